Context: an optimization exercise on an open-source flow, tuned for small area, a short achievable clock period and few clock cycles. The choices shown serve that exercise and are no tape-out recipe.
RTL that was checked went through simulation tests only; none was proved equivalent to the original.
Order is by start time. A run may have started before the one above it ended, and the first run may already hold edits.
The series may have gaps, and a smaller design here may also do less where the tests do not look.
Only the layout flow was run in runs 5, 6, 13, 17, 19, 24, 25, 28 and 29; the RTL was not checked for function there.
Power is estimated from default activity; no workload was simulated.

==> flow/config.mk <==
export PLATFORM = sky130hd
export DESIGN_NAME = divider
export DESIGN_NICKNAME = divider
export VERILOG_FILES = /design/flow/design.v
export SDC_FILE = /design/flow/constraint.sdc
export NUM_CORES = 4
export LEC_CHECK = 0
export CAP_MARGIN = 20
export CORE_MARGIN = 2
export CORE_UTILIZATION = 40
export PLACE_DENSITY = 0.6
export SLEW_MARGIN = 20
==> flow/design.v <==
module divider
	# (parameter SIZE = 32)
   (input clk,
	input start,
	input reset,
	input [SIZE - 1:0] divisor, dividend,
	output reg error, done,
	output [SIZE - 1:0] quotient, remainder
	);
localparam [3-1:0] 
	WAIT_FOR_START = 0,
	CHECK_DIVIDE_BY_ZERO = 1,
	ERROR = 2,
	SHIFT_LEFT = 3,
	SHIFT_RIGHT = 4,
	NO_ERROR = 5;
wire cnt_is_0, divisor_is_0, dvsr_less_than_dvnd, shifted_divisor_MSB;
reg init, left, right, sub;
reg [SIZE-1:0] q, r;
reg [SIZE-1:0] shifted_divisor;
reg [$clog2(SIZE):0] cnt;
assign	shifted_divisor_MSB = shifted_divisor[SIZE-1];
assign	divisor_is_0 = (shifted_divisor == 0) ? 1'b1 : 1'b0;
assign	dvsr_less_than_dvnd = (shifted_divisor <= r) ? 1'b1 : 1'b0;
assign	cnt_is_0 = (cnt == 0) ? 1'b1 : 1'b0;
assign remainder = r;
assign quotient = q;
	always @( posedge clk )
		if ( init )
			shifted_divisor <= divisor;
		else if (left )
			shifted_divisor <= {shifted_divisor[SIZE-2:0], 1'b0};
		else if (right )
			shifted_divisor <= {1'b0, shifted_divisor[SIZE-1:1]};
		else
			shifted_divisor <= shifted_divisor;
	always @( posedge clk )
		if ( init == 1'b1 )
			cnt <= 1;
		else if (left == 1'b1)
			cnt <= (cnt + 1);
		else if (right == 1'b1)
			cnt <= (cnt - 1);
		else
			cnt <= cnt;
	always @( posedge clk )
		if ( init == 1'b1 )
			r <= dividend;
		else if (sub == 1'b1)
			r <= (r - shifted_divisor);
		else
			r <= r;
	always @( posedge clk )
		if ( init == 1'b1 )
			q <= 0;
		else if (right == 1)
			q <= {q[SIZE-2:0], sub};
	reg [3-1:0] state, next_state;
	always @( posedge clk )
		if ( reset == 1'b1 )
			state <= WAIT_FOR_START;
		else
			state <= next_state;
	always @(*)
	begin
		init = 1'b0;
		left = 1'b0;
		right = 1'b0;
		sub = 1'b0;
		error = 1'b0; 
		done = 1'b0;
		casex( state )
			WAIT_FOR_START: 
				if( start == 1'b1 )
				begin
					next_state = CHECK_DIVIDE_BY_ZERO;
					init = 1'b1;
				end
				else
					next_state = WAIT_FOR_START;
			CHECK_DIVIDE_BY_ZERO:
				if( divisor_is_0 == 1'b0 )
					next_state = SHIFT_LEFT;
				else
					next_state = ERROR; 
			ERROR:
			begin
				next_state = WAIT_FOR_START;
				error = 1'b1;
				done = 1'b1;
			end
			SHIFT_LEFT:
				if( shifted_divisor_MSB == 1'b1 )
					next_state = SHIFT_RIGHT;
				else
				begin
					next_state = SHIFT_LEFT;
					left = 1'b1;
				end
			SHIFT_RIGHT:
				if( cnt_is_0 == 1'b1 )
						next_state = NO_ERROR;
				else if( dvsr_less_than_dvnd == 1'b1 )
				begin
					next_state = SHIFT_RIGHT;
					sub = 1'b1;
					right = 1'b1;
				end
				else
				begin
					next_state = SHIFT_RIGHT;
					right = 1'b1;
				end
			NO_ERROR:
			begin
				next_state = WAIT_FOR_START; 
				done = 1'b1;
			end
			default: next_state = {3{1'bx}};
		endcase
	end
endmodule
==> flow/run.sh <==
#!/bin/bash
# synth_recipe.tcl (not shown) runs the flow's synth.tcl, then flattens the netlist and writes it again
# the make line also repeats each setting of config.mk as NAME=value (left out here)
make -C /OpenROAD-flow-scripts/flow DESIGN_CONFIG=/design/flow/config.mk WORK_HOME=/design/flow/orfs CLKGATE_MAP_FILE= SYNTH_SCRIPT=/design/flow/synth_recipe.tcl finish
==> flow/constraint.sdc <==
create_clock -name core_clock -period 4.0 [get_ports {clk}]
set_input_delay 0.8000 -clock core_clock [delete_from_list [all_inputs] [get_ports {clk}]]
set_output_delay 0.8000 -clock core_clock [all_outputs]
set_load 0.01 [all_outputs]
==> results of run 1 <==
sequential cells by signal, summed over array words and instances (netlist names):
| register | flops |
|---|---|
| q | 32 |
| r | 32 |
| shifted_divisor | 32 |
| cnt | 6 |
| state | 3 |
critical path, cell delays in order, from the launching register on:
cell       delay, ps
edfxtp_1         390
inv_1             70
ha_1             160
inv_1             60
fa_1             410
a21oi_1          240
o221ai_2         160
a21oi_1          360
nor2_1           130
a2111oi_0        390
o21ai_0          150
nand2_1          100
nand2_1          190
buf_4            340
synthesized netlist by cell type (12+ instances only):
cell type and count:
nand2_1 143, a21oi_1 111, nor2_1 75, edfxtp_1 64, o21ai_0 63, inv_1 42, dfxtp_1 41, ha_1 36
clkbuf_1 34, xnor2_1 19, a21o_1 18, nand3_1 13, nand4_1 12
power by group:
group / switching (mW) / total [mW] / leakage, nW / internal [mW]
clock network: 0.484 / 0.940 / 0.154 / 0.456
registers: 0.0889 / 1.42 / 0.941 / 1.33
logic: 0.857 / 1.53 / 2.04 / 0.671
metal layers:
| metal | global-route usage | vias to the layer above | share of wire |
|---|---|---|---|
| met5 | 0 | - | 0 |
| met4 | 0.0616 | 0 | 0.014 |
| met3 | 0.0496 | 17 | 0.057 |
| met2 | 0.350 | 144 | 0.47 |
| met1 | 0.274 | 2763 | 0.46 |
| li1 | - | 2973 | - |
final cells by class:
type	count	area, sq um	area share
clock buffers	9	225	0.0269
inverters	43	161	0.0193
well taps	216	270	0.0323
repair buffers	142	1400	0.167
flip-flops and latches	105	2740	0.328
clock inverters	7	98.8	0.0118
multi-input cells	590	3480	0.415
worst paths after layout:
check	start	cells after the start	end	slack, ps
max	r[0]$_DFFE_PP_	13	r[21]$_DFFE_PP_	560
min reg2reg	q[31]$_SDFFE_PP0P_	2	q[31]$_SDFFE_PP0P_	470
min	q[31]$_SDFFE_PP0P_	2	q[31]$_SDFFE_PP0P_	470
max reg2reg	r[0]$_DFFE_PP_	13	r[21]$_DFFE_PP_	560
metrics by stage:
stage	total power, mW	cells
floorplan	2.48	780
global placement	2.94	1096
detailed placement	2.96	1096
CTS	3.92	1112
global route	4.14	1112
finish	3.89	1112
layout by cell type, fill, tap and decap left out, drive strengths merged, types with 8 or more instances in the layout:
cell           instances
a21o                  18
a21oi                113
buf                   10
clkbuf                 9
clkdlybuf4s50        132
dfxtp                 41
edfxtp                64
ha                    36
inv                   45
nand2                143
nand3                 13
nand4                 12
nor2                  75
nor4                   8
o21ai                 66
xnor2                 19
xor2                  10
cell families (layout without fill, tap and decap cells):
logic type      count (synthesis)  after routing
compound gates                240            240
xor+xnor                       29             29
fa+ha+maj                      38             38
buf+inv                        85            201
flops                         105            105
mux                             7              7
simple gates                  276            276
==> qor.txt, run 1 <==
Status - finished clean
Synth area leaders - edfxtp_1 (29%), dfxtp_1 (13%), a21oi_1 (8.5%)
Clk slew on worst S/H paths - 90 ps
XOR/XNOR Fraction of Synth Area - 0.0389
Routed WL per cell - 16.2 um
Tcrit/Tclk final - 0.861
Die area - 17400 sq um
Total grt overflow - 0
Iteration-0 DRC count of the detailed router - 331
Largest family of logic cells by synthesized area - compound AO/OA/AOI/OAI gates
Total negative slack - 0 ps
Die Height - 132 um
Remaining antenna violation count - 0
FFs w/ async S/R, synth - 0
CTS Buf Count - 9
Synth Instances - 780
Slew margin rel. - 0.472
Power density over the cells - 464 nW/um^2
Clock latency (worst-skew pair) - 370 ps
Setup ws final - 556 ps
Final Max Slew Viols - 0
Adder-Cell Fraction of Synth Area - 0.0751
Clock skew - 10.2 ps
Synth Area in Compound Gates - 0.226
Worst Tran Pin Value - 792 ps
Fmax - 290 MHz
Post-Syn Area - 6530 sq um
Hold Path Class - reg2reg
CP Launch Type - register
Hold_buf cts - 0
Hold slack - 466 ps
Root buffer selected by CTS - clkbuf_16
Final setup vio count - 0
CP arrival - 3520 ps
Leakage - 3.14 nW
Vias/cell - 5.30
Crit path capture type - register
DP Worst Slack - 582 ps
Hold Vio Cnt, Final - 0
Synth Area in Simple Gates - 0.180
Layout cell share with drive strength beyond 1 - 0.0502
Number of global-route vias before repair - 5826
# port buffers - 132
Post-synth top area cell - edfxtp_1
Worst vdd ir - 0.240 mV
Yosys cell types - 62
Final core utilization - 0.525
Worst-path maximum fanout - 27
Diodes inserted - 0
Setup Buffers After CTS - 0
WL final - 18.1 mm
Fin crit period - 3440 ps
Setup CP Type - reg2reg
Io pins - 133
Starting Density - 0.410
Worst EP required - 4080 ps
GRT Total Usage - 0.210
First-pass GRT wire length - 29.6 mm
Clock sink total - 105
Fillers - 1498
Post-synthesis sequential area ratio - 0.420
Chip width - 132 um
GP Congestion - 0.871
Ys flop type - edfxtp_1
Clock tree buffer depth - 2
Pin count of the biggest net entering global routing - 84
Clock H-tree levels - 3
YS warnings - 1
Post-CTS Resized - 0
Post-Layout Inst Area - 8370 sq um
Synthesized flop and latch total - 105
Syn Area/Cell - 8.38 sq um
Post-synth EDFFs - 64
1st-pass router iterations - 5
DRC Markers - 0
CTS tree - yes
Yosys top cell area share - 0.294
Vias - 5897
Synthesized Nets - 885
# Max-Cap Violations - 0
Post-synthesis mux area share - 0.0109
Area post-placement - 8050 sq um
# rows - 46
Area Growth Syn to Fin - 28.2%
Nets@finish - 996
Post-DP HPWL - 13.5 mm
Initial antenna violation count - 0
RSZ-0062 raised after global routing - false
CORE AREA - 15900 sq um
Testbench counts, summed over its fixed seeds: cycles 59,532.
==> inputs of run 2 (changes only) <==
==> flow/design.v (replaced) <==
module divider
	# (parameter SIZE = 32)
   (input clk,
	input start,
	input reset,
	input [SIZE - 1:0] divisor, dividend,
	output reg error, done,
	output [SIZE - 1:0] quotient, remainder
	);
localparam [1:0] IDLE = 2'd0, NORM = 2'd1, ITER = 2'd2, FIN = 2'd3;
reg [1:0] state;
reg [SIZE-1:0] r, q, d;
reg [4:0] cnt;
reg err;
function [5:0] lzc;
	input [SIZE-1:0] x;
	integer i;
	begin
		lzc = 6'd32;
		for (i = 0; i < SIZE; i = i + 1)
			if (x[i]) lzc = SIZE - 1 - i;
	end
endfunction
wire [5:0] lz_d = lzc(d);
wire [5:0] lz_r = lzc(r);
wire       d_zero = (d == 0);
wire [6:0] n = {1'b0, lz_d} - {1'b0, lz_r};
wire       q_zero = n[6];             
wire [SIZE:0] diff = {1'b0, r} - {1'b0, d};
wire          ge = ~diff[SIZE];
assign quotient  = q;
assign remainder = r;
always @(*) begin
	done  = 1'b0;
	error = 1'b0;
	case (state)
		NORM: begin
			done  = d_zero | q_zero;
			error = d_zero;
		end
		FIN: done = 1'b1;
		default: ;
	endcase
end
always @(posedge clk) begin
	if (reset) begin
		state <= IDLE;
	end else begin
		case (state)
			IDLE:
				if (start) state <= NORM;
			NORM:
				if (d_zero | q_zero) state <= IDLE;
				else state <= ITER;
			ITER:
				if (cnt == 0) state <= FIN;
			FIN:
				state <= IDLE;
		endcase
	end
end
always @(posedge clk) begin
	case (state)
		IDLE: begin
			r <= dividend;
			d <= divisor;
			q <= 0;
		end
		NORM: begin
			d   <= d << n[4:0];
			cnt <= n[4:0];
		end
		ITER: begin
			if (ge) r <= diff[SIZE-1:0];
			q   <= {q[SIZE-2:0], ge};
			d   <= d >> 1;
			cnt <= cnt - 1'b1;
		end
		default: ;
	endcase
end
endmodule
==> run 2 against run 1 <==
  * The layout now fails its checks (setup timing)
  * Global-route usage up 3.4 points
  * Flip-flop and latch count down 2
  * Design area grew 53%
  * Non-clock buffer count up 203
  * Critical path type is now reg2out
  * Fmax decreased by 25%
==> qor.txt, run 2 <==
Status - complete, but fails checks (was finished clean)
Failed Checks - setup timing
RR Startpoint - d[0]$_DFFE_PP_ (was r[0]$_DFFE_PP_)
Die area - 23500 sq um (was 17400 sq um)
Min-Delay Endpoint - q[6]$_SDFFCE_PN0P_ (was q[31]$_SDFFE_PP0P_)
DRC Markers - 0 (unchanged)
CTS Buf Count - 9 (unchanged)
CTS tree - yes (unchanged)
Slew margin rel. - 0.420 (was 0.472)
YS warnings - 1 (unchanged)
Final core utilization - 0.587 (was 0.525)
Non-Filler Instances - 1549 (was 1112)
R2r endpoint - d[28]$_DFFE_PP_ (was r[21]$_DFFE_PP_)
Synth area leaders - edfxtp_1 (34%), ha_1 (6.3%), mux4_2 (4.8%) (was edfxtp_1 (29%), dfxtp_1 (13%), a21oi_1 (8.5%))
Clock tree buffer depth - 2 (unchanged)
Number of global-route vias before repair - 8345 (was 5826)
Hold_buf cts - 0 (unchanged)
Crit path capture type - primary output (was register)
Syn Area/Cell - 9.30 sq um (was 8.38 sq um)
FFs w/ async S/R, synth - 0 (unchanged)
Pin count of the biggest net entering global routing - 69 (was 84)
Most frequent cell after synthesis - edfxtp_1 (was nand2_1)
Hold Path Stages - 1 (was 2)
Commonest cells post-synth - edfxtp_1 (101), nor2_1 (95), a21oi_1 (85) (was nand2_1 (143), a21oi_1 (111), nor2_1 (75))
Synthesized Nets - 1073 (was 885)
Starting Density - 0.409 (was 0.410)
# port buffers - 132 (unchanged)
Setup ws final - -589 ps (was 556 ps)
First-pass GRT wire length - 45.5 mm (was 29.6 mm)
Reg2reg path depth - 19 (was 13)
Commonest non-fill, non-tap cell in the layout - buf_4 (was nand2_1)
Post-synth top area cell - edfxtp_1 (unchanged)
Fin crit period - 4590 ps (was 3440 ps)
1st-pass router iterations - 5 (unchanged)
Clock sink total - 103 (was 105)
Final setup vio count - 33 (was 0)
CP Launch Type - register (unchanged)
Layout cell share with drive strength beyond 1 - 0.296 (was 0.0502)
Worst EP required - 3200 ps (was 4080 ps)
R2R Setup Slk - -570 ps (was 560 ps)
Top Registers - d: 32 flops, q: 32 flops, r: 32 flops (was q: 32 flops, r: 32 flops, shifted_divisor: 32 flops)
Diodes inserted - 0 (unchanged)
Post-DP HPWL - 22.5 mm (was 13.5 mm)
Io pins - 133 (unchanged)
Synth Instances - 959 (was 780)
Total grt overflow - 0 (unchanged)
Die Height - 153 um (was 132 um)
Synthesized flop and latch total - 103 (was 105)
# Max-Cap Violations - 0 (unchanged)
Iteration-0 DRC count of the detailed router - 768 (was 331)
Chip width - 153 um (was 132 um)
Fmax - 218 MHz (was 290 MHz)
Setup CP Type - reg2out (was reg2reg)
RSZ-0062 raised after global routing - true (was false)
Post-synth EDFFs - 101 (was 64)
Clock skew - 13.0 ps (was 10.2 ps)
Commonest non-fill, non-tap cells in the layout - buf_4 (190), clkdlybuf4s50_1 (131), edfxtp_1 (101) (was nand2_1 (143), clkdlybuf4s50_1 (132), a21oi_1 (110))
Ys flop type - edfxtp_1 (unchanged)
WL final - 29.5 mm (was 18.1 mm)
Placed cells - 1506 (was 1096)
Vias/cell - 5.65 (was 5.30)
Initial antenna violation count - 0 (unchanged)
Yosys top cell area share - 0.340 (was 0.294)
Worst-path maximum fanout - 3 (was 27)
Final Max Slew Viols - 0 (unchanged)
Clock latency (worst-skew pair) - 370 ps (about the same)
Clock H-tree levels - 3 (unchanged)
CP arrival - 3790 ps (was 3520 ps)
Area of the multi-input gates - 5760 sq um (was 3480 sq um)
Routed WL per cell - 19.1 um (was 16.2 um)
GRT Total Usage - 0.244 (was 0.210)
Remaining antenna violation count - 0 (unchanged)
Vias - 8754 (was 5897)
CORE AREA - 21800 sq um (was 15900 sq um)
Worst Tran Pin Value - 870 ps (was 792 ps)
GP Congestion - 0.940 (was 0.871)
Tcrit/Tclk final - 1.15 (was 0.861)
Fillers - 1938 (was 1498)
Post-synthesis sequential area ratio - 0.345 (was 0.420)
Post-Syn Area - 8920 sq um (was 6530 sq um)
Yosys cell types - 79 (was 62)
Register area - 3070 sq um (was 2740 sq um)
Hold Vio Cnt, Final - 0 (unchanged)
# rows - 54 (was 46)
Hold Path Class - reg2reg (unchanged)
Nets@finish - 1378 (was 996)
Root buffer selected by CTS - clkbuf_16 (unchanged)
Area Growth Syn to Fin - 43.7% (was 28.2%)
Clk slew on worst S/H paths - 90 ps (about the same)
Min-delay src - q[5]$_SDFFCE_PN0P_ (was q[31]$_SDFFE_PP0P_)
==> run 2: changes by cell type after synthesis, moves of 12 or more <==
cell      previous run  this run
mux2_2               1        24
nor3_1               7        27
mux2i_1              6        35
nand2_1            143        82
and2_1               1        36
dfxtp_1             41         2
o21ai_0             63        43
a22oi_1              0        18
edfxtp_1            64       101
a211oi_1             3        15
a21oi_1            111        85
nor2_1              75        95
inv_1               42        63
mux4_2               0        19
==> run 2: layout make-up <==
type	count	area share
flip-flops and latches	103	0.240
well taps	280	0.0273
clock buffers	9	0.0176
multi-input cells	741	0.449
clock inverters	7	0.00693
inverters	64	0.0187
repair buffers	345	0.241
==> run 2: stage by stage <==
step / setup slack, ps / instance area (sq um) / hold slack (ps) / TNS, ps
floorplan: -194 / 8930 / 527 / -574
global placement: -643 / 11700 / 546 / -13890
detailed placement: -716 / 11700 / 553 / -15830
CTS: -587 / 12400 / 574 / -11700
global route: -768 / 12800 / 590 / -17960
finish: -589 / 12800 / 565 / -10690
==> run 2: kinds of logic after synthesis <==
group / Yosys count / share of synthesized area
mux: 80 / 0.123
simple gates: 321 / 0.173
fa+ha+maj: 47 / 0.0676
compound gates: 266 / 0.194
flops: 103 / 0.345
xor+xnor: 27 / 0.0303
buf+inv: 115 / 0.0672
==> run 2: how the worst max path moves through the flow <==
stage,start,slack [ps],depth (start not counted),endpoint
final,d[0]$_DFFE_PP_,-590,18,done
after floorplan,d[1]$_DFFE_PP_,-190,16,d[30]$_DFFE_PP_
after global placement,r[1]$_DFFE_PP_,-640,19,d[25]$_DFFE_PP_
after CTS,d[0]$_DFFE_PP_,-590,18,done
after detailed placement,r[18]$_DFFE_PP_,-720,16,d[25]$_DFFE_PP_
after global routing,d[0]$_DFFE_PP_,-770,18,done
==> run 2: timing repair <==
item                       CTS  global route
hold endpoints to repair     0             0
setup endpoints to repair   33            35
gates resized for setup     70            65
buffers inserted            17            11
pin swaps                   27            44
gates cloned                 0             1
==> run 2: critical path, stage by stage (launching register included) <==
cell,delay (ps)
edfxtp_1,430
buf_6,150
nor2_4,100
o311ai_4,100
a311oi_2,270
o31ai_1,120
a211oi_1,260
nor3_2,80
o311ai_2,240
a31oi_2,170
fa_2,410
a21o_1,180
a21oi_2,160
nor2b_1,70
o21a_1,170
o21bai_1,130
buf_4,140
a21o_1,110
buf_2,120
==> run 2: routing by layer <==
metal | global-route usage | part of all wire | vias to the layer above
met1 | 0.328 | 0.44 | 4197
li1 | - | - | 4197
met3 | 0.0235 | 0.041 | 59
met5 | 0 | 0 | -
met2 | 0.408 | 0.48 | 301
met4 | 0.0952 | 0.032 | 0
Testbench counts for the RTL of run 2, summed over its fixed seeds: cycles 13,020.
Power of run 2 is left out: the tool's default activity adds up to more than one toggle a clock period on the data nets, which glitch-free logic cannot reach.
==> inputs of run 3 (changes only) <==
==> flow/design.v (replaced) <==
module divider
	# (parameter SIZE = 32)
   (input clk,
	input start,
	input reset,
	input [SIZE - 1:0] divisor, dividend,
	output reg error, done,
	output [SIZE - 1:0] quotient, remainder
	);
localparam [1:0] IDLE = 2'd0, NORM = 2'd1, ITER = 2'd2;
reg [1:0] state;
reg [SIZE-1:0] r, q, d;
reg [4:0] cnt;
function [5:0] lzc;
	input [SIZE-1:0] x;
	integer i;
	begin
		lzc = 6'd32;
		for (i = 0; i < SIZE; i = i + 1)
			if (x[i]) lzc = SIZE - 1 - i;
	end
endfunction
function [SIZE-1:0] smear;
	input [SIZE-1:0] x;
	integer i;
	begin
		smear = x;
		for (i = 1; i < SIZE; i = i * 2)
			smear = smear | (smear >> i);
	end
endfunction
wire [5:0] n_in = lzc(divisor) - lzc(dividend);
wire       dvsr_zero = (divisor == 0);
wire       q_zero = dvsr_zero | (|(divisor & ~smear(dividend)));
wire [SIZE:0] diff = {1'b0, r} - {1'b0, d};
wire          ge = ~diff[SIZE];
assign quotient  = q;
assign remainder = r;
always @(posedge clk) begin
	if (reset) begin
		state <= IDLE;
		done  <= 1'b0;
		error <= 1'b0;
	end else begin
		done  <= 1'b0;
		error <= 1'b0;
		case (state)
			IDLE:
				if (start) begin
					done  <= q_zero;
					error <= dvsr_zero;
					if (!q_zero) state <= NORM;
				end
			NORM:
				state <= ITER;
			ITER:
				if (cnt == 0) begin
					state <= IDLE;
					done  <= 1'b1;
				end
			default:
				state <= IDLE;
		endcase
	end
end
always @(posedge clk) begin
	case (state)
		IDLE: begin
			r   <= dividend;
			d   <= divisor;
			q   <= 0;
			cnt <= n_in[4:0];
		end
		NORM: begin
			d <= d << cnt;
		end
		default: begin
			if (ge) r <= diff[SIZE-1:0];
			q   <= {q[SIZE-2:0], ge};
			d   <= d >> 1;
			cnt <= cnt - 1'b1;
		end
	endcase
end
endmodule
==> run 3 against run 2 <==
  * The run now finishes clean
  * Worst hold slack got worse by 12 ps
  * Setup slack improved by 900 ps
  * Global-route usage rose by 2.7 points
  * Area after synthesis fell by 8.2%
  * Non-clock buffer count fell by 159
  * Register-to-register slack improved by 1000 ps
  * Critical endpoint is now cnt[4]$_DFFE_PN_
==> qor.txt, run 3 <==
Top Usage Layer GRT - met2 (unchanged)
Met3 Use GR - 0.0450 (was 0.0235)
Met1 Use GR - 0.392 (was 0.328)
Nets@finish - 1222 (was 1378)
Slew margin rel. - 0.336 (was 0.420)
Global-route met2 utilization - 0.408 (about the same)
Crit-path max cell delay - 530 ps (was 430 ps)
RSZ-0062 raised after global routing - false (was true)
Chip width - 147 um (was 153 um)
Top Registers - d: 32 flops, q: 32 flops, r: 32 flops (unchanged)
CTS tree - yes (unchanged)
Clock sink total - 105 (was 103)
FFs w/ async S/R, synth - 0 (unchanged)
Most frequent cell after synthesis - nand2_1 (was edfxtp_1)
Layout cell share with drive strength beyond 1 - 0.0955 (was 0.296)
Worst-path maximum fanout - 4 (was 3)
Worst Tran Pin Value - 996 ps (was 870 ps)
GP Congestion - 1.02 (was 0.940)
Post-synthesis sequential area ratio - 0.341 (was 0.345)
Post-DP HPWL - 23.2 mm (was 22.5 mm)
Largest family of logic cells by synthesized area - compound AO/OA/AOI/OAI gates (unchanged)
Pwr Total - 5.58 mW
R2r endpoint - r[9]$_DFFE_PP_ (was d[28]$_DFFE_PP_)
Post-CTS Resized - 0 (was 70)
Initial antenna violation count - 0 (unchanged)
Io pins - 133 (unchanged)
Status - finished clean (was complete, but fails checks)
Hold Vio Cnt, Final - 0 (unchanged)
# port buffers - 132 (unchanged)
GRT Total Usage - 0.272 (was 0.244)
Synth Instances - 962 (was 959)
Final Max Slew Viols - 0 (unchanged)
Die area - 21600 sq um (was 23500 sq um)
Commonest non-fill, non-tap cells in the layout - clkdlybuf4s50_1 (132), nand2_1 (108), a21oi_1 (87) (was buf_4 (190), clkdlybuf4s50_1 (131), edfxtp_1 (101))
Post-synthesis mux area share - 0.0755 (was 0.123)
Setup CP Type - in2reg (was reg2out)
CP bufs+invs - 2 (was 3)
Slowest cell on crit path - clkdlybuf4s50_1 (was edfxtp_1)
Power density over the cells - 537 nW/um^2
Critical path launch point - divisor[1] (was d[0]$_DFFE_PP_)
# Max-Cap Violations - 0 (unchanged)
Crit path capture type - register (was primary output)
Synth Area in Simple Gates - 0.188 (was 0.173)
# rows - 52 (was 54)
First-pass GRT wire length - 44.9 mm (was 45.5 mm)
Post-synth top area cell - edfxtp_1 (unchanged)
Clock skew - 8.77 ps (was 13.0 ps)
Synth area leaders - edfxtp_1 (25%), dfxtp_1 (8.8%), ha_1 (5.7%) (was edfxtp_1 (34%), ha_1 (6.3%), mux4_2 (4.8%))
CP Launch Type - input pin (was register)
Post-synth EDFFs - 69 (was 101)
Number of global-route vias before repair - 7814 (was 8345)
1st-pass router iterations - 8 (was 5)
Fmax - 271 MHz (was 218 MHz)
Critical path endpoint - cnt[4]$_DFFE_PN_ (was done)
Synth Area in Compound Gates - 0.255 (was 0.194)
Family with the most delay on the worst path - compound AO/OA/AOI/OAI gates (unchanged)
DRC Markers - 0 (unchanged)
Leakage - 4.29 nW
Yosys cell types - 71 (was 79)
Yosys top cell area share - 0.253 (was 0.340)
Total grt overflow - 0 (unchanged)
Commonest cells post-synth - nand2_1 (108), a21oi_1 (87), nor2_1 (84) (was edfxtp_1 (101), nor2_1 (95), a21oi_1 (85))
CP dominant cell by count - o31ai_1 (was a21o_1)
Worst vdd ir - 0.293 mV
XOR/XNOR Fraction of Synth Area - 0.0289 (was 0.0303)
Adder-Cell Fraction of Synth Area - 0.0614 (was 0.0676)
Routed WL per cell - 21.4 um (was 19.1 um)
Clk slew on worst S/H paths - 80 ps (was 90 ps)
Reg2reg path depth - 12 (was 19)
Total negative slack - 0 ps (was -10690 ps)
R2R Setup Slk - 460 ps (was -570 ps)
Synthesized Nets - 1068 (was 1073)
Critical Path Stages - 16 (was 18)
WL final - 29.7 mm (was 29.5 mm)
Vias - 8162 (was 8754)
YS warnings - 1 (unchanged)
Fin crit period - 3690 ps (was 4590 ps)
Vias/cell - 5.87 (was 5.65)
Clock tree buffer depth - 2 (unchanged)
Hold Path Class - reg2reg (unchanged)
Starting Density - 0.406 (was 0.409)
Iteration-0 DRC count of the detailed router - 809 (was 768)
CORE AREA - 20200 sq um (was 21800 sq um)
Hold_buf cts - 0 (unchanged)
Post-Syn Area - 8190 sq um (was 8920 sq um)
Worst EP required - 4100 ps (was 3200 ps)
Ys flop type - edfxtp_1 (unchanged)
Area Growth Syn to Fin - 27.1% (was 43.7%)
Final setup vio count - 0 (was 33)
Pin count of the biggest net entering global routing - 43 (was 69)
RR Startpoint - r[0]$_DFFE_PP_ (was d[0]$_DFFE_PP_)
Critical path, cell by cell - clkdlybuf4s50_1 -> nor2_1 -> o31ai_1 -> a211oi_1 -> o31ai_1 -> a211oi_1 -> nor3_1 -> o31ai_1 -> a21o_1 -> fa_1 -> inv_1 -> a21o_1 -> a21oi_1 -> xor2_1 -> xnor2_1 -> o21ai_0 (was buf_6 -> nor2_4 -> o311ai_4 -> a311oi_2 -> o31ai_1 -> a211oi_1 -> nor3_2 -> o311ai_2 -> a31oi_2 -> fa_2 -> a21o_1 -> a21oi_2 -> nor2b_1 -> o21a_1 -> o21bai_1 -> buf_4 -> a21o_1 -> buf_2)
Clock latency (worst-skew pair) - 370 ps (about the same)
Die Height - 147 um (was 153 um)
Clock H-tree levels - 3 (unchanged)
Root buffer selected by CTS - clkbuf_16 (unchanged)
Commonest non-fill, non-tap cell in the layout - clkdlybuf4s50_1 (was buf_4)
Tcrit/Tclk final - 0.922 (was 1.15)
Diodes inserted - 0 (unchanged)
Final core utilization - 0.516 (was 0.587)
CTS Buf Count - 9 (unchanged)
Setup Buffers After CTS - 0 (was 17)
Synthesized flop and latch total - 105 (was 103)
CP arrival - 3790 ps (about the same)
Syn Area/Cell - 8.51 sq um (was 9.30 sq um)
Remaining antenna violation count - 0 (unchanged)
-- run 3: cell types whose count changed in the layout (fill, tap and decap cells not counted), sizes merged, moves of 13 or more --
cell | before | now
o21ai | 46 | 73
nand2 | 82 | 108
edfxtp | 101 | 69
mux2 | 24 | 2
dfxtp | 2 | 36
nor3 | 27 | 14
buf | 213 | 54
-- run 3: worst reg2reg max path: stages, from the launching register on --
cell and delay (ps):
edfxtp_1 350, inv_1 50, ha_1 210, fa_1 440, nor2b_4 140, o31a_1 280
o31ai_4 120, a211o_2 370, a211oi_2 250, o211a_1 190, o21ai_0 210, a211oi_4 320
buf_12 250
-- run 3: routing by layer --
| layer | vias to the layer above | wire [um] |
|---|---|---|
| li1 | 3885 | - |
| met2 | 328 | 13100 |
| met1 | 3892 | 13600 |
| met3 | 57 | 2220 |
| met5 | - | 0 |
| met4 | 0 | 854 |
-- run 3: area by class of cell --
class / instances / area [sq um]
clock buffer: 10 / 229
clock inverter: 6 / 60.1
fill: 2009 / 9760
inverter: 63 / 236
multi-input combinational: 751 / 5010
sequential: 105 / 2790
tap: 270 / 338
timing repair buffer: 186 / 1740
-- run 3: how the worst min path moves through the flow --
stage,from,slack (ps),to,cells past startpoint
2_1_floorplan,d[17]$_DFF_P_,480,d[16]$_DFF_P_,2
3_3_place_gp,q[18]$_SDFFCE_PP0N_,530,q[19]$_SDFFCE_PP0N_,1
3_5_place_dp,q[8]$_SDFFCE_PP0N_,540,q[9]$_SDFFCE_PP0N_,1
4_1_cts,q[8]$_SDFFCE_PP0N_,560,q[9]$_SDFFCE_PP0N_,1
5_1_grt,q[10]$_SDFFCE_PP0N_,570,q[11]$_SDFFCE_PP0N_,1
6_report,q[8]$_SDFFCE_PP0N_,550,q[9]$_SDFFCE_PP0N_,1
-- run 3: cells by family (layout without fill, tap and decap cells) --
logic type | count (synthesis) | in the layout
buffers and inverters | 106 | 265
multiplexers | 44 | 44
AND/OR/NAND/NOR | 323 | 323
AO/OA/AOI/OAI | 318 | 318
adder cells (fa/ha/maj) | 39 | 39
flip-flops | 105 | 105
XOR/XNOR | 27 | 27
-- run 3: power by group --
group	total, mW	switching (mW)	leakage (nW)	internal (mW)
Clock	0.921	0.482	0.134	0.439
Combinational	2.98	1.68	3.09	1.30
Sequential	1.68	0.274	1.06	1.40
-- run 3: per-stage QoR --
stage                     setup WS [ps]  std cells  cell area, sq um  hold slack [ps]
after floorplan                     285        962              8200              484
after global placement            -76.2       1375             10100              530
after detailed placement          -87.7       1375             10100              538
after CTS                           307       1391             10400              558
after global routing               44.8       1391             10400              567
final                               312       1391             10400              553
Testbench counts for the RTL of run 3, summed over its fixed seeds: cycles 13,020.
==> inputs of run 4 (changes only) <==
==> flow/flow/run.sh (new file) <==
#!/bin/bash
set -euo pipefail
export BUFFER_PORTS_ARGS="-buffer_cell sky130_fd_sc_hd__buf_1"
bash standard.sh > standard.log 2>&1
==> flow/standard.sh (new file) <==
#!/bin/bash
# synth_recipe.tcl (not shown) runs the flow's synth.tcl, then flattens the netlist and writes it again
# the make line also repeats each setting of config.mk as NAME=value (left out here)
make -C /OpenROAD-flow-scripts/flow DESIGN_CONFIG=/design/flow/config.mk WORK_HOME=/design/flow/orfs CLKGATE_MAP_FILE= SYNTH_SCRIPT=/design/flow/synth_recipe.tcl "${@:-finish}"
removed: flow/run.sh
==> run 4 against run 3 <==
  * Sequential share of layout area increased by 3.1 points
  * Fmax grew 4.5%
  * Critical path depth is 4 lower
  * Total power is 4.8% lower
  * Area after synthesis unchanged
  * Die area is the same
  * Largest cell class unchanged
==> qor.txt, run 4 <==
YS warnings - 1 (unchanged)
WL final - 28.0 mm (was 29.7 mm)
Initial antenna violation count - 0 (unchanged)
Clk slew on worst S/H paths - 80 ps (about the same)
Clock sink total - 105 (unchanged)
Clock tree buffer depth - 2 (unchanged)
# rows - 52 (unchanged)
Worst EP required - 4060 ps (was 4100 ps)
Top Registers - d: 32 flops, q: 32 flops, r: 32 flops (unchanged)
Area of the multi-input gates - 5000 sq um (was 5010 sq um)
Placed cells - 1342 (was 1375)
Synthesized flop and latch total - 105 (unchanged)
Post-CTS Resized - 0 (unchanged)
Clock skew - 8.91 ps (was 8.77 ps)
Status - finished clean (unchanged)
Clock H-tree levels - 3 (unchanged)
# port buffers - 132 (unchanged)
CTS Buf Count - 9 (unchanged)
Area Growth Syn to Fin - 13.9% (was 27.1%)
Remaining antenna violation count - 0 (unchanged)
Commonest non-fill, non-tap cells in the layout - buf_1 (132), nand2_1 (108), a21oi_1 (87) (was clkdlybuf4s50_1 (132), nand2_1 (108), a21oi_1 (87))
Total negative slack - 0 ps (unchanged)
Clock latency (worst-skew pair) - 370 ps (about the same)
Commonest cells post-synth - nand2_1 (108), a21oi_1 (87), nor2_1 (84) (unchanged)
GRT Total Usage - 0.257 (was 0.272)
Synth Instances - 962 (unchanged)
Ys flop type - edfxtp_1 (unchanged)
Commonest non-fill, non-tap cell in the layout - buf_1 (was clkdlybuf4s50_1)
Most frequent cell after synthesis - nand2_1 (unchanged)
Total grt overflow - 0 (unchanged)
Root buffer selected by CTS - clkbuf_16 (unchanged)
Leakage - 3.79 nW (was 4.29 nW)
Area post-placement - 9040 sq um (was 10100 sq um)
DRC Markers - 0 (unchanged)
CTS tree - yes (unchanged)
Hold Vio Cnt, Final - 0 (unchanged)
Worst Tran Pin Value - 978 ps (was 996 ps)
Nets@finish - 1189 (was 1222)
Hold slack - 550 ps (was 553 ps)
Power density over the cells - 570 nW/um^2 (was 537 nW/um^2)
Pin count of the biggest net entering global routing - 41 (was 43)
1st-pass router iterations - 6 (was 8)
Synthesized Nets - 1068 (unchanged)
Io pins - 133 (unchanged)
Final core utilization - 0.462 (was 0.516)
Hold_buf cts - 0 (unchanged)
Non-Filler Instances - 1358 (was 1391)
Fillers - 2096 (was 2009)
CORE AREA - 20200 sq um (unchanged)
Final setup vio count - 0 (unchanged)
Reg2reg path depth - 12 (unchanged)
GP Congestion - 1.01 (was 1.02)
Final Max Slew Viols - 0 (unchanged)
Hold Path Class - reg2reg (unchanged)
Post-Layout Inst Area - 9320 sq um (was 10400 sq um)
Number of global-route vias before repair - 7452 (was 7814)
First-pass GRT wire length - 42.8 mm (was 44.9 mm)
Post-DP HPWL - 21.7 mm (was 23.2 mm)
Post-Syn Area - 8190 sq um (unchanged)
Diodes inserted - 0 (unchanged)
Post-synth top area cell - edfxtp_1 (unchanged)
Fmax - 283 MHz (was 271 MHz)
Setup CP Type - reg2reg (was in2reg)
Post-synthesis sequential area ratio - 0.341 (unchanged)
Die area - 21600 sq um (unchanged)
# Max-Cap Violations - 0 (unchanged)
Worst-path maximum fanout - 28 (was 4)
FFs w/ async S/R, synth - 0 (unchanged)
Post-synth EDFFs - 69 (unchanged)
Vias - 7967 (was 8162)
RSZ-0062 raised after global routing - false (unchanged)
Hold Path Stages - 1 (unchanged)
Vias/cell - 5.87 (about the same)
Fin crit period - 3530 ps (was 3690 ps)
Syn Area/Cell - 8.51 sq um (unchanged)
Layout cell share with drive strength beyond 1 - 0.0680 (was 0.0955)
Worst vdd ir - 0.229 mV (was 0.293 mV)
Yosys top cell area share - 0.253 (unchanged)
Slew margin rel. - 0.348 (was 0.336)
Synth area leaders - edfxtp_1 (25%), dfxtp_1 (8.8%), ha_1 (5.7%) (unchanged)
Routed WL per cell - 20.7 um (was 21.4 um)
Yosys cell types - 71 (unchanged)
Chip width - 147 um (unchanged)
Crit path capture type - register (unchanged)
Register area - 2790 sq um (unchanged)
CP Launch Type - register (was input pin)
Starting Density - 0.406 (unchanged)
Tcrit/Tclk final - 0.882 (was 0.922)
Die Height - 147 um (unchanged)
Iteration-0 DRC count of the detailed router - 820 (was 809)
Setup Buffers After CTS - 0 (unchanged)
CP arrival - 3590 ps (was 3790 ps)
## run 4: cell types whose count changed in the layout (fill, tap and decap cells not counted), moves of 2 or more
cell             delta
clkinv_4            +2
buf_1             +132
buf_4              -33
clkdlybuf4s50_1   -132
## run 4: worst max-delay path, stage by stage, from the launching register on
cell and delay, ps:
edfxtp_1 350, inv_1 50, ha_1 220, fa_1 450
nor2b_4 130, o31a_1 260, o31ai_4 110, a211o_2 360
a211oi_2 260, o211a_1 200, o21ai_0 210, a211oi_4 340
buf_12 240
## run 4: power breakdown
group          internal [mW]  switching (mW)
sequential              1.40           0.242
clock                  0.436           0.476
combinational           1.09            1.67
total                   2.93            2.39
## run 4: final timing paths
kind | from | to | slack [ps]
max | r[0]$_DFFE_PP_ | r[4]$_DFFE_PP_ | 470
min | q[9]$_SDFFCE_PP0N_ | q[10]$_SDFFCE_PP0N_ | 550
max reg2reg | r[0]$_DFFE_PP_ | r[4]$_DFFE_PP_ | 470
min reg2reg | q[9]$_SDFFCE_PP0N_ | q[10]$_SDFFCE_PP0N_ | 550
## run 4: layout make-up
class                   count  area share
multi-input cells         751       0.537
flip-flops and latches    105       0.300
repair buffers            153      0.0714
well taps                 270      0.0362
inverters                  63      0.0254
clock buffers               9      0.0242
clock inverters             7     0.00658
## run 4: kinds of logic after synthesis
family,count (synthesis),synth area share
xor+xnor,27,0.0289
fa+ha+maj,39,0.0614
compound gates,318,0.255
flops,105,0.341
buf+inv,106,0.0500
mux,44,0.0755
simple gates,323,0.188
## run 4: through the flow
step	setup WS [ps]	total power, mW
after global routing	196	5.66
after detailed placement	283	4.36
after floorplan	285	3.58
after global placement	334	4.36
final	471	5.31
after CTS	458	5.28
## run 4: per-layer routing
metal,GRT usage,up-vias,routed length [um]
met5,0,-,0
met4,0.0995,0,906
met3,0.0422,52,2330
met2,0.387,389,12300
met1,0.368,3707,12500
li1,-,3819,-
==> inputs of run 5 (changes only) <==
--- a/flow/design.v
+++ b/flow/design.v
@@ -32,8 +32,24 @@
 wire [5:0] n_in = lzc(divisor) - lzc(dividend);
 wire       dvsr_zero = (divisor == 0);
 wire       q_zero = dvsr_zero | (|(divisor & ~smear(dividend)));
-wire [SIZE:0] diff = {1'b0, r} - {1'b0, d};
-wire          ge = ~diff[SIZE];
+function [SIZE:0] sub_ks;      
+	input [SIZE-1:0] a, b;
+	reg [SIZE:0] g, p;
+	integer k, s;
+	begin
+		g = {a & ~b, 1'b1};        
+		p = {~(a ^ b), 1'b0};
+		for (s = 1; s <= SIZE; s = s * 2)
+			for (k = SIZE; k >= s; k = k - 1) begin
+				g[k] = g[k] | (p[k] & g[k-s]);
+				p[k] = p[k] & p[k-s];
+			end
+		sub_ks = {g[SIZE], ~(a ^ b) ^ g[SIZE-1:0]};
+	end
+endfunction
+wire [SIZE:0] sres = sub_ks(r, d);
+wire [SIZE-1:0] diff = sres[SIZE-1:0];
+wire          ge = sres[SIZE];
 assign quotient  = q;
 assign remainder = r;
 always @(posedge clk) begin
@@ -75,7 +91,7 @@
 			d <= d << cnt;
 		end
 		default: begin
-			if (ge) r <= diff[SIZE-1:0];
+			if (ge) r <= diff;
 			q   <= {q[SIZE-2:0], ge};
 			d   <= d >> 1;
 			cnt <= cnt - 1'b1;
--- a/flow/config.mk
+++ b/flow/config.mk
@@ -9,4 +9,5 @@
 export CORE_MARGIN = 2
 export CORE_UTILIZATION = 40
 export PLACE_DENSITY = 0.6
+export SETUP_SLACK_MARGIN = 1.5
 export SLEW_MARGIN = 20
==> run 5 against run 4 <==
  * Still clean on timing, DRC and antenna
  * Non-clock buffer count rose by 55
  * Global-route usage rose by 1.1 points
  * Total power rose by 13%
  * Final cell count rose by 4.3%
  * Count of clock-buffer cells in the layout did not move
  * First-iteration DRC count fell by 16%
  * Critical path depth rose by 4
  * Routed wire length rose by 2.7%
  * Worst hold slack got worse by 0.97 ps
  * Setup slack improved by 280 ps
  * Largest power group unchanged
  * Highest routed layer unchanged
==> qor.txt, run 5 <==
Min-delay src - q[30]$_SDFFCE_PP0N_ (was q[9]$_SDFFCE_PP0N_)
DRC Markers - 0 (unchanged)
RR Startpoint - d[24]$_DFF_P_ (was r[0]$_DFFE_PP_)
Fmax - 308 MHz (was 283 MHz)
Commonest non-fill, non-tap cell in the layout - buf_1 (unchanged)
Layout cell share with drive strength beyond 1 - 0.212 (was 0.0680)
CP Launch Type - input pin (was register)
Post-synth top area cell - edfxtp_1 (unchanged)
Synth area leaders - edfxtp_1 (26%), dfxtp_1 (8.9%), ha_1 (5.9%) (was edfxtp_1 (25%), dfxtp_1 (8.8%), ha_1 (5.7%))
CP arrival - 3360 ps (was 3590 ps)
Slowest cell on crit path - fa_2 (was fa_1)
Post-synthesis sequential area ratio - 0.345 (was 0.341)
Clock latency (worst-skew pair) - 380 ps (was 370 ps)
CTS tree - yes (unchanged)
Top Registers - d: 32 flops, q: 32 flops, r: 32 flops (unchanged)
Fin crit period - 3250 ps (was 3530 ps)
Root buffer selected by CTS - clkbuf_16 (unchanged)
Diodes inserted - 0 (unchanged)
GRT Total Usage - 0.268 (was 0.257)
Worst vdd ir - 0.337 mV (was 0.229 mV)
Crit path capture type - register (unchanged)
Hold Path Class - reg2reg (unchanged)
Final setup vio count - 0 (unchanged)
Hold slack - 549 ps (was 550 ps)
Vias/cell - 5.86 (was 5.87)
Clock sink total - 105 (unchanged)
Synthesized Nets - 1073 (was 1068)
Final Max Slew Viols - 0 (unchanged)
# port buffers - 132 (unchanged)
Clock skew - 14.3 ps (was 8.91 ps)
Slew margin rel. - 0.404 (was 0.348)
Post-DP HPWL - 20.5 mm (was 21.7 mm)
Post-Syn Area - 8100 sq um (was 8190 sq um)
Status - finished clean (unchanged)
Min-Delay Endpoint - q[31]$_SDFFCE_PP0N_ (was q[10]$_SDFFCE_PP0N_)
Post-synth EDFFs - 69 (unchanged)
Area of the multi-input gates - 5530 sq um (was 5000 sq um)
Starting Density - 0.404 (was 0.406)
Synth Instances - 967 (was 962)
CORE AREA - 20000 sq um (was 20200 sq um)
Leakage - 4.19 nW (was 3.79 nW)
Synthesized flop and latch total - 105 (unchanged)
Setup CP Type - in2reg (was reg2reg)
YS warnings - 1 (unchanged)
1st-pass router iterations - 6 (unchanged)
Family with the most delay on the worst path - compound AO/OA/AOI/OAI gates (unchanged)
WL final - 28.8 mm (was 28.0 mm)
Commonest non-fill, non-tap cells in the layout - buf_1 (115), nand2_1 (107), nor2_1 (77) (was buf_1 (132), nand2_1 (108), a21oi_1 (87))
Critical path, cell by cell - buf_8 -> buf_4 -> nor2_4 -> nor3_2 -> o31ai_2 -> a21boi_2 -> o31ai_2 -> a211oi_2 -> o31ai_2 -> a31oi_1 -> fa_2 -> buf_4 -> buf_4 -> xnor2_1 -> nor2_1 -> a31oi_1 (was inv_1 -> ha_1 -> fa_1 -> nor2b_4 -> o31a_1 -> o31ai_4 -> a211o_2 -> a211oi_2 -> o211a_1 -> o21ai_0 -> a211oi_4 -> buf_12)
Die area - 21400 sq um (was 21600 sq um)
Power density over the cells - 570 nW/um^2 (about the same)
Crit-path max cell delay - 380 ps (was 450 ps)
Fillers - 1902 (was 2096)
# rows - 52 (unchanged)
First-pass GRT wire length - 44.7 mm (was 42.8 mm)
Reg2reg path depth - 12 (unchanged)
Total negative slack - 0 ps (unchanged)
# Max-Cap Violations - 0 (unchanged)
Clock tree buffer depth - 2 (unchanged)
Pwr Total - 6.01 mW (was 5.31 mW)
Hold Path Stages - 1 (unchanged)
Clock H-tree levels - 3 (unchanged)
Worst Tran Pin Value - 894 ps (was 978 ps)
Io pins - 133 (unchanged)
Syn Area/Cell - 8.38 sq um (was 8.51 sq um)
Number of global-route vias before repair - 7965 (was 7452)
Ys flop type - edfxtp_1 (unchanged)
Hold Vio Cnt, Final - 0 (unchanged)
Pin count of the biggest net entering global routing - 45 (was 41)
Worst EP required - 4110 ps (was 4060 ps)
Clk slew on worst S/H paths - 90 ps (was 80 ps)
Remaining antenna violation count - 0 (unchanged)
R2R Setup Slk - 1020 ps (was 470 ps)
Total grt overflow - 0 (unchanged)
Commonest cells post-synth - nand2_1 (107), a21oi_1 (84), nor2_1 (83) (was nand2_1 (108), a21oi_1 (87), nor2_1 (84))
Area Growth Syn to Fin - 30.1% (was 13.9%)
Register area - 2830 sq um (was 2790 sq um)
R2r endpoint - r[24]$_DFFE_PP_ (was r[4]$_DFFE_PP_)
Chip width - 146 um (was 147 um)
Vias - 8301 (was 7967)
Yosys cell types - 72 (was 71)
Yosys top cell area share - 0.256 (was 0.253)
GP Congestion - 0.956 (was 1.01)
RSZ-0062 raised after global routing - true (was false)
Routed WL per cell - 20.3 um (was 20.7 um)
CP bufs+invs - 4 (was 2)
Die Height - 146 um (was 147 um)
Initial antenna violation count - 0 (unchanged)
FFs w/ async S/R, synth - 0 (unchanged)
CTS Buf Count - 9 (unchanged)
Most frequent cell after synthesis - nand2_1 (unchanged)
Tcrit/Tclk final - 0.812 (was 0.882)
Iteration-0 DRC count of the detailed router - 691 (was 820)
Nets@finish - 1247 (was 1189)
Worst-path maximum fanout - 2 (was 28)
run 5: changes by cell type after synthesis, sizes merged, moves of 7 or more:
cell / before / now
o21ai: 73 / 84
clkbuf: 28 / 39
xnor2: 13 / 20
mux2i: 28 / 37
buf: 15 / 6
o221ai: 9 / 19
run 5: stage by stage:
| stage | std cells | utilization | setup WS, ps | area [sq um] |
|---|---|---|---|---|
| finish | 1416 | 0.526 | 751 | 10500 |
| global placement | 1340 | 0.452 | 314 | 9060 |
| floorplan | 967 | - | 887 | 8270 |
| CTS | 1397 | 0.510 | 783 | 10200 |
| detailed placement | 1340 | 0.452 | 292 | 9060 |
| global route | 1416 | 0.526 | 680 | 10500 |
run 5: worst max-delay path by stage:
stage	start	endpoint	slack, ps	cells after the start
floorplan	divisor[4]	cnt[4]$_DFFE_PN_	890	15
global placement	dividend[2]	cnt[4]$_DFFE_PN_	310	15
detailed placement	dividend[2]	cnt[4]$_DFFE_PN_	290	15
CTS	dividend[0]	cnt[4]$_DFFE_PN_	780	17
global route	dividend[2]	cnt[4]$_DFFE_PN_	680	16
finish	dividend[0]	cnt[2]$_DFFE_PN_	750	16
run 5: final cells by class:
cell class | count | share of cell area
Multi-Input combinational cell | 748 | 0.524
Tap cell | 270 | 0.0321
Clock inverter | 7 | 0.00795
Clock buffer | 9 | 0.0214
Timing Repair Buffer | 208 | 0.121
Inverter | 69 | 0.0248
Sequential cell | 105 | 0.269
run 5: kinds of logic after synthesis:
logic type | synth area share
multiplexers | 0.0721
flip-flops | 0.345
AO/OA/AOI/OAI | 0.241
buffers and inverters | 0.0535
adder cells (fa/ha/maj) | 0.0612
AND/OR/NAND/NOR | 0.192
XOR/XNOR | 0.0357
run 5: per-layer routing:
layer	global-route usage	wire, um
met5	0	0
met4	0.110	1120
met3	0.0431	2000
met2	0.426	13500
met1	0.365	12200
run 5: repair_timing:
action | 4_1_cts | 5_1_grt
resized for setup | 118 | 53
hold buffers | 0 | 0
endpoints found under the setup margin | 58 | 58
cloned | 3 | 0
pin swaps | 68 | 51
buffers inserted | 38 | 19
run 5: report_power, final:
part	switching, mW	internal (mW)
Combinational	1.91	1.54
Sequential	0.200	1.40
Clock	0.511	0.451
==> inputs of run 6 (changes only) <==
--- a/flow/config.mk
+++ b/flow/config.mk
@@ -9,5 +9,4 @@
 export CORE_MARGIN = 2
 export CORE_UTILIZATION = 40
 export PLACE_DENSITY = 0.6
-export SETUP_SLACK_MARGIN = 1.5
 export SLEW_MARGIN = 20
==> run 6 against run 5 <==
  * Largest power group unchanged
  * Combinational power decreased by 23%
  * Setup slack worse by 330 ps
  * Highest routed layer unchanged
  * Flip-flop and latch count stayed put
  * Clock power decreased by 4.9%
  * Total power is 15% lower
  * Clock skew increased by 3.0 ps
  * Utilization is 6.5 points lower
==> qor.txt, run 6 <==
Status - finished clean (unchanged)
CP arrival - 3670 ps (was 3360 ps)
Tcrit/Tclk final - 0.894 (was 0.812)
CTS Buf Count - 9 (unchanged)
Synthesized Nets - 1073 (unchanged)
First-pass GRT wire length - 40.8 mm (was 44.7 mm)
Worst vdd ir - 0.238 mV (was 0.337 mV)
Hold Path Class - reg2reg (unchanged)
CP Launch Type - register (was input pin)
Adder-Cell Fraction of Synth Area - 0.0612 (unchanged)
Commonest non-fill, non-tap cells in the layout - buf_1 (132), nand2_1 (107), a21oi_1 (83) (was buf_1 (115), nand2_1 (107), nor2_1 (77))
Placed cells - 1344 (was 1340)
Syn Area/Cell - 8.38 sq um (unchanged)
Synthesized flop and latch total - 105 (unchanged)
Nets@finish - 1191 (was 1247)
Slew margin rel. - 0.426 (was 0.404)
Setup ws final - 426 ps (was 751 ps)
Diodes inserted - 0 (unchanged)
Total grt overflow - 0 (unchanged)
Post-synthesis sequential area ratio - 0.345 (unchanged)
Commonest cells post-synth - nand2_1 (107), a21oi_1 (84), nor2_1 (83) (unchanged)
Setup CP Type - reg2reg (was in2reg)
Hold Vio Cnt, Final - 0 (unchanged)
Post-Syn Area - 8100 sq um (unchanged)
Synth Area in Compound Gates - 0.241 (unchanged)
Chip width - 146 um (unchanged)
Iteration-0 DRC count of the detailed router - 761 (was 691)
Clock H-tree levels - 3 (unchanged)
Clk slew on worst S/H paths - 70 ps (was 90 ps)
Non-Filler Instances - 1360 (was 1416)
Total negative slack - 0 ps (unchanged)
Initial antenna violation count - 0 (unchanged)
Clock latency (worst-skew pair) - 360 ps (was 380 ps)
Critical path launch point - d[3]$_DFF_P_ (was dividend[0])
Synth Area in Simple Gates - 0.192 (unchanged)
CTS tree - yes (unchanged)
Clock skew - 17.3 ps (was 14.3 ps)
Commonest non-fill, non-tap cell in the layout - buf_1 (unchanged)
YS warnings - 1 (unchanged)
Die Height - 146 um (unchanged)
DRC Markers - 0 (unchanged)
GRT Total Usage - 0.244 (was 0.268)
Most frequent cell after synthesis - nand2_1 (unchanged)
Post-synth EDFFs - 69 (unchanged)
Top Registers - d: 32 flops, q: 32 flops, r: 32 flops (unchanged)
Final setup vio count - 0 (unchanged)
Number of global-route vias before repair - 7399 (was 7965)
Fmax - 280 MHz (was 308 MHz)
Routed WL per cell - 19.4 um (was 20.3 um)
Crit path capture type - register (unchanged)
1st-pass router iterations - 5 (was 6)
Clock sink total - 105 (unchanged)
Post-DP HPWL - 20.1 mm (was 20.5 mm)
Root buffer selected by CTS - clkbuf_16 (unchanged)
Starting Density - 0.404 (unchanged)
# Max-Cap Violations - 0 (unchanged)
# port buffers - 132 (unchanged)
Remaining antenna violation count - 0 (unchanged)
Clock tree buffer depth - 2 (unchanged)
Synth area leaders - edfxtp_1 (26%), dfxtp_1 (8.9%), ha_1 (5.9%) (unchanged)
Io pins - 133 (unchanged)
Ys flop type - edfxtp_1 (unchanged)
# rows - 52 (unchanged)
DP Worst Slack - 235 ps (was 292 ps)
CORE AREA - 20000 sq um (unchanged)
Die area - 21400 sq um (unchanged)
Hold_buf cts - 0 (unchanged)
Yosys top cell area share - 0.256 (unchanged)
RR Startpoint - d[3]$_DFF_P_ (was d[24]$_DFF_P_)
Power density over the cells - 555 nW/um^2 (was 570 nW/um^2)
Area Growth Syn to Fin - 14.0% (was 30.1%)
Layout cell share with drive strength beyond 1 - 0.0505 (was 0.212)
Pin count of the biggest net entering global routing - 41 (was 45)
RSZ-0062 raised after global routing - false (was true)
GP Congestion - 0.974 (was 0.956)
Fin crit period - 3570 ps (was 3250 ps)
Setup Buffers After CTS - 0 (was 38)
Leakage - 3.73 nW (was 4.19 nW)
Worst Tran Pin Value - 861 ps (was 894 ps)
Post-CTS Resized - 0 (was 118)
Yosys cell types - 72 (unchanged)
Vias - 7833 (was 8301)
Worst EP required - 4100 ps (was 4110 ps)
WL final - 26.3 mm (was 28.8 mm)
Post-synth top area cell - edfxtp_1 (unchanged)
Synth Instances - 967 (unchanged)
Largest family of logic cells by synthesized area - compound AO/OA/AOI/OAI gates (unchanged)
Worst-path maximum fanout - 32 (was 2)
FFs w/ async S/R, synth - 0 (unchanged)
XOR/XNOR Fraction of Synth Area - 0.0357 (unchanged)
Post-synthesis mux area share - 0.0721 (unchanged)
Final Max Slew Viols - 0 (unchanged)
Vias/cell - 5.76 (was 5.86)
Min-delay src - q[29]$_SDFFCE_PP0N_ (was q[30]$_SDFFCE_PP0N_)
## run 6: cell counts after synthesis
No cell type changed its count.
## run 6: worst max-delay path: stages, from the launching register on
cell     delay [ps]
dfxtp_1         410
inv_1            70
ha_1            230
or3_1           380
o22ai_1         300
o21ai_1         270
and4b_1         330
o31ai_1         480
o31ai_1         170
a21oi_1         330
a21oi_4         110
buf_12          200
## run 6: layout make-up
type / instances / area (sq um)
inverters: 69 / 259
clock inverters: 4 / 47.5
fillers: 2044 / 10800
well taps: 270 / 338
flip-flops and latches: 105 / 2790
repair buffers: 152 / 671
clock buffers: 12 / 236
multi-input cells: 748 / 4890
## run 6: logic make-up after synthesis
kind of cell,after synthesis
and+or+nand+nor,320
muxes,48
DFF,105
buffers and inverters,114
AOI/OAI and AO/OA,308
xor gates and xnor gates,33
adders and majority gates,39
## run 6: worst paths after layout
check / endpoint / slack [ps] / cells after the start
min: q[30]$_SDFFCE_PP0N_ / 550 / 1
min reg2reg: q[30]$_SDFFCE_PP0N_ / 550 / 1
max: r[11]$_DFFE_PP_ / 430 / 11
max reg2reg: r[11]$_DFFE_PP_ / 430 / 11
## run 6: routing by layer
| metal | GRT usage | wire length, um | vias up |
|---|---|---|---|
| li1 | - | - | 3793 |
| met1 | 0.333 | 11700 | 3646 |
| met2 | 0.389 | 11900 | 338 |
| met3 | 0.0384 | 1900 | 56 |
| met4 | 0.0942 | 879 | 0 |
| met5 | 0 | 0 | - |
## run 6: metrics by stage
stage / area [sq um] / power, mW / utilization / hold slack (ps)
floorplan: 8100 / 3.44 / - / 478
global placement: 8950 / 4.17 / 0.447 / 535
detailed placement: 8950 / 4.18 / 0.447 / 537
CTS: 9240 / 5.10 / 0.461 / 549
global route: 9240 / 5.47 / 0.461 / 576
finish: 9240 / 5.12 / 0.461 / 550
## run 6: power breakdown
part,switching (mW),internal (mW),total [mW]
Clock,0.429,0.486,0.915
Sequential,0.176,1.39,1.57
Combinational,1.61,1.03,2.64
Total,2.22,2.91,5.12
==> inputs of run 7 (changes only) <==
--- a/flow/design.v
+++ b/flow/design.v
@@ -11,11 +11,12 @@
 reg [1:0] state;
 reg [SIZE-1:0] r, q, d;
 reg [4:0] cnt;
-function [5:0] lzc;
+reg [4:0] lz_d, lz_r;     
+function [4:0] lzc;      
 	input [SIZE-1:0] x;
 	integer i;
 	begin
-		lzc = 6'd32;
+		lzc = 5'd0;
 		for (i = 0; i < SIZE; i = i + 1)
 			if (x[i]) lzc = SIZE - 1 - i;
 	end
@@ -29,7 +30,7 @@
 			smear = smear | (smear >> i);
 	end
 endfunction
-wire [5:0] n_in = lzc(divisor) - lzc(dividend);
+wire [4:0] n = lz_d - lz_r;    
 wire       dvsr_zero = (divisor == 0);
 wire       q_zero = dvsr_zero | (|(divisor & ~smear(dividend)));
 function [SIZE:0] sub_ks;      
@@ -79,23 +80,22 @@
 		endcase
 	end
 end
+wire idle = (state == IDLE);
+wire take = ge & (state == ITER);
+always @(posedge clk)
+	r <= ({SIZE{idle}} & dividend) | ({SIZE{take}} & diff) | ({SIZE{~idle & ~take}} & r);
+always @(posedge clk) begin
+	lz_d <= lzc(divisor);
+	lz_r <= lzc(dividend);
+end
+always @(posedge clk)
+	q <= idle ? {SIZE{1'b0}} : {q[SIZE-2:0], take};
 always @(posedge clk) begin
 	case (state)
-		IDLE: begin
-			r   <= dividend;
-			d   <= divisor;
-			q   <= 0;
-			cnt <= n_in[4:0];
-		end
-		NORM: begin
-			d <= d << cnt;
-		end
-		default: begin
-			if (ge) r <= diff;
-			q   <= {q[SIZE-2:0], ge};
-			d   <= d >> 1;
-			cnt <= cnt - 1'b1;
-		end
+		IDLE: d <= divisor;
+		NORM: d <= d << n;
+		default: d <= d >> 1;
 	endcase
+	cnt <= (state == NORM) ? n : cnt - 1'b1;
 end
 endmodule
--- a/flow/config.mk
+++ b/flow/config.mk
@@ -7,6 +7,6 @@
 export LEC_CHECK = 0
 export CAP_MARGIN = 20
 export CORE_MARGIN = 2
-export CORE_UTILIZATION = 40
-export PLACE_DENSITY = 0.6
+export CORE_UTILIZATION = 65
+export PLACE_DENSITY = 0.8
 export SLEW_MARGIN = 20
==> run 7 against run 6 <==
  * Still clean
  * Clock skew shrank 9.0 ps
  * Global-route usage grew 15 points
  * Sequential power is 8% lower
  * Area after synthesis fell by 2.5%
  * Sequential share of layout area down 5.1 points
  * Critical endpoint is now d[30]$_DFF_P_
==> qor.txt, run 7 <==
Post-CTS Resized - 0 (unchanged)
Post-synth EDFFs - 0 (was 69)
R2r endpoint - d[30]$_DFF_P_ (was r[11]$_DFFE_PP_)
Synth Instances - 967 (unchanged)
Total negative slack - 0 ps (unchanged)
Fmax - 294 MHz (was 280 MHz)
CORE AREA - 11900 sq um (was 20000 sq um)
Status - finished clean (unchanged)
Post-DP HPWL - 18.6 mm (was 20.1 mm)
Sequential power share - 0.277 (was 0.306)
CP Launch Type - register (unchanged)
Nets@finish - 1191 (unchanged)
Slew margin rel. - 0.428 (was 0.426)
Synthesized flop and latch total - 115 (was 105)
Synth area leaders - dfxtp_1 (29%), mux2i_1 (7.0%), ha_1 (6.0%) (was edfxtp_1 (26%), dfxtp_1 (8.9%), ha_1 (5.9%))
Area Growth Syn to Fin - 16.2% (was 14.0%)
1st-pass router iterations - 7 (was 5)
Die Height - 114 um (was 146 um)
Commonest cells post-synth - dfxtp_1 (115), nor2_1 (99), inv_1 (74) (was nand2_1 (107), a21oi_1 (84), nor2_1 (83))
Remaining antenna violation count - 0 (unchanged)
Crit path capture type - register (unchanged)
GP Congestion - 0.974 (about the same)
Fillers - 913 (was 2044)
RSZ-0062 raised after global routing - false (unchanged)
Post-synthesis sequential area ratio - 0.292 (was 0.345)
Io pins - 133 (unchanged)
Hold_buf cts - 0 (unchanged)
Commonest non-fill, non-tap cells in the layout - buf_1 (132), dfxtp_1 (114), nor2_1 (98) (was buf_1 (132), nand2_1 (107), a21oi_1 (83))
Hold Path Class - reg2reg (unchanged)
Die area - 13000 sq um (was 21400 sq um)
Commonest non-fill, non-tap cell in the layout - buf_1 (unchanged)
Worst Tran Pin Value - 858 ps (was 861 ps)
Clock H-tree levels - 4 (was 3)
Iteration-0 DRC count of the detailed router - 876 (was 761)
YS warnings - 1 (unchanged)
# Max-Cap Violations - 0 (unchanged)
Post-synth top area cell - dfxtp_1 (was edfxtp_1)
Total grt overflow - 0 (unchanged)
Starting Density - 0.663 (was 0.404)
Root buffer selected by CTS - clkbuf_16 (unchanged)
Clk slew on worst S/H paths - 50 ps (was 70 ps)
Power density over the cells - 566 nW/um^2 (was 555 nW/um^2)
Min-Delay Endpoint - q[22]$_SDFF_PP0_ (was q[30]$_SDFFCE_PP0N_)
Sw Share - 0.378 (was 0.433)
# rows - 40 (was 52)
Worst EP required - 4360 ps (was 4100 ps)
Yosys top cell area share - 0.292 (was 0.256)
Chip width - 114 um (was 146 um)
CTS Buf Count - 17 (was 9)
Leakage - 3.85 nW (was 3.73 nW)
RR Startpoint - lz_d[0]$_SDFF_PP0_ (was d[3]$_DFF_P_)
# port buffers - 132 (unchanged)
Initial antenna violation count - 0 (unchanged)
Final Max Slew Viols - 0 (unchanged)
Number of global-route vias before repair - 7427 (was 7399)
Final core utilization - 0.770 (was 0.461)
Setup Buffers After CTS - 0 (unchanged)
Syn Area/Cell - 8.17 sq um (was 8.38 sq um)
Setup CP Type - reg2reg (unchanged)
Routed WL per cell - 20.6 um (was 19.4 um)
Tcrit/Tclk final - 0.849 (was 0.894)
Setup ws final - 603 ps (was 426 ps)
Reg2reg path depth - 12 (was 11)
Most frequent cell after synthesis - dfxtp_1 (was nand2_1)
Clock latency (worst-skew pair) - 420 ps (was 360 ps)
Layout cell share with drive strength beyond 1 - 0.0783 (was 0.0505)
Pin count of the biggest net entering global routing - 53 (was 41)
Synthesized Nets - 1073 (unchanged)
CP arrival - 3760 ps (was 3670 ps)
Clock network power share - 0.332 (was 0.179)
Fin crit period - 3400 ps (was 3570 ps)
Comb power frac - 0.392 (was 0.515)
First-pass GRT wire length - 39.6 mm (was 40.8 mm)
Hold Path Stages - 1 (unchanged)
R2R Setup Slk - 600 ps (was 430 ps)
CTS tree - yes (unchanged)
DP Worst Slack - 688 ps (was 235 ps)
Top Registers - d: 32 flops, q: 32 flops, r: 32 flops (unchanged)
Vias/cell - 6.62 (was 5.76)
Vias - 8242 (was 7833)
Hold Vio Cnt, Final - 0 (unchanged)
WL final - 25.7 mm (was 26.3 mm)
Worst vdd ir - 0.442 mV (was 0.238 mV)
GRT Total Usage - 0.395 (was 0.244)
DRC Markers - 0 (unchanged)
Final setup vio count - 0 (unchanged)
Clock sink total - 115 (was 105)
Diodes inserted - 0 (unchanged)
Clock tree buffer depth - 2 (unchanged)
Yosys cell types - 67 (was 72)
Post-Syn Area - 7900 sq um (was 8100 sq um)
FFs w/ async S/R, synth - 0 (unchanged)
Total internal power - 3.23 mW (was 2.91 mW)
Ys flop type - dfxtp_1 (was edfxtp_1)
Clock skew - 8.27 ps (was 17.3 ps)
Total net switching power - 1.96 mW (was 2.22 mW)
Min-delay src - q[21]$_SDFF_PP0_ (was q[29]$_SDFFCE_PP0N_)
Worst-path maximum fanout - 36 (was 32)
==> run 7: changes by cell type after synthesis, sizes merged, moves of 10 or more <==
| cell | previous run | this run |
|---|---|---|
| edfxtp | 69 | 0 |
| a221oi | 0 | 16 |
| nor2 | 83 | 99 |
| dfxtp | 36 | 115 |
| nor3 | 14 | 27 |
| a22oi | 29 | 10 |
| o221ai | 19 | 9 |
| a221o | 1 | 27 |
| o21ai | 84 | 74 |
| nand2 | 107 | 58 |
| mux2i | 37 | 55 |
| a21oi | 84 | 68 |
| a211oi | 8 | 26 |
==> run 7: metrics by stage <==
stage | power (mW) | hold WS, ps | area (sq um) | cells
6_report | 5.20 | 451 | 9180 | 1245
5_1_grt | 5.44 | 465 | 9180 | 1245
4_1_cts | 5.13 | 451 | 9180 | 1245
3_5_place_dp | 3.39 | 438 | 8510 | 1213
3_3_place_gp | 3.38 | 432 | 8510 | 1213
2_1_floorplan | 2.88 | 438 | 7900 | 967
==> run 7: kinds of logic after synthesis <==
kind of cell    after synthesis  synth area share
compound gates              303             0.265
simple gates                283             0.171
buf+inv                     123            0.0624
flops                       115             0.292
mux                          72             0.113
fa+ha+maj                    39            0.0627
xor+xnor                     32            0.0355
==> run 7: worst max-delay path by stage <==
stage | startpoint | endpoint | slack (ps) | cells after the start
after floorplan | lz_d[0]$_SDFF_PP0_ | d[30]$_DFF_P_ | 1310 | 12
after detailed placement | lz_d[0]$_SDFF_PP0_ | d[28]$_DFF_P_ | 690 | 11
final | lz_d[0]$_SDFF_PP0_ | d[30]$_DFF_P_ | 600 | 12
after CTS | lz_d[0]$_SDFF_PP0_ | d[28]$_DFF_P_ | 620 | 11
after global placement | lz_d[0]$_SDFF_PP0_ | d[30]$_DFF_P_ | 740 | 12
after global routing | lz_d[0]$_SDFF_PP0_ | d[30]$_DFF_P_ | 300 | 12
==> run 7: power by group through the flow <==
stage                     sequential [mW]  combinational, mW  clock, mW
after floorplan                      1.43               1.44          0
after global placement               1.45               1.93          0
after detailed placement             1.45               1.94          0
after CTS                            1.43               1.98       1.72
after global routing                 1.45               2.21       1.78
final                                1.44               2.04       1.72
==> run 7: cell type report <==
type / instances / area [sq um] / area share
tap: 147 / 184 / 0.0200
timing repair buffer: 146 / 601 / 0.0654
clock buffer: 18 / 439 / 0.0479
multi-input combinational: 729 / 5140 / 0.560
clock inverter: 14 / 226 / 0.0247
inverter: 76 / 285 / 0.0311
sequential: 115 / 2300 / 0.251
==> run 7: critical path, cell delays in order (launching register included) <==
cell and delay [ps]:
dfxtp_1 300, inv_1 60, ha_2 160, inv_1 60
fa_2 1100, buf_4 310, mux2_2 350, o21ai_0 210
nor2_1 70, a311oi_1 280, a21oi_1 70, a211oi_1 260
a21o_1 100
==> run 7: layer usage <==
| metal | vias up | track usage | wire length, um |
|---|---|---|---|
| met2 | 474 | 0.595 | 11500 |
| met3 | 54 | 0.106 | 2970 |
| met5 | - | 0 | 0 |
| li1 | 3810 | - | - |
| met4 | 0 | 0.141 | 673 |
| met1 | 3904 | 0.546 | 10600 |
Testbench counts for the RTL of run 7, summed over its fixed seeds: cycles 13,020.
==> inputs of run 8 (changes only) <==
--- a/flow/config.mk
+++ b/flow/config.mk
@@ -7,6 +7,7 @@
 export LEC_CHECK = 0
 export CAP_MARGIN = 20
 export CORE_MARGIN = 2
-export CORE_UTILIZATION = 65
-export PLACE_DENSITY = 0.8
+export CORE_UTILIZATION = 40
+export PLACE_DENSITY = 0.6
+export SETUP_SLACK_MARGIN = 0.5
 export SLEW_MARGIN = 20
==> run 8 against run 7 <==
  * Clock power shrank 15%
  * Setup slack improved by 99 ps
  * Critical path depth is 1 lower
  * Critical endpoint is now r[0]$_DFF_P_
  * Utilization down 30 points
  * Still clean on timing, DRC and antenna
  * Worst hold slack lost 1.7 ps
  * Die area up 60%
  * Design area grew 0.33%
  * Combinational power down 2%
  * Non-clock buffer count fell by 2
  * Fmax increased by 3.0%
==> qor.txt, run 8 <==
YS warnings - 1 (unchanged)
CP Launch Type - register (unchanged)
Setup CP Type - reg2reg (unchanged)
Min-Delay Endpoint - q[8]$_SDFF_PP0_ (was q[22]$_SDFF_PP0_)
Clock tree buffer depth - 2 (unchanged)
Post-CTS Resized - 0 (unchanged)
Post-synthesis sequential area ratio - 0.292 (unchanged)
Initial antenna violation count - 2 (was 0)
Syn Area/Cell - 8.17 sq um (unchanged)
Synthesized Nets - 1073 (unchanged)
Leakage - 3.79 nW (was 3.85 nW)
Top Registers - d: 32 flops, q: 32 flops, r: 32 flops (unchanged)
# Max-Cap Violations - 0 (unchanged)
Worst EP required - 4290 ps (was 4360 ps)
Vias/cell - 5.84 (was 6.62)
Synth area leaders - dfxtp_1 (29%), mux2i_1 (7.0%), ha_1 (6.0%) (unchanged)
Hold Path Stages - 1 (unchanged)
First-pass GRT wire length - 41.4 mm (was 39.6 mm)
Slew margin rel. - 0.255 (was 0.428)
Reg2reg path depth - 11 (was 12)
Commonest cells post-synth - dfxtp_1 (115), nor2_1 (99), inv_1 (74) (unchanged)
Number of global-route vias before repair - 7329 (was 7427)
Status - finished clean (unchanged)
CP arrival - 3590 ps (was 3760 ps)
WL final - 27.1 mm (was 25.7 mm)
Final setup vio count - 0 (unchanged)
Post-synth EDFFs - 0 (unchanged)
Yosys top cell area share - 0.292 (unchanged)
Tcrit/Tclk final - 0.824 (was 0.849)
Register area - 2300 sq um (unchanged)
Ys flop type - dfxtp_1 (unchanged)
Pwr Total - 4.90 mW (was 5.20 mW)
Nets@finish - 1189 (was 1191)
Post-DP HPWL - 20.5 mm (was 18.6 mm)
Area Growth Syn to Fin - 16.6% (was 16.2%)
Starting Density - 0.407 (was 0.663)
FFs w/ async S/R, synth - 0 (unchanged)
Hold slack - 449 ps (was 451 ps)
RSZ-0062 raised after global routing - false (unchanged)
DP Worst Slack - 642 ps (was 688 ps)
Worst-path maximum fanout - 27 (was 36)
Synth Instances - 967 (unchanged)
Synthesized flop and latch total - 115 (unchanged)
Fin crit period - 3300 ps (was 3400 ps)
Final Max Slew Viols - 0 (unchanged)
Clock H-tree levels - 4 (unchanged)
Post-Syn Area - 7900 sq um (unchanged)
Total negative slack - 0 ps (unchanged)
Routed WL per cell - 19.9 um (was 20.6 um)
R2R Setup Slk - 700 ps (was 600 ps)
# port buffers - 132 (unchanged)
Post-synth top area cell - dfxtp_1 (unchanged)
Total grt overflow - 0 (unchanged)
CORE AREA - 19400 sq um (was 11900 sq um)
Most frequent cell after synthesis - dfxtp_1 (unchanged)
Setup Buffers After CTS - 0 (unchanged)
# rows - 51 (was 40)
Setup ws final - 703 ps (was 603 ps)
Chip width - 145 um (was 114 um)
Pin count of the biggest net entering global routing - 56 (was 53)
Clock skew - 7.31 ps (was 8.27 ps)
Hold Vio Cnt, Final - 0 (unchanged)
1st-pass router iterations - 7 (unchanged)
Die area - 20900 sq um (was 13000 sq um)
Vias - 7956 (was 8242)
Min-delay src - q[7]$_SDFF_PP0_ (was q[21]$_SDFF_PP0_)
Commonest non-fill, non-tap cell in the layout - buf_1 (unchanged)
DRC Markers - 0 (unchanged)
Worst Tran Pin Value - 1110 ps (was 858 ps)
Worst vdd ir - 0.329 mV (was 0.442 mV)
Hold Path Class - reg2reg (unchanged)
Clock latency (worst-skew pair) - 430 ps (was 420 ps)
Yosys cell types - 67 (unchanged)
Non-Filler Instances - 1362 (was 1245)
Met1 Use GR - 0.367 (was 0.546)
Die Height - 145 um (was 114 um)
Area post-placement - 8640 sq um (was 8510 sq um)
Top Usage Layer GRT - met2 (unchanged)
Fillers - 1999 (was 913)
Area of the multi-input gates - 5140 sq um (unchanged)
Clock sink total - 115 (unchanged)
Placed cells - 1329 (was 1213)
Power density over the cells - 532 nW/um^2 (was 566 nW/um^2)
Layout cell share with drive strength beyond 1 - 0.0766 (was 0.0783)
Crit path capture type - register (unchanged)
Commonest non-fill, non-tap cells in the layout - buf_1 (132), dfxtp_1 (114), nor2_1 (98) (unchanged)
Iteration-0 DRC count of the detailed router - 1031 (was 876)
Met3 Use GR - 0.0533 (was 0.106)
RR Startpoint - d[5]$_DFF_P_ (was lz_d[0]$_SDFF_PP0_)
CTS tree - yes (unchanged)
Clk slew on worst S/H paths - 60 ps (was 50 ps)
Global-route met2 utilization - 0.402 (was 0.595)
GP Congestion - 0.955 (was 0.974)
GRT Total Usage - 0.263 (was 0.395)
Root buffer selected by CTS - clkbuf_16 (unchanged)
CTS Buf Count - 17 (unchanged)
Hold_buf cts - 0 (unchanged)
Fmax - 303 MHz (was 294 MHz)
Final core utilization - 0.475 (was 0.770)
Post-Layout Inst Area - 9210 sq um (was 9180 sq um)
R2r endpoint - r[0]$_DFF_P_ (was d[30]$_DFF_P_)
Remaining antenna violation count - 0 (unchanged)
Io pins - 133 (unchanged)
## run 8: cell counts after synthesis
No cell type changed its count.
## run 8: cell families (layout without fill, tap and decap cells)
logic type | count (synthesis) | after routing | synth area share
mux | 72 | 72 | 0.113
compound gates | 303 | 303 | 0.265
fa+ha+maj | 39 | 39 | 0.0627
buf+inv | 123 | 252 | 0.0624
flops | 115 | 115 | 0.292
other cells | 0 | 1 | 0
simple gates | 283 | 283 | 0.171
xor+xnor | 32 | 32 | 0.0355
## run 8: how the worst max path moves through the flow
stage | slack (ps) | cells past startpoint | to | start
floorplan | 1310 | 12 | d[30]$_DFF_P_ | lz_d[0]$_SDFF_PP0_
global placement | 630 | 10 | done$_SDFF_PP0_ | dividend[1]
detailed placement | 640 | 10 | done$_SDFF_PP0_ | dividend[1]
CTS | 730 | 11 | r[24]$_DFF_P_ | d[5]$_DFF_P_
global route | 520 | 13 | d[27]$_DFF_P_ | lz_d[0]$_SDFF_PP0_
finish | 700 | 11 | r[0]$_DFF_P_ | d[5]$_DFF_P_
## run 8: per-layer routing
metal / up-vias / routed length, um
met3: 46 / 1870
met1: 3797 / 12200
met2: 311 / 12400
met4: 0 / 619
li1: 3802 / -
met5: - / 0
## run 8: power breakdown
part	switching, mW	internal [mW]	total, mW	leakage, nW
registers	0.153	1.29	1.44	0.954
clock network	0.640	0.826	1.47	0.260
logic	1.18	0.807	1.99	2.57
total	1.97	2.92	4.90	3.79
## run 8: worst max-delay path, stage by stage (launching register included)
cell	delay [ps]
dfxtp_1	430
inv_1	110
ha_1	340
a211o_1	320
o21a_1	210
o41ai_2	370
o21ai_2	190
o2111ai_2	290
a21o_1	150
a21o_1	230
buf_4	360
a221oi_1	140
## run 8: cell type report
type,instances,area share
antenna,1,0.000272
tap,265,0.0360
timing repair buffer,144,0.0636
inverter,76,0.0310
multi-input combinational,729,0.558
sequential,115,0.250
clock inverter,14,0.0132
clock buffer,18,0.0477
==> inputs of run 9 (changes only) <==
--- a/flow/config.mk
+++ b/flow/config.mk
@@ -9,5 +9,5 @@
 export CORE_MARGIN = 2
 export CORE_UTILIZATION = 40
 export PLACE_DENSITY = 0.6
-export SETUP_SLACK_MARGIN = 0.5
+export SETUP_SLACK_MARGIN = 1.2
 export SLEW_MARGIN = 20
==> run 9 against run 8 <==
  * Area after synthesis unchanged
  * Clock power about the same
  * Flip-flop and latch count is the same
  * Critical path depth is 1 higher
  * Die area did not move
  * Critical endpoint is now r[28]$_DFF_P_
  * Design area rose by 15%
  * Utilization grew 7.1 points
  * Largest cell class unchanged
  * Worst hold slack better by 1.4 ps
  * Combinational power rose by 34%
  * Final cell count grew 3.3%
  * Clock skew is essentially flat
  * Global-route usage rose by 0.83 points
==> qor.txt, run 9 <==
Status - finished clean (unchanged)
Fin crit period - 2840 ps (was 3300 ps)
Hold Vio Cnt, Final - 0 (unchanged)
Yosys cell types - 67 (unchanged)
Remaining antenna violation count - 0 (unchanged)
Routed WL per cell - 21.4 um (was 19.9 um)
FFs w/ async S/R, synth - 0 (unchanged)
Die Height - 145 um (unchanged)
Synthesized Nets - 1073 (unchanged)
Post-synthesis mux area share - 0.113 (unchanged)
Slowest cell on crit path - or4_1 (was dfxtp_1)
Leakage - 4.11 nW (was 3.79 nW)
Iteration-0 DRC count of the detailed router - 1132 (was 1031)
Clock tree buffer depth - 2 (unchanged)
Largest family of logic cells by synthesized area - compound AO/OA/AOI/OAI gates (unchanged)
Clk slew on worst S/H paths - 60 ps (about the same)
Hold Path Class - reg2reg (unchanged)
Vias - 8529 (was 7956)
Crit path capture type - register (unchanged)
DRC Markers - 0 (unchanged)
Total negative slack - 0 ps (unchanged)
Post-Layout Inst Area - 10600 sq um (was 9210 sq um)
Die area - 20900 sq um (unchanged)
CORE AREA - 19400 sq um (unchanged)
Initial antenna violation count - 2 (unchanged)
Layout cell share with drive strength beyond 1 - 0.226 (was 0.0766)
Nets@finish - 1234 (was 1189)
First-pass GRT wire length - 42.6 mm (was 41.4 mm)
Total grt overflow - 0 (unchanged)
Final setup vio count - 0 (unchanged)
Io pins - 133 (unchanged)
Clock H-tree levels - 4 (unchanged)
Commonest cells post-synth - dfxtp_1 (115), nor2_1 (99), inv_1 (74) (unchanged)
Worst Tran Pin Value - 867 ps (was 1110 ps)
GRT Total Usage - 0.271 (was 0.263)
Synthesized flop and latch total - 115 (unchanged)
Commonest non-fill, non-tap cells in the layout - buf_1 (132), dfxtp_1 (90), nor2_1 (80) (was buf_1 (132), dfxtp_1 (114), nor2_1 (98))
Clock latency (worst-skew pair) - 430 ps (about the same)
Fillers - 1833 (was 1999)
Ys flop type - dfxtp_1 (unchanged)
Pin count of the biggest net entering global routing - 56 (unchanged)
# port buffers - 132 (unchanged)
Worst EP required - 4320 ps (was 4290 ps)
Setup ws final - 1160 ps (was 703 ps)
Synth area leaders - dfxtp_1 (29%), mux2i_1 (7.0%), ha_1 (6.0%) (unchanged)
Post-DP HPWL - 20.5 mm (unchanged)
Power density over the cells - 529 nW/um^2 (was 532 nW/um^2)
Most frequent cell after synthesis - dfxtp_1 (unchanged)
Tcrit/Tclk final - 0.711 (was 0.824)
# rows - 51 (unchanged)
Commonest non-fill, non-tap cell in the layout - buf_1 (unchanged)
CTS tree - yes (unchanged)
Adder-Cell Fraction of Synth Area - 0.0627 (unchanged)
CTS Buf Count - 17 (unchanged)
Fmax - 352 MHz (was 303 MHz)
Crit-path max cell delay - 440 ps (was 430 ps)
DP Worst Slack - 642 ps (unchanged)
CP arrival - 3160 ps (was 3590 ps)
RSZ-0062 raised after global routing - true (was false)
Post-synth EDFFs - 0 (unchanged)
Synth Area in Compound Gates - 0.265 (unchanged)
Area post-placement - 8640 sq um (unchanged)
CP Launch Type - register (unchanged)
Post-synth top area cell - dfxtp_1 (unchanged)
Critical path, cell by cell - inv_1 -> ha_4 -> nand2_1 -> o21ai_1 -> or4_1 -> a32oi_2 -> o21ai_4 -> o2111ai_4 -> a211o_4 -> clkbuf_16 -> a21oi_2 -> a221o_1 (was inv_1 -> ha_1 -> a211o_1 -> o21a_1 -> o41ai_2 -> o21ai_2 -> o2111ai_2 -> a21o_1 -> a21o_1 -> buf_4 -> a221oi_1)
Final Max Slew Viols - 0 (unchanged)
Syn Area/Cell - 8.17 sq um (unchanged)
Worst-path maximum fanout - 6 (was 27)
XOR/XNOR Fraction of Synth Area - 0.0355 (unchanged)
Root buffer selected by CTS - clkbuf_16 (unchanged)
Number of global-route vias before repair - 7543 (was 7329)
Area Growth Syn to Fin - 34.0% (was 16.6%)
Worst vdd ir - 0.342 mV (was 0.329 mV)
Setup CP Type - reg2reg (unchanged)
Synth Area in Simple Gates - 0.171 (unchanged)
GP Congestion - 0.955 (unchanged)
Post-synthesis sequential area ratio - 0.292 (unchanged)
Top Registers - d: 32 flops, q: 32 flops, r: 32 flops (unchanged)
Post-Syn Area - 7900 sq um (unchanged)
Clock sink total - 115 (unchanged)
WL final - 30.2 mm (was 27.1 mm)
# Max-Cap Violations - 0 (unchanged)
Synth Instances - 967 (unchanged)
Yosys top cell area share - 0.292 (unchanged)
Vias/cell - 6.06 (was 5.84)
Slew margin rel. - 0.422 (was 0.255)
Chip width - 145 um (unchanged)
Starting Density - 0.407 (unchanged)
YS warnings - 1 (unchanged)
Hold_buf cts - 0 (unchanged)
1st-pass router iterations - 5 (was 7)
Clock skew - 7.31 ps (about the same)
[run 9: logic make-up after synthesis]
logic type                 count (synthesis)
DFF                                      115
adders and majority gates                 39
AOI/OAI and AO/OA                        303
buffers and inverters                    123
muxes                                     72
and+or+nand+nor                          283
xor gates and xnor gates                  32
[run 9: metal layers]
layer | up-vias | global-route usage | part of all wire
met5 | - | 0 | 0
met1 | 4087 | 0.373 | 0.42
met4 | 0 | 0.102 | 0.038
li1 | 3899 | - | -
met2 | 443 | 0.420 | 0.46
met3 | 100 | 0.0520 | 0.081
[run 9: final cells by class]
cell class / instances / area, sq um / share of cell area
multi-input cells: 730 / 5950 / 0.562
clock buffers: 18 / 439 / 0.0415
well taps: 265 / 332 / 0.0313
clock inverters: 14 / 121 / 0.0115
flip-flops and latches: 115 / 2360 / 0.223
repair buffers: 188 / 1090 / 0.103
inverters: 76 / 290 / 0.0274
diodes: 1 / 2.50 / 0.000237
[run 9: metrics by stage]
stage	std cells	hold slack (ps)	total power [mW]	utilization
finish	1407	450	5.60	0.545
global route	1407	468	5.88	0.545
floorplan	967	438	2.88	-
detailed placement	1329	438	3.40	0.446
global placement	1329	431	3.40	0.446
CTS	1372	453	5.05	0.495
[run 9: what timing repair did]
action,in CTS,in global routing
setup buffers,10,28
pin swaps,12,51
gates resized for setup,56,150
endpoints found under the setup margin,59,60
cloned,1,6
[run 9: final timing paths]
kind	start	to	slack, ps	depth (start not counted)
worst max-delay path	d[18]$_DFF_P_	r[28]$_DFF_P_	1160	12
worst max register to register	d[18]$_DFF_P_	r[28]$_DFF_P_	1160	12
worst min register to register	q[7]$_SDFF_PP0_	q[8]$_SDFF_PP0_	450	1
worst min-delay path	q[7]$_SDFF_PP0_	q[8]$_SDFF_PP0_	450	1
[run 9: where the power goes]
part | internal, mW | leakage [nW] | switching (mW)
clock network | 0.826 | 0.260 | 0.641
registers | 1.30 | 0.959 | 0.172
logic | 1.16 | 2.90 | 1.50
total | 3.28 | 4.11 | 2.31
[run 9: critical path: cells and delay by family (launching register included)]
kind                     cells  cell delay, ps
AO/OA/AOI/OAI                7            1260
adder cells (fa/ha/maj)      1             240
buffers and inverters        2             310
flip-flops                   1             370
AND/OR/NAND/NOR              2             530
==> inputs of run 10 (changes only) <==
--- a/flow/config.mk
+++ b/flow/config.mk
@@ -9,5 +9,4 @@
 export CORE_MARGIN = 2
 export CORE_UTILIZATION = 40
 export PLACE_DENSITY = 0.6
-export SETUP_SLACK_MARGIN = 1.2
 export SLEW_MARGIN = 20
==> run 10 against run 9 <==
  * Critical path depth shrank 1
  * Worst hold slack lost 1.4 ps
  * Global-route usage shrank 0.83 points
  * Total power shrank 13%
  * Sequential share of layout area grew 2.7 points
  * First-iteration DRC count shrank 8.9%
  * Count of clock-buffer cells in the layout is the same
  * Design area shrank 13%
  * Clock skew is essentially flat
  * Area after synthesis is the same
  * Combinational power shrank 25%
  * Flip-flop and latch count is the same
  * Critical endpoint is now r[0]$_DFF_P_
==> qor.txt, run 10 <==
Area of the multi-input gates - 5140 sq um (was 5950 sq um)
Hold Vio Cnt, Final - 0 (unchanged)
Sw Share - 0.403 (was 0.413)
Slew margin rel. - 0.255 (was 0.422)
Post-DP HPWL - 20.5 mm (unchanged)
Layout cell share with drive strength beyond 1 - 0.0766 (was 0.226)
Met3 Use GR - 0.0533 (was 0.0520)
Register area - 2300 sq um (was 2360 sq um)
GRT Total Usage - 0.263 (was 0.271)
Io pins - 133 (unchanged)
Synth Area in Simple Gates - 0.171 (unchanged)
Commonest cells post-synth - dfxtp_1 (115), nor2_1 (99), inv_1 (74) (unchanged)
Fin crit period - 3300 ps (was 2840 ps)
CP arrival - 3590 ps (was 3160 ps)
Routed WL per cell - 19.9 um (was 21.4 um)
1st-pass router iterations - 7 (was 5)
Iteration-0 DRC count of the detailed router - 1031 (was 1132)
Post-synthesis sequential area ratio - 0.292 (unchanged)
Total negative slack - 0 ps (unchanged)
Clock latency (worst-skew pair) - 430 ps (about the same)
Yosys cell types - 67 (unchanged)
Pwr Total - 4.90 mW (was 5.60 mW)
CTS tree - yes (unchanged)
Hold_buf cts - 0 (unchanged)
Status - finished clean (unchanged)
Post-Syn Area - 7900 sq um (unchanged)
Setup ws final - 703 ps (was 1160 ps)
Post-CTS Resized - 0 (was 56)
Commonest non-fill, non-tap cells in the layout - buf_1 (132), dfxtp_1 (114), nor2_1 (98) (was buf_1 (132), dfxtp_1 (90), nor2_1 (80))
Area Growth Syn to Fin - 16.6% (was 34.0%)
Clock H-tree levels - 4 (unchanged)
Post-synth EDFFs - 0 (unchanged)
Synth Area in Compound Gates - 0.265 (unchanged)
Top Registers - d: 32 flops, q: 32 flops, r: 32 flops (unchanged)
Number of global-route vias before repair - 7329 (was 7543)
Met1 Use GR - 0.367 (was 0.373)
Clock skew - 7.31 ps (about the same)
Synth area leaders - dfxtp_1 (29%), mux2i_1 (7.0%), ha_1 (6.0%) (unchanged)
Chip width - 145 um (unchanged)
Setup CP Type - reg2reg (unchanged)
XOR/XNOR Fraction of Synth Area - 0.0355 (unchanged)
# rows - 51 (unchanged)
FFs w/ async S/R, synth - 0 (unchanged)
DRC Markers - 0 (unchanged)
Total internal power - 2.92 mW (was 3.28 mW)
Final core utilization - 0.475 (was 0.545)
Power density over the cells - 532 nW/um^2 (was 529 nW/um^2)
Yosys top cell area share - 0.292 (unchanged)
# Max-Cap Violations - 0 (unchanged)
Clock sink total - 115 (unchanged)
Largest family of logic cells by synthesized area - compound AO/OA/AOI/OAI gates (unchanged)
Crit path capture type - register (unchanged)
First-pass GRT wire length - 41.4 mm (was 42.6 mm)
Setup Buffers After CTS - 0 (was 10)
Sequential power share - 0.294 (was 0.263)
Worst-path maximum fanout - 27 (was 6)
Nets@finish - 1189 (was 1234)
Area post-placement - 8640 sq um (unchanged)
Root buffer selected by CTS - clkbuf_16 (unchanged)
Fmax - 303 MHz (was 352 MHz)
Leakage - 3.79 nW (was 4.11 nW)
YS warnings - 1 (unchanged)
Adder-Cell Fraction of Synth Area - 0.0627 (unchanged)
Vias/cell - 5.84 (was 6.06)
Synthesized Nets - 1073 (unchanged)
Commonest non-fill, non-tap cell in the layout - buf_1 (unchanged)
CP Launch Type - register (unchanged)
Synthesized flop and latch total - 115 (unchanged)
DP Worst Slack - 642 ps (unchanged)
Total net switching power - 1.97 mW (was 2.31 mW)
Vias - 7956 (was 8529)
Worst Tran Pin Value - 1110 ps (was 867 ps)
Worst vdd ir - 0.329 mV (was 0.342 mV)
Top Usage Layer GRT - met2 (unchanged)
Fillers - 1999 (was 1833)
Pin count of the biggest net entering global routing - 56 (unchanged)
Hold Path Class - reg2reg (unchanged)
Placed cells - 1329 (unchanged)
Clk slew on worst S/H paths - 60 ps (about the same)
WL final - 27.1 mm (was 30.2 mm)
Total grt overflow - 0 (unchanged)
CTS Buf Count - 17 (unchanged)
Post-synth top area cell - dfxtp_1 (unchanged)
Hold slack - 449 ps (was 450 ps)
Die Height - 145 um (unchanged)
Ys flop type - dfxtp_1 (unchanged)
Final Max Slew Viols - 0 (unchanged)
# port buffers - 132 (unchanged)
Post-synthesis mux area share - 0.113 (unchanged)
Syn Area/Cell - 8.17 sq um (unchanged)
Comb power frac - 0.406 (was 0.475)
Most frequent cell after synthesis - dfxtp_1 (unchanged)
GP Congestion - 0.955 (unchanged)
Remaining antenna violation count - 0 (unchanged)
Tcrit/Tclk final - 0.824 (was 0.711)
Die area - 20900 sq um (unchanged)
Non-Filler Instances - 1362 (was 1407)
Clock tree buffer depth - 2 (unchanged)
Global-route met2 utilization - 0.402 (was 0.420)
Clock network power share - 0.299 (was 0.262)
Starting Density - 0.407 (unchanged)
RSZ-0062 raised after global routing - false (was true)
Synth Instances - 967 (unchanged)
CORE AREA - 19400 sq um (unchanged)
Worst EP required - 4290 ps (was 4320 ps)
Post-Layout Inst Area - 9210 sq um (was 10600 sq um)
Initial antenna violation count - 2 (unchanged)
Final setup vio count - 0 (unchanged)
==> run 10: path summary, 6_finish.rpt <==
| kind | endpoint | slack [ps] | cells past startpoint | startpoint |
|---|---|---|---|---|
| hold / removal | q[8]$_SDFF_PP0_ | 450 | 1 | q[7]$_SDFF_PP0_ |
| setup / recovery | r[0]$_DFF_P_ | 700 | 11 | d[5]$_DFF_P_ |
| hold reg to reg | q[8]$_SDFF_PP0_ | 450 | 1 | q[7]$_SDFF_PP0_ |
| setup reg to reg | r[0]$_DFF_P_ | 700 | 11 | d[5]$_DFF_P_ |
==> run 10: kinds of logic after synthesis <==
| logic type | count (synthesis) |
|---|---|
| fa+ha+maj | 39 |
| flops | 115 |
| xor+xnor | 32 |
| mux | 72 |
| simple gates | 283 |
| compound gates | 303 |
| buf+inv | 123 |
==> run 10: routing by layer <==
layer	vias up	wire [um]
met2	311	12400
met1	3797	12200
met4	0	619
met3	46	1870
li1	3802	-
met5	-	0
==> run 10: layout make-up <==
class / instances / area share
multi-input combinational: 729 / 0.558
sequential: 115 / 0.250
timing repair buffer: 144 / 0.0636
clock buffer: 18 / 0.0477
tap: 265 / 0.0360
inverter: 76 / 0.0310
clock inverter: 14 / 0.0132
antenna: 1 / 0.000272
==> run 10: power by group through the flow <==
stage,clock network [mW],logic [mW],registers [mW]
after global routing,1.54,2.19,1.46
final,1.47,1.99,1.44
after floorplan,0,1.44,1.43
after CTS,1.48,1.96,1.44
after detailed placement,0,1.94,1.46
after global placement,0,1.94,1.46
==> run 10: worst max-delay path, cell delays in order (launching register included) <==
cell and delay, ps:
dfxtp_1 430, inv_1 110, ha_1 340, a211o_1 320, o21a_1 210, o41ai_2 370, o21ai_2 190, o2111ai_2 290
a21o_1 150, a21o_1 230, buf_4 360, a221oi_1 140
==> inputs of run 11 (changes only) <==
--- a/flow/config.mk
+++ b/flow/config.mk
@@ -8,5 +8,8 @@
 export CAP_MARGIN = 20
 export CORE_MARGIN = 2
 export CORE_UTILIZATION = 40
+export CTS_BUF_LIST = sky130_fd_sc_hd__clkbuf_8
+export CTS_CLUSTER_DIAMETER = 100
+export CTS_CLUSTER_SIZE = 40
 export PLACE_DENSITY = 0.6
 export SLEW_MARGIN = 20
==> run 11 against run 10 <==
  * Still clean
  * Setup slack gained 16 ps
  * Global-route usage is 0.10 points lower
  * Flip-flop and latch count is the same
  * Count of clock-buffer cells in the layout unchanged
  * Total power decreased by 8.5%
  * Critical path depth did not move
  * Worst hold slack gained 7.2 ps
  * Utilization decreased by 0.99 points
  * Critical endpoint unchanged
  * Largest cell class unchanged
==> qor.txt, run 11 <==
Total negative slack - 0 ps (unchanged)
CTS tree - yes (unchanged)
CP dominant cell by count - a21o_1 (unchanged)
Vias/cell - 5.82 (was 5.84)
Critical path, cell by cell - inv_1 -> ha_1 -> a211o_1 -> o21a_1 -> o41ai_2 -> o21ai_2 -> o2111ai_2 -> a21o_1 -> a21o_1 -> buf_4 -> a221oi_1 (unchanged)
Critical path launch point - d[5]$_DFF_P_ (unchanged)
Crit path capture type - register (unchanged)
Reg2reg path depth - 11 (unchanged)
Commonest non-fill, non-tap cells in the layout - buf_1 (132), dfxtp_1 (114), nor2_1 (98) (unchanged)
Yosys cell types - 67 (unchanged)
YS warnings - 1 (unchanged)
Synth Instances - 967 (unchanged)
Top Registers - d: 32 flops, q: 32 flops, r: 32 flops (unchanged)
CP Launch Type - register (unchanged)
Fin crit period - 3280 ps (was 3300 ps)
Pin count of the biggest net entering global routing - 56 (unchanged)
Commonest cells post-synth - dfxtp_1 (115), nor2_1 (99), inv_1 (74) (unchanged)
Leakage - 3.70 nW (was 3.79 nW)
GRT Total Usage - 0.262 (was 0.263)
Syn Area/Cell - 8.17 sq um (unchanged)
Status - finished clean (unchanged)
Post-synthesis sequential area ratio - 0.292 (unchanged)
Clock latency (worst-skew pair) - 450 ps (was 430 ps)
Commonest non-fill, non-tap cell in the layout - buf_1 (unchanged)
Ys flop type - dfxtp_1 (unchanged)
Most frequent cell after synthesis - dfxtp_1 (unchanged)
# rows - 51 (unchanged)
1st-pass router iterations - 5 (was 7)
RR Startpoint - d[5]$_DFF_P_ (unchanged)
Final Max Slew Viols - 0 (unchanged)
Synth area leaders - dfxtp_1 (29%), mux2i_1 (7.0%), ha_1 (6.0%) (unchanged)
Chip width - 145 um (unchanged)
Die Height - 145 um (unchanged)
Routed WL per cell - 19.8 um (was 19.9 um)
Hold Vio Cnt, Final - 0 (unchanged)
Initial antenna violation count - 2 (unchanged)
RSZ-0062 raised after global routing - false (unchanged)
Clock skew - 14.2 ps (was 7.31 ps)
Critical path endpoint - r[0]$_DFF_P_ (unchanged)
Worst-path maximum fanout - 27 (unchanged)
Vias - 7931 (was 7956)
Clock H-tree levels - 4 (unchanged)
Setup Buffers After CTS - 0 (unchanged)
Worst vdd ir - 0.231 mV (was 0.329 mV)
Starting Density - 0.407 (unchanged)
First-pass GRT wire length - 41.4 mm (about the same)
# port buffers - 132 (unchanged)
Post-synth EDFFs - 0 (unchanged)
Slew margin rel. - 0.278 (was 0.255)
Root buffer selected by CTS - clkbuf_8 (was clkbuf_16)
Iteration-0 DRC count of the detailed router - 1033 (was 1031)
Area Growth Syn to Fin - 14.2% (was 16.6%)
Slowest cell on crit path - dfxtp_1 (unchanged)
Synthesized flop and latch total - 115 (unchanged)
Remaining antenna violation count - 0 (unchanged)
DRC Markers - 0 (unchanged)
Nets@finish - 1189 (unchanged)
WL final - 27.0 mm (was 27.1 mm)
Io pins - 133 (unchanged)
Power density over the cells - 497 nW/um^2 (was 532 nW/um^2)
Fmax - 305 MHz (was 303 MHz)
Worst EP required - 4320 ps (was 4290 ps)
Post-synth top area cell - dfxtp_1 (unchanged)
Yosys top cell area share - 0.292 (unchanged)
Post-Syn Area - 7900 sq um (unchanged)
Post-DP HPWL - 20.5 mm (unchanged)
Crit-path max cell delay - 420 ps (was 430 ps)
Layout cell share with drive strength beyond 1 - 0.0766 (unchanged)
Worst Tran Pin Value - 1080 ps (was 1110 ps)
Tcrit/Tclk final - 0.820 (was 0.824)
Total grt overflow - 0 (unchanged)
Final setup vio count - 0 (unchanged)
Setup CP Type - reg2reg (unchanged)
Pwr Total - 4.48 mW (was 4.90 mW)
CP arrival - 3600 ps (was 3590 ps)
CTS Buf Count - 17 (unchanged)
Number of global-route vias before repair - 7334 (was 7329)
Die area - 20900 sq um (unchanged)
Post-CTS Resized - 0 (unchanged)
FFs w/ async S/R, synth - 0 (unchanged)
CORE AREA - 19400 sq um (unchanged)
Hold slack - 456 ps (was 449 ps)
Hold Path Class - reg2reg (unchanged)
Hold_buf cts - 0 (unchanged)
GP Congestion - 0.955 (unchanged)
Synthesized Nets - 1073 (unchanged)
Clk slew on worst S/H paths - 90 ps (was 60 ps)
R2R Setup Slk - 720 ps (was 700 ps)
Clock sink total - 115 (unchanged)
Clock tree buffer depth - 2 (unchanged)
# Max-Cap Violations - 0 (unchanged)
R2r endpoint - r[0]$_DFF_P_ (unchanged)
-- run 11: changes by cell type in the layout (fill, tap and decap cells not counted) --
cell	delta
clkbuf_8	+17
clkbuf_16	-17
-- run 11: per-layer routing --
metal  GRT usage  vias to the layer above  share of wire
met3      0.0474                       49          0.081
met4      0.0904                        0          0.027
met1       0.368                     3741           0.44
met2       0.403                      331           0.45
li1            -                     3810              -
met5           0                        -              0
-- run 11: how the worst min path moves through the flow --
stage	slack, ps	endpoint	from	depth (start not counted)
2_1_floorplan	440	cnt[0]$_DFF_P_	cnt[0]$_DFF_P_	1
6_report	460	q[8]$_SDFF_PP0_	q[7]$_SDFF_PP0_	1
3_3_place_gp	430	q[14]$_SDFF_PP0_	q[13]$_SDFF_PP0_	1
3_5_place_dp	440	q[8]$_SDFF_PP0_	q[7]$_SDFF_PP0_	1
4_1_cts	460	q[8]$_SDFF_PP0_	q[7]$_SDFF_PP0_	1
5_1_grt	470	q[27]$_SDFF_PP0_	q[26]$_SDFF_PP0_	1
-- run 11: area by class of cell --
cell class | instances | area [sq um]
Clock inverter | 14 | 121
Sequential cell | 115 | 2300
Multi-Input combinational cell | 729 | 5140
Antenna cell | 1 | 2.50
Fill cell | 2020 | 10400
Inverter | 76 | 285
Timing Repair Buffer | 144 | 586
Tap cell | 265 | 332
Clock buffer | 18 | 248
-- run 11: power breakdown --
part / switching, mW / internal [mW] / leakage [nW]
combinational: 1.18 / 0.807 / 2.57
clock: 0.589 / 0.463 / 0.173
sequential: 0.153 / 1.29 / 0.954
-- run 11: cells by family after synthesis --
logic type | Yosys count | share of synthesized area
flops | 115 | 0.292
fa+ha+maj | 39 | 0.0627
compound gates | 303 | 0.265
xor+xnor | 32 | 0.0355
simple gates | 283 | 0.171
mux | 72 | 0.113
buf+inv | 123 | 0.0624
-- run 11: critical path, delay by kind of cell (launching register included) --
family	cells	cell delay, ps
DFF	1	420
buffers and inverters	2	470
AOI/OAI and AO/OA	8	1890
adders and majority gates	1	340
-- run 11: stage by stage --
stage	util	cell area (sq um)	std cells	setup WS, ps
2_1_floorplan	-	7900	967	1310
3_3_place_gp	0.446	8640	1329	632
3_5_place_dp	0.446	8640	1329	642
4_1_cts	0.465	9010	1361	722
5_1_grt	0.465	9020	1362	509
6_report	0.465	9020	1362	719
==> inputs of run 12 (changes only) <==
--- a/flow/config.mk
+++ b/flow/config.mk
@@ -8,8 +8,7 @@
 export CAP_MARGIN = 20
 export CORE_MARGIN = 2
 export CORE_UTILIZATION = 40
-export CTS_BUF_LIST = sky130_fd_sc_hd__clkbuf_8
-export CTS_CLUSTER_DIAMETER = 100
-export CTS_CLUSTER_SIZE = 40
 export PLACE_DENSITY = 0.6
+export SETUP_SLACK_MARGIN = 1.2
 export SLEW_MARGIN = 20
+export TNS_END_PERCENT = 0
==> run 12 against run 11 <==
  * Via count up 5.5%
  * Fmax up 15%
  * Total power up 19%
  * Synthesized cell count unchanged
  * Area after synthesis unchanged
  * Design area up 12%
  * Final cell count up 2.7%
  * Worst hold slack worse by 7.3 ps
  * Largest power group unchanged
==> qor.txt, run 12 <==
Status - finished clean (unchanged)
Nets@finish - 1226 (was 1189)
# rows - 51 (unchanged)
Vias - 8368 (was 7931)
Synthesized flop and latch total - 115 (unchanged)
Comb power frac - 0.449 (was 0.444)
R2r endpoint - r[23]$_DFF_P_ (was r[0]$_DFF_P_)
Crit path capture type - register (unchanged)
Synthesized Nets - 1073 (unchanged)
Total grt overflow - 0 (unchanged)
Tcrit/Tclk final - 0.713 (was 0.820)
Clock skew - 7.18 ps (was 14.2 ps)
Power density over the cells - 528 nW/um^2 (was 497 nW/um^2)
Hold Vio Cnt, Final - 0 (unchanged)
Sw Share - 0.402 (was 0.430)
Worst Tran Pin Value - 815 ps (was 1080 ps)
Root buffer selected by CTS - clkbuf_16 (was clkbuf_8)
RR Startpoint - d[3]$_DFF_P_ (was d[5]$_DFF_P_)
Starting Density - 0.407 (unchanged)
DRC Markers - 0 (unchanged)
FFs w/ async S/R, synth - 0 (unchanged)
Io pins - 133 (unchanged)
Post-DP HPWL - 20.5 mm (unchanged)
Post-synth top area cell - dfxtp_1 (unchanged)
Die Height - 145 um (unchanged)
Area post-placement - 8640 sq um (unchanged)
Remaining antenna violation count - 0 (unchanged)
Worst EP required - 4310 ps (was 4320 ps)
Synth Instances - 967 (unchanged)
Iteration-0 DRC count of the detailed router - 1201 (was 1033)
Slew margin rel. - 0.456 (was 0.278)
Final setup vio count - 0 (unchanged)
# Max-Cap Violations - 0 (unchanged)
CP Launch Type - register (unchanged)
Post-synthesis sequential area ratio - 0.292 (unchanged)
Clock network power share - 0.276 (was 0.235)
1st-pass router iterations - 5 (unchanged)
Clock tree buffer depth - 2 (unchanged)
Clock sink total - 115 (unchanged)
CORE AREA - 19400 sq um (unchanged)
CP arrival - 3170 ps (was 3600 ps)
Critical path endpoint - r[23]$_DFF_P_ (was r[0]$_DFF_P_)
Hold_buf cts - 0 (unchanged)
Fillers - 1900 (was 2020)
# port buffers - 132 (unchanged)
Layout cell share with drive strength beyond 1 - 0.171 (was 0.0766)
Post-Layout Inst Area - 10100 sq um (was 9020 sq um)
Ys flop type - dfxtp_1 (unchanged)
Fmax - 351 MHz (was 305 MHz)
Sequential power share - 0.275 (was 0.321)
Routed WL per cell - 20.4 um (was 19.8 um)
Commonest non-fill, non-tap cell in the layout - buf_1 (unchanged)
Vias/cell - 5.98 (was 5.82)
Setup CP Type - reg2reg (unchanged)
Clk slew on worst S/H paths - 60 ps (was 90 ps)
Chip width - 145 um (unchanged)
Initial antenna violation count - 2 (unchanged)
Clock H-tree levels - 4 (unchanged)
Syn Area/Cell - 8.17 sq um (unchanged)
Area of the multi-input gates - 5590 sq um (was 5140 sq um)
Post-synth EDFFs - 0 (unchanged)
RSZ-0062 raised after global routing - true (was false)
Critical path launch point - d[3]$_DFF_P_ (was d[5]$_DFF_P_)
Pin count of the biggest net entering global routing - 56 (unchanged)
Synth area leaders - dfxtp_1 (29%), mux2i_1 (7.0%), ha_1 (6.0%) (unchanged)
Worst-path maximum fanout - 27 (unchanged)
Area Growth Syn to Fin - 27.5% (was 14.2%)
CTS tree - yes (unchanged)
Hold Path Class - reg2reg (unchanged)
Leakage - 4.01 nW (was 3.70 nW)
Die area - 20900 sq um (unchanged)
GRT Total Usage - 0.265 (was 0.262)
Reg2reg path depth - 12 (was 11)
Total negative slack - 0 ps (unchanged)
WL final - 28.6 mm (was 27.0 mm)
GP Congestion - 0.955 (unchanged)
Top Registers - d: 32 flops, q: 32 flops, r: 32 flops (unchanged)
Number of global-route vias before repair - 7439 (was 7334)
R2R Setup Slk - 1150 ps (was 720 ps)
Register area - 2350 sq um (was 2300 sq um)
Fin crit period - 2850 ps (was 3280 ps)
CTS Buf Count - 17 (unchanged)
Worst vdd ir - 0.334 mV (was 0.231 mV)
Most frequent cell after synthesis - dfxtp_1 (unchanged)
Yosys cell types - 67 (unchanged)
Post-Syn Area - 7900 sq um (unchanged)
Yosys top cell area share - 0.292 (unchanged)
Total internal power - 3.18 mW (was 2.56 mW)
Clock latency (worst-skew pair) - 420 ps (was 450 ps)
Final Max Slew Viols - 0 (unchanged)
YS warnings - 1 (unchanged)
Total net switching power - 2.14 mW (was 1.93 mW)
Commonest cells post-synth - dfxtp_1 (115), nor2_1 (99), inv_1 (74) (unchanged)
Final core utilization - 0.519 (was 0.465)
Commonest non-fill, non-tap cells in the layout - buf_1 (132), nor2_1 (96), dfxtp_1 (96) (was buf_1 (132), dfxtp_1 (114), nor2_1 (98))
First-pass GRT wire length - 41.8 mm (was 41.4 mm)
[run 12: cell counts after synthesis]
Identical to the previous run, type by type.
[run 12: cell type report]
cell class,instances,share of cell area
Antenna cell,1,0.000249
Clock buffer,18,0.0436
Clock inverter,14,0.0121
Inverter,76,0.0286
Multi-Input combinational cell,730,0.555
Sequential cell,115,0.234
Tap cell,265,0.0329
Timing Repair Buffer,180,0.0937
[run 12: cells by family (layout without fill, tap and decap cells)]
| family | count (synthesis) | in the layout | share of synthesized area |
|---|---|---|---|
| AOI/OAI and AO/OA | 303 | 303 | 0.265 |
| and+or+nand+nor | 283 | 283 | 0.171 |
| buffers and inverters | 123 | 288 | 0.0624 |
| DFF | 115 | 115 | 0.292 |
| muxes | 72 | 72 | 0.113 |
| adders and majority gates | 39 | 39 | 0.0627 |
| xor gates and xnor gates | 32 | 33 | 0.0355 |
| other | 0 | 1 | 0 |
[run 12: critical path, cell delays in order, from the launching register on]
cell and delay (ps):
dfxtp_4 370, inv_1 50, ha_2 330, o21ai_2 70, a21oi_2 190, o21a_1 210, o41ai_4 110, o21ai_2 250
o2111ai_4 180, a21o_1 210, a21o_4 250, buf_12 170, a221o_1 340
[run 12: worst min path at each step]
stage | endpoint | slack [ps] | startpoint | depth (start not counted)
after CTS | q[8]$_SDFF_PP0_ | 450 | q[7]$_SDFF_PP0_ | 1
after detailed placement | q[8]$_SDFF_PP0_ | 440 | q[7]$_SDFF_PP0_ | 1
after global routing | q[27]$_SDFF_PP0_ | 470 | q[26]$_SDFF_PP0_ | 1
final | q[8]$_SDFF_PP0_ | 450 | q[7]$_SDFF_PP0_ | 1
after global placement | q[14]$_SDFF_PP0_ | 430 | q[13]$_SDFF_PP0_ | 1
after floorplan | cnt[0]$_DFF_P_ | 440 | cnt[0]$_DFF_P_ | 1
[run 12: repair_timing]
action | CTS | global route
gates resized for setup | 24 | 91
buffers inserted | 5 | 30
pin swaps | 6 | 27
gates cloned | 0 | 2
setup endpoints to repair | 59 | 67
[run 12: layer usage]
| metal | track usage | up-vias | wire [um] |
|---|---|---|---|
| met5 | 0 | - | 0 |
| met1 | 0.369 | 3989 | 12200 |
| li1 | - | 3871 | - |
| met2 | 0.410 | 437 | 13200 |
| met3 | 0.0540 | 71 | 2270 |
| met4 | 0.0910 | 0 | 893 |
[run 12: through the flow]
step           setup slack, ps  hold slack [ps]  power, mW  instances
6_report                  1150              449       5.31       1399
2_1_floorplan             1310              438       2.88        967
3_5_place_dp               642              438       3.40       1329
3_3_place_gp               632              431       3.40       1329
4_1_cts                   1080              453       4.95       1366
5_1_grt                   1030              468       5.62       1399
[run 12: power by group through the flow]
stage / Clock, mW / Sequential (mW) / Combinational [mW]
after CTS: 1.48 / 1.44 / 2.03
after global placement: 0 / 1.46 / 1.94
after floorplan: 0 / 1.43 / 1.44
after detailed placement: 0 / 1.46 / 1.94
final: 1.47 / 1.46 / 2.39
after global routing: 1.55 / 1.48 / 2.60
==> inputs of run 13 (changes only) <==
--- a/flow/design.v
+++ b/flow/design.v
@@ -32,7 +32,7 @@
 endfunction
 wire [4:0] n = lz_d - lz_r;    
 wire       dvsr_zero = (divisor == 0);
-wire       q_zero = dvsr_zero | (|(divisor & ~smear(dividend)));
+wire       q_zero = dvsr_zero | (lzc(divisor) < lzc(dividend)) | (dividend == 0);
 function [SIZE:0] sub_ks;      
 	input [SIZE-1:0] a, b;
 	reg [SIZE:0] g, p;
--- a/flow/config.mk
+++ b/flow/config.mk
@@ -8,7 +8,6 @@
 export CAP_MARGIN = 20
 export CORE_MARGIN = 2
 export CORE_UTILIZATION = 40
+export CTS_BUF_LIST = sky130_fd_sc_hd__clkbuf_8
 export PLACE_DENSITY = 0.6
-export SETUP_SLACK_MARGIN = 1.2
 export SLEW_MARGIN = 20
-export TNS_END_PERCENT = 0
==> run 13 against run 12 <==
  * Still clean
  * Area after synthesis is 1.9% lower
  * Clock power shrank 26%
  * Worst hold slack improved by 1.4 ps
  * Critical path depth did not move
  * Critical endpoint is now r[31]$_DFF_P_
==> qor.txt, run 13 <==
Power density over the cells - 525 nW/um^2 (was 528 nW/um^2)
RSZ-0062 raised after global routing - false (was true)
Synth Instances - 947 (was 967)
Fmax - 280 MHz (was 351 MHz)
Hold Vio Cnt, Final - 0 (unchanged)
Pwr Total - 4.67 mW (was 5.31 mW)
Non-Filler Instances - 1339 (was 1399)
Worst vdd ir - 0.294 mV (was 0.334 mV)
XOR/XNOR Fraction of Synth Area - 0.0396 (was 0.0355)
Worst Tran Pin Value - 1100 ps (was 815 ps)
Post-Syn Area - 7750 sq um (was 7900 sq um)
Leakage - 3.68 nW (was 4.01 nW)
Number of global-route vias before repair - 7004 (was 7439)
Hold Path Stages - 1 (unchanged)
WL final - 24.3 mm (was 28.6 mm)
Clock skew - 15.5 ps (was 7.18 ps)
Yosys top cell area share - 0.297 (was 0.292)
Total negative slack - 0 ps (unchanged)
Reg2reg path depth - 12 (unchanged)
Clock latency (worst-skew pair) - 450 ps (was 420 ps)
Nets@finish - 1176 (was 1226)
GRT Total Usage - 0.238 (was 0.265)
First-pass GRT wire length - 37.4 mm (was 41.8 mm)
R2R Setup Slk - 430 ps (was 1150 ps)
Slew margin rel. - 0.267 (was 0.456)
Diodes inserted - 0 (was 1)
FFs w/ async S/R, synth - 0 (unchanged)
Synth area leaders - dfxtp_1 (30%), ha_1 (6.8%), mux2i_1 (5.7%) (was dfxtp_1 (29%), mux2i_1 (7.0%), ha_1 (6.0%))
Most frequent cell after synthesis - dfxtp_1 (unchanged)
Pin count of the biggest net entering global routing - 57 (was 56)
Clock sink total - 115 (unchanged)
Io pins - 133 (unchanged)
Syn Area/Cell - 8.18 sq um (was 8.17 sq um)
Hold Path Class - reg2reg (unchanged)
Clk slew on worst S/H paths - 80 ps (was 60 ps)
Placed cells - 1307 (was 1329)
Final setup vio count - 0 (unchanged)
Die Height - 143 um (was 145 um)
CP arrival - 3920 ps (was 3170 ps)
Worst EP required - 4350 ps (was 4310 ps)
Layout cell share with drive strength beyond 1 - 0.0778 (was 0.171)
RR Startpoint - d[2]$_DFF_P_ (was d[3]$_DFF_P_)
Tcrit/Tclk final - 0.893 (was 0.713)
Initial antenna violation count - 0 (was 2)
Crit path capture type - register (unchanged)
Status - finished clean (unchanged)
Post-CTS Resized - 0 (was 24)
Remaining antenna violation count - 0 (unchanged)
Total grt overflow - 0 (unchanged)
Iteration-0 DRC count of the detailed router - 643 (was 1201)
Post-synth top area cell - dfxtp_1 (unchanged)
# Max-Cap Violations - 0 (unchanged)
Area Growth Syn to Fin - 14.9% (was 27.5%)
Worst-path maximum fanout - 15 (was 27)
Synth Area in Simple Gates - 0.151 (was 0.171)
Vias - 7521 (was 8368)
Largest family of logic cells by synthesized area - compound AO/OA/AOI/OAI gates (unchanged)
Vias/cell - 5.62 (was 5.98)
Root buffer selected by CTS - clkbuf_8 (was clkbuf_16)
Hold slack - 450 ps (was 449 ps)
Yosys cell types - 65 (was 67)
Synth Area in Compound Gates - 0.282 (was 0.265)
R2r endpoint - r[31]$_DFF_P_ (was r[23]$_DFF_P_)
Die area - 20500 sq um (was 20900 sq um)
Post-DP HPWL - 18.8 mm (was 20.5 mm)
YS warnings - 1 (unchanged)
Fin crit period - 3570 ps (was 2850 ps)
Top Registers - d: 32 flops, q: 32 flops, r: 32 flops (unchanged)
Final Max Slew Viols - 0 (unchanged)
1st-pass router iterations - 5 (unchanged)
Final core utilization - 0.473 (was 0.519)
# port buffers - 132 (unchanged)
Post-synthesis mux area share - 0.0990 (was 0.113)
Setup CP Type - reg2reg (unchanged)
CTS Buf Count - 17 (unchanged)
CTS tree - yes (unchanged)
Commonest non-fill, non-tap cells in the layout - buf_1 (132), dfxtp_1 (114), a21oi_1 (81) (was buf_1 (132), nor2_1 (96), dfxtp_1 (96))
Setup Buffers After CTS - 0 (was 5)
DRC Markers - 0 (unchanged)
Synthesized Nets - 1057 (was 1073)
Clock tree buffer depth - 2 (unchanged)
# rows - 50 (was 51)
Adder-Cell Fraction of Synth Area - 0.0704 (was 0.0627)
Min-Delay Endpoint - q[3]$_SDFF_PP0_ (was q[8]$_SDFF_PP0_)
GP Congestion - 0.915 (was 0.955)
Starting Density - 0.411 (was 0.407)
Ys flop type - dfxtp_1 (unchanged)
CORE AREA - 18800 sq um (was 19400 sq um)
Min-delay src - q[2]$_SDFF_PP0_ (was q[7]$_SDFF_PP0_)
Routed WL per cell - 18.2 um (was 20.4 um)
Clock H-tree levels - 4 (unchanged)
Post-synthesis sequential area ratio - 0.297 (was 0.292)
Hold_buf cts - 0 (unchanged)
Post-synth EDFFs - 0 (unchanged)
Synthesized flop and latch total - 115 (unchanged)
Commonest cells post-synth - dfxtp_1 (115), a21oi_1 (81), nand2_1 (74) (was dfxtp_1 (115), nor2_1 (99), inv_1 (74))
CP Launch Type - register (unchanged)
Chip width - 143 um (was 145 um)
Commonest non-fill, non-tap cell in the layout - buf_1 (unchanged)
## run 13: critical path: stages (launching register included)
cell       delay, ps
dfxtp_1          420
inv_1             90
ha_1             320
o21a_1           200
a2bb2oi_2        160
o21ai_2          250
a41oi_4          210
a2111oi_4        470
o31ai_2          140
o2111ai_2        260
a21o_2           460
inv_2            190
a222oi_1         290
## run 13: how the worst max path moves through the flow
stage | start | to | slack [ps]
2_1_floorplan | dividend[4] | done$_SDFF_PP0_ | 840
5_1_grt | d[11]$_DFF_P_ | r[31]$_DFF_P_ | 190
3_3_place_gp | divisor[0] | done$_SDFF_PP0_ | 270
6_report | d[2]$_DFF_P_ | r[31]$_DFF_P_ | 430
3_5_place_dp | divisor[0] | done$_SDFF_PP0_ | 210
4_1_cts | d[2]$_DFF_P_ | r[31]$_DFF_P_ | 480
## run 13: cell families after synthesis
logic type | Yosys count
AOI/OAI and AO/OA | 330
and+or+nand+nor | 245
buffers and inverters | 118
DFF | 115
muxes | 61
adders and majority gates | 43
xor gates and xnor gates | 35
## run 13: per-layer routing
layer / vias up / wire [um] / GRT usage
li1: 3713 / - / -
met1: 3462 / 10800 / 0.315
met2: 297 / 11100 / 0.384
met3: 49 / 1640 / 0.0396
met4: 0 / 761 / 0.0964
met5: - / 0 / 0
## run 13: power breakdown
| group | total (mW) | switching, mW | leakage, nW | internal, mW |
|---|---|---|---|---|
| clock network | 1.09 | 0.566 | 0.195 | 0.528 |
| registers | 1.46 | 0.163 | 0.955 | 1.30 |
| logic | 2.11 | 1.25 | 2.53 | 0.867 |
| total | 4.67 | 1.98 | 3.68 | 2.70 |
## run 13: through the flow
stage	setup slack, ps	instance area [sq um]
detailed placement	208	8510
global placement	270	8510
global route	193	8900
finish	428	8900
floorplan	838	7750
CTS	479	8900
## run 13: final cells by class
class / instances / area (sq um)
Sequential cell: 115 / 2300
Multi-Input combinational cell: 714 / 5000
Clock inverter: 14 / 146
Tap cell: 260 / 325
Clock buffer: 18 / 248
Fill cell: 1917 / 9930
Timing Repair Buffer: 148 / 616
Inverter: 70 / 263
==> inputs of run 14 (changes only) <==
--- a/flow/design.v
+++ b/flow/design.v
@@ -32,7 +32,7 @@
 endfunction
 wire [4:0] n = lz_d - lz_r;    
 wire       dvsr_zero = (divisor == 0);
-wire       q_zero = dvsr_zero | (lzc(divisor) < lzc(dividend)) | (dividend == 0);
+wire       q_zero = dvsr_zero | (|(divisor & ~smear(dividend)));
 function [SIZE:0] sub_ks;      
 	input [SIZE-1:0] a, b;
 	reg [SIZE:0] g, p;
--- a/flow/config.mk
+++ b/flow/config.mk
@@ -10,4 +10,6 @@
 export CORE_UTILIZATION = 40
 export CTS_BUF_LIST = sky130_fd_sc_hd__clkbuf_8
 export PLACE_DENSITY = 0.6
+export SETUP_SLACK_MARGIN = 1.5
 export SLEW_MARGIN = 20
+export TNS_END_PERCENT = 0
==> run 14 against run 13 <==
  * Still clean on timing, DRC and antenna
  * Sequential power about the same
  * Critical endpoint is now d[30]$_DFF_P_
  * Utilization increased by 4.4 points
  * First-iteration DRC count increased by 25%
  * Register-to-register slack gained 740 ps
  * Count of clock-buffer cells in the layout is 1 lower
  * Non-clock buffer count increased by 28
  * Die area rose by 1.9%
  * Clock power rose by 5%
  * Sequential share of layout area decreased by 2.5 points
  * Routed wire length rose by 15%
  * Combinational power increased by 16%
  * Worst hold slack got worse by 0.80 ps
==> qor.txt, run 14 <==
Crit path capture type - register (unchanged)
Clock tree buffer depth - 2 (unchanged)
Commonest non-fill, non-tap cells in the layout - buf_1 (132), nor2_1 (94), dfxtp_1 (93) (was buf_1 (132), dfxtp_1 (114), a21oi_1 (81))
Synth area leaders - dfxtp_1 (29%), mux2i_1 (7.0%), ha_1 (6.0%) (was dfxtp_1 (30%), ha_1 (6.8%), mux2i_1 (5.7%))
Post-synth EDFFs - 0 (unchanged)
Total negative slack - 0 ps (unchanged)
Slowest cell on crit path - fa_2 (was a2111oi_4)
Slew margin rel. - 0.567 (was 0.267)
# Max-Cap Violations - 0 (unchanged)
Family with the most delay on the worst path - multiplexers (was compound AO/OA/AOI/OAI gates)
# port buffers - 132 (unchanged)
Post-DP HPWL - 20.5 mm (was 18.8 mm)
Worst vdd ir - 0.248 mV (was 0.294 mV)
Iteration-0 DRC count of the detailed router - 806 (was 643)
GP Congestion - 0.943 (was 0.915)
Top Registers - d: 32 flops, q: 32 flops, r: 32 flops (unchanged)
Syn Area/Cell - 8.17 sq um (was 8.18 sq um)
Hold Path Class - reg2reg (unchanged)
Post-Syn Area - 7900 sq um (was 7750 sq um)
Worst EP required - 4360 ps (was 4350 ps)
YS warnings - 1 (unchanged)
CORE AREA - 19400 sq um (was 18800 sq um)
Starting Density - 0.407 (was 0.411)
Chip width - 145 um (was 143 um)
Commonest cells post-synth - dfxtp_1 (115), nor2_1 (99), inv_1 (74) (was dfxtp_1 (115), a21oi_1 (81), nand2_1 (74))
Root buffer selected by CTS - clkbuf_8 (unchanged)
Clock latency (worst-skew pair) - 460 ps (was 450 ps)
Initial antenna violation count - 1 (was 0)
DRC Markers - 0 (unchanged)
Tcrit/Tclk final - 0.708 (was 0.893)
CTS Buf Count - 17 (unchanged)
Status - finished clean (unchanged)
Commonest non-fill, non-tap cell in the layout - buf_1 (unchanged)
Hold Vio Cnt, Final - 0 (unchanged)
CP Launch Type - register (unchanged)
Remaining antenna violation count - 0 (unchanged)
Most frequent cell after synthesis - dfxtp_1 (unchanged)
# rows - 51 (was 50)
Number of global-route vias before repair - 7813 (was 7004)
Die Height - 145 um (was 143 um)
Io pins - 133 (unchanged)
Post-synthesis sequential area ratio - 0.292 (was 0.297)
Vias - 8200 (was 7521)
Clock H-tree levels - 4 (unchanged)
Vias/cell - 5.88 (was 5.62)
Synthesized Nets - 1073 (was 1057)
Yosys top cell area share - 0.292 (was 0.297)
Clock skew - 11.6 ps (was 15.5 ps)
CP dominant cell by count - inv_2
CTS tree - yes (unchanged)
Clk slew on worst S/H paths - 80 ps (about the same)
Pwr Total - 5.04 mW (was 4.67 mW)
CP bufs+invs - 3 (was 2)
Post-synth top area cell - dfxtp_1 (unchanged)
Hold slack - 449 ps (was 450 ps)
Synth Instances - 967 (was 947)
Worst Tran Pin Value - 650 ps (was 1100 ps)
Total grt overflow - 0 (unchanged)
Final core utilization - 0.516 (was 0.473)
FFs w/ async S/R, synth - 0 (unchanged)
Die area - 20900 sq um (was 20500 sq um)
Final setup vio count - 0 (unchanged)
Fillers - 1936 (was 1917)
Layout cell share with drive strength beyond 1 - 0.184 (was 0.0778)
1st-pass router iterations - 5 (unchanged)
CP arrival - 3190 ps (was 3920 ps)
Crit-path max cell delay - 630 ps (was 470 ps)
Yosys cell types - 67 (was 65)
Nets@finish - 1221 (was 1176)
RSZ-0062 raised after global routing - true (was false)
Hold_buf cts - 0 (unchanged)
First-pass GRT wire length - 42.8 mm (was 37.4 mm)
Fin crit period - 2830 ps (was 3570 ps)
Ys flop type - dfxtp_1 (unchanged)
Final Max Slew Viols - 0 (unchanged)
Worst-path maximum fanout - 7 (was 15)
Synthesized flop and latch total - 115 (unchanged)
Pin count of the biggest net entering global routing - 54 (was 57)
Area Growth Syn to Fin - 26.8% (was 14.9%)
Clock sink total - 115 (unchanged)
Fmax - 353 MHz (was 280 MHz)
WL final - 27.9 mm (was 24.3 mm)
Setup CP Type - reg2reg (unchanged)
Leakage - 3.94 nW (was 3.68 nW)
GRT Total Usage - 0.270 (was 0.238)
Routed WL per cell - 20.0 um (was 18.2 um)
Power density over the cells - 503 nW/um^2 (was 525 nW/um^2)
Critical path, cell by cell - inv_2 -> ha_4 -> inv_2 -> fa_2 -> buf_12 -> mux4_2 -> mux2i_1 -> mux2i_2 -> a21oi_2 -> a211oi_1 -> a21o_1 (was inv_1 -> ha_1 -> o21a_1 -> a2bb2oi_2 -> o21ai_2 -> a41oi_4 -> a2111oi_4 -> o31ai_2 -> o2111ai_2 -> a21o_2 -> inv_2 -> a222oi_1)
run 14: worst register-to-register path, stage by stage (launching register included):
cell and delay, ps:
dfxtp_2 320, inv_2 60, ha_4 120, inv_2 40, fa_2 630, buf_12 160
mux4_2 320, mux2i_1 410, mux2i_2 220, a21oi_2 210, a211oi_1 90, a21o_1 170
run 14: cells by family (layout without fill, tap and decap cells):
group,after synthesis,after routing,share of synthesized area
fa+ha+maj,39,39,0.0627
compound gates,303,303,0.265
xor+xnor,32,32,0.0355
mux,72,72,0.113
flops,115,115,0.292
other cells,0,2,0
buf+inv,123,284,0.0624
simple gates,283,283,0.171
run 14: final timing paths:
kind                                          from               end  slack (ps)  depth (start not counted)
worst min register to register    q[24]$_SDFF_PP0_  q[25]$_SDFF_PP0_         450                          1
worst max-delay path            lz_d[0]$_SDFF_PP0_     d[30]$_DFF_P_        1170                         11
worst max register to register  lz_d[0]$_SDFF_PP0_     d[30]$_DFF_P_        1170                         11
worst min-delay path              q[24]$_SDFF_PP0_  q[25]$_SDFF_PP0_         450                          1
run 14: power by group:
group	leakage, nW	total [mW]	internal (mW)	switching (mW)
Combinational	2.78	2.44	1.08	1.37
Clock	0.204	1.14	0.572	0.571
Sequential	0.957	1.45	1.29	0.154
Total	3.94	5.04	2.94	2.09
run 14: layer usage:
layer  vias to the layer above  share of wire  track usage
met5                         -              0            0
li1                       3860              -            -
met1                      3882           0.43        0.371
met4                         0          0.036        0.113
met2                       387           0.45        0.412
met3                        71          0.083       0.0563
run 14: layout make-up:
| type | count | area [sq um] | area share |
|---|---|---|---|
| clock buffer | 17 | 234 | 0.0234 |
| sequential | 115 | 2340 | 0.234 |
| timing repair buffer | 176 | 968 | 0.0967 |
| antenna | 2 | 5.00 | 0.000500 |
| tap | 265 | 332 | 0.0331 |
| multi-input combinational | 729 | 5680 | 0.567 |
| clock inverter | 15 | 171 | 0.0171 |
| inverter | 76 | 288 | 0.0287 |
run 14: timing repair:
item                                    4_1_cts  5_1_grt
pin swaps                                    25       11
gates resized for setup                      99       13
endpoints found under the setup margin       67       69
setup buffers                                19        5
cloned                                        3        0
hold endpoints to repair                      0        0
run 14: through the flow:
stage          area [sq um]  cells  worst slack (ps)
2_1_floorplan          8010    967              1470
3_3_place_gp           8790   1334               651
3_5_place_dp           8790   1334               642
4_1_cts                9900   1388              1240
5_1_grt               10000   1394              1090
6_report              10000   1395              1170
Testbench counts for the RTL of run 14, summed over its fixed seeds: cycles 13,020.
==> inputs of run 15 (changes only) <==
--- a/flow/config.mk
+++ b/flow/config.mk
@@ -10,6 +10,6 @@
 export CORE_UTILIZATION = 40
 export CTS_BUF_LIST = sky130_fd_sc_hd__clkbuf_8
 export PLACE_DENSITY = 0.6
-export SETUP_SLACK_MARGIN = 1.5
+export SETUP_SLACK_MARGIN = 2.0
 export SLEW_MARGIN = 20
 export TNS_END_PERCENT = 0
==> run 15 against run 14 <==
  * Combinational power is 2% lower
  * Still clean on timing, DRC and antenna
  * Worst hold slack got worse by 2.0 ps
  * Sequential power about the same
  * Via count down 0.61%
  * Area after synthesis unchanged
  * Global-route usage down 0.20 points
  * Final cell count is 0.79% lower
==> qor.txt, run 15 <==
Hold Vio Cnt, Final - 0 (unchanged)
CP arrival - 3180 ps (was 3190 ps)
Number of global-route vias before repair - 7588 (was 7813)
CP Launch Type - register (unchanged)
Status - finished clean (unchanged)
Setup ws final - 1170 ps (about the same)
Commonest non-fill, non-tap cell in the layout - buf_1 (unchanged)
Leakage - 3.89 nW (was 3.94 nW)
Slew margin rel. - 0.522 (was 0.567)
Synthesized flop and latch total - 115 (unchanged)
RR Startpoint - lz_d[0]$_SDFF_PP0_ (unchanged)
Layout cell share with drive strength beyond 1 - 0.169 (was 0.184)
Post-synth EDFFs - 0 (unchanged)
Yosys cell types - 67 (unchanged)
DP Worst Slack - 635 ps (was 642 ps)
# port buffers - 132 (unchanged)
Clock skew - 15.2 ps (was 11.6 ps)
Most frequent cell after synthesis - dfxtp_1 (unchanged)
Vias/cell - 5.89 (was 5.88)
Routed WL per cell - 20.3 um (was 20.0 um)
Area post-placement - 8780 sq um (was 8790 sq um)
Ys flop type - dfxtp_1 (unchanged)
Clock tree buffer depth - 2 (unchanged)
Total grt overflow - 0 (unchanged)
Clock sink total - 115 (unchanged)
Worst EP required - 4340 ps (was 4360 ps)
Synthesized Nets - 1073 (unchanged)
CTS Buf Count - 17 (unchanged)
Initial antenna violation count - 1 (unchanged)
Top Registers - d: 32 flops, q: 32 flops, r: 32 flops (unchanged)
Starting Density - 0.407 (unchanged)
Min-delay src - q[10]$_SDFF_PP0_ (was q[24]$_SDFF_PP0_)
Post-synthesis sequential area ratio - 0.292 (unchanged)
GP Congestion - 0.955 (was 0.943)
Post-synth top area cell - dfxtp_1 (unchanged)
GRT Total Usage - 0.268 (was 0.270)
Clk slew on worst S/H paths - 90 ps (was 80 ps)
Fillers - 1927 (was 1936)
# Max-Cap Violations - 0 (unchanged)
DRC Markers - 0 (unchanged)
Clock latency (worst-skew pair) - 480 ps (was 460 ps)
Root buffer selected by CTS - clkbuf_8 (unchanged)
R2r endpoint - d[25]$_DFF_P_ (was d[30]$_DFF_P_)
Commonest non-fill, non-tap cells in the layout - buf_1 (132), nor2_1 (94), dfxtp_1 (93) (unchanged)
Post-Layout Inst Area - 9860 sq um (was 10000 sq um)
Worst Tran Pin Value - 717 ps (was 650 ps)
Reg2reg path depth - 11 (unchanged)
CORE AREA - 19400 sq um (unchanged)
Final Max Slew Viols - 0 (unchanged)
# rows - 51 (unchanged)
Power density over the cells - 509 nW/um^2 (was 503 nW/um^2)
Setup CP Type - reg2reg (unchanged)
Remaining antenna violation count - 0 (unchanged)
Yosys top cell area share - 0.292 (unchanged)
Hold Path Class - reg2reg (unchanged)
Die area - 20900 sq um (unchanged)
Hold Path Stages - 1 (unchanged)
Vias - 8150 (was 8200)
Iteration-0 DRC count of the detailed router - 793 (was 806)
Hold_buf cts - 0 (unchanged)
CTS tree - yes (unchanged)
Worst-path maximum fanout - 8 (was 7)
Clock H-tree levels - 4 (unchanged)
WL final - 28.0 mm (was 27.9 mm)
1st-pass router iterations - 6 (was 5)
Fin crit period - 2830 ps (about the same)
Final core utilization - 0.508 (was 0.516)
YS warnings - 1 (unchanged)
Post-DP HPWL - 20.4 mm (was 20.5 mm)
Io pins - 133 (unchanged)
Worst vdd ir - 0.236 mV (was 0.248 mV)
Total negative slack - 0 ps (unchanged)
Crit path capture type - register (unchanged)
Final setup vio count - 0 (unchanged)
Synth area leaders - dfxtp_1 (29%), mux2i_1 (7.0%), ha_1 (6.0%) (unchanged)
Post-Syn Area - 7900 sq um (unchanged)
Fmax - 353 MHz (about the same)
Min-Delay Endpoint - q[11]$_SDFF_PP0_ (was q[25]$_SDFF_PP0_)
Syn Area/Cell - 8.17 sq um (unchanged)
R2R Setup Slk - 1170 ps (about the same)
Tcrit/Tclk final - 0.709 (was 0.708)
Synth Instances - 967 (unchanged)
Nets@finish - 1211 (was 1221)
RSZ-0062 raised after global routing - true (unchanged)
Area of the multi-input gates - 5630 sq um (was 5680 sq um)
Die Height - 145 um (unchanged)
Commonest cells post-synth - dfxtp_1 (115), nor2_1 (99), inv_1 (74) (unchanged)
Area Growth Syn to Fin - 24.9% (was 26.8%)
FFs w/ async S/R, synth - 0 (unchanged)
Pin count of the biggest net entering global routing - 50 (was 54)
First-pass GRT wire length - 42.5 mm (was 42.8 mm)
Chip width - 145 um (unchanged)
Register area - 2340 sq um (about the same)
==> run 15: stage by stage <==
stage                     total power [mW]  instances  hold slack (ps)
after detailed placement              3.45       1333              439
after global placement                3.46       1333              431
after CTS                             4.81       1375              455
after floorplan                       2.92        967              438
after global routing                  5.29       1383              476
final                                 5.02       1384              447
==> run 15: kinds of logic (layout without fill, tap and decap cells) <==
family	after synthesis	count (layout)	synth area share
other	0	1	0
adders and majority gates	39	39	0.0627
DFF	115	115	0.292
and+or+nand+nor	283	283	0.171
buffers and inverters	123	274	0.0624
muxes	72	72	0.113
AOI/OAI and AO/OA	303	303	0.265
xor gates and xnor gates	32	32	0.0355
==> run 15: worst max path at each step <==
stage	start	to	slack, ps	cells past startpoint
6_report	lz_d[0]$_SDFF_PP0_	d[25]$_DFF_P_	1170	11
5_1_grt	d[13]$_DFF_P_	r[29]$_DFF_P_	1130	11
4_1_cts	d[4]$_DFF_P_	r[29]$_DFF_P_	1230	11
3_5_place_dp	dividend[1]	state[0]$_SDFFE_PP0P_	630	10
3_3_place_gp	dividend[1]	state[0]$_SDFFE_PP0P_	570	10
2_1_floorplan	d[5]$_DFF_P_	r[3]$_DFF_P_	1470	12
==> run 15: what timing repair did <==
| action | in CTS | in global routing |
|---|---|---|
| pin swaps | 13 | 7 |
| buffers inserted | 9 | 7 |
| gates resized for setup | 64 | 46 |
| endpoints found under the setup margin | 74 | 75 |
| gates cloned | 1 | 1 |
==> run 15: area by class of cell <==
type	instances	area share
antenna	1	0.000254
clock buffer	18	0.0251
clock inverter	14	0.0170
inverter	76	0.0292
multi-input combinational	729	0.571
sequential	115	0.238
tap	265	0.0336
timing repair buffer	166	0.0860
==> run 15: routing by layer <==
metal	track usage	up-vias	part of all wire
met2	0.408	325	0.45
met5	0	-	0.00032
met1	0.371	3923	0.45
li1	-	3834	-
met3	0.0563	66	0.073
met4	0.105	2	0.029
==> run 15: power breakdown <==
group / internal [mW] / switching (mW) / total [mW] / leakage (nW)
Clock: 0.591 / 0.593 / 1.18 / 0.206
Sequential: 1.29 / 0.160 / 1.45 / 0.957
Combinational: 1.04 / 1.35 / 2.38 / 2.72
==> run 15: critical path, stage by stage (launching register included) <==
cell and delay (ps):
dfxtp_1 310, inv_2 60, ha_4 120, inv_1 50
fa_2 580, buf_12 150, buf_8 140, mux4_2 360
mux2i_2 260, mux2i_1 200, a211oi_2 370, o31ai_1 100
==> inputs of run 16 (changes only) <==
==> flow/flow/run.sh (replaced) <==
#!/bin/bash
set -euo pipefail
export BUFFER_PORTS_ARGS="-buffer_cell sky130_fd_sc_hd__buf_1"
export CTS_ARGS="-sink_clustering_enable -repair_clock_nets -sink_clustering_size 30 -sink_clustering_max_diameter 200 -buf_list sky130_fd_sc_hd__clkbuf_8 -root_buf sky130_fd_sc_hd__clkbuf_8"
bash standard.sh > standard.log 2>&1
==> run 16 against run 15 <==
  * Area after synthesis stayed put
  * Via count stayed put
  * Die area stayed put
  * Setup slack stayed put
  * Register-to-register slack hardly changed
  * Sequential power hardly changed
  * Fmax stayed put
  * Global-route usage stayed put
  * Flip-flop and latch count stayed put
  * Combinational power hardly changed
  * Design area stayed put
  * Critical path depth stayed put
  * Critical path type unchanged
==> qor.txt, run 16 <==
Status - finished clean (unchanged)
Starting Density - 0.407 (unchanged)
Post-DP HPWL - 20.4 mm (unchanged)
Placed cells - 1333 (unchanged)
Post-synthesis mux area share - 0.113 (unchanged)
Adder-Cell Fraction of Synth Area - 0.0627 (unchanged)
Worst-path maximum fanout - 8 (unchanged)
Leakage - 3.89 nW (unchanged)
Pwr Total - 5.02 mW (unchanged)
Synth Area in Simple Gates - 0.171 (unchanged)
Synth Area in Compound Gates - 0.265 (unchanged)
Die area - 20900 sq um (unchanged)
Synth area leaders - dfxtp_1 (29%), mux2i_1 (7.0%), ha_1 (6.0%) (unchanged)
Die Height - 145 um (unchanged)
Most frequent cell after synthesis - dfxtp_1 (unchanged)
Post-synth top area cell - dfxtp_1 (unchanged)
Root buffer selected by CTS - clkbuf_8 (unchanged)
Critical path launch point - lz_d[0]$_SDFF_PP0_ (unchanged)
Top Usage Layer GRT - met2 (unchanged)
Synthesized flop and latch total - 115 (unchanged)
Top Registers - d: 32 flops, q: 32 flops, r: 32 flops (unchanged)
Vias/cell - 5.89 (unchanged)
R2r endpoint - d[25]$_DFF_P_ (unchanged)
Clock H-tree levels - 4 (unchanged)
XOR/XNOR Fraction of Synth Area - 0.0355 (unchanged)
Pin count of the biggest net entering global routing - 50 (unchanged)
CTS tree - yes (unchanged)
Total grt overflow - 0 (unchanged)
Critical path endpoint - d[25]$_DFF_P_ (unchanged)
Clock skew - 15.2 ps (unchanged)
# port buffers - 132 (unchanged)
Hold Vio Cnt, Final - 0 (unchanged)
Global-route met2 utilization - 0.408 (unchanged)
Synth Instances - 967 (unchanged)
First-pass GRT wire length - 42.5 mm (unchanged)
Final Max Slew Viols - 0 (unchanged)
Non-Filler Instances - 1384 (unchanged)
DRC Markers - 0 (unchanged)
Tcrit/Tclk final - 0.709 (unchanged)
CORE AREA - 19400 sq um (unchanged)
Layout cell share with drive strength beyond 1 - 0.169 (unchanged)
Post-synth EDFFs - 0 (unchanged)
Area Growth Syn to Fin - 24.9% (unchanged)
R2R Setup Slk - 1170 ps (about the same)
Clk slew on worst S/H paths - 90 ps (about the same)
Setup CP Type - reg2reg (unchanged)
GP Congestion - 0.955 (unchanged)
Post-synthesis sequential area ratio - 0.292 (unchanged)
Worst vdd ir - 0.236 mV (unchanged)
Met3 Use GR - 0.0563 (unchanged)
YS warnings - 1 (unchanged)
Io pins - 133 (unchanged)
Yosys cell types - 67 (unchanged)
Final setup vio count - 0 (unchanged)
Fillers - 1927 (unchanged)
Synthesized Nets - 1073 (unchanged)
Syn Area/Cell - 8.17 sq um (unchanged)
Commonest non-fill, non-tap cells in the layout - buf_1 (132), nor2_1 (94), dfxtp_1 (93) (unchanged)
Chip width - 145 um (unchanged)
Reg2reg path depth - 11 (unchanged)
Crit path capture type - register (unchanged)
RR Startpoint - lz_d[0]$_SDFF_PP0_ (unchanged)
CP Launch Type - register (unchanged)
Ys flop type - dfxtp_1 (unchanged)
Post-Syn Area - 7900 sq um (unchanged)
RSZ-0062 raised after global routing - true (unchanged)
Nets@finish - 1211 (unchanged)
Commonest non-fill, non-tap cell in the layout - buf_1 (unchanged)
Clock latency (worst-skew pair) - 480 ps (about the same)
CP arrival - 3180 ps (about the same)
CTS Buf Count - 17 (unchanged)
Fmax - 353 MHz (unchanged)
Initial antenna violation count - 1 (unchanged)
WL final - 28.0 mm (unchanged)
Power density over the cells - 509 nW/um^2 (unchanged)
Iteration-0 DRC count of the detailed router - 793 (unchanged)
Clock sink total - 115 (unchanged)
Met1 Use GR - 0.371 (unchanged)
FFs w/ async S/R, synth - 0 (unchanged)
Worst Tran Pin Value - 717 ps (unchanged)
# rows - 51 (unchanged)
Vias - 8150 (unchanged)
GRT Total Usage - 0.268 (unchanged)
Routed WL per cell - 20.3 um (unchanged)
Fin crit period - 2830 ps (unchanged)
Clock tree buffer depth - 2 (unchanged)
Largest family of logic cells by synthesized area - compound AO/OA/AOI/OAI gates (unchanged)
1st-pass router iterations - 6 (unchanged)
# Max-Cap Violations - 0 (unchanged)
Commonest cells post-synth - dfxtp_1 (115), nor2_1 (99), inv_1 (74) (unchanged)
Yosys top cell area share - 0.292 (unchanged)
Hold slack - 447 ps (unchanged)
Hold Path Class - reg2reg (unchanged)
Number of global-route vias before repair - 7588 (unchanged)
Total negative slack - 0 ps (unchanged)
Remaining antenna violation count - 0 (unchanged)
Slew margin rel. - 0.522 (unchanged)
Worst EP required - 4340 ps (about the same)
[run 16: per-layer routing]
| metal | vias up | part of all wire |
|---|---|---|
| met1 | 3923 | 0.45 |
| met4 | 2 | 0.029 |
| met3 | 66 | 0.073 |
| met2 | 325 | 0.45 |
| li1 | 3834 | - |
| met5 | - | 0.00032 |
[run 16: stage by stage]
stage | util | instance area, sq um | setup WS [ps]
after floorplan | - | 8010 | 1470
after global placement | 0.453 | 8780 | 566
after detailed placement | 0.453 | 8780 | 635
after CTS | 0.493 | 9560 | 1230
after global routing | 0.508 | 9860 | 1130
final | 0.508 | 9860 | 1170
[run 16: worst min path at each step]
stage | start | endpoint | slack [ps] | cells past startpoint
6_report | q[10]$_SDFF_PP0_ | q[11]$_SDFF_PP0_ | 450 | 1
3_3_place_gp | q[13]$_SDFF_PP0_ | q[14]$_SDFF_PP0_ | 430 | 1
2_1_floorplan | cnt[0]$_DFF_P_ | cnt[0]$_DFF_P_ | 440 | 1
4_1_cts | q[10]$_SDFF_PP0_ | q[11]$_SDFF_PP0_ | 450 | 1
3_5_place_dp | q[12]$_SDFF_PP0_ | q[13]$_SDFF_PP0_ | 440 | 1
5_1_grt | q[16]$_SDFF_PP0_ | q[17]$_SDFF_PP0_ | 480 | 1
[run 16: kinds of logic after synthesis]
group,after synthesis
AOI/OAI and AO/OA,303
xor gates and xnor gates,32
adders and majority gates,39
buffers and inverters,123
DFF,115
muxes,72
and+or+nand+nor,283
[run 16: what timing repair did]
item / 4_1_cts / 5_1_grt
gates resized for setup: 64 / 46
endpoints found under the hold margin: 0 / 0
setup endpoints to repair: 74 / 75
cloned: 1 / 1
pin swaps: 13 / 7
setup buffers: 9 / 7
hold buffers: 0 / 0
[run 16: cell type report]
type	instances	area, sq um	area share
Inverter	76	288	0.0292
Clock inverter	14	168	0.0170
Clock buffer	18	248	0.0251
Sequential cell	115	2340	0.238
Timing Repair Buffer	166	848	0.0860
Antenna cell	1	2.50	0.000254
Tap cell	265	332	0.0336
Multi-Input combinational cell	729	5630	0.571
[run 16: critical path: stages, from the launching register on]
cell      delay, ps
dfxtp_1         310
inv_2            60
ha_4            120
inv_1            50
fa_2            580
buf_12          150
buf_8           140
mux4_2          360
mux2i_2         260
mux2i_1         200
a211oi_2        370
o31ai_1         100
[run 16: power by group]
part | switching, mW | internal, mW
logic | 1.35 | 1.04
registers | 0.160 | 1.29
clock network | 0.593 | 0.591
total | 2.10 | 2.92
==> inputs of run 17 (changes only) <==
--- a/flow/design.v
+++ b/flow/design.v
@@ -33,22 +33,27 @@
 wire [4:0] n = lz_d - lz_r;    
 wire       dvsr_zero = (divisor == 0);
 wire       q_zero = dvsr_zero | (|(divisor & ~smear(dividend)));
-function [SIZE:0] sub_ks;      
+function [SIZE:0] sub_pp;      
 	input [SIZE-1:0] a, b;
 	reg [SIZE:0] g, p;
-	integer k, s;
+	integer i, s;
 	begin
 		g = {a & ~b, 1'b1};        
 		p = {~(a ^ b), 1'b0};
 		for (s = 1; s <= SIZE; s = s * 2)
-			for (k = SIZE; k >= s; k = k - 1) begin
-				g[k] = g[k] | (p[k] & g[k-s]);
-				p[k] = p[k] & p[k-s];
+			for (i = 2*s-1; i <= SIZE; i = i + 2*s) begin
+				g[i] = g[i] | (p[i] & g[i-s]);
+				p[i] = p[i] & p[i-s];
 			end
-		sub_ks = {g[SIZE], ~(a ^ b) ^ g[SIZE-1:0]};
+		for (s = SIZE; s >= 1; s = s / 2)
+			for (i = 3*s-1; i <= SIZE; i = i + 2*s) begin
+				g[i] = g[i] | (p[i] & g[i-s]);
+				p[i] = p[i] & p[i-s];
+			end
+		sub_pp = {g[SIZE], ~(a ^ b) ^ g[SIZE-1:0]};
 	end
 endfunction
-wire [SIZE:0] sres = sub_ks(r, d);
+wire [SIZE:0] sres = sub_pp(r, d);
 wire [SIZE-1:0] diff = sres[SIZE-1:0];
 wire          ge = sres[SIZE];
 assign quotient  = q;
==> flow/flow/run.sh (replaced) <==
#!/bin/bash
set -euo pipefail
export BUFFER_PORTS_ARGS="-buffer_cell sky130_fd_sc_hd__buf_1"
bash standard.sh > standard.log 2>&1
==> run 17 against run 16 <==
  * Combinational power fell by 16%
  * Register-to-register slack got worse by 320 ps
  * Critical path type unchanged
  * Worst hold slack improved by 14 ps
  * Setup slack got worse by 320 ps
  * Count of clock-buffer cells in the layout fell by 1
  * Critical path depth rose by 6
  * Still clean on timing, DRC and antenna
  * Sequential share of layout area rose by 1.0 points
  * Flip-flop and latch count did not move
==> qor.txt, run 17 <==
Status - finished clean (unchanged)
Post-synthesis sequential area ratio - 0.299 (was 0.292)
Commonest non-fill, non-tap cells in the layout - buf_1 (132), nand2_1 (108), dfxtp_1 (96) (was buf_1 (132), nor2_1 (94), dfxtp_1 (93))
Slew margin rel. - 0.476 (was 0.522)
Pin count of the biggest net entering global routing - 59 (was 50)
Fin crit period - 3160 ps (was 2830 ps)
CTS tree - yes (unchanged)
Hold_buf cts - 0 (unchanged)
Commonest non-fill, non-tap cell in the layout - buf_1 (unchanged)
Clock latency (worst-skew pair) - 450 ps (was 480 ps)
Clock skew - 17.0 ps (was 15.2 ps)
Area Growth Syn to Fin - 22.1% (was 24.9%)
DRC Markers - 0 (unchanged)
Non-Filler Instances - 1332 (was 1384)
FFs w/ async S/R, synth - 0 (unchanged)
# rows - 50 (was 51)
Crit path capture type - register (unchanged)
XOR/XNOR Fraction of Synth Area - 0.0279 (was 0.0355)
Ys flop type - dfxtp_1 (unchanged)
Initial antenna violation count - 0 (was 1)
Final Max Slew Viols - 0 (unchanged)
Number of global-route vias before repair - 7275 (was 7588)
Vias/cell - 5.79 (was 5.89)
Synth area leaders - dfxtp_1 (30%), mux2i_1 (8.2%), ha_1 (5.8%) (was dfxtp_1 (29%), mux2i_1 (7.0%), ha_1 (6.0%))
Yosys cell types - 61 (was 67)
# port buffers - 132 (unchanged)
GP Congestion - 0.975 (was 0.955)
CP Launch Type - register (unchanged)
Placed cells - 1280 (was 1333)
WL final - 26.6 mm (was 28.0 mm)
Leakage - 3.84 nW (was 3.89 nW)
Chip width - 143 um (was 145 um)
GRT Total Usage - 0.261 (was 0.268)
Synthesized Nets - 1038 (was 1073)
Largest family of logic cells by synthesized area - compound AO/OA/AOI/OAI gates (unchanged)
DP Worst Slack - 425 ps (was 635 ps)
Most frequent cell after synthesis - dfxtp_1 (unchanged)
Synth Area in Compound Gates - 0.225 (was 0.265)
Iteration-0 DRC count of the detailed router - 665 (was 793)
Worst vdd ir - 0.241 mV (was 0.236 mV)
Hold slack - 462 ps (was 447 ps)
1st-pass router iterations - 6 (unchanged)
Post-synth EDFFs - 0 (unchanged)
Tcrit/Tclk final - 0.789 (was 0.709)
Worst-path maximum fanout - 13 (was 8)
Hold Path Class - reg2reg (unchanged)
CORE AREA - 18800 sq um (was 19400 sq um)
Clock H-tree levels - 4 (unchanged)
Remaining antenna violation count - 0 (unchanged)
CTS Buf Count - 17 (unchanged)
Io pins - 133 (unchanged)
Synth Instances - 918 (was 967)
Routed WL per cell - 19.9 um (was 20.3 um)
Clock tree buffer depth - 2 (unchanged)
First-pass GRT wire length - 40.4 mm (was 42.5 mm)
Adder-Cell Fraction of Synth Area - 0.103 (was 0.0627)
Total negative slack - 0 ps (unchanged)
Area post-placement - 8470 sq um (was 8780 sq um)
Synth Area in Simple Gates - 0.171 (about the same)
Die area - 20400 sq um (was 20900 sq um)
Root buffer selected by CTS - clkbuf_8 (unchanged)
Starting Density - 0.409 (was 0.407)
Top Registers - d: 32 flops, q: 32 flops, r: 32 flops (unchanged)
Post-synthesis mux area share - 0.111 (was 0.113)
Post-Syn Area - 7700 sq um (was 7900 sq um)
YS warnings - 1 (unchanged)
Layout cell share with drive strength beyond 1 - 0.134 (was 0.169)
Post-Layout Inst Area - 9410 sq um (was 9860 sq um)
Diodes inserted - 0 (was 1)
Setup CP Type - reg2reg (unchanged)
Power density over the cells - 498 nW/um^2 (was 509 nW/um^2)
Post-synth top area cell - dfxtp_1 (unchanged)
Vias - 7713 (was 8150)
Clk slew on worst S/H paths - 80 ps (was 90 ps)
Hold Vio Cnt, Final - 0 (unchanged)
Worst Tran Pin Value - 779 ps (was 717 ps)
Clock sink total - 115 (unchanged)
Post-DP HPWL - 19.7 mm (was 20.4 mm)
# Max-Cap Violations - 0 (unchanged)
Setup ws final - 843 ps (was 1170 ps)
Fmax - 317 MHz (was 353 MHz)
Yosys top cell area share - 0.299 (was 0.292)
RSZ-0062 raised after global routing - true (unchanged)
Total grt overflow - 0 (unchanged)
CP arrival - 3490 ps (was 3180 ps)
Nets@finish - 1179 (was 1211)
Commonest cells post-synth - dfxtp_1 (115), nand2_1 (109), nor2_1 (77) (was dfxtp_1 (115), nor2_1 (99), inv_1 (74))
Synthesized flop and latch total - 115 (unchanged)
Die Height - 143 um (was 145 um)
Final setup vio count - 0 (unchanged)
Syn Area/Cell - 8.39 sq um (was 8.17 sq um)
Worst EP required - 4330 ps (was 4340 ps)
==> run 17: changes by cell type after synthesis, sizes merged, moves of 9 or more <==
| cell | previous run | this run |
|---|---|---|
| nor2 | 99 | 77 |
| a22oi | 10 | 22 |
| fa | 1 | 17 |
| nand2 | 58 | 110 |
| xor2 | 13 | 3 |
| a21oi | 68 | 57 |
| nor2b | 12 | 41 |
| nor3 | 27 | 11 |
| and2 | 32 | 1 |
| inv | 75 | 66 |
| a221o | 27 | 16 |
| o21ai | 74 | 48 |
==> run 17: path summary, 6_finish.rpt <==
path              cells after the start              from  slack, ps               end
hold / removal                        1  q[11]$_SDFF_PP0_        460  q[12]$_SDFF_PP0_
setup / recovery                     17     d[12]$_DFF_P_        840      r[0]$_DFF_P_
hold reg to reg                       1  q[11]$_SDFF_PP0_        460  q[12]$_SDFF_PP0_
setup reg to reg                     17     d[12]$_DFF_P_        840      r[0]$_DFF_P_
==> run 17: timing repair <==
action	4_1_cts	5_1_grt
gates resized for setup	39	24
pin swaps	16	12
buffers inserted	15	4
cloned	1	0
setup endpoints to repair	72	74
endpoints found under the hold margin	0	0
==> run 17: per-layer routing <==
metal  vias up  share of wire  global-route usage  wire [um]
met1      3750           0.45               0.365      11900
met2       333           0.46               0.408      12300
li1       3594              -                   -          -
met4         0          0.022              0.0886        573
met3        36          0.068              0.0449       1800
met5         -              0                   0          0
==> run 17: logic make-up (layout without fill, tap and decap cells) <==
kind of cell / after synthesis / in the layout
XOR/XNOR: 22 / 22
AND/OR/NAND/NOR: 287 / 287
AO/OA/AOI/OAI: 255 / 255
adder cells (fa/ha/maj): 53 / 53
multiplexers: 74 / 74
flip-flops: 115 / 115
buffers and inverters: 112 / 266
==> run 17: worst max-delay path, cell delays in order, from the launching register on <==
cell,delay [ps]
dfxtp_2,350
inv_2,80
ha_4,280
o21ai_0,90
a21oi_1,210
a211oi_2,70
nor3_2,230
o21ai_4,120
a211oi_4,280
nor2_4,70
o31ai_4,190
fa_2,290
nand2_8,80
clkinv_8,70
nor2_4,40
buf_6,140
buf_12,140
a221o_1,290
==> run 17: final cells by class <==
type | instances | area (sq um)
clock buffers | 17 | 234
well taps | 260 | 325
flip-flops and latches | 115 | 2330
clock inverters | 15 | 204
repair buffers | 167 | 827
inverters | 67 | 264
fillers | 1850 | 9420
multi-input cells | 691 | 5220
==> run 17: stage by stage <==
| step | power, mW | util |
|---|---|---|
| 2_1_floorplan | 2.70 | - |
| 3_3_place_gp | 3.21 | 0.450 |
| 3_5_place_dp | 3.22 | 0.450 |
| 4_1_cts | 4.57 | 0.490 |
| 5_1_grt | 4.94 | 0.500 |
| 6_report | 4.68 | 0.500 |
==> run 17: power by group <==
part	switching [mW]	internal, mW
sequential	0.165	1.29
clock	0.539	0.685
combinational	1.15	0.853
total	1.85	2.83
==> inputs of run 18 (changes only) <==
--- a/flow/design.v
+++ b/flow/design.v
@@ -33,27 +33,22 @@
 wire [4:0] n = lz_d - lz_r;    
 wire       dvsr_zero = (divisor == 0);
 wire       q_zero = dvsr_zero | (|(divisor & ~smear(dividend)));
-function [SIZE:0] sub_pp;      
+function [SIZE:0] sub_ks;      
 	input [SIZE-1:0] a, b;
 	reg [SIZE:0] g, p;
-	integer i, s;
+	integer k, s;
 	begin
 		g = {a & ~b, 1'b1};        
 		p = {~(a ^ b), 1'b0};
 		for (s = 1; s <= SIZE; s = s * 2)
-			for (i = 2*s-1; i <= SIZE; i = i + 2*s) begin
-				g[i] = g[i] | (p[i] & g[i-s]);
-				p[i] = p[i] & p[i-s];
+			for (k = SIZE; k >= s; k = k - 1) begin
+				g[k] = g[k] | (p[k] & g[k-s]);
+				p[k] = p[k] & p[k-s];
 			end
-		for (s = SIZE; s >= 1; s = s / 2)
-			for (i = 3*s-1; i <= SIZE; i = i + 2*s) begin
-				g[i] = g[i] | (p[i] & g[i-s]);
-				p[i] = p[i] & p[i-s];
-			end
-		sub_pp = {g[SIZE], ~(a ^ b) ^ g[SIZE-1:0]};
+		sub_ks = {g[SIZE], ~(a ^ b) ^ g[SIZE-1:0]};
 	end
 endfunction
-wire [SIZE:0] sres = sub_pp(r, d);
+wire [SIZE:0] sres = sub_ks(r, d);
 wire [SIZE-1:0] diff = sres[SIZE-1:0];
 wire          ge = sres[SIZE];
 assign quotient  = q;
==> flow/flow/run.sh (replaced) <==
#!/bin/bash
set -euo pipefail
export BUFFER_PORTS_ARGS="-buffer_cell sky130_fd_sc_hd__buf_1"
export CTS_ARGS="-sink_clustering_enable -repair_clock_nets -buf_list sky130_fd_sc_hd__clkbuf_8 -dont_use_dummy_load"
bash standard.sh > standard.log 2>&1
==> run 18 against run 17 <==
  * Clock skew up 16 ps
  * Sequential power is essentially flat
  * Critical endpoint is now d[25]$_DFF_P_
  * Still clean
  * Sequential share of layout area shrank 0.67 points
  * Utilization up 0.21 points
  * First-iteration DRC count rose by 33%
  * Critical path depth fell by 7
==> qor.txt, run 18 <==
Fmax - 352 MHz (was 317 MHz)
Setup CP Type - reg2reg (unchanged)
# port buffers - 132 (unchanged)
Vias/cell - 5.97 (was 5.79)
Final Max Slew Viols - 0 (unchanged)
Final setup vio count - 0 (unchanged)
Commonest non-fill, non-tap cell in the layout - buf_1 (unchanged)
CP Launch Type - register (unchanged)
Commonest non-fill, non-tap cells in the layout - buf_1 (132), nor2_1 (94), dfxtp_1 (90) (was buf_1 (132), nand2_1 (108), dfxtp_1 (96))
CTS tree - yes (unchanged)
Post-synth EDFFs - 0 (unchanged)
Most frequent cell after synthesis - dfxtp_1 (unchanged)
Worst vdd ir - 0.230 mV (was 0.241 mV)
Worst-path maximum fanout - 7 (was 13)
Total internal power - 2.72 mW (was 2.83 mW)
Layout cell share with drive strength beyond 1 - 0.169 (was 0.134)
Adder-Cell Fraction of Synth Area - 0.0627 (was 0.103)
Power density over the cells - 477 nW/um^2 (was 498 nW/um^2)
Pin count of the biggest net entering global routing - 50 (was 59)
# rows - 51 (was 50)
Post-Syn Area - 7900 sq um (was 7700 sq um)
1st-pass router iterations - 5 (was 6)
Hold Vio Cnt, Final - 0 (unchanged)
YS warnings - 1 (unchanged)
CORE AREA - 19400 sq um (was 18800 sq um)
Clk slew on worst S/H paths - 70 ps (was 80 ps)
Total negative slack - 0 ps (unchanged)
Vias - 8210 (was 7713)
Synth Instances - 967 (was 918)
Routed WL per cell - 20.3 um (was 19.9 um)
Clock H-tree levels - 4 (unchanged)
Synthesized flop and latch total - 115 (unchanged)
Diodes inserted - 0 (unchanged)
Post-synthesis mux area share - 0.113 (was 0.111)
Crit path capture type - register (unchanged)
Worst EP required - 4330 ps (about the same)
Hold Path Class - reg2reg (unchanged)
CTS Buf Count - 17 (unchanged)
Post-synthesis sequential area ratio - 0.292 (was 0.299)
Post-DP HPWL - 20.4 mm (was 19.7 mm)
Synth area leaders - dfxtp_1 (29%), mux2i_1 (7.0%), ha_1 (6.0%) (was dfxtp_1 (30%), mux2i_1 (8.2%), ha_1 (5.8%))
Largest family of logic cells by synthesized area - compound AO/OA/AOI/OAI gates (unchanged)
Die area - 20900 sq um (was 20400 sq um)
GP Congestion - 0.955 (was 0.975)
Synthesized Nets - 1073 (was 1038)
Comb power frac - 0.513 (was 0.427)
Chip width - 145 um (was 143 um)
Area Growth Syn to Fin - 23.3% (was 22.1%)
Remaining antenna violation count - 0 (unchanged)
Yosys top cell area share - 0.292 (was 0.299)
Starting Density - 0.407 (was 0.409)
Ys flop type - dfxtp_1 (unchanged)
Worst Tran Pin Value - 718 ps (was 779 ps)
Nets@finish - 1218 (was 1179)
Leakage - 3.85 nW (was 3.84 nW)
DRC Markers - 0 (unchanged)
Commonest cells post-synth - dfxtp_1 (115), nor2_1 (99), inv_1 (74) (was dfxtp_1 (115), nand2_1 (109), nor2_1 (77))
Clock skew - 33.3 ps (was 17.0 ps)
Number of global-route vias before repair - 7596 (was 7275)
Iteration-0 DRC count of the detailed router - 882 (was 665)
Sequential power share - 0.314 (was 0.312)
Hold slack - 440 ps (was 462 ps)
Die Height - 145 um (was 143 um)
Tcrit/Tclk final - 0.709 (was 0.789)
Yosys cell types - 67 (was 61)
Top Registers - d: 32 flops, q: 32 flops, r: 32 flops (unchanged)
Root buffer selected by CTS - clkbuf_8 (unchanged)
Post-synth top area cell - dfxtp_1 (unchanged)
Total grt overflow - 0 (unchanged)
Syn Area/Cell - 8.17 sq um (was 8.39 sq um)
Clock network power share - 0.174 (was 0.261)
Clock sink total - 115 (unchanged)
DP Worst Slack - 635 ps (was 425 ps)
Pwr Total - 4.64 mW (was 4.68 mW)
Fin crit period - 2840 ps (was 3160 ps)
Total net switching power - 1.93 mW (was 1.85 mW)
WL final - 27.9 mm (was 26.6 mm)
Initial antenna violation count - 0 (unchanged)
Clock latency (worst-skew pair) - 470 ps (was 450 ps)
Slew margin rel. - 0.521 (was 0.476)
RSZ-0062 raised after global routing - true (unchanged)
Area post-placement - 8780 sq um (was 8470 sq um)
GRT Total Usage - 0.269 (was 0.261)
Status - finished clean (unchanged)
Setup ws final - 1160 ps (was 843 ps)
FFs w/ async S/R, synth - 0 (unchanged)
First-pass GRT wire length - 42.6 mm (was 40.4 mm)
Synth Area in Compound Gates - 0.265 (was 0.225)
Sw Share - 0.415 (was 0.395)
# Max-Cap Violations - 0 (unchanged)
Synth Area in Simple Gates - 0.171 (about the same)
Post-Layout Inst Area - 9730 sq um (was 9410 sq um)
XOR/XNOR Fraction of Synth Area - 0.0355 (was 0.0279)
CP arrival - 3170 ps (was 3490 ps)
Clock tree buffer depth - 2 (unchanged)
Io pins - 133 (unchanged)
## run 18: logic make-up (layout without fill, tap and decap cells)
kind of cell / after synthesis / count (layout)
xor gates and xnor gates: 32 / 32
buffers and inverters: 123 / 266
muxes: 72 / 72
adders and majority gates: 39 / 39
DFF: 115 / 115
and+or+nand+nor: 283 / 283
AOI/OAI and AO/OA: 303 / 303
## run 18: final timing paths
kind / startpoint / to / slack [ps] / cells after the start
hold reg to reg: q[10]$_SDFF_PP0_ / q[11]$_SDFF_PP0_ / 440 / 1
setup / recovery: lz_d[0]$_SDFF_PP0_ / d[25]$_DFF_P_ / 1160 / 10
setup reg to reg: lz_d[0]$_SDFF_PP0_ / d[25]$_DFF_P_ / 1160 / 10
hold / removal: q[10]$_SDFF_PP0_ / q[11]$_SDFF_PP0_ / 440 / 1
## run 18: cell type report
type,instances,area (sq um)
fill,1931,9670
inverter,76,288
multi-input combinational,729,5610
clock buffer,17,234
timing repair buffer,173,922
sequential,115,2350
tap,265,332
## run 18: stage by stage
stage | util | cells
detailed placement | 0.453 | 1333
global placement | 0.453 | 1333
CTS | 0.491 | 1372
global route | 0.502 | 1375
finish | 0.502 | 1375
floorplan | - | 967
## run 18: routing by layer
layer / vias up / track usage / wire [um]
met1: 3882 / 0.374 / 12200
met5: - / 0 / 0
met3: 71 / 0.0536 / 2360
met4: 0 / 0.114 / 941
met2: 413 / 0.405 / 12500
li1: 3844 / - / -
## run 18: what timing repair did
item,in CTS,in global routing
gates cloned,2,1
gates resized for setup,71,42
setup buffers,20,2
pin swaps,14,10
setup endpoints to repair,74,79
endpoints found under the hold margin,0,0
hold buffers,0,0
## run 18: critical path, cell delays in order (launching register included)
cell and delay [ps]:
dfxtp_2 310, inv_2 60, ha_4 120, inv_2 40, fa_2 650, clkbuf_16 200
mux4_2 300, mux2i_1 260, mux2i_1 200, a211oi_1 470, o31ai_1 100
## run 18: power by group through the flow
stage	clock (mW)	sequential, mW	combinational, mW
after global placement	0	1.47	1.99
final	0.807	1.46	2.38
after global routing	0.858	1.47	2.58
after detailed placement	0	1.46	1.99
after CTS	0.818	1.45	2.22
after floorplan	0	1.44	1.48
Testbench counts for the RTL of run 18, summed over its fixed seeds: cycles 13,020.
==> inputs of run 19 (changes only) <==
--- a/flow/design.v
+++ b/flow/design.v
@@ -32,7 +32,7 @@
 endfunction
 wire [4:0] n = lz_d - lz_r;    
 wire       dvsr_zero = (divisor == 0);
-wire       q_zero = dvsr_zero | (|(divisor & ~smear(dividend)));
+wire       q_zero = dvsr_zero | (lzc(divisor) < lzc(dividend)) | (dividend == 0);
 function [SIZE:0] sub_ks;      
 	input [SIZE-1:0] a, b;
 	reg [SIZE:0] g, p;
==> run 19 against run 18 <==
  * Register-to-register slack lost 370 ps
  * Final cell count down 2.7%
  * Area after synthesis fell by 1.9%
  * Via count decreased by 7.4%
  * Non-clock buffer count decreased by 12
  * Total power is 2.5% lower
  * Clock skew down 10 ps
  * Critical path type unchanged
  * Critical endpoint is now r[12]$_DFF_P_
==> qor.txt, run 19 <==
RR Startpoint - r[0]$_DFF_P_ (was lz_d[0]$_SDFF_PP0_)
Critical path launch point - r[0]$_DFF_P_ (was lz_d[0]$_SDFF_PP0_)
CTS Buf Count - 17 (unchanged)
Post-synth EDFFs - 0 (unchanged)
# port buffers - 132 (unchanged)
Clock latency (worst-skew pair) - 440 ps (was 470 ps)
Clock skew - 23.1 ps (was 33.3 ps)
DRC Markers - 0 (unchanged)
Post-synth top area cell - dfxtp_1 (unchanged)
GP Congestion - 0.941 (was 0.955)
Synth Instances - 947 (was 967)
Nets@finish - 1190 (was 1218)
Vias/cell - 5.68 (was 5.97)
Total negative slack - 0 ps (unchanged)
# rows - 50 (was 51)
Vias - 7601 (was 8210)
CORE AREA - 18800 sq um (was 19400 sq um)
Post-synthesis sequential area ratio - 0.297 (was 0.292)
Setup CP Type - reg2reg (unchanged)
Hold_buf cts - 0 (unchanged)
Ys flop type - dfxtp_1 (unchanged)
Power density over the cells - 493 nW/um^2 (was 477 nW/um^2)
Synthesized flop and latch total - 115 (unchanged)
Initial antenna violation count - 0 (unchanged)
Slowest cell on crit path - a2111oi_4 (was fa_2)
Worst Tran Pin Value - 932 ps (was 718 ps)
Worst-path maximum fanout - 5 (was 7)
Clock sink total - 115 (unchanged)
Final Max Slew Viols - 0 (unchanged)
Number of global-route vias before repair - 6937 (was 7596)
Fmax - 311 MHz (was 352 MHz)
Commonest non-fill, non-tap cell in the layout - buf_1 (unchanged)
Root buffer selected by CTS - clkbuf_8 (unchanged)
Remaining antenna violation count - 0 (unchanged)
Die Height - 143 um (was 145 um)
Hold Vio Cnt, Final - 0 (unchanged)
Synthesized Nets - 1057 (was 1073)
Total grt overflow - 0 (unchanged)
Top Registers - d: 32 flops, q: 32 flops, r: 32 flops (unchanged)
Slew margin rel. - 0.376 (was 0.521)
CP dominant cell by count - o21ai_2
Worst EP required - 4310 ps (was 4330 ps)
Io pins - 133 (unchanged)
First-pass GRT wire length - 38.1 mm (was 42.6 mm)
Status - finished clean (unchanged)
RSZ-0062 raised after global routing - true (unchanged)
Pwr Total - 4.53 mW (was 4.64 mW)
Clock H-tree levels - 4 (unchanged)
Leakage - 3.75 nW (was 3.85 nW)
Final setup vio count - 0 (unchanged)
Synth area leaders - dfxtp_1 (30%), ha_1 (6.8%), mux2i_1 (5.7%) (was dfxtp_1 (29%), mux2i_1 (7.0%), ha_1 (6.0%))
Diodes inserted - 0 (unchanged)
Non-Filler Instances - 1338 (was 1375)
Family with the most delay on the worst path - compound AO/OA/AOI/OAI gates (was adder cells)
Crit path capture type - register (unchanged)
FFs w/ async S/R, synth - 0 (unchanged)
CTS tree - yes (unchanged)
Yosys cell types - 65 (was 67)
Routed WL per cell - 19.0 um (was 20.3 um)
Most frequent cell after synthesis - dfxtp_1 (unchanged)
Chip width - 143 um (was 145 um)
YS warnings - 1 (unchanged)
CP Launch Type - register (unchanged)
Tcrit/Tclk final - 0.803 (was 0.709)
DP Worst Slack - 66.9 ps (was 635 ps)
Die area - 20500 sq um (was 20900 sq um)
Fin crit period - 3210 ps (was 2840 ps)
Hold Path Class - reg2reg (unchanged)
Pin count of the biggest net entering global routing - 47 (was 50)
Yosys top cell area share - 0.297 (was 0.292)
Fillers - 1861 (was 1931)
Iteration-0 DRC count of the detailed router - 620 (was 882)
Area Growth Syn to Fin - 18.4% (was 23.3%)
Crit-path max cell delay - 490 ps (was 650 ps)
Clock tree buffer depth - 2 (unchanged)
Commonest cells post-synth - dfxtp_1 (115), a21oi_1 (81), nand2_1 (74) (was dfxtp_1 (115), nor2_1 (99), inv_1 (74))
Min-delay src - q[3]$_SDFF_PP0_ (was q[10]$_SDFF_PP0_)
Setup ws final - 789 ps (was 1160 ps)
Commonest non-fill, non-tap cells in the layout - buf_1 (126), dfxtp_1 (105), a21oi_1 (79) (was buf_1 (132), nor2_1 (94), dfxtp_1 (90))
WL final - 25.4 mm (was 27.9 mm)
# Max-Cap Violations - 0 (unchanged)
Starting Density - 0.411 (was 0.407)
Syn Area/Cell - 8.18 sq um (was 8.17 sq um)
1st-pass router iterations - 8 (was 5)
Post-DP HPWL - 19.0 mm (was 20.4 mm)
GRT Total Usage - 0.242 (was 0.269)
Post-Syn Area - 7750 sq um (was 7900 sq um)
Worst vdd ir - 0.263 mV (was 0.230 mV)
CP arrival - 3530 ps (was 3170 ps)
Clk slew on worst S/H paths - 80 ps (was 70 ps)
CP bufs+invs - 2 (was 3)
Layout cell share with drive strength beyond 1 - 0.122 (was 0.169)
Placed cells - 1309 (was 1333)
Critical path, cell by cell - inv_1 -> ha_1 -> o21ai_2 -> a2bb2oi_2 -> o21ai_2 -> a41oi_4 -> a2111oi_4 -> o31ai_4 -> o2111ai_4 -> a21o_4 -> buf_4 -> nor2_1 -> a221o_1 (was inv_2 -> ha_4 -> inv_2 -> fa_2 -> clkbuf_16 -> mux4_2 -> mux2i_1 -> mux2i_1 -> a211oi_1 -> o31ai_1)
## run 19: changes by cell type in the layout (fill, tap and decap cells not counted), sizes merged, moves of 6 or more
cell and change:
a21oi +13, inv -6, mux2i -11, nor2 -42, o21ai +13, nor2b -8
a22oi +15, a221o -22, o21a +7, nand2 +16, buf -11
## run 19: per-stage QoR
step | hold slack [ps] | instance area, sq um | util
2_1_floorplan | 428 | 7770 | -
3_3_place_gp | 429 | 8540 | 0.454
3_5_place_dp | 438 | 8540 | 0.454
4_1_cts | 442 | 8970 | 0.477
5_1_grt | 450 | 9170 | 0.487
6_report | 441 | 9170 | 0.487
## run 19: repair_timing
| item | 4_1_cts | 5_1_grt |
|---|---|---|
| setup buffers | 6 | 5 |
| endpoints found under the setup margin | 72 | 75 |
| cloned | 0 | 1 |
| gates resized for setup | 34 | 32 |
| pin swaps | 20 | 21 |
| endpoints found under the hold margin | 0 | 0 |
## run 19: worst reg2reg max path, cell delays in order (launching register included)
cell and delay (ps):
dfxtp_2 360, inv_1 60, ha_1 320, o21ai_2 170, a2bb2oi_2 110, o21ai_2 200
a41oi_4 210, a2111oi_4 500, o31ai_4 150, o2111ai_4 350, a21o_4 240, buf_4 140
nor2_1 40, a221o_1 250
## run 19: final cells by class
| class | count | area, sq um | share of cell area |
|---|---|---|---|
| tap | 260 | 325 | 0.0355 |
| sequential | 115 | 2320 | 0.253 |
| timing repair buffer | 161 | 779 | 0.0850 |
| inverter | 70 | 263 | 0.0286 |
| multi-input combinational | 715 | 5250 | 0.572 |
| clock buffer | 17 | 234 | 0.0255 |
## run 19: layer usage
| metal | wire length, um | GRT usage | vias up |
|---|---|---|---|
| met1 | 11400 | 0.323 | 3548 |
| met2 | 11800 | 0.396 | 281 |
| met3 | 1500 | 0.0412 | 45 |
| met5 | 0 | 0 | - |
| li1 | - | - | 3727 |
| met4 | 576 | 0.0813 | 0 |
## run 19: path summary, 6_finish.rpt
path,slack [ps],endpoint,cells past startpoint
setup / recovery,790,r[12]$_DFF_P_,13
hold / removal,440,q[4]$_SDFF_PP0_,1
setup reg to reg,790,r[12]$_DFF_P_,13
hold reg to reg,440,q[4]$_SDFF_PP0_,1
## run 19: report_power, final
group / switching, mW / total, mW / leakage [nW] / internal, mW
Clock: 0.425 / 0.798 / 0.122 / 0.373
Sequential: 0.163 / 1.47 / 0.956 / 1.31
Combinational: 1.31 / 2.26 / 2.67 / 0.949
## run 19: kinds of logic (layout without fill, tap and decap cells)
logic type,count (synthesis),in the layout,share of synthesized area
buf+inv,118,248,0.0604
mux,61,61,0.0990
simple gates,245,245,0.151
xor+xnor,35,35,0.0396
compound gates,330,331,0.282
flops,115,115,0.297
fa+ha+maj,43,43,0.0704
==> inputs of run 20 (changes only) <==
--- a/flow/design.v
+++ b/flow/design.v
@@ -32,7 +32,7 @@
 endfunction
 wire [4:0] n = lz_d - lz_r;    
 wire       dvsr_zero = (divisor == 0);
-wire       q_zero = dvsr_zero | (lzc(divisor) < lzc(dividend)) | (dividend == 0);
+wire       q_zero = dvsr_zero | (|(divisor & ~smear(dividend)));
 function [SIZE:0] sub_ks;      
 	input [SIZE-1:0] a, b;
 	reg [SIZE:0] g, p;
==> flow/flow/run.sh (replaced) <==
#!/bin/bash
set -euo pipefail
export BUFFER_PORTS_ARGS="-buffer_cell sky130_fd_sc_hd__buf_1"
export CTS_ARGS="-sink_clustering_enable -repair_clock_nets -buf_list sky130_fd_sc_hd__clkbuf_8 -dont_use_dummy_load"
bash standard.sh place > standard_place.log 2>&1
export SETUP_SLACK_MARGIN=2.0
bash standard.sh > standard.log 2>&1
--- a/flow/config.mk
+++ b/flow/config.mk
@@ -8,8 +8,6 @@
 export CAP_MARGIN = 20
 export CORE_MARGIN = 2
 export CORE_UTILIZATION = 40
-export CTS_BUF_LIST = sky130_fd_sc_hd__clkbuf_8
 export PLACE_DENSITY = 0.6
-export SETUP_SLACK_MARGIN = 2.0
 export SLEW_MARGIN = 20
 export TNS_END_PERCENT = 0
==> run 20 against run 19 <==
  * Still clean
  * Setup slack improved by 300 ps
  * Area after synthesis increased by 1.9%
  * Synthesized cell count increased by 2.1%
  * Utilization increased by 1.7 points
  * Global-route usage increased by 3.1 points
  * First-iteration DRC count increased by 80%
  * Flip-flop and latch count unchanged
  * Total power increased by 2.3%
  * Critical path type unchanged
  * Largest power group unchanged
  * Highest routed layer unchanged
==> qor.txt, run 20 <==
Status - finished clean (unchanged)
Commonest non-fill, non-tap cells in the layout - buf_1 (132), nor2_1 (95), dfxtp_1 (95) (was buf_1 (126), dfxtp_1 (105), a21oi_1 (79))
Non-Filler Instances - 1378 (was 1338)
Number of global-route vias before repair - 7575 (was 6937)
# port buffers - 132 (unchanged)
Met1 WL - 12.7 mm (was 11.4 mm)
RR Startpoint - d[2]$_DFF_P_ (was r[0]$_DFF_P_)
# rows - 51 (was 50)
Synthesized flop and latch total - 115 (unchanged)
Clock H-tree levels - 4 (unchanged)
CP arrival - 3290 ps (was 3530 ps)
GP Congestion - 0.955 (was 0.941)
Iteration-0 DRC count of the detailed router - 1115 (was 620)
Sequential power share - 0.316 (was 0.324)
Crit path capture type - register (unchanged)
Total grt overflow - 0 (unchanged)
CORE AREA - 19400 sq um (was 18800 sq um)
Post-Syn Area - 7900 sq um (was 7750 sq um)
RSZ-0062 raised after global routing - true (unchanged)
Total internal power - 2.70 mW (was 2.63 mW)
Clock network power share - 0.174 (was 0.176)
Most frequent cell after synthesis - dfxtp_1 (unchanged)
Nets@finish - 1220 (was 1190)
Fmax - 343 MHz (was 311 MHz)
Die area - 20900 sq um (was 20500 sq um)
Commonest non-fill, non-tap cell in the layout - buf_1 (unchanged)
Hold Path Class - reg2reg (unchanged)
Initial antenna violation count - 1 (was 0)
Worst Tran Pin Value - 802 ps (was 932 ps)
Final setup vio count - 0 (unchanged)
Comb power frac - 0.510 (was 0.499)
Routed WL per cell - 20.9 um (was 19.0 um)
Vias/cell - 6.00 (was 5.68)
Ys flop type - dfxtp_1 (unchanged)
Fin crit period - 2910 ps (was 3210 ps)
Min-Delay Endpoint - q[14]$_SDFF_PP0_ (was q[4]$_SDFF_PP0_)
Power density over the cells - 473 nW/um^2 (was 493 nW/um^2)
GRT Total Usage - 0.273 (was 0.242)
WL final - 28.8 mm (was 25.4 mm)
R2R Setup Slk - 1090 ps (was 790 ps)
Root buffer selected by CTS - clkbuf_8 (unchanged)
Area Growth Syn to Fin - 23.8% (was 18.4%)
Leakage - 3.88 nW (was 3.75 nW)
Remaining antenna violation count - 0 (unchanged)
Setup ws final - 1090 ps (was 789 ps)
Clock tree buffer depth - 2 (unchanged)
Starting Density - 0.407 (was 0.411)
DP Worst Slack - 642 ps (was 66.9 ps)
CP Launch Type - register (unchanged)
Sw Share - 0.417 (was 0.420)
CTS Buf Count - 17 (unchanged)
Worst EP required - 4380 ps (was 4310 ps)
Placed cells - 1329 (was 1309)
WL met2 - 13.3 mm (was 11.8 mm)
Layout cell share with drive strength beyond 1 - 0.158 (was 0.122)
Hold Path Stages - 1 (unchanged)
Final Max Slew Viols - 0 (unchanged)
DRC Markers - 0 (unchanged)
Worst vdd ir - 0.241 mV (was 0.263 mV)
Setup CP Type - reg2reg (unchanged)
Max layer used - met4 (unchanged)
Pwr Total - 4.63 mW (was 4.53 mW)
# Max-Cap Violations - 0 (unchanged)
Hold Vio Cnt, Final - 0 (unchanged)
Clk slew on worst S/H paths - 90 ps (was 80 ps)
Synth area leaders - dfxtp_1 (29%), mux2i_1 (7.0%), ha_1 (6.0%) (was dfxtp_1 (30%), ha_1 (6.8%), mux2i_1 (5.7%))
First-pass GRT wire length - 43.2 mm (was 38.1 mm)
1st-pass router iterations - 6 (was 8)
Top Registers - d: 32 flops, q: 32 flops, r: 32 flops (unchanged)
Syn Area/Cell - 8.17 sq um (was 8.18 sq um)
Worst-path maximum fanout - 6 (was 5)
Post-synth EDFFs - 0 (unchanged)
Total negative slack - 0 ps (unchanged)
Min-delay src - q[13]$_SDFF_PP0_ (was q[3]$_SDFF_PP0_)
Fillers - 1918 (was 1861)
Clock latency (worst-skew pair) - 460 ps (was 440 ps)
Yosys cell types - 67 (was 65)
Vias - 8274 (was 7601)
Chip width - 145 um (was 143 um)
YS warnings - 1 (unchanged)
CTS tree - yes (unchanged)
Io pins - 133 (unchanged)
Post-synthesis sequential area ratio - 0.292 (was 0.297)
Clock sink total - 115 (unchanged)
Post-DP HPWL - 20.5 mm (was 19.0 mm)
Commonest cells post-synth - dfxtp_1 (115), nor2_1 (99), inv_1 (74) (was dfxtp_1 (115), a21oi_1 (81), nand2_1 (74))
Met3 routed wirelength - 1.96 mm (was 1.50 mm)
Clock skew - 33.5 ps (was 23.1 ps)
R2r endpoint - r[3]$_DFF_P_ (was r[12]$_DFF_P_)
FFs w/ async S/R, synth - 0 (unchanged)
Synthesized Nets - 1073 (was 1057)
Post-synth top area cell - dfxtp_1 (unchanged)
Pin count of the biggest net entering global routing - 56 (was 47)
Synth Instances - 967 (was 947)
Total net switching power - 1.93 mW (was 1.90 mW)
Yosys top cell area share - 0.292 (was 0.297)
Slew margin rel. - 0.465 (was 0.376)
Die Height - 145 um (was 143 um)
Tcrit/Tclk final - 0.728 (was 0.803)
Reg2reg path depth - 14 (was 13)
==> run 20: cell count changes after synthesis, moves of 6 or more <==
cell	change
nor2b_1	+8
a21oi_1	-15
a22oi_1	-15
o21ai_0	+7
o21a_1	-7
nand2_1	-16
inv_1	+6
mux2i_1	+11
o21ai_1	-20
a221o_1	+22
nor2_1	+42
==> run 20: worst max path at each step <==
| stage | startpoint | end | slack [ps] | cells past startpoint |
|---|---|---|---|---|
| final | d[2]$_DFF_P_ | r[3]$_DFF_P_ | 1090 | 14 |
| after global routing | d[2]$_DFF_P_ | r[27]$_DFF_P_ | 980 | 11 |
| after CTS | d[5]$_DFF_P_ | r[10]$_DFF_P_ | 1160 | 13 |
| after detailed placement | dividend[1] | done$_SDFF_PP0_ | 640 | 10 |
| after global placement | dividend[1] | done$_SDFF_PP0_ | 630 | 10 |
| after floorplan | lz_d[0]$_SDFF_PP0_ | d[30]$_DFF_P_ | 1310 | 12 |
==> run 20: worst max-delay path, cell delays in order (launching register included) <==
cell,delay [ps]
dfxtp_4,370
inv_1,60
ha_4,280
o21ai_2,70
a21oi_2,170
o21a_1,230
o41ai_4,100
o21ai_4,250
o2111ai_4,170
buf_6,160
a211o_4,350
buf_4,150
buf_12,140
a211oi_4,190
a221o_1,140
==> run 20: layer usage <==
metal	GRT usage	vias up
met5	0	-
met4	0.0935	0
met3	0.0361	63
met2	0.435	373
met1	0.381	4004
li1	-	3834
==> run 20: power by group through the flow <==
stage / Sequential (mW) / Combinational [mW] / Clock [mW]
3_3_place_gp: 1.46 / 1.94 / 0
5_1_grt: 1.48 / 2.56 / 0.865
6_report: 1.46 / 2.36 / 0.806
3_5_place_dp: 1.46 / 1.94 / 0
4_1_cts: 1.45 / 2.21 / 0.821
2_1_floorplan: 1.43 / 1.44 / 0
==> run 20: through the flow <==
step | area, sq um | util | hold WS (ps)
CTS | 9590 | 0.494 | 451
finish | 9780 | 0.504 | 445
global placement | 8640 | 0.446 | 431
global route | 9780 | 0.504 | 447
detailed placement | 8640 | 0.446 | 438
floorplan | 7900 | - | 438
==> run 20: final cells by class <==
type / instances / area (sq um) / share of cell area
diodes: 1 / 2.50 / 0.000256
flip-flops and latches: 115 / 2340 / 0.240
inverters: 76 / 290 / 0.0297
multi-input cells: 729 / 5610 / 0.574
repair buffers: 175 / 967 / 0.0989
well taps: 265 / 332 / 0.0339
clock buffers: 17 / 234 / 0.0239
==> run 20: logic make-up (layout without fill, tap and decap cells) <==
group / count (synthesis) / count (layout) / synth area share
simple gates: 283 / 283 / 0.171
mux: 72 / 72 / 0.113
buf+inv: 123 / 268 / 0.0624
fa+ha+maj: 39 / 39 / 0.0627
flops: 115 / 115 / 0.292
compound gates: 303 / 303 / 0.265
other cells: 0 / 1 / 0
xor+xnor: 32 / 32 / 0.0355
==> run 20: repair_timing <==
action | 4_1_cts | 5_1_grt
pin swaps | 15 | 13
endpoints found under the setup margin | 75 | 77
resized for setup | 91 | 31
gates cloned | 4 | 0
hold buffers | 0 | 0
buffers inserted | 19 | 8
Testbench counts for the RTL of run 20, summed over its fixed seeds: cycles 13,020.
==> inputs of run 21 (changes only) <==
==> flow/flow/run.sh (replaced) <==
#!/bin/bash
set -euo pipefail
export BUFFER_PORTS_ARGS="-buffer_cell sky130_fd_sc_hd__buf_1"
export CTS_ARGS="-sink_clustering_enable -repair_clock_nets -buf_list sky130_fd_sc_hd__clkbuf_8 -dont_use_dummy_load"
bash standard.sh > standard.log 2>&1
--- a/flow/config.mk
+++ b/flow/config.mk
@@ -8,6 +8,7 @@
 export CAP_MARGIN = 20
 export CORE_MARGIN = 2
 export CORE_UTILIZATION = 40
-export PLACE_DENSITY = 0.6
+export PLACE_DENSITY = 0.75
+export SETUP_SLACK_MARGIN = 2.0
 export SLEW_MARGIN = 20
 export TNS_END_PERCENT = 0
==> run 21 against run 20 <==
  * Critical path depth down 2
  * Die area unchanged
  * Clock skew decreased by 2.2 ps
  * Area after synthesis is the same
  * Highest routed layer unchanged
==> qor.txt, run 21 <==
Total grt overflow - 0 (unchanged)
YS warnings - 1 (unchanged)
Layout cell share with drive strength beyond 1 - 0.177 (was 0.158)
Clk slew on worst S/H paths - 80 ps (was 90 ps)
Crit path capture type - register (unchanged)
Setup CP Type - reg2reg (unchanged)
Critical path, cell by cell - inv_2 -> ha_4 -> inv_2 -> fa_2 -> buf_12 -> mux4_2 -> mux2i_2 -> mux2i_1 -> mux2i_1 -> nor2_1 -> a21oi_1 -> o21ai_0 (was inv_1 -> ha_4 -> o21ai_2 -> a21oi_2 -> o21a_1 -> o41ai_4 -> o21ai_4 -> o2111ai_4 -> buf_6 -> a211o_4 -> buf_4 -> buf_12 -> a211oi_4 -> a221o_1)
Yosys cell types - 67 (unchanged)
Total negative slack - 0 ps (unchanged)
Commonest cells post-synth - dfxtp_1 (115), nor2_1 (99), inv_1 (74) (unchanged)
Synth area leaders - dfxtp_1 (29%), mux2i_1 (7.0%), ha_1 (6.0%) (unchanged)
GRT Total Usage - 0.270 (was 0.273)
Post-synthesis sequential area ratio - 0.292 (unchanged)
CP Launch Type - register (unchanged)
Post-synth top area cell - dfxtp_1 (unchanged)
Io pins - 133 (unchanged)
First-pass GRT wire length - 43.1 mm (was 43.2 mm)
Family with the most delay on the worst path - multiplexers (was compound AO/OA/AOI/OAI gates)
Hold Path Class - reg2reg (unchanged)
Post-Layout Inst Area - 9870 sq um (was 9780 sq um)
FFs w/ async S/R, synth - 0 (unchanged)
CORE AREA - 19400 sq um (unchanged)
Crit-path max cell delay - 600 ps (was 370 ps)
Vias/cell - 6.19 (was 6.00)
Clock sink total - 115 (unchanged)
Commonest non-fill, non-tap cell in the layout - buf_1 (unchanged)
DRC Markers - 0 (unchanged)
Synthesized Nets - 1073 (unchanged)
Clock H-tree levels - 4 (unchanged)
Top Registers - d: 32 flops, q: 32 flops, r: 32 flops (unchanged)
Die Height - 145 um (unchanged)
Hold_buf cts - 0 (unchanged)
Nets@finish - 1230 (was 1220)
1st-pass router iterations - 7 (was 6)
Remaining antenna violation count - 0 (unchanged)
XOR/XNOR Fraction of Synth Area - 0.0355 (unchanged)
Routed WL per cell - 20.7 um (was 20.9 um)
Synth Area in Simple Gates - 0.171 (unchanged)
Chip width - 145 um (unchanged)
Adder-Cell Fraction of Synth Area - 0.0627 (unchanged)
Vias - 8595 (was 8274)
Fmax - 355 MHz (was 343 MHz)
Fin crit period - 2820 ps (was 2910 ps)
Iteration-0 DRC count of the detailed router - 1170 (was 1115)
Most frequent cell after synthesis - dfxtp_1 (unchanged)
Fillers - 1865 (was 1918)
Synthesized flop and latch total - 115 (unchanged)
Clock tree buffer depth - 2 (unchanged)
Syn Area/Cell - 8.17 sq um (unchanged)
Starting Density - 0.407 (unchanged)
Slew margin rel. - 0.553 (was 0.465)
Clock latency (worst-skew pair) - 460 ps (about the same)
CP arrival - 3160 ps (was 3290 ps)
Post-synthesis mux area share - 0.113 (unchanged)
WL final - 28.7 mm (was 28.8 mm)
Area post-placement - 8780 sq um (was 8640 sq um)
Pin count of the biggest net entering global routing - 51 (was 56)
CTS tree - yes (unchanged)
RSZ-0062 raised after global routing - true (unchanged)
GP Congestion - 0.977 (was 0.955)
Final Max Slew Viols - 0 (unchanged)
Worst Tran Pin Value - 667 ps (was 802 ps)
Commonest non-fill, non-tap cells in the layout - buf_1 (132), nor2_1 (95), dfxtp_1 (92) (was buf_1 (132), nor2_1 (95), dfxtp_1 (95))
Post-DP HPWL - 20.0 mm (was 20.5 mm)
Hold slack - 442 ps (was 445 ps)
Synth Instances - 967 (unchanged)
Root buffer selected by CTS - clkbuf_8 (unchanged)
Final core utilization - 0.509 (was 0.504)
Post-Syn Area - 7900 sq um (unchanged)
CP bufs+invs - 3 (was 4)
Area Growth Syn to Fin - 25.1% (was 23.8%)
Leakage - 3.90 nW (was 3.88 nW)
Yosys top cell area share - 0.292 (unchanged)
Number of global-route vias before repair - 7814 (was 7575)
Initial antenna violation count - 0 (was 1)
Status - finished clean (unchanged)
Worst-path maximum fanout - 8 (was 6)
Ys flop type - dfxtp_1 (unchanged)
# port buffers - 132 (unchanged)
Tcrit/Tclk final - 0.705 (was 0.728)
Clock skew - 31.3 ps (was 33.5 ps)
CTS Buf Count - 17 (unchanged)
# Max-Cap Violations - 0 (unchanged)
Post-synth EDFFs - 0 (unchanged)
Worst EP required - 4340 ps (was 4380 ps)
Hold Vio Cnt, Final - 0 (unchanged)
Slowest cell on crit path - fa_2 (was dfxtp_4)
Power density over the cells - 479 nW/um^2 (was 473 nW/um^2)
Synth Area in Compound Gates - 0.265 (unchanged)
Final setup vio count - 0 (unchanged)
Largest family of logic cells by synthesized area - compound AO/OA/AOI/OAI gates (unchanged)
# rows - 51 (unchanged)
Worst vdd ir - 0.283 mV (was 0.241 mV)
Die area - 20900 sq um (unchanged)
## run 21: logic make-up (layout without fill, tap and decap cells)
group                      count (synthesis)  in the layout
DFF                                      115            115
muxes                                     72             72
adders and majority gates                 39             39
and+or+nand+nor                          283            283
buffers and inverters                    123            278
xor gates and xnor gates                  32             32
AOI/OAI and AO/OA                        303            303
other                                      0              1
## run 21: layer usage
metal,vias to the layer above,track usage,routed length (um)
met5,-,0,0
met2,560,0.431,13300
li1,3865,-,-
met3,81,0.0626,3060
met1,4089,0.353,11300
met4,0,0.108,1060
## run 21: final timing paths
check / from / to / slack, ps / cells past startpoint
worst max-delay path: lz_d[0]$_SDFF_PP0_ / d[28]$_DFF_P_ / 1180 / 12
worst min-delay path: q[16]$_SDFF_PP0_ / q[17]$_SDFF_PP0_ / 440 / 1
worst max register to register: lz_d[0]$_SDFF_PP0_ / d[28]$_DFF_P_ / 1180 / 12
worst min register to register: q[16]$_SDFF_PP0_ / q[17]$_SDFF_PP0_ / 440 / 1
## run 21: report_power, final
part	internal [mW]	switching (mW)
combinational	1.09	1.38
clock	0.372	0.430
sequential	1.30	0.162
total	2.76	1.97
## run 21: area by class of cell
type | count | area, sq um | area share
multi-input combinational | 729 | 5650 | 0.572
tap | 265 | 332 | 0.0336
antenna | 1 | 2.50 | 0.000253
timing repair buffer | 185 | 1020 | 0.104
inverter | 76 | 290 | 0.0294
sequential | 115 | 2350 | 0.238
clock buffer | 17 | 234 | 0.0237
## run 21: through the flow
step / power [mW] / cells / worst slack, ps
2_1_floorplan: 2.92 / 967 / 1470
3_3_place_gp: 3.43 / 1333 / 479
3_5_place_dp: 3.45 / 1333 / 546
4_1_cts: 4.53 / 1382 / 1250
5_1_grt: 4.96 / 1387 / 1120
6_report: 4.73 / 1388 / 1180
## run 21: repair_timing
action                                 4_1_cts  5_1_grt
pin swaps                                   18       10
setup buffers                               29        5
setup endpoints to repair                   71       73
gates cloned                                 3        0
endpoints found under the hold margin        0        0
gates resized for setup                     88       28
## run 21: worst register-to-register path: stages, from the launching register on
cell	delay, ps
dfxtp_1	310
inv_2	60
ha_4	120
inv_2	40
fa_2	600
buf_12	150
mux4_2	540
mux2i_2	210
mux2i_1	140
mux2i_1	280
nor2_1	90
a21oi_1	110
o21ai_0	80
==> inputs of run 22 (changes only) <==
--- a/flow/config.mk
+++ b/flow/config.mk
@@ -8,7 +8,8 @@
 export CAP_MARGIN = 20
 export CORE_MARGIN = 2
 export CORE_UTILIZATION = 40
-export PLACE_DENSITY = 0.75
-export SETUP_SLACK_MARGIN = 2.0
+export CTS_BUF_LIST = sky130_fd_sc_hd__clkbuf_8
+export PLACE_DENSITY = 0.6
+export SETUP_SLACK_MARGIN = 3.0
 export SLEW_MARGIN = 20
 export TNS_END_PERCENT = 0
==> run 22 against run 21 <==
  * Total power is 1.8% lower
  * Fmax is 0.67% lower
  * Clock skew is 2.0 ps higher
  * Flip-flop and latch count stayed put
  * Non-clock buffer count is 12 lower
  * Critical path type unchanged
  * Critical path depth is 2 lower
  * Combinational power is 4% lower
  * Setup slack worse by 19 ps
  * Die area stayed put
==> qor.txt, run 22 <==
Die area - 20900 sq um (unchanged)
Worst-path maximum fanout - 7 (was 8)
Slew margin rel. - 0.521 (was 0.553)
Die Height - 145 um (unchanged)
Crit path capture type - register (unchanged)
Most frequent cell after synthesis - dfxtp_1 (unchanged)
Setup CP Type - reg2reg (unchanged)
Register area - 2350 sq um (about the same)
Routed WL per cell - 20.3 um (was 20.7 um)
Post-DP HPWL - 20.4 mm (was 20.0 mm)
Fin crit period - 2840 ps (was 2820 ps)
WL final - 27.9 mm (was 28.7 mm)
Iteration-0 DRC count of the detailed router - 882 (was 1170)
Starting Density - 0.407 (unchanged)
Synthesized Nets - 1073 (unchanged)
CORE AREA - 19400 sq um (unchanged)
Root buffer selected by CTS - clkbuf_8 (unchanged)
Chip width - 145 um (unchanged)
Leakage - 3.85 nW (was 3.90 nW)
Pin count of the biggest net entering global routing - 50 (was 51)
CTS Buf Count - 17 (unchanged)
GP Congestion - 0.955 (was 0.977)
Met3 Use GR - 0.0536 (was 0.0626)
Yosys cell types - 67 (unchanged)
Post-synthesis sequential area ratio - 0.292 (unchanged)
CTS tree - yes (unchanged)
Io pins - 133 (unchanged)
Syn Area/Cell - 8.17 sq um (unchanged)
Post-Layout Inst Area - 9730 sq um (was 9870 sq um)
First-pass GRT wire length - 42.6 mm (was 43.1 mm)
Vias - 8210 (was 8595)
RSZ-0062 raised after global routing - true (unchanged)
Yosys top cell area share - 0.292 (unchanged)
Post-synth EDFFs - 0 (unchanged)
Area Growth Syn to Fin - 23.3% (was 25.1%)
Total negative slack - 0 ps (unchanged)
Placed cells - 1333 (unchanged)
Diodes inserted - 0 (was 1)
R2R Setup Slk - 1160 ps (was 1180 ps)
Met1 Use GR - 0.374 (was 0.353)
Synth area leaders - dfxtp_1 (29%), mux2i_1 (7.0%), ha_1 (6.0%) (unchanged)
Nets@finish - 1218 (was 1230)
Synthesized flop and latch total - 115 (unchanged)
Remaining antenna violation count - 0 (unchanged)
# Max-Cap Violations - 0 (unchanged)
DRC Markers - 0 (unchanged)
Worst Tran Pin Value - 718 ps (was 667 ps)
CP Launch Type - register (unchanged)
# rows - 51 (unchanged)
Post-synth top area cell - dfxtp_1 (unchanged)
Final Max Slew Viols - 0 (unchanged)
Non-Filler Instances - 1375 (was 1388)
Clock skew - 33.3 ps (was 31.3 ps)
Clk slew on worst S/H paths - 70 ps (was 80 ps)
Fillers - 1931 (was 1865)
Global-route met2 utilization - 0.405 (was 0.431)
Final setup vio count - 0 (unchanged)
Total grt overflow - 0 (unchanged)
Top Usage Layer GRT - met2 (unchanged)
Vias/cell - 5.97 (was 6.19)
GRT Total Usage - 0.269 (was 0.270)
Clock latency (worst-skew pair) - 470 ps (was 460 ps)
Slowest cell on crit path - fa_2 (unchanged)
Synth Instances - 967 (unchanged)
YS warnings - 1 (unchanged)
Top Registers - d: 32 flops, q: 32 flops, r: 32 flops (unchanged)
FFs w/ async S/R, synth - 0 (unchanged)
Initial antenna violation count - 0 (unchanged)
Tcrit/Tclk final - 0.709 (was 0.705)
Worst EP required - 4330 ps (was 4340 ps)
Worst vdd ir - 0.230 mV (was 0.283 mV)
Area of the multi-input gates - 5610 sq um (was 5650 sq um)
Hold_buf cts - 0 (unchanged)
Fmax - 352 MHz (was 355 MHz)
Critical path, cell by cell - inv_2 -> ha_4 -> inv_2 -> fa_2 -> clkbuf_16 -> mux4_2 -> mux2i_1 -> mux2i_1 -> a211oi_1 -> o31ai_1 (was inv_2 -> ha_4 -> inv_2 -> fa_2 -> buf_12 -> mux4_2 -> mux2i_2 -> mux2i_1 -> mux2i_1 -> nor2_1 -> a21oi_1 -> o21ai_0)
Clock sink total - 115 (unchanged)
Ys flop type - dfxtp_1 (unchanged)
# port buffers - 132 (unchanged)
CP arrival - 3170 ps (was 3160 ps)
Layout cell share with drive strength beyond 1 - 0.169 (was 0.177)
1st-pass router iterations - 5 (was 7)
Hold Path Class - reg2reg (unchanged)
Hold Vio Cnt, Final - 0 (unchanged)
Number of global-route vias before repair - 7596 (was 7814)
Commonest cells post-synth - dfxtp_1 (115), nor2_1 (99), inv_1 (74) (unchanged)
Post-Syn Area - 7900 sq um (unchanged)
Power density over the cells - 477 nW/um^2 (was 479 nW/um^2)
Area post-placement - 8780 sq um (unchanged)
Commonest non-fill, non-tap cell in the layout - buf_1 (unchanged)
Clock H-tree levels - 4 (unchanged)
Pwr Total - 4.64 mW (was 4.73 mW)
Status - finished clean (unchanged)
CP bufs+invs - 3 (unchanged)
Crit-path max cell delay - 650 ps (was 600 ps)
Family with the most delay on the worst path - adder cells (was multiplexers)
Commonest non-fill, non-tap cells in the layout - buf_1 (132), nor2_1 (94), dfxtp_1 (90) (was buf_1 (132), nor2_1 (95), dfxtp_1 (92))
Clock tree buffer depth - 2 (unchanged)
==> run 22: cell counts after synthesis <==
Identical to the previous run, type by type.
==> run 22: logic make-up after synthesis <==
| family | Yosys count | synth area share |
|---|---|---|
| multiplexers | 72 | 0.113 |
| buffers and inverters | 123 | 0.0624 |
| AND/OR/NAND/NOR | 283 | 0.171 |
| flip-flops | 115 | 0.292 |
| AO/OA/AOI/OAI | 303 | 0.265 |
| XOR/XNOR | 32 | 0.0355 |
| adder cells (fa/ha/maj) | 39 | 0.0627 |
==> run 22: what timing repair did <==
item,CTS,global route
gates resized for setup,71,42
setup endpoints to repair,181,181
cloned,2,1
pin swaps,14,10
buffers inserted,20,2
==> run 22: through the flow <==
step | hold slack, ps | setup WS, ps | util
finish | 440 | 1160 | 0.502
global route | 467 | 1100 | 0.502
CTS | 442 | 1220 | 0.491
detailed placement | 439 | 635 | 0.453
global placement | 431 | 566 | 0.453
floorplan | 438 | 1470 | -
==> run 22: final timing paths <==
check	start	to	depth (start not counted)
max	lz_d[0]$_SDFF_PP0_	d[25]$_DFF_P_	10
max reg2reg	lz_d[0]$_SDFF_PP0_	d[25]$_DFF_P_	10
min	q[10]$_SDFF_PP0_	q[11]$_SDFF_PP0_	1
min reg2reg	q[10]$_SDFF_PP0_	q[11]$_SDFF_PP0_	1
==> run 22: power by group <==
group	internal, mW	switching (mW)	leakage [nW]
Sequential	1.30	0.159	0.958
Combinational	1.05	1.33	2.77
Clock	0.372	0.435	0.122
Total	2.72	1.93	3.85
==> run 22: per-layer routing <==
layer	wire length [um]	share of wire	vias up
li1	-	-	3844
met1	12200	0.44	3882
met2	12500	0.45	413
met3	2360	0.085	71
met4	941	0.034	0
met5	0	0	-
==> run 22: cell type report <==
cell class | instances | area share
multi-input combinational | 729 | 0.576
tap | 265 | 0.0341
clock buffer | 17 | 0.0240
inverter | 76 | 0.0296
timing repair buffer | 173 | 0.0947
sequential | 115 | 0.241
==> inputs of run 23 (changes only) <==
--- a/flow/config.mk
+++ b/flow/config.mk
@@ -10,6 +10,6 @@
 export CORE_UTILIZATION = 40
 export CTS_BUF_LIST = sky130_fd_sc_hd__clkbuf_8
 export PLACE_DENSITY = 0.6
-export SETUP_SLACK_MARGIN = 3.0
+export SETUP_SLACK_MARGIN = 1.6
 export SLEW_MARGIN = 20
 export TNS_END_PERCENT = 0
==> run 23 against run 22 <==
  * Still clean on timing, DRC and antenna
  * Critical path depth unchanged
  * First-iteration DRC count unchanged
  * Utilization unchanged
  * Setup slack unchanged
  * Die area unchanged
  * Synthesized cell count unchanged
  * Clock power about the same
  * Sequential power about the same
  * Area after synthesis unchanged
  * Clock skew unchanged
  * Highest routed layer unchanged
==> qor.txt, run 23 <==
Leakage - 3.85 nW (unchanged)
1st-pass router iterations - 5 (unchanged)
Slew margin rel. - 0.521 (unchanged)
R2R Setup Slk - 1160 ps (about the same)
Clock H-tree levels - 4 (unchanged)
Final Max Slew Viols - 0 (unchanged)
Post-DP HPWL - 20.4 mm (unchanged)
Worst-path maximum fanout - 7 (unchanged)
Setup CP Type - reg2reg (unchanged)
RSZ-0062 raised after global routing - true (unchanged)
Clock latency (worst-skew pair) - 470 ps (about the same)
Starting Density - 0.407 (unchanged)
Root buffer selected by CTS - clkbuf_8 (unchanged)
GP Congestion - 0.955 (unchanged)
GRT Total Usage - 0.269 (unchanged)
Ys flop type - dfxtp_1 (unchanged)
Synth area leaders - dfxtp_1 (29%), mux2i_1 (7.0%), ha_1 (6.0%) (unchanged)
Clock sink total - 115 (unchanged)
Pin count of the biggest net entering global routing - 50 (unchanged)
Fmax - 352 MHz (unchanged)
Iteration-0 DRC count of the detailed router - 882 (unchanged)
Post-synthesis sequential area ratio - 0.292 (unchanged)
Commonest cells post-synth - dfxtp_1 (115), nor2_1 (99), inv_1 (74) (unchanged)
Post-synth EDFFs - 0 (unchanged)
CTS Buf Count - 17 (unchanged)
Post-Layout Inst Area - 9730 sq um (unchanged)
Commonest non-fill, non-tap cell in the layout - buf_1 (unchanged)
Total grt overflow - 0 (unchanged)
Top Registers - d: 32 flops, q: 32 flops, r: 32 flops (unchanged)
Final setup vio count - 0 (unchanged)
Total negative slack - 0 ps (unchanged)
Pwr Total - 4.64 mW (unchanged)
Status - finished clean (unchanged)
Hold_buf cts - 0 (unchanged)
Area post-placement - 8780 sq um (unchanged)
Remaining antenna violation count - 0 (unchanged)
CP arrival - 3170 ps (about the same)
Chip width - 145 um (unchanged)
CORE AREA - 19400 sq um (unchanged)
Fin crit period - 2840 ps (unchanged)
Layout cell share with drive strength beyond 1 - 0.169 (unchanged)
Clk slew on worst S/H paths - 70 ps (about the same)
Critical path endpoint - d[25]$_DFF_P_ (unchanged)
Vias/cell - 5.97 (unchanged)
Nets@finish - 1218 (unchanged)
Worst Tran Pin Value - 718 ps (unchanged)
RR Startpoint - lz_d[0]$_SDFF_PP0_ (unchanged)
# port buffers - 132 (unchanged)
Crit path capture type - register (unchanged)
Commonest non-fill, non-tap cells in the layout - buf_1 (132), nor2_1 (94), dfxtp_1 (90) (unchanged)
Hold Path Class - reg2reg (unchanged)
Clock skew - 33.3 ps (unchanged)
Power density over the cells - 477 nW/um^2 (unchanged)
Post-synth top area cell - dfxtp_1 (unchanged)
Non-Filler Instances - 1375 (unchanged)
Critical path launch point - lz_d[0]$_SDFF_PP0_ (unchanged)
Reg2reg path depth - 10 (unchanged)
Die Height - 145 um (unchanged)
Tcrit/Tclk final - 0.709 (unchanged)
# rows - 51 (unchanged)
Yosys cell types - 67 (unchanged)
FFs w/ async S/R, synth - 0 (unchanged)
Hold Vio Cnt, Final - 0 (unchanged)
Synthesized Nets - 1073 (unchanged)
Io pins - 133 (unchanged)
Synthesized flop and latch total - 115 (unchanged)
Initial antenna violation count - 0 (unchanged)
Most frequent cell after synthesis - dfxtp_1 (unchanged)
Worst EP required - 4330 ps (about the same)
R2r endpoint - d[25]$_DFF_P_ (unchanged)
Routed WL per cell - 20.3 um (unchanged)
Syn Area/Cell - 8.17 sq um (unchanged)
Synth Instances - 967 (unchanged)
Area Growth Syn to Fin - 23.3% (unchanged)
Yosys top cell area share - 0.292 (unchanged)
Vias - 8210 (unchanged)
YS warnings - 1 (unchanged)
CTS tree - yes (unchanged)
WL final - 27.9 mm (unchanged)
# Max-Cap Violations - 0 (unchanged)
Diodes inserted - 0 (unchanged)
Number of global-route vias before repair - 7596 (unchanged)
Worst vdd ir - 0.230 mV (unchanged)
First-pass GRT wire length - 42.6 mm (unchanged)
Clock tree buffer depth - 2 (unchanged)
Final core utilization - 0.502 (unchanged)
CP Launch Type - register (unchanged)
DRC Markers - 0 (unchanged)
Post-Syn Area - 7900 sq um (unchanged)
Die area - 20900 sq um (unchanged)
Placed cells - 1333 (unchanged)
[run 23: cell counts after synthesis]
No cell type changed its count.
[run 23: power breakdown]
part | switching [mW] | internal (mW)
clock | 0.435 | 0.372
combinational | 1.33 | 1.05
sequential | 0.159 | 1.30
total | 1.93 | 2.72
[run 23: final cells by class]
type	count	area [sq um]
fillers	1931	9670
inverters	76	288
repair buffers	173	922
clock buffers	17	234
flip-flops and latches	115	2350
well taps	265	332
multi-input cells	729	5610
[run 23: timing repair]
item | 4_1_cts | 5_1_grt
endpoints found under the setup margin | 67 | 70
buffers inserted | 20 | 2
gates resized for setup | 71 | 42
pin swaps | 14 | 10
cloned | 2 | 1
[run 23: cells by family after synthesis]
| logic type | count (synthesis) | synth area share |
|---|---|---|
| buffers and inverters | 123 | 0.0624 |
| adders and majority gates | 39 | 0.0627 |
| muxes | 72 | 0.113 |
| xor gates and xnor gates | 32 | 0.0355 |
| DFF | 115 | 0.292 |
| and+or+nand+nor | 283 | 0.171 |
| AOI/OAI and AO/OA | 303 | 0.265 |
[run 23: worst min-delay path by stage]
stage,startpoint,endpoint,cells after the start
finish,q[10]$_SDFF_PP0_,q[11]$_SDFF_PP0_,1
global route,q[13]$_SDFF_PP0_,q[14]$_SDFF_PP0_,1
CTS,q[10]$_SDFF_PP0_,q[11]$_SDFF_PP0_,1
detailed placement,q[12]$_SDFF_PP0_,q[13]$_SDFF_PP0_,1
global placement,q[13]$_SDFF_PP0_,q[14]$_SDFF_PP0_,1
floorplan,cnt[0]$_DFF_P_,cnt[0]$_DFF_P_,1
[run 23: stage by stage]
| stage | setup WS (ps) | hold WS [ps] |
|---|---|---|
| after floorplan | 1470 | 438 |
| after global placement | 566 | 431 |
| after detailed placement | 635 | 439 |
| after CTS | 1220 | 442 |
| after global routing | 1100 | 467 |
| final | 1160 | 440 |
[run 23: layer usage]
layer	track usage	vias to the layer above	routed length (um)
li1	-	3844	-
met1	0.374	3882	12200
met2	0.405	413	12500
met3	0.0536	71	2360
met4	0.114	0	941
met5	0	-	0
[run 23: worst max-delay path, cell delays in order, from the launching register on]
cell and delay (ps):
dfxtp_2 310, inv_2 60, ha_4 120, inv_2 40
fa_2 650, clkbuf_16 200, mux4_2 300, mux2i_1 260
mux2i_1 200, a211oi_1 470, o31ai_1 100
==> inputs of run 24 (changes only) <==
--- a/flow/design.v
+++ b/flow/design.v
@@ -33,22 +33,33 @@
 wire [4:0] n = lz_d - lz_r;    
 wire       dvsr_zero = (divisor == 0);
 wire       q_zero = dvsr_zero | (|(divisor & ~smear(dividend)));
-function [SIZE:0] sub_ks;      
+function [SIZE:0] sub_pp;      
 	input [SIZE-1:0] a, b;
 	reg [SIZE:0] g, p;
 	integer k, s;
 	begin
 		g = {a & ~b, 1'b1};        
 		p = {~(a ^ b), 1'b0};
-		for (s = 1; s <= SIZE; s = s * 2)
-			for (k = SIZE; k >= s; k = k - 1) begin
-				g[k] = g[k] | (p[k] & g[k-s]);
-				p[k] = p[k] & p[k-s];
+		for (k = SIZE; k >= 1; k = k - 1)
+			if (k % 2 == 1) begin
+				g[k] = g[k] | (p[k] & g[k-1]);
+				p[k] = p[k] & p[k-1];
 			end
-		sub_ks = {g[SIZE], ~(a ^ b) ^ g[SIZE-1:0]};
+		for (s = 2; s <= SIZE; s = s * 2)
+			for (k = SIZE; k >= s; k = k - 1)
+				if (k % 2 == 1) begin
+					g[k] = g[k] | (p[k] & g[k-s]);
+					p[k] = p[k] & p[k-s];
+				end
+		for (k = SIZE; k >= 2; k = k - 1)
+			if (k % 2 == 0) begin
+				g[k] = g[k] | (p[k] & g[k-1]);
+				p[k] = p[k] & p[k-1];
+			end
+		sub_pp = {g[SIZE], ~(a ^ b) ^ g[SIZE-1:0]};
 	end
 endfunction
-wire [SIZE:0] sres = sub_ks(r, d);
+wire [SIZE:0] sres = sub_pp(r, d);
 wire [SIZE-1:0] diff = sres[SIZE-1:0];
 wire          ge = sres[SIZE];
 assign quotient  = q;
--- a/flow/config.mk
+++ b/flow/config.mk
@@ -10,6 +10,6 @@
 export CORE_UTILIZATION = 40
 export CTS_BUF_LIST = sky130_fd_sc_hd__clkbuf_8
 export PLACE_DENSITY = 0.6
-export SETUP_SLACK_MARGIN = 1.6
+export SETUP_SLACK_MARGIN = 2.0
 export SLEW_MARGIN = 20
 export TNS_END_PERCENT = 0
==> run 24 against run 23 <==
  * Final cell count down 4.7%
  * Combinational power fell by 18%
  * Routed wire length is 9.8% lower
  * First-iteration DRC count shrank 25%
  * Utilization down 1.4 points
  * Critical path type unchanged
  * Largest cell class unchanged
  * Largest power group unchanged
  * Highest routed layer unchanged
==> qor.txt, run 24 <==
Post-synth EDFFs - 0 (unchanged)
Min-Delay Endpoint - q[7]$_SDFF_PP0_ (was q[11]$_SDFF_PP0_)
Synth Area in Simple Gates - 0.176 (was 0.171)
Vias - 7473 (was 8210)
Fin crit period - 3440 ps (was 2840 ps)
Worst EP required - 4370 ps (was 4330 ps)
Total net switching power - 1.66 mW (was 1.93 mW)
Synth area leaders - dfxtp_1 (30%), mux2i_1 (7.6%), ha_1 (5.8%) (was dfxtp_1 (29%), mux2i_1 (7.0%), ha_1 (6.0%))
Pin count of the biggest net entering global routing - 59 (was 50)
Total internal power - 2.54 mW (was 2.72 mW)
Post-synth top area cell - dfxtp_1 (unchanged)
Setup CP Type - reg2reg (unchanged)
Worst vdd ir - 0.243 mV (was 0.230 mV)
Yosys top cell area share - 0.298 (was 0.292)
Area of the multi-input gates - 5230 sq um (was 5610 sq um)
CP Launch Type - register (unchanged)
WL final - 25.2 mm (was 27.9 mm)
Area Growth Syn to Fin - 18.9% (was 23.3%)
Remaining antenna violation count - 0 (unchanged)
CTS Buf Count - 17 (unchanged)
Largest family of logic cells by synthesized area - compound AO/OA/AOI/OAI gates (unchanged)
Starting Density - 0.410 (was 0.407)
Io pins - 133 (unchanged)
Register area - 2340 sq um (was 2350 sq um)
Syn Area/Cell - 8.47 sq um (was 8.17 sq um)
Clk slew on worst S/H paths - 70 ps (about the same)
YS warnings - 1 (unchanged)
Status - finished clean (unchanged)
GP Congestion - 0.952 (was 0.955)
Hold Path Class - reg2reg (unchanged)
CORE AREA - 18800 sq um (was 19400 sq um)
1st-pass router iterations - 6 (was 5)
Placed cells - 1275 (was 1333)
Total negative slack - 0 ps (unchanged)
Clock network power share - 0.188 (was 0.174)
R2r endpoint - r[4]$_DFF_P_ (was d[25]$_DFF_P_)
Tcrit/Tclk final - 0.861 (was 0.709)
Sequential power share - 0.348 (was 0.314)
Worst Tran Pin Value - 1080 ps (was 718 ps)
Vias/cell - 5.70 (was 5.97)
Initial antenna violation count - 0 (unchanged)
Number of global-route vias before repair - 7036 (was 7596)
Power density over the cells - 458 nW/um^2 (was 477 nW/um^2)
Post-Syn Area - 7720 sq um (was 7900 sq um)
Commonest non-fill, non-tap cells in the layout - buf_1 (132), dfxtp_1 (93), nand2_1 (88) (was buf_1 (132), nor2_1 (94), dfxtp_1 (90))
Non-Filler Instances - 1310 (was 1375)
Routed WL per cell - 19.2 um (was 20.3 um)
GRT Total Usage - 0.250 (was 0.269)
Most frequent cell after synthesis - dfxtp_1 (unchanged)
Clock sink total - 115 (unchanged)
Crit path capture type - register (unchanged)
Commonest cells post-synth - dfxtp_1 (115), nor2_1 (90), nand2_1 (89) (was dfxtp_1 (115), nor2_1 (99), inv_1 (74))
Clock skew - 31.5 ps (was 33.3 ps)
Hold Vio Cnt, Final - 0 (unchanged)
Adder-Cell Fraction of Synth Area - 0.102 (was 0.0627)
First-pass GRT wire length - 38.7 mm (was 42.6 mm)
R2R Setup Slk - 560 ps (was 1160 ps)
Pwr Total - 4.20 mW (was 4.64 mW)
Top Registers - d: 32 flops, q: 32 flops, r: 32 flops (unchanged)
Root buffer selected by CTS - clkbuf_8 (unchanged)
Min-delay src - q[6]$_SDFF_PP0_ (was q[10]$_SDFF_PP0_)
Yosys cell types - 62 (was 67)
Hold slack - 442 ps (was 440 ps)
Slew margin rel. - 0.280 (was 0.521)
XOR/XNOR Fraction of Synth Area - 0.0274 (was 0.0355)
Commonest non-fill, non-tap cell in the layout - buf_1 (unchanged)
FFs w/ async S/R, synth - 0 (unchanged)
Clock latency (worst-skew pair) - 450 ps (was 470 ps)
Final setup vio count - 0 (unchanged)
Reg2reg path depth - 16 (was 10)
RSZ-0062 raised after global routing - true (unchanged)
Final Max Slew Viols - 0 (unchanged)
Leakage - 3.69 nW (was 3.85 nW)
RR Startpoint - r[1]$_DFF_P_ (was lz_d[0]$_SDFF_PP0_)
Iteration-0 DRC count of the detailed router - 664 (was 882)
Hold Path Stages - 1 (unchanged)
Total grt overflow - 0 (unchanged)
Comb power frac - 0.464 (was 0.513)
Die area - 20400 sq um (was 20900 sq um)
Clock H-tree levels - 4 (unchanged)
# rows - 50 (was 51)
Chip width - 143 um (was 145 um)
Diodes inserted - 0 (unchanged)
Sw Share - 0.396 (was 0.415)
Fmax - 290 MHz (was 352 MHz)
Post-DP HPWL - 19.2 mm (was 20.4 mm)
Synthesized flop and latch total - 115 (unchanged)
Layout cell share with drive strength beyond 1 - 0.130 (was 0.169)
Fillers - 1907 (was 1931)
Post-synthesis sequential area ratio - 0.298 (was 0.292)
# port buffers - 132 (unchanged)
DRC Markers - 0 (unchanged)
Worst-path maximum fanout - 13 (was 7)
Synth Area in Compound Gates - 0.223 (was 0.265)
Die Height - 143 um (was 145 um)
Synth Instances - 912 (was 967)
Post-synthesis mux area share - 0.116 (was 0.113)
Synthesized Nets - 1032 (was 1073)
Hold_buf cts - 0 (unchanged)
Nets@finish - 1172 (was 1218)
Clock tree buffer depth - 2 (unchanged)
CP arrival - 3810 ps (was 3170 ps)
Ys flop type - dfxtp_1 (unchanged)
CTS tree - yes (unchanged)
# Max-Cap Violations - 0 (unchanged)
## run 24: cell count changes in the layout (fill, tap and decap cells not counted), moves of 13 or more
cell | previous run | this run
a22oi_1 | 10 | 24
nor2b_1 | 12 | 42
nand2_1 | 58 | 88
fa_1 | 0 | 15
and2_1 | 32 | 0
mux2i_1 | 46 | 59
## run 24: final cells by class
cell class	instances	share of cell area
clock buffer	17	0.0255
tap	260	0.0354
multi-input combinational	692	0.569
sequential	115	0.255
timing repair buffer	166	0.0888
inverter	60	0.0256
## run 24: power by group through the flow
stage	Combinational, mW	Sequential [mW]	Clock (mW)
floorplan	1.29	1.45	0
global placement	1.76	1.47	0
detailed placement	1.76	1.47	0
CTS	1.91	1.46	0.819
global route	2.14	1.48	0.878
finish	1.95	1.46	0.791
## run 24: how the worst max path moves through the flow
stage,start,to,cells past startpoint
floorplan,r[1]$_DFF_P_,r[14]$_DFF_P_,14
global placement,d[9]$_DFF_P_,r[12]$_DFF_P_,15
detailed placement,d[9]$_DFF_P_,r[4]$_DFF_P_,16
CTS,d[1]$_DFF_P_,r[4]$_DFF_P_,17
global route,d[11]$_DFF_P_,r[4]$_DFF_P_,18
finish,r[1]$_DFF_P_,r[4]$_DFF_P_,16
## run 24: timing repair
item	CTS	global route
cloned	1	0
setup buffers	16	1
pin swaps	10	4
endpoints found under the setup margin	74	97
gates resized for setup	48	4
## run 24: per-layer routing
layer | track usage | part of all wire
met4 | 0.0943 | 0.026
met3 | 0.0486 | 0.073
met2 | 0.382 | 0.45
met5 | 0 | 0
met1 | 0.348 | 0.45
## run 24: stage by stage
step | setup slack [ps] | cell area [sq um] | utilization
CTS | 576 | 9170 | 0.487
global placement | 384 | 8590 | 0.456
global route | 383 | 9180 | 0.488
finish | 557 | 9180 | 0.488
detailed placement | 314 | 8590 | 0.456
floorplan | 756 | 7840 | -
## run 24: cells by family after synthesis
| logic type | after synthesis |
|---|---|
| XOR/XNOR | 22 |
| adder cells (fa/ha/maj) | 53 |
| flip-flops | 115 |
| AND/OR/NAND/NOR | 287 |
| AO/OA/AOI/OAI | 255 |
| buffers and inverters | 105 |
| multiplexers | 75 |
## run 24: critical path, cell delays in order, from the launching register on
cell and delay, ps:
dfxtp_4 370, ha_4 230, nor2b_4 120, o31a_1 310, o21ai_4 230, a21oi_4 90, o32a_4 340, a22o_4 270
nor4_4 160, o41ai_2 110, fa_2 370, nand2_4 120, clkinv_4 60, nor2_4 170, buf_12 130, buf_12 130
a221o_1 150
==> inputs of run 25 (changes only) <==
--- a/flow/design.v
+++ b/flow/design.v
@@ -33,33 +33,23 @@
 wire [4:0] n = lz_d - lz_r;    
 wire       dvsr_zero = (divisor == 0);
 wire       q_zero = dvsr_zero | (|(divisor & ~smear(dividend)));
-function [SIZE:0] sub_pp;      
+function [SIZE:0] sub_ks;      
 	input [SIZE-1:0] a, b;
 	reg [SIZE:0] g, p;
 	integer k, s;
 	begin
 		g = {a & ~b, 1'b1};        
 		p = {~(a ^ b), 1'b0};
-		for (k = SIZE; k >= 1; k = k - 1)
-			if (k % 2 == 1) begin
-				g[k] = g[k] | (p[k] & g[k-1]);
-				p[k] = p[k] & p[k-1];
-			end
-		for (s = 2; s <= SIZE; s = s * 2)
-			for (k = SIZE; k >= s; k = k - 1)
-				if (k % 2 == 1) begin
-					g[k] = g[k] | (p[k] & g[k-s]);
-					p[k] = p[k] & p[k-s];
+		for (s = 1; s <= SIZE; s = s * 2)
+			for (k = 0; k <= SIZE; k = k + 1)
+				if ((k / s) % 2 == 1) begin
+					g[k] = g[k] | (p[k] & g[(k / s) * s - 1]);
+					p[k] = p[k] & p[(k / s) * s - 1];
 				end
-		for (k = SIZE; k >= 2; k = k - 1)
-			if (k % 2 == 0) begin
-				g[k] = g[k] | (p[k] & g[k-1]);
-				p[k] = p[k] & p[k-1];
-			end
-		sub_pp = {g[SIZE], ~(a ^ b) ^ g[SIZE-1:0]};
+		sub_ks = {g[SIZE], ~(a ^ b) ^ g[SIZE-1:0]};
 	end
 endfunction
-wire [SIZE:0] sres = sub_pp(r, d);
+wire [SIZE:0] sres = sub_ks(r, d);
 wire [SIZE-1:0] diff = sres[SIZE-1:0];
 wire          ge = sres[SIZE];
 assign quotient  = q;
==> run 25 against run 24 <==
  * Clock power grew 1%
  * Critical path depth grew 5
  * Synthesized cell count increased by 2.3%
  * Area after synthesis grew 0.24%
  * Combinational power up 12%
  * Largest power group unchanged
  * Routed wire length grew 5.6%
  * Register-to-register slack better by 40 ps
  * Still clean on timing, DRC and antenna
  * Sequential power about the same
  * Final cell count grew 2.4%
  * Non-clock buffer count is 11 higher
==> qor.txt, run 25 <==
Status - finished clean (unchanged)
Pwr Total - 4.43 mW (was 4.20 mW)
Post-synth top area cell - dfxtp_1 (unchanged)
Post-synth EDFFs - 0 (unchanged)
Layout cell share with drive strength beyond 1 - 0.134 (was 0.130)
Non-Filler Instances - 1342 (was 1310)
Post-DP HPWL - 19.5 mm (was 19.2 mm)
Worst vdd ir - 0.250 mV (was 0.243 mV)
Starting Density - 0.411 (was 0.410)
FFs w/ async S/R, synth - 0 (unchanged)
CTS Buf Count - 17 (unchanged)
Routed WL per cell - 19.8 um (was 19.2 um)
Remaining antenna violation count - 0 (unchanged)
Final Max Slew Viols - 0 (unchanged)
Worst Tran Pin Value - 779 ps (was 1080 ps)
Hold Path Class - reg2reg (unchanged)
Clock network power share - 0.181 (was 0.188)
Crit-path max cell delay - 470 ps (was 370 ps)
Clock skew - 25.9 ps (was 31.5 ps)
Chip width - 143 um (about the same)
Commonest non-fill, non-tap cells in the layout - buf_1 (132), dfxtp_1 (97), nor2_1 (77) (was buf_1 (132), dfxtp_1 (93), nand2_1 (88))
Leakage - 3.82 nW (was 3.69 nW)
YS warnings - 1 (unchanged)
Total negative slack - 0 ps (unchanged)
Worst-path maximum fanout - 4 (was 13)
GRT Total Usage - 0.262 (was 0.250)
Tcrit/Tclk final - 0.851 (was 0.861)
Fin crit period - 3400 ps (was 3440 ps)
Commonest non-fill, non-tap cell in the layout - buf_1 (unchanged)
Ys flop type - dfxtp_1 (unchanged)
Worst EP required - 4370 ps (about the same)
Io pins - 133 (unchanged)
CP Launch Type - register (unchanged)
Most frequent cell after synthesis - dfxtp_1 (unchanged)
Total internal power - 2.63 mW (was 2.54 mW)
Synth area leaders - dfxtp_1 (30%), mux2i_1 (8.7%), ha_1 (5.8%) (was dfxtp_1 (30%), mux2i_1 (7.6%), ha_1 (5.8%))
Nets@finish - 1193 (was 1172)
Sw Share - 0.406 (was 0.396)
# rows - 50 (unchanged)
CP arrival - 3780 ps (was 3810 ps)
CP dominant cell by count - buf_4 (was buf_12)
Yosys cell types - 77 (was 62)
Total net switching power - 1.80 mW (was 1.66 mW)
WL final - 26.6 mm (was 25.2 mm)
Hold Vio Cnt, Final - 0 (unchanged)
1st-pass router iterations - 5 (was 6)
Critical path, cell by cell - inv_2 -> ha_4 -> a21o_4 -> or4_4 -> o22ai_4 -> buf_6 -> buf_4 -> buf_4 -> buf_4 -> buf_4 -> buf_4 -> buf_4 -> buf_4 -> buf_4 -> buf_4 -> buf_4 -> inv_2 -> o21ai_4 -> a21oi_2 -> or4b_1 -> nand3_1 (was ha_4 -> nor2b_4 -> o31a_1 -> o21ai_4 -> a21oi_4 -> o32a_4 -> a22o_4 -> nor4_4 -> o41ai_2 -> fa_2 -> nand2_4 -> clkinv_4 -> nor2_4 -> buf_12 -> buf_12 -> a221o_1)
Vias/cell - 5.80 (was 5.70)
Fmax - 294 MHz (was 290 MHz)
Clock latency (worst-skew pair) - 440 ps (was 450 ps)
Final setup vio count - 0 (unchanged)
Initial antenna violation count - 0 (unchanged)
Clock tree buffer depth - 2 (unchanged)
Number of global-route vias before repair - 7208 (was 7036)
Vias - 7785 (was 7473)
# Max-Cap Violations - 0 (unchanged)
Synthesized Nets - 1042 (was 1032)
# port buffers - 132 (unchanged)
Post-Syn Area - 7740 sq um (was 7720 sq um)
Synth Instances - 933 (was 912)
Slowest cell on crit path - or4b_1 (was dfxtp_4)
Die area - 20500 sq um (was 20400 sq um)
Top Registers - d: 32 flops, q: 32 flops, r: 32 flops (unchanged)
Iteration-0 DRC count of the detailed router - 809 (was 664)
Register area - 2330 sq um (was 2340 sq um)
Slew margin rel. - 0.479 (was 0.280)
Power density over the cells - 473 nW/um^2 (was 458 nW/um^2)
First-pass GRT wire length - 41.0 mm (was 38.7 mm)
Area Growth Syn to Fin - 20.8% (was 18.9%)
Diodes inserted - 0 (unchanged)
Post-synthesis sequential area ratio - 0.297 (was 0.298)
Syn Area/Cell - 8.30 sq um (was 8.47 sq um)
CTS tree - yes (unchanged)
Synthesized flop and latch total - 115 (unchanged)
DRC Markers - 0 (unchanged)
Pin count of the biggest net entering global routing - 55 (was 59)
Root buffer selected by CTS - clkbuf_8 (unchanged)
GP Congestion - 0.967 (was 0.952)
Yosys top cell area share - 0.297 (was 0.298)
Crit path capture type - register (unchanged)
Setup CP Type - reg2reg (unchanged)
Area of the multi-input gates - 5250 sq um (was 5230 sq um)
Commonest cells post-synth - dfxtp_1 (115), nor2_1 (80), nand2_1 (69) (was dfxtp_1 (115), nor2_1 (90), nand2_1 (89))
Sequential power share - 0.327 (was 0.348)
Placed cells - 1294 (was 1275)
Clock H-tree levels - 4 (unchanged)
Clk slew on worst S/H paths - 70 ps (about the same)
Fillers - 1876 (was 1907)
Comb power frac - 0.492 (was 0.464)
Total grt overflow - 0 (unchanged)
RSZ-0062 raised after global routing - true (unchanged)
Clock sink total - 115 (unchanged)
CORE AREA - 18800 sq um (unchanged)
Die Height - 143 um (about the same)
-- run 25: cell count changes after synthesis, moves of 8 or more --
| cell | previous run | this run |
|---|---|---|
| mux2i_1 | 59 | 67 |
| nor2b_1 | 43 | 9 |
| nand2_1 | 89 | 69 |
| a21oi_1 | 56 | 66 |
| and2_1 | 0 | 32 |
| o211ai_1 | 2 | 12 |
| a221o_1 | 16 | 7 |
| fa_1 | 17 | 6 |
| nor2_1 | 90 | 80 |
-- run 25: stage by stage --
stage               hold slack (ps)  setup WS [ps]  cell area, sq um  utilization
finish                          449            597              9350        0.497
global route                    464            497              9350        0.497
CTS                             449            684              9280        0.493
detailed placement              439            534              8580        0.455
global placement                431            578              8580        0.455
floorplan                       438            961              7830            -
-- run 25: worst paths after layout --
| kind | slack (ps) | startpoint | depth (start not counted) | end |
|---|---|---|---|---|
| max | 600 | d[18]$_DFF_P_ | 21 | r[22]$_DFF_P_ |
| max reg2reg | 600 | d[18]$_DFF_P_ | 21 | r[22]$_DFF_P_ |
| min reg2reg | 450 | q[28]$_SDFF_PP0_ | 1 | q[29]$_SDFF_PP0_ |
| min | 450 | q[28]$_SDFF_PP0_ | 1 | q[29]$_SDFF_PP0_ |
-- run 25: kinds of logic (layout without fill, tap and decap cells) --
group	Yosys count	in the layout	share of synthesized area
and+or+nand+nor	271	271	0.172
AOI/OAI and AO/OA	291	291	0.254
DFF	115	115	0.297
xor gates and xnor gates	22	22	0.0268
buffers and inverters	112	261	0.0579
adders and majority gates	42	42	0.0737
muxes	80	80	0.118
-- run 25: critical path: cells and delay by family, from the launching register on --
family / cells / cell delay, ps
DFF: 1 / 360
adders and majority gates: 1 / 240
AOI/OAI and AO/OA: 4 / 640
and+or+nand+nor: 3 / 990
buffers and inverters: 13 / 1130
-- run 25: area by class of cell --
type,count,share of cell area
Clock buffer,17,0.0250
Inverter,67,0.0282
Sequential cell,115,0.249
Timing Repair Buffer,177,0.102
Multi-Input combinational cell,706,0.561
Tap cell,260,0.0348
-- run 25: layer usage --
metal  up-vias  part of all wire  GRT usage
li1       3718                 -          -
met1      3711              0.44      0.369
met2       317              0.47      0.418
met3        39             0.071     0.0396
met4         0             0.018     0.0657
met5         -                 0          0
-- run 25: what timing repair did --
| item | in CTS | in global routing |
|---|---|---|
| gates cloned | 3 | 0 |
| gates resized for setup | 39 | 10 |
| setup buffers | 24 | 4 |
| pin swaps | 12 | 9 |
| setup endpoints to repair | 72 | 75 |
| hold buffers | 0 | 0 |
-- run 25: power by group through the flow --
| stage | Combinational (mW) | Sequential [mW] | Clock, mW |
|---|---|---|---|
| after floorplan | 1.37 | 1.44 | 0 |
| after global placement | 1.87 | 1.46 | 0 |
| after detailed placement | 1.87 | 1.46 | 0 |
| after CTS | 2.09 | 1.44 | 0.814 |
| after global routing | 2.38 | 1.47 | 0.856 |
| final | 2.18 | 1.45 | 0.801 |
==> inputs of run 26 (changes only) <==
--- a/flow/design.v
+++ b/flow/design.v
@@ -41,11 +41,10 @@
 		g = {a & ~b, 1'b1};        
 		p = {~(a ^ b), 1'b0};
 		for (s = 1; s <= SIZE; s = s * 2)
-			for (k = 0; k <= SIZE; k = k + 1)
-				if ((k / s) % 2 == 1) begin
-					g[k] = g[k] | (p[k] & g[(k / s) * s - 1]);
-					p[k] = p[k] & p[(k / s) * s - 1];
-				end
+			for (k = SIZE; k >= s; k = k - 1) begin
+				g[k] = g[k] | (p[k] & g[k-s]);
+				p[k] = p[k] & p[k-s];
+			end
 		sub_ks = {g[SIZE], ~(a ^ b) ^ g[SIZE-1:0]};
 	end
 endfunction
==> flow/flow/run.sh (replaced) <==
#!/bin/bash
set -euo pipefail
export BUFFER_PORTS_ARGS="-buffer_cell sky130_fd_sc_hd__buf_1"
bash standard.sh > standard.log 2>&1
--- a/flow/config.mk
+++ b/flow/config.mk
@@ -9,6 +9,7 @@
 export CORE_MARGIN = 2
 export CORE_UTILIZATION = 40
 export CTS_BUF_LIST = sky130_fd_sc_hd__clkbuf_8
+export GPL_ROUTABILITY_DRIVEN = 0
 export PLACE_DENSITY = 0.6
 export SETUP_SLACK_MARGIN = 2.0
 export SLEW_MARGIN = 20
==> run 26 against run 25 <==
  * Flip-flop and latch count is the same
  * Global-route usage up 0.52 points
  * Final cell count is 3.6% higher
  * Die area increased by 1.9%
  * Highest routed layer unchanged
  * Area after synthesis rose by 2.0%
  * Critical path type unchanged
  * Total power grew 13%
  * Still clean
==> qor.txt, run 26 <==
Total negative slack - 0 ps (unchanged)
Non-Filler Instances - 1390 (was 1342)
Clock latency (worst-skew pair) - 450 ps (was 440 ps)
Hold Vio Cnt, Final - 0 (unchanged)
Die area - 20900 sq um (was 20500 sq um)
Post-Syn Area - 7900 sq um (was 7740 sq um)
CP arrival - 3160 ps (was 3780 ps)
Commonest cells post-synth - dfxtp_1 (115), nor2_1 (99), inv_1 (74) (was dfxtp_1 (115), nor2_1 (80), nand2_1 (69))
Pwr Total - 5.00 mW (was 4.43 mW)
Final Max Slew Viols - 0 (unchanged)
Total grt overflow - 0 (unchanged)
Clock skew - 10.9 ps (was 25.9 ps)
Tcrit/Tclk final - 0.705 (was 0.851)
FFs w/ async S/R, synth - 0 (unchanged)
Setup CP Type - reg2reg (unchanged)
Worst Tran Pin Value - 862 ps (was 779 ps)
DP Worst Slack - 653 ps (was 534 ps)
Initial antenna violation count - 1 (was 0)
Post-DP HPWL - 20.4 mm (was 19.5 mm)
Clock network power share - 0.225 (was 0.181)
Chip width - 145 um (was 143 um)
Vias/cell - 5.88 (was 5.80)
Status - finished clean (unchanged)
Root buffer selected by CTS - clkbuf_8 (unchanged)
Area post-placement - 8770 sq um (was 8580 sq um)
Area of the multi-input gates - 5610 sq um (was 5250 sq um)
Routed WL per cell - 20.1 um (was 19.8 um)
Hold slack - 453 ps (was 449 ps)
Top Registers - d: 32 flops, q: 32 flops, r: 32 flops (unchanged)
# Max-Cap Violations - 0 (unchanged)
Fin crit period - 2820 ps (was 3400 ps)
Setup ws final - 1180 ps (was 597 ps)
Synthesized Nets - 1073 (was 1042)
# rows - 51 (was 50)
Total internal power - 2.93 mW (was 2.63 mW)
Hold Path Class - reg2reg (unchanged)
R2R Setup Slk - 1180 ps (was 600 ps)
Hold_buf cts - 0 (unchanged)
Power density over the cells - 506 nW/um^2 (was 473 nW/um^2)
Post-synth EDFFs - 0 (unchanged)
Fmax - 355 MHz (was 294 MHz)
Most frequent cell after synthesis - dfxtp_1 (unchanged)
Syn Area/Cell - 8.17 sq um (was 8.30 sq um)
Worst-path maximum fanout - 6 (was 4)
Remaining antenna violation count - 0 (unchanged)
Placed cells - 1332 (was 1294)
DRC Markers - 0 (unchanged)
Post-Layout Inst Area - 9880 sq um (was 9350 sq um)
Clock H-tree levels - 4 (unchanged)
CORE AREA - 19400 sq um (was 18800 sq um)
1st-pass router iterations - 5 (unchanged)
Io pins - 133 (unchanged)
Post-synthesis sequential area ratio - 0.292 (was 0.297)
Clock sink total - 115 (unchanged)
Iteration-0 DRC count of the detailed router - 943 (was 809)
WL final - 28.0 mm (was 26.6 mm)
Synth Instances - 967 (was 933)
Slew margin rel. - 0.420 (was 0.479)
Pin count of the biggest net entering global routing - 46 (was 55)
Comb power frac - 0.483 (was 0.492)
CTS tree - yes (unchanged)
Starting Density - 0.407 (was 0.411)
Synthesized flop and latch total - 115 (unchanged)
Number of global-route vias before repair - 7514 (was 7208)
Area Growth Syn to Fin - 25.1% (was 20.8%)
Nets@finish - 1217 (was 1193)
Sw Share - 0.414 (was 0.406)
# port buffers - 132 (unchanged)
Fillers - 1933 (was 1876)
Leakage - 3.90 nW (was 3.82 nW)
Yosys top cell area share - 0.292 (was 0.297)
Total net switching power - 2.07 mW (was 1.80 mW)
Clk slew on worst S/H paths - 80 ps (was 70 ps)
Post-synth top area cell - dfxtp_1 (unchanged)
Yosys cell types - 67 (was 77)
Sequential power share - 0.292 (was 0.327)
YS warnings - 1 (unchanged)
Synth area leaders - dfxtp_1 (29%), mux2i_1 (7.0%), ha_1 (6.0%) (was dfxtp_1 (30%), mux2i_1 (8.7%), ha_1 (5.8%))
CP Launch Type - register (unchanged)
Commonest non-fill, non-tap cell in the layout - buf_1 (unchanged)
Final setup vio count - 0 (unchanged)
RSZ-0062 raised after global routing - true (unchanged)
Final core utilization - 0.509 (was 0.497)
CTS Buf Count - 17 (unchanged)
Worst vdd ir - 0.241 mV (was 0.250 mV)
GRT Total Usage - 0.267 (was 0.262)
First-pass GRT wire length - 42.3 mm (was 41.0 mm)
Commonest non-fill, non-tap cells in the layout - buf_1 (132), nor2_1 (96), dfxtp_1 (90) (was buf_1 (132), dfxtp_1 (97), nor2_1 (77))
Register area - 2350 sq um (was 2330 sq um)
Crit path capture type - register (unchanged)
Vias - 8168 (was 7785)
Die Height - 145 um (was 143 um)
Clock tree buffer depth - 2 (unchanged)
Layout cell share with drive strength beyond 1 - 0.183 (was 0.134)
Ys flop type - dfxtp_1 (unchanged)
Worst EP required - 4340 ps (was 4370 ps)
## run 26: power groups by stage
stage	sequential, mW	combinational (mW)	clock, mW
detailed placement	1.46	2.00	0
global placement	1.47	2.00	0
finish	1.46	2.41	1.13
floorplan	1.44	1.48	0
global route	1.48	2.62	1.18
CTS	1.45	2.17	1.13
## run 26: what timing repair did
item | in CTS | in global routing
pin swaps | 15 | 11
endpoints found under the setup margin | 74 | 75
cloned | 1 | 1
setup buffers | 14 | 9
gates resized for setup | 53 | 68
## run 26: worst max-delay path, cell delays in order (launching register included)
cell	delay, ps
dfxtp_4	380
inv_2	60
ha_4	230
nand2_1	110
o21ai_2	70
or4_4	480
a32oi_2	230
o21ai_4	110
o2111ai_4	250
a211o_4	280
clkbuf_16	190
nor3_1	60
a221o_1	250
## run 26: cell families after synthesis
family | share of synthesized area
AND/OR/NAND/NOR | 0.171
XOR/XNOR | 0.0355
buffers and inverters | 0.0624
flip-flops | 0.292
multiplexers | 0.113
adder cells (fa/ha/maj) | 0.0627
AO/OA/AOI/OAI | 0.265
## run 26: path summary, 6_finish.rpt
kind,start,end,cells past startpoint
hold / removal,q[30]$_SDFF_PP0_,q[31]$_SDFF_PP0_,1
setup reg to reg,d[18]$_DFF_P_,r[1]$_DFF_P_,12
hold reg to reg,q[30]$_SDFF_PP0_,q[31]$_SDFF_PP0_,1
setup / recovery,d[18]$_DFF_P_,r[1]$_DFF_P_,12
## run 26: area by class of cell
cell class | count | share of cell area
tap | 265 | 0.0336
inverter | 76 | 0.0291
sequential | 115 | 0.238
timing repair buffer | 172 | 0.0908
clock buffer | 18 | 0.0251
antenna | 1 | 0.000253
clock inverter | 14 | 0.0153
multi-input combinational | 729 | 0.568
## run 26: per-layer routing
metal / vias up / track usage / share of wire
met3: 48 / 0.0454 / 0.075
met2: 360 / 0.412 / 0.46
met4: 0 / 0.0848 / 0.027
met5: - / 0 / 0
li1: 3851 / - / -
met1: 3909 / 0.379 / 0.44
Testbench counts for the RTL of run 26, summed over its fixed seeds: cycles 13,020.
==> inputs of run 27 (changes only) <==
--- a/flow/config.mk
+++ b/flow/config.mk
@@ -6,10 +6,11 @@
 export NUM_CORES = 4
 export LEC_CHECK = 0
 export CAP_MARGIN = 20
+export CELL_PAD_IN_SITES_DETAIL_PLACEMENT = 0
+export CELL_PAD_IN_SITES_GLOBAL_PLACEMENT = 0
 export CORE_MARGIN = 2
 export CORE_UTILIZATION = 40
 export CTS_BUF_LIST = sky130_fd_sc_hd__clkbuf_8
-export GPL_ROUTABILITY_DRIVEN = 0
 export PLACE_DENSITY = 0.6
 export SETUP_SLACK_MARGIN = 2.0
 export SLEW_MARGIN = 20
==> run 27 against run 26 <==
  * Global-route usage rose by 0.12 points
  * Critical path depth fell by 1
  * Die area did not move
  * Sequential power barely moved
  * Fmax fell by 0.52%
  * Register-to-register slack barely moved
  * Via count fell by 0.22%
  * Clock power rose by 4%
  * Synthesized cell count did not move
  * First-iteration DRC count fell by 16%
==> qor.txt, run 27 <==
Clock tree buffer depth - 2 (unchanged)
Total grt overflow - 0 (unchanged)
Remaining antenna violation count - 0 (unchanged)
Synth area leaders - dfxtp_1 (29%), mux2i_1 (7.0%), ha_1 (6.0%) (unchanged)
Commonest non-fill, non-tap cell in the layout - buf_1 (unchanged)
RR Startpoint - lz_d[0]$_SDFF_PP0_ (was d[18]$_DFF_P_)
Fin crit period - 2830 ps (was 2820 ps)
R2R Setup Slk - 1170 ps (was 1180 ps)
Hold slack - 447 ps (was 453 ps)
Status - finished clean (unchanged)
Yosys cell types - 67 (unchanged)
CTS Buf Count - 17 (unchanged)
Clock skew - 15.2 ps (was 10.9 ps)
Post-Syn Area - 7900 sq um (unchanged)
# rows - 51 (unchanged)
Vias/cell - 5.89 (was 5.88)
R2r endpoint - d[25]$_DFF_P_ (was r[1]$_DFF_P_)
CP Launch Type - register (unchanged)
Hold Path Class - reg2reg (unchanged)
Slew margin rel. - 0.522 (was 0.420)
Clk slew on worst S/H paths - 90 ps (was 80 ps)
Iteration-0 DRC count of the detailed router - 793 (was 943)
CP bufs+invs - 4 (was 2)
First-pass GRT wire length - 42.5 mm (was 42.3 mm)
Worst Tran Pin Value - 717 ps (was 862 ps)
Die area - 20900 sq um (unchanged)
Setup ws final - 1170 ps (was 1180 ps)
Vias - 8150 (was 8168)
Hold_buf cts - 0 (unchanged)
Family with the most delay on the worst path - multiplexers (was compound AO/OA/AOI/OAI gates)
Reg2reg path depth - 11 (was 12)
Tcrit/Tclk final - 0.709 (was 0.705)
Fmax - 353 MHz (was 355 MHz)
Clock latency (worst-skew pair) - 480 ps (was 450 ps)
Most frequent cell after synthesis - dfxtp_1 (unchanged)
DRC Markers - 0 (unchanged)
Area Growth Syn to Fin - 24.9% (was 25.1%)
Io pins - 133 (unchanged)
Ys flop type - dfxtp_1 (unchanged)
WL final - 28.0 mm (about the same)
Chip width - 145 um (unchanged)
Placed cells - 1333 (was 1332)
# port buffers - 132 (unchanged)
Syn Area/Cell - 8.17 sq um (unchanged)
Non-Filler Instances - 1384 (was 1390)
Crit-path max cell delay - 580 ps (was 480 ps)
Post-DP HPWL - 20.4 mm (about the same)
Clock sink total - 115 (unchanged)
YS warnings - 1 (unchanged)
DP Worst Slack - 635 ps (was 653 ps)
Worst vdd ir - 0.236 mV (was 0.241 mV)
Post-Layout Inst Area - 9860 sq um (was 9880 sq um)
Crit path capture type - register (unchanged)
Min-delay src - q[10]$_SDFF_PP0_ (was q[30]$_SDFF_PP0_)
Final core utilization - 0.508 (was 0.509)
Total negative slack - 0 ps (unchanged)
Leakage - 3.89 nW (was 3.90 nW)
CORE AREA - 19400 sq um (unchanged)
Min-Delay Endpoint - q[11]$_SDFF_PP0_ (was q[31]$_SDFF_PP0_)
Power density over the cells - 509 nW/um^2 (was 506 nW/um^2)
RSZ-0062 raised after global routing - true (unchanged)
Hold Vio Cnt, Final - 0 (unchanged)
Pwr Total - 5.02 mW (was 5.00 mW)
Final setup vio count - 0 (unchanged)
Yosys top cell area share - 0.292 (unchanged)
Setup CP Type - reg2reg (unchanged)
Routed WL per cell - 20.3 um (was 20.1 um)
GP Congestion - 0.955
Root buffer selected by CTS - clkbuf_8 (unchanged)
Commonest cells post-synth - dfxtp_1 (115), nor2_1 (99), inv_1 (74) (unchanged)
1st-pass router iterations - 6 (was 5)
Initial antenna violation count - 1 (unchanged)
# Max-Cap Violations - 0 (unchanged)
Post-synthesis sequential area ratio - 0.292 (unchanged)
Synthesized Nets - 1073 (unchanged)
Commonest non-fill, non-tap cells in the layout - buf_1 (132), nor2_1 (94), dfxtp_1 (93) (was buf_1 (132), nor2_1 (96), dfxtp_1 (90))
GRT Total Usage - 0.268 (was 0.267)
CP arrival - 3180 ps (was 3160 ps)
FFs w/ async S/R, synth - 0 (unchanged)
Worst EP required - 4340 ps (about the same)
Post-synth EDFFs - 0 (unchanged)
Nets@finish - 1211 (was 1217)
CTS tree - yes (unchanged)
Number of global-route vias before repair - 7588 (was 7514)
Critical path, cell by cell - inv_2 -> ha_4 -> inv_1 -> fa_2 -> buf_12 -> buf_8 -> mux4_2 -> mux2i_2 -> mux2i_1 -> a211oi_2 -> o31ai_1 (was inv_2 -> ha_4 -> nand2_1 -> o21ai_2 -> or4_4 -> a32oi_2 -> o21ai_4 -> o2111ai_4 -> a211o_4 -> clkbuf_16 -> nor3_1 -> a221o_1)
Clock H-tree levels - 4 (unchanged)
Layout cell share with drive strength beyond 1 - 0.169 (was 0.183)
Pin count of the biggest net entering global routing - 50 (was 46)
Die Height - 145 um (unchanged)
Final Max Slew Viols - 0 (unchanged)
Starting Density - 0.407 (unchanged)
Hold Path Stages - 1 (unchanged)
Post-synth top area cell - dfxtp_1 (unchanged)
Synthesized flop and latch total - 115 (unchanged)
Top Registers - d: 32 flops, q: 32 flops, r: 32 flops (unchanged)
Slowest cell on crit path - fa_2 (was or4_4)
Synth Instances - 967 (unchanged)
Area post-placement - 8780 sq um (was 8770 sq um)
Worst-path maximum fanout - 8 (was 6)
## run 27: power breakdown
part           leakage [nW]  internal [mW]  switching [mW]
registers             0.957           1.29           0.160
logic                  2.72           1.04            1.35
clock network         0.206          0.591           0.593
## run 27: timing repair
action / 4_1_cts / 5_1_grt
endpoints found under the hold margin: 0 / 0
setup endpoints to repair: 74 / 75
buffers inserted: 9 / 7
gates cloned: 1 / 1
pin swaps: 13 / 7
gates resized for setup: 64 / 46
## run 27: worst max-delay path by stage
stage,from,end,cells past startpoint
after floorplan,d[5]$_DFF_P_,r[3]$_DFF_P_,12
after global placement,dividend[1],state[0]$_SDFFE_PP0P_,10
after detailed placement,dividend[1],state[0]$_SDFFE_PP0P_,10
after CTS,d[4]$_DFF_P_,r[29]$_DFF_P_,11
after global routing,d[13]$_DFF_P_,r[29]$_DFF_P_,11
final,lz_d[0]$_SDFF_PP0_,d[25]$_DFF_P_,11
## run 27: kinds of logic (layout without fill, tap and decap cells)
logic type | after synthesis | in the layout | synth area share
adder cells (fa/ha/maj) | 39 | 39 | 0.0627
multiplexers | 72 | 72 | 0.113
AO/OA/AOI/OAI | 303 | 303 | 0.265
XOR/XNOR | 32 | 32 | 0.0355
buffers and inverters | 123 | 274 | 0.0624
AND/OR/NAND/NOR | 283 | 283 | 0.171
other | 0 | 1 | 0
flip-flops | 115 | 115 | 0.292
## run 27: metal layers
metal | vias to the layer above | wire [um] | global-route usage
met2 | 325 | 12600 | 0.408
met5 | - | 9 | 0
met3 | 66 | 2050 | 0.0563
met4 | 2 | 825 | 0.105
met1 | 3923 | 12600 | 0.371
li1 | 3834 | - | -
## run 27: cell type report
class / count / area, sq um
antenna: 1 / 2.50
clock buffer: 18 / 248
clock inverter: 14 / 168
fill: 1927 / 9540
inverter: 76 / 288
multi-input combinational: 729 / 5630
sequential: 115 / 2340
tap: 265 / 332
timing repair buffer: 166 / 848
==> inputs of run 28 (changes only) <==
--- a/flow/design.v
+++ b/flow/design.v
@@ -9,7 +9,8 @@
 	);
 localparam [1:0] IDLE = 2'd0, NORM = 2'd1, ITER = 2'd2;
 reg [1:0] state;
-reg [SIZE-1:0] r, q, d;
+reg [SIZE-1:0] r, q;
+reg [SIZE-1:0] dn;        
 reg [4:0] cnt;
 reg [4:0] lz_d, lz_r;     
 function [4:0] lzc;      
@@ -34,21 +35,21 @@
 wire       dvsr_zero = (divisor == 0);
 wire       q_zero = dvsr_zero | (|(divisor & ~smear(dividend)));
 function [SIZE:0] sub_ks;      
-	input [SIZE-1:0] a, b;
+	input [SIZE-1:0] a, bn;
 	reg [SIZE:0] g, p;
 	integer k, s;
 	begin
-		g = {a & ~b, 1'b1};        
-		p = {~(a ^ b), 1'b0};
+		g = {a & bn, 1'b1};        
+		p = {a ^ bn, 1'b0};
 		for (s = 1; s <= SIZE; s = s * 2)
 			for (k = SIZE; k >= s; k = k - 1) begin
 				g[k] = g[k] | (p[k] & g[k-s]);
 				p[k] = p[k] & p[k-s];
 			end
-		sub_ks = {g[SIZE], ~(a ^ b) ^ g[SIZE-1:0]};
+		sub_ks = {g[SIZE], a ^ bn ^ g[SIZE-1:0]};
 	end
 endfunction
-wire [SIZE:0] sres = sub_ks(r, d);
+wire [SIZE:0] sres = sub_ks(r, dn);
 wire [SIZE-1:0] diff = sres[SIZE-1:0];
 wire          ge = sres[SIZE];
 assign quotient  = q;
@@ -92,9 +93,9 @@
 	q <= idle ? {SIZE{1'b0}} : {q[SIZE-2:0], take};
 always @(posedge clk) begin
 	case (state)
-		IDLE: d <= divisor;
-		NORM: d <= d << n;
-		default: d <= d >> 1;
+		IDLE: dn <= ~divisor;
+		NORM: dn <= ~(~dn << n);
+		default: dn <= {1'b1, dn[SIZE-1:1]};
 	endcase
 	cnt <= (state == NORM) ? n : cnt - 1'b1;
 end
==> flow/flow/run.sh (replaced) <==
#!/bin/bash
set -euo pipefail
export BUFFER_PORTS_ARGS="-buffer_cell sky130_fd_sc_hd__buf_1"
export CTS_ARGS="-sink_clustering_enable -repair_clock_nets -buf_list sky130_fd_sc_hd__clkbuf_8 -dont_use_dummy_load"
bash standard.sh > standard.log 2>&1
--- a/flow/config.mk
+++ b/flow/config.mk
@@ -6,8 +6,6 @@
 export NUM_CORES = 4
 export LEC_CHECK = 0
 export CAP_MARGIN = 20
-export CELL_PAD_IN_SITES_DETAIL_PLACEMENT = 0
-export CELL_PAD_IN_SITES_GLOBAL_PLACEMENT = 0
 export CORE_MARGIN = 2
 export CORE_UTILIZATION = 40
 export CTS_BUF_LIST = sky130_fd_sc_hd__clkbuf_8
==> run 28 against run 27 <==
  * Highest routed layer unchanged
  * Die area grew 2.9%
  * Non-clock buffer count grew 4
  * Sequential share of layout area grew 0.16 points
  * Design area shrank 2.3%
  * Critical endpoint is now dn[23]$_DFF_P_
  * Critical path depth is the same
  * Area after synthesis grew 3.0%
  * Setup slack lost 140 ps
  * Via count grew 4.3%
  * Utilization shrank 2.9 points
  * Clock skew grew 26 ps
  * Clock power shrank 31%
==> qor.txt, run 28 <==
Commonest non-fill, non-tap cell in the layout - buf_1 (unchanged)
WL final - 29.1 mm (was 28.0 mm)
Clock sink total - 115 (unchanged)
Remaining antenna violation count - 0 (unchanged)
Die area - 21500 sq um (was 20900 sq um)
YS warnings - 1 (unchanged)
Layout cell share with drive strength beyond 1 - 0.136 (was 0.169)
Root buffer selected by CTS - clkbuf_8 (unchanged)
Pin count of the biggest net entering global routing - 50 (unchanged)
# rows - 52 (was 51)
Worst EP required - 4330 ps (was 4340 ps)
GRT Total Usage - 0.266 (was 0.268)
Io pins - 133 (unchanged)
Final Max Slew Viols - 0 (unchanged)
Worst vdd ir - 0.234 mV (was 0.236 mV)
Final setup vio count - 0 (unchanged)
Synth Instances - 995 (was 967)
Leakage - 3.74 nW (was 3.89 nW)
Routed WL per cell - 20.7 um (was 20.3 um)
CORE AREA - 20100 sq um (was 19400 sq um)
Vias/cell - 6.04 (was 5.89)
CTS tree - yes (unchanged)
Hold Path Class - reg2reg (unchanged)
Commonest cells post-synth - dfxtp_1 (115), nor2_1 (91), nand2_1 (77) (was dfxtp_1 (115), nor2_1 (99), inv_1 (74))
Yosys cell types - 75 (was 67)
Fin crit period - 2970 ps (was 2830 ps)
Total grt overflow - 0 (unchanged)
# Max-Cap Violations - 0 (unchanged)
Die Height - 147 um (was 145 um)
Slew margin rel. - 0.408 (was 0.522)
Worst Tran Pin Value - 888 ps (was 717 ps)
Fillers - 1995 (was 1927)
Syn Area/Cell - 8.17 sq um (about the same)
FFs w/ async S/R, synth - 0 (unchanged)
Fmax - 336 MHz (was 353 MHz)
Total negative slack - 0 ps (unchanged)
Tcrit/Tclk final - 0.743 (was 0.709)
Post-synth top area cell - dfxtp_1 (unchanged)
Ys flop type - dfxtp_1 (unchanged)
Area Growth Syn to Fin - 18.5% (was 24.9%)
1st-pass router iterations - 6 (unchanged)
Initial antenna violation count - 2 (was 1)
Power density over the cells - 502 nW/um^2 (was 509 nW/um^2)
DRC Markers - 0 (unchanged)
Starting Density - 0.405 (was 0.407)
Hold Vio Cnt, Final - 0 (unchanged)
Number of global-route vias before repair - 7971 (was 7588)
Iteration-0 DRC count of the detailed router - 973 (was 793)
Clock H-tree levels - 4 (unchanged)
CP Launch Type - register (unchanged)
Synth area leaders - dfxtp_1 (28%), ha_1 (5.8%), mux2i_1 (5.4%) (was dfxtp_1 (29%), mux2i_1 (7.0%), ha_1 (6.0%))
Yosys top cell area share - 0.283 (was 0.292)
Nets@finish - 1243 (was 1211)
Crit path capture type - register (unchanged)
Clk slew on worst S/H paths - 90 ps (about the same)
CTS Buf Count - 17 (unchanged)
CP arrival - 3300 ps (was 3180 ps)
GP Congestion - 0.900 (was 0.955)
Vias - 8498 (was 8150)
# port buffers - 132 (unchanged)
Most frequent cell after synthesis - dfxtp_1 (unchanged)
Post-DP HPWL - 21.4 mm (was 20.4 mm)
First-pass GRT wire length - 44.5 mm (was 42.5 mm)
Clock latency (worst-skew pair) - 460 ps (was 480 ps)
Chip width - 147 um (was 145 um)
Worst-path maximum fanout - 5 (was 8)
RSZ-0062 raised after global routing - true (unchanged)
Post-synth EDFFs - 0 (unchanged)
Clock tree buffer depth - 2 (unchanged)
Setup CP Type - reg2reg (unchanged)
Clock skew - 41.3 ps (was 15.2 ps)
Top Registers - dn: 32 flops, q: 32 flops, r: 32 flops (was d: 32 flops, q: 32 flops, r: 32 flops)
Pwr Total - 4.83 mW (was 5.02 mW)
Post-Syn Area - 8130 sq um (was 7900 sq um)
Synthesized flop and latch total - 115 (unchanged)
Post-synthesis sequential area ratio - 0.283 (was 0.292)
Status - finished clean (unchanged)
Synthesized Nets - 1101 (was 1073)
Commonest non-fill, non-tap cells in the layout - buf_1 (132), dfxtp_1 (112), nor2_1 (89) (was buf_1 (132), nor2_1 (94), dfxtp_1 (93))
run 28: cell count changes after synthesis, moves of 9 or more:
cell / before / now
xor2_1: 13 / 22
o22ai_1: 1 / 11
buf_2: 7 / 16
nand2_1: 58 / 77
and3_1: 1 / 10
a221oi_2: 1 / 10
a221o_1: 27 / 4
inv_1: 74 / 50
o21ai_1: 5 / 24
mux2i_1: 55 / 44
nand3_1: 9 / 22
a22oi_1: 10 / 19
run 28: layer usage:
layer / up-vias / share of wire / global-route usage
met5: - / 0.00041 / 0
met3: 91 / 0.090 / 0.0534
met1: 3977 / 0.42 / 0.359
li1: 3938 / - / -
met2: 490 / 0.45 / 0.418
met4: 2 / 0.040 / 0.110
run 28: critical path: stages, from the launching register on:
cell and delay (ps):
dfxtp_1 300, inv_1 50, ha_2 160, inv_2 40, fa_2 640, clkbuf_16 200, mux4_2 530, mux2i_2 260
mux2i_1 150, o221ai_2 180, o21ai_1 90, mux2_2 260
run 28: kinds of logic after synthesis:
logic type | count (synthesis) | share of synthesized area
buffers and inverters | 98 | 0.0509
AND/OR/NAND/NOR | 326 | 0.196
XOR/XNOR | 35 | 0.0386
flip-flops | 115 | 0.283
adder cells (fa/ha/maj) | 39 | 0.0609
multiplexers | 69 | 0.112
AO/OA/AOI/OAI | 313 | 0.258
run 28: final timing paths:
kind,startpoint,endpoint,slack [ps],depth (start not counted)
hold / removal,q[20]$_SDFF_PP0_,q[21]$_SDFF_PP0_,430,1
hold reg to reg,q[20]$_SDFF_PP0_,q[21]$_SDFF_PP0_,430,1
setup / recovery,lz_d[0]$_SDFF_PP0_,dn[23]$_DFF_P_,1030,11
setup reg to reg,lz_d[0]$_SDFF_PP0_,dn[23]$_DFF_P_,1030,11
run 28: area by class of cell:
class	count	area [sq um]	share of cell area
Antenna cell	1	2.50	0.000260
Clock buffer	17	234	0.0243
Inverter	51	194	0.0201
Multi-Input combinational cell	782	5680	0.590
Sequential cell	115	2310	0.239
Tap cell	270	338	0.0351
Timing Repair Buffer	170	880	0.0913
run 28: stage by stage:
step                       util  area [sq um]  hold slack (ps)  setup slack, ps  cells
after floorplan               -          8150              439             1360    995
after global placement    0.444          8920              433              969   1369
after detailed placement  0.444          8920              435              982   1369
after CTS                 0.463          9310              441             1090   1391
after global routing      0.479          9640              464              900   1406
final                     0.479          9640              435             1030   1406
run 28: power by group:
part / leakage [nW] / internal, mW / switching (mW)
registers: 0.955 / 1.30 / 0.215
logic: 2.67 / 1.06 / 1.44
clock network: 0.122 / 0.373 / 0.441
total: 3.74 / 2.74 / 2.10
run 28: timing repair:
item | in CTS | in global routing
resized for setup | 16 | 46
pin swaps | 2 | 12
cloned | 2 | 2
hold buffers | 0 | 0
setup buffers | 3 | 12
setup endpoints to repair | 72 | 73
==> inputs of run 29 (changes only) <==
==> flow/flow/run.sh (replaced) <==
#!/bin/bash
set -euo pipefail
export BUFFER_PORTS_ARGS="-buffer_cell sky130_fd_sc_hd__buf_1"
bash standard.sh > standard.log 2>&1
==> run 29 against run 28 <==
  * Still clean
  * Clock power is about 40% higher
  * Non-clock buffer count fell by 1
  * Die area is the same
  * Fmax grew 0.87%
  * Combinational power about the same
  * Synthesized cell count is the same
  * Largest cell class unchanged
==> qor.txt, run 29 <==
Hold Vio Cnt, Final - 0 (unchanged)
R2R Setup Slk - 1050 ps (was 1030 ps)
Comb power frac - 0.483 (was 0.518)
Worst vdd ir - 0.257 mV (was 0.234 mV)
Final setup vio count - 0 (unchanged)
Setup CP Type - reg2reg (unchanged)
Post-Syn Area - 8130 sq um (unchanged)
Final Max Slew Viols - 0 (unchanged)
Critical path endpoint - dn[23]$_DFF_P_ (unchanged)
GRT Total Usage - 0.266 (about the same)
CP arrival - 3300 ps (about the same)
Clk slew on worst S/H paths - 90 ps (about the same)
GP Congestion - 0.900 (unchanged)
# port buffers - 132 (unchanged)
Commonest non-fill, non-tap cells in the layout - buf_1 (132), dfxtp_1 (112), nor2_1 (89) (unchanged)
Syn Area/Cell - 8.17 sq um (unchanged)
Clock H-tree levels - 4 (unchanged)
Top Registers - dn: 32 flops, q: 32 flops, r: 32 flops (unchanged)
Die Height - 147 um (unchanged)
Iteration-0 DRC count of the detailed router - 885 (was 973)
First-pass GRT wire length - 44.6 mm (was 44.5 mm)
Layout cell share with drive strength beyond 1 - 0.142 (was 0.136)
Power density over the cells - 526 nW/um^2 (was 502 nW/um^2)
DP Worst Slack - 982 ps (unchanged)
Sequential power share - 0.296 (was 0.314)
Commonest non-fill, non-tap cell in the layout - buf_1 (unchanged)
Reg2reg path depth - 11 (unchanged)
Fin crit period - 2950 ps (was 2970 ps)
Starting Density - 0.405 (unchanged)
Worst Tran Pin Value - 869 ps (was 888 ps)
Routed WL per cell - 20.6 um (was 20.7 um)
Total net switching power - 2.26 mW (was 2.10 mW)
Nets@finish - 1242 (was 1243)
WL final - 29.3 mm (was 29.1 mm)
Leakage - 3.82 nW (was 3.74 nW)
Critical path launch point - lz_d[0]$_SDFF_PP0_ (unchanged)
Number of global-route vias before repair - 8044 (was 7971)
Status - finished clean (unchanged)
Commonest cells post-synth - dfxtp_1 (115), nor2_1 (91), nand2_1 (77) (unchanged)
Die area - 21500 sq um (unchanged)
CP bufs+invs - 3 (unchanged)
FFs w/ async S/R, synth - 0 (unchanged)
Critical Path Stages - 11 (unchanged)
Root buffer selected by CTS - clkbuf_8 (unchanged)
Hold Path Class - reg2reg (unchanged)
Synthesized Nets - 1101 (unchanged)
Slowest cell on crit path - fa_2 (unchanged)
Crit path capture type - register (unchanged)
Clock sink total - 115 (unchanged)
Remaining antenna violation count - 0 (unchanged)
DRC Markers - 0 (unchanged)
Fillers - 1973 (was 1995)
Synth area leaders - dfxtp_1 (28%), ha_1 (5.8%), mux2i_1 (5.4%) (unchanged)
Worst-path maximum fanout - 5 (unchanged)
Post-synth top area cell - dfxtp_1 (unchanged)
Synthesized flop and latch total - 115 (unchanged)
Pin count of the biggest net entering global routing - 50 (unchanged)
Yosys cell types - 75 (unchanged)
Clock network power share - 0.221 (was 0.168)
Initial antenna violation count - 1 (was 2)
Slew margin rel. - 0.421 (was 0.408)
RSZ-0062 raised after global routing - true (unchanged)
Worst EP required - 4350 ps (was 4330 ps)
Yosys top cell area share - 0.283 (unchanged)
# Max-Cap Violations - 0 (unchanged)
Final core utilization - 0.486 (was 0.479)
Total grt overflow - 0 (unchanged)
Clock latency (worst-skew pair) - 460 ps (about the same)
CP Launch Type - register (unchanged)
Clock skew - 14.3 ps (was 41.3 ps)
Total negative slack - 0 ps (unchanged)
RR Startpoint - lz_d[0]$_SDFF_PP0_ (unchanged)
Family with the most delay on the worst path - multiplexers (unchanged)
Crit-path max cell delay - 630 ps (was 640 ps)
Ys flop type - dfxtp_1 (unchanged)
Most frequent cell after synthesis - dfxtp_1 (unchanged)
YS warnings - 1 (unchanged)
CORE AREA - 20100 sq um (unchanged)
Synth Instances - 995 (unchanged)
Setup ws final - 1050 ps (was 1030 ps)
Critical path, cell by cell - inv_1 -> ha_2 -> inv_2 -> fa_2 -> clkbuf_16 -> mux4_2 -> mux2i_2 -> mux2i_1 -> o221ai_2 -> o21ai_0 -> mux2_2 (was inv_1 -> ha_2 -> inv_2 -> fa_2 -> clkbuf_16 -> mux4_2 -> mux2i_2 -> mux2i_1 -> o221ai_2 -> o21ai_1 -> mux2_2)
Area Growth Syn to Fin - 20.1% (was 18.5%)
Tcrit/Tclk final - 0.737 (was 0.743)
CTS tree - yes (unchanged)
# rows - 52 (unchanged)
Clock tree buffer depth - 2 (unchanged)
Chip width - 147 um (unchanged)
CTS Buf Count - 17 (unchanged)
R2r endpoint - dn[23]$_DFF_P_ (unchanged)
Io pins - 133 (unchanged)
1st-pass router iterations - 7 (was 6)
Post-DP HPWL - 21.4 mm (unchanged)
Vias - 8526 (was 8498)
Post-synthesis sequential area ratio - 0.283 (unchanged)
Sw Share - 0.441 (was 0.434)
Fmax - 339 MHz (was 336 MHz)
Total internal power - 2.87 mW (was 2.74 mW)
Vias/cell - 6.00 (was 6.04)
Post-synth EDFFs - 0 (unchanged)
==> run 29: cell counts after synthesis <==
No cell type changed its count.
==> run 29: area by class of cell <==
cell class	count	area, sq um	share of cell area
Clock inverter	15	165	0.0169
Inverter	51	194	0.0199
Multi-Input combinational cell	782	5640	0.577
Sequential cell	115	2310	0.236
Clock buffer	17	234	0.0240
Tap cell	270	338	0.0346
Antenna cell	2	5.00	0.000513
Timing Repair Buffer	169	886	0.0907
==> run 29: worst min path at each step <==
| stage | startpoint | end | slack, ps | depth (start not counted) |
|---|---|---|---|---|
| after detailed placement | q[23]$_SDFF_PP0_ | q[24]$_SDFF_PP0_ | 440 | 1 |
| final | q[23]$_SDFF_PP0_ | q[24]$_SDFF_PP0_ | 450 | 1 |
| after global placement | q[13]$_SDFF_PP0_ | q[14]$_SDFF_PP0_ | 430 | 1 |
| after CTS | q[23]$_SDFF_PP0_ | q[24]$_SDFF_PP0_ | 460 | 1 |
| after floorplan | cnt[0]$_DFF_P_ | cnt[0]$_DFF_P_ | 440 | 1 |
| after global routing | q[12]$_SDFF_PP0_ | q[13]$_SDFF_PP0_ | 480 | 1 |
==> run 29: cell families (layout without fill, tap and decap cells) <==
kind of cell               Yosys count  after routing  share of synthesized area
muxes                               69             69                      0.112
xor gates and xnor gates            35             35                     0.0386
other                                0              2                          0
AOI/OAI and AO/OA                  313            313                      0.258
and+or+nand+nor                    326            326                      0.196
buffers and inverters               98            252                     0.0509
adders and majority gates           39             39                     0.0609
DFF                                115            115                      0.283
==> run 29: power by group through the flow <==
stage	combinational [mW]	sequential (mW)	clock (mW)
after floorplan	1.63	1.46	0
after detailed placement	2.16	1.53	0
final	2.48	1.52	1.14
after global routing	2.70	1.53	1.20
after global placement	2.16	1.52	0
after CTS	2.25	1.50	1.16
==> run 29: stage by stage <==
step	instance area (sq um)	total power [mW]	hold WS, ps	std cells
6_report	9760	5.14	454	1421
5_1_grt	9760	5.43	475	1420
4_1_cts	9450	4.91	458	1405
3_5_place_dp	8920	3.69	435	1369
3_3_place_gp	8920	3.68	433	1369
2_1_floorplan	8150	3.09	439	995
==> run 29: layer usage <==
metal	up-vias	part of all wire	wire length, um	track usage
li1	3962	-	-	-
met1	4023	0.43	12500	0.358
met2	442	0.45	13100	0.417
met3	99	0.083	2430	0.0541
met4	0	0.045	1320	0.112
met5	-	0	0	0
==> run 29: timing repair <==
action / 4_1_cts / 5_1_grt
gates resized for setup: 13 / 37
cloned: 2 / 3
setup buffers: 2 / 11
pin swaps: 2 / 8
hold buffers: 0 / 0
endpoints found under the setup margin: 72 / 73

-- re-timing with driven ports --
Ports are ideal in the flow. The routed layouts listed here were re-timed in OpenROAD. Step 1: set_driving_cell puts a clkbuf_16 on clk and a buf_2 on each other input, an assumption about the parent block. Step 2 times the ports against the registers' clock, not the clock port: input delays grow and output delays shrink by t, the midpoint of the rising clock arrivals with the driver on. Slacks: ideal / step 1 / step 2; pairs: ideal / step 1.
run | shift t [ns] | slack for setup (ns) | worst data-port slew with drivers (ns)
run 1 | 0.407 | 0.556 / 0.556 / 0.556 | 0.05
run 2 | 0.408 | -0.589 / -0.635 / -0.575 | 0.06
run 3 | 0.413 | 0.312 / 0.332 / -0.082 | 0.05
run 4 | 0.411 | 0.471 / 0.471 / 0.295 | 0.06
run 5 | 0.422 | 0.751 / 0.757 / 0.334 | 0.06
run 6 | 0.402 | 0.426 / 0.426 / 0.159 | 0.06
run 7 | 0.460 | 0.603 / 0.603 / 0.603 | 0.06
run 8 | 0.468 | 0.703 / 0.703 / 0.619 | 0.08
run 9 | 0.471 | 1.158 / 1.158 / 0.949 | 0.08
run 10 | 0.468 | 0.703 / 0.703 / 0.619 | 0.08
run 11 | 0.485 | 0.719 / 0.719 / 0.690 | 0.08
run 12 | 0.467 | 1.149 / 1.149 / 0.876 | 0.08
run 13 | 0.480 | 0.428 / 0.428 / 0.141 | 0.04
run 14 | 0.491 | 1.167 / 1.167 / 0.822 | 0.08
run 15 | 0.516 | 1.165 / 1.165 / 0.863 | 0.07
run 16 | 0.516 | 1.165 / 1.165 / 0.863 | 0.07
run 17 | 0.484 | 0.843 / 0.843 / 0.843 | 0.07
run 18 | 0.496 | 1.162 / 1.162 / 0.849 | 0.07
run 19 | 0.468 | 0.789 / 0.786 / 0.319 | 0.06
run 20 | 0.480 | 1.087 / 1.087 / 0.833 | 0.08
run 21 | 0.484 | 1.181 / 1.181 / 0.956 | 0.10
run 22 | 0.496 | 1.162 / 1.162 / 0.849 | 0.07
run 23 | 0.496 | 1.162 / 1.162 / 0.849 | 0.07
run 24 | 0.481 | 0.557 / 0.557 / 0.557 | 0.06
run 25 | 0.469 | 0.597 / 0.597 / 0.597 | 0.05
run 26 | 0.490 | 1.180 / 1.180 / 0.718 | 0.08
run 27 | 0.516 | 1.165 / 1.165 / 0.863 | 0.07
run 28 | 0.478 | 1.028 / 1.028 / 0.956 | 0.09
run 29 | 0.497 | 1.054 / 1.054 / 0.984 | 0.10
Met with ideal ports but missed after step 2: setup timing in run 3. The setup slack of run 19, which loses most, moves by -0.003 ns with the drivers and by -0.470 ns with both steps.
